From an optimization exercise on the open Yosys and OpenROAD flow, aimed at small area; shortcuts taken in it are not production practice.
Where RTL was checked, it was by simulation tests only, not by an equivalence proof against the original.
The runs stand in the order in which they began. Some may have run side by side, so a run need not build on the results above it, and the first need not be the original design.
Not every run is shown, and edits may drop behaviour that the tests do not exercise.
For runs 1 and 6 to 8, only the layout was checked, not whether the RTL still works.
In runs 16 to 19 the design's own scripts or RTL, not TritonCTS, make the clock network.
No driver is modelled on the clock port, so clock power and skew are understated where the tree is cut down; a real chip needs a root buffer or a tree.
No activity file was given, so power comes from the tool's default toggle rates.

===== flow/design.v =====
`timescale 1ns / 1ps
module oneshot_universal(clk, rst, btn, btn_trig);
parameter WIDTH = 1;
input clk, rst;
input [WIDTH-1:0] btn;
reg [WIDTH-1:0] btn_reg;
output reg [WIDTH-1:0] btn_trig;
always @(negedge rst or posedge clk) begin
    if(!rst) begin
        btn_reg <= {WIDTH{1'b0}};
        btn_trig <= {WIDTH{1'b0}};
    end
    else begin
        btn_reg <= btn;
        btn_trig <= btn & ~btn_reg;
    end
end
endmodule
`timescale 1ns / 1ps
module clock(rst, clk, time_spd, add_hour_t, hour, min, sec, d_or_n);
input rst, clk;
input add_hour_t;
input [1:0] time_spd;
output reg [7:0] hour, min, sec;
output reg d_or_n;
reg i2so, so2st, st2mo, mo2mt, mt2ho, ho2ht, ht2d;
wire i2so_t, so2st_t, st2mo_t, mo2mt_t, mt2ho_t, ho2ht_t, ht2d_t;
reg [12:0] i;
oneshot_universal #(.WIDTH(7)) u2(clk, rst, {i2so, so2st, st2mo, mo2mt, mt2ho, ho2ht, ht2d}, {i2so_t, so2st_t, st2mo_t, mo2mt_t, mt2ho_t, ho2ht_t, ht2d_t});
always @(negedge rst or posedge clk) begin  
    if(~rst) begin;
        i <= 0;
        i2so<=0;
    end
    else begin
        case(time_spd) 
            2'b00 : 
                if(i>=1000) begin
                    i2so <= 1;
                    i<=0;
                end
                else begin
                    i<=i+1;
                    i2so<=0;
                end
            2'b01 : if(i>=100) begin
                    i2so <= 1;
                    i<=0;
                end
                else begin
                    i<=i+1;
                    i2so<=0;
                end
            2'b10 : if(i>=10) begin
                    i2so <= 1;
                    i<=0;
                end
                else begin
                    i<=i+1;
                    i2so<=0;
                end
            2'b11 : if(i>=5) begin
                    i2so <= 1;
                    i<=0;
                end
                else begin
                    i<=i+1;
                    i2so<=0;
                end
        endcase
    end
end
always @(negedge rst or posedge clk) begin  
    if(~rst) begin
        sec[3:0] <= 0;
        so2st<=0;
    end
    else begin
        if(i2so_t) begin
            if(sec[3:0]==9) begin
                sec[3:0]<=0;
                so2st<=1;
            end
            else begin
                sec[3:0] <= sec[3:0] + 1;
                so2st<=0;
            end
        end
    end
end
always @(negedge rst or posedge clk) begin  
    if(~rst) begin
        sec[7:4] <= 0;
        st2mo<=0;
    end
    else begin
        if(so2st_t) begin
            if(sec[7:4]==5) begin
                sec[7:4]<=0;
                st2mo<=1;
            end
            else begin
                sec[7:4] <= sec[7:4] + 1;
                st2mo<=0;
            end
        end
    end
end
always @(negedge rst or posedge clk) begin  
    if(~rst) begin
        min[3:0] <= 0;
        mo2mt<=0;
    end
    else begin
        if(st2mo_t) begin
            if(min[3:0]==9) begin
                min[3:0]<=0;
                mo2mt<=1;
            end
            else begin
                min[3:0] <= min[3:0] + 1;
                mo2mt<=0;
            end
        end
    end
end
always @(negedge rst or posedge clk) begin  
    if(~rst) begin
        min[7:4] <= 0;
        mt2ho<=0;
    end
    else begin
        if(mo2mt_t) begin
            if(min[7:4]==5) begin
                min[7:4]<=0;
                mt2ho<=1;
            end
            else begin
                min[7:4] <= min[7:4] + 1;
                mt2ho<=0;
            end
        end
    end
end
always @(negedge rst or posedge clk) begin  
    if(~rst) begin
        hour[3:0] <= 0;
        ho2ht<=0;
        ht2d<=0;
    end
    else begin
        if(mt2ho_t | add_hour_t) begin
            if(hour[3:0]==9) begin
                hour[3:0]<=0;
                ho2ht <= 1;
            end
            else begin
                if(hour[3:0]==3 & hour[7:4]==2) begin
                    hour[3:0]<=0;
                    ht2d <= 1;
                end
                else begin
                    hour[3:0] <= hour[3:0] + 1;
                    ht2d <= 0;
                    ho2ht <= 0;
                end
            end
        end
    end
end
always @(negedge rst or posedge clk) begin
    if(~rst) begin
        hour[7:4] <= 0;
    end
    else begin
        if(ht2d_t) hour[7:4]<=0;
        else begin
            if(ho2ht_t) hour[7:4] <= hour[7:4] + 1;
        end
    end
end
always @(negedge rst or posedge clk) begin
    if(~rst) begin
        d_or_n <= 1;  
    end
    else begin
        if(hour[7:4]*10 + hour[3:0] >= 8 & hour[7:4]*10 + hour[3:0] < 23) begin
            d_or_n <= 0;
        end
        else d_or_n <= 1;
    end
end
endmodule
`timescale 1ns / 1ps
`timescale 1ns / 1ps
module LCD(rst, clk, hour, min, sec, d_or_n, t_state, LCD_RS, LCD_RW, LCD_DATA);
input rst, clk, d_or_n;
input [2:0] t_state;
input [7:0] hour, min, sec; 
output LCD_RS, LCD_RW;
output reg [7:0] LCD_DATA;
reg LCD_text;
reg LCD_RS, LCD_RW;
reg [2:0] state; 
parameter DELAY = 3'b000,
          FUNCTION_SET = 3'b001,
          ENTRY_MODE = 3'b010,
          DISP_ONOFF = 3'b011,
          LINE1 = 3'b100,
          LINE2 = 3'b101,
          DELAY_T = 3'b110,
          CLEAR_DISP = 3'b111;
integer cnt;
always @(posedge clk or negedge rst)
begin
    if(!rst) begin
        state <= DELAY;
        cnt <= 0;
    end
    else
    begin
        case(state)
            DELAY : begin
                if(cnt >= 70) begin
                    state <= FUNCTION_SET;
                    cnt <= 0;
                end
                else cnt <= cnt + 1;
            end
            FUNCTION_SET : begin
                if(cnt >= 30) begin
                    state <= DISP_ONOFF;
                    cnt <= 0;
                end
                else cnt <= cnt + 1;
            end
            DISP_ONOFF : begin
                if(cnt >= 30) begin
                    state <= ENTRY_MODE;
                    cnt <= 0;
                end
                else cnt <= cnt + 1;
            end
            ENTRY_MODE : begin
                if(cnt >= 30) begin
                    state <= LINE1;
                    cnt <= 0;
                end
                else cnt <= cnt + 1;
            end
            LINE1 : begin
                if(cnt >= 20) begin
                    state <= LINE2;
                    cnt <= 0;
                end
                else cnt <= cnt + 1;
            end
            LINE2 : begin
                if(cnt >= 20) begin
                    state <= DELAY_T;
                    cnt <= 0;
                end
                else cnt <= cnt + 1;
            end
            DELAY_T : begin
                if(cnt >= 200) begin
                    state <= CLEAR_DISP;
                    cnt <= 0;
                end
                else cnt <= cnt + 1;
            end
            CLEAR_DISP : begin
                if(cnt >= 5) begin
                    state <= LINE1;
                    cnt <= 0;
                end
                else cnt <= cnt + 1;
            end
            default : state <= DELAY;
        endcase
    end
end
always @(posedge clk or negedge rst)
begin
    if(!rst) 
        {LCD_RS, LCD_RW, LCD_DATA} <= 10'b1_1_00000000;
    else begin
        case(state)
            FUNCTION_SET :
                {LCD_RS, LCD_RW, LCD_DATA} <= 10'b0_0_0011_1000;
            DISP_ONOFF :
                {LCD_RS, LCD_RW, LCD_DATA} <= 10'b0_0_0000_1100;
            ENTRY_MODE :
                {LCD_RS, LCD_RW, LCD_DATA} <= 10'b0_0_0000_0110;
            LINE1 :
                begin
                    case(cnt)
                    00 : {LCD_RS, LCD_RW, LCD_DATA} <= 10'b0_0_1000_0000;  
                    01 : {LCD_RS, LCD_RW, LCD_DATA} <= 10'b1_0_0101_0100;  
                    02 : {LCD_RS, LCD_RW, LCD_DATA} <= 10'b1_0_0110_1001;  
                    03 : {LCD_RS, LCD_RW, LCD_DATA} <= 10'b1_0_0110_1101;  
                    04 : {LCD_RS, LCD_RW, LCD_DATA} <= 10'b1_0_0110_0101;  
                    05 : {LCD_RS, LCD_RW, LCD_DATA} <= 10'b1_0_0010_0000; 
                    06 : {LCD_RS, LCD_RW, LCD_DATA} <= 10'b1_0_0011_1010;  
                    07 : {LCD_RS, LCD_RW, LCD_DATA} <= 10'b1_0_0010_0000;
                    08 : case(hour[7:4])  
                            0 : {LCD_RS, LCD_RW, LCD_DATA} <= 10'b1_0_0011_0000; 
                            1 : {LCD_RS, LCD_RW, LCD_DATA} <= 10'b1_0_0011_0001; 
                            2 : {LCD_RS, LCD_RW, LCD_DATA} <= 10'b1_0_0011_0010;
                            3 : {LCD_RS, LCD_RW, LCD_DATA} <= 10'b1_0_0011_0011;
                            4 : {LCD_RS, LCD_RW, LCD_DATA} <= 10'b1_0_0011_0100;
                            5 : {LCD_RS, LCD_RW, LCD_DATA} <= 10'b1_0_0011_0101;
                            6 : {LCD_RS, LCD_RW, LCD_DATA} <= 10'b1_0_0011_0110;
                            7 : {LCD_RS, LCD_RW, LCD_DATA} <= 10'b1_0_0011_0111;
                            8 : {LCD_RS, LCD_RW, LCD_DATA} <= 10'b1_0_0011_1000;
                            9 : {LCD_RS, LCD_RW, LCD_DATA} <= 10'b1_0_0011_1001;
                        endcase
                    09 : case(hour[3:0])  
                            0 : {LCD_RS, LCD_RW, LCD_DATA} <= 10'b1_0_0011_0000;
                            1 : {LCD_RS, LCD_RW, LCD_DATA} <= 10'b1_0_0011_0001;
                            2 : {LCD_RS, LCD_RW, LCD_DATA} <= 10'b1_0_0011_0010;
                            3 : {LCD_RS, LCD_RW, LCD_DATA} <= 10'b1_0_0011_0011;
                            4 : {LCD_RS, LCD_RW, LCD_DATA} <= 10'b1_0_0011_0100;
                            5 : {LCD_RS, LCD_RW, LCD_DATA} <= 10'b1_0_0011_0101;
                            6 : {LCD_RS, LCD_RW, LCD_DATA} <= 10'b1_0_0011_0110;
                            7 : {LCD_RS, LCD_RW, LCD_DATA} <= 10'b1_0_0011_0111;
                            8 : {LCD_RS, LCD_RW, LCD_DATA} <= 10'b1_0_0011_1000;
                            9 : {LCD_RS, LCD_RW, LCD_DATA} <= 10'b1_0_0011_1001;
                        endcase
                    10 : {LCD_RS, LCD_RW, LCD_DATA} <= 10'b1_0_0011_1010;  
                    11 : case(min[7:4])  
                            0 : {LCD_RS, LCD_RW, LCD_DATA} <= 10'b1_0_0011_0000;
                            1 : {LCD_RS, LCD_RW, LCD_DATA} <= 10'b1_0_0011_0001;
                            2 : {LCD_RS, LCD_RW, LCD_DATA} <= 10'b1_0_0011_0010;
                            3 : {LCD_RS, LCD_RW, LCD_DATA} <= 10'b1_0_0011_0011;
                            4 : {LCD_RS, LCD_RW, LCD_DATA} <= 10'b1_0_0011_0100;
                            5 : {LCD_RS, LCD_RW, LCD_DATA} <= 10'b1_0_0011_0101;
                            6 : {LCD_RS, LCD_RW, LCD_DATA} <= 10'b1_0_0011_0110;
                            7 : {LCD_RS, LCD_RW, LCD_DATA} <= 10'b1_0_0011_0111;
                            8 : {LCD_RS, LCD_RW, LCD_DATA} <= 10'b1_0_0011_1000;
                            9 : {LCD_RS, LCD_RW, LCD_DATA} <= 10'b1_0_0011_1001;
                        endcase
                    12 : case(min[3:0])  
                            0 : {LCD_RS, LCD_RW, LCD_DATA} <= 10'b1_0_0011_0000;
                            1 : {LCD_RS, LCD_RW, LCD_DATA} <= 10'b1_0_0011_0001;
                            2 : {LCD_RS, LCD_RW, LCD_DATA} <= 10'b1_0_0011_0010;
                            3 : {LCD_RS, LCD_RW, LCD_DATA} <= 10'b1_0_0011_0011;
                            4 : {LCD_RS, LCD_RW, LCD_DATA} <= 10'b1_0_0011_0100;
                            5 : {LCD_RS, LCD_RW, LCD_DATA} <= 10'b1_0_0011_0101;
                            6 : {LCD_RS, LCD_RW, LCD_DATA} <= 10'b1_0_0011_0110;
                            7 : {LCD_RS, LCD_RW, LCD_DATA} <= 10'b1_0_0011_0111;
                            8 : {LCD_RS, LCD_RW, LCD_DATA} <= 10'b1_0_0011_1000;
                            9 : {LCD_RS, LCD_RW, LCD_DATA} <= 10'b1_0_0011_1001;
                         endcase
                     13 : {LCD_RS, LCD_RW, LCD_DATA} <= 10'b1_0_0011_1010;  
                     14 : case(sec[7:4])  
                            0 : {LCD_RS, LCD_RW, LCD_DATA} <= 10'b1_0_0011_0000;
                            1 : {LCD_RS, LCD_RW, LCD_DATA} <= 10'b1_0_0011_0001;
                            2 : {LCD_RS, LCD_RW, LCD_DATA} <= 10'b1_0_0011_0010;
                            3 : {LCD_RS, LCD_RW, LCD_DATA} <= 10'b1_0_0011_0011;
                            4 : {LCD_RS, LCD_RW, LCD_DATA} <= 10'b1_0_0011_0100;
                            5 : {LCD_RS, LCD_RW, LCD_DATA} <= 10'b1_0_0011_0101;
                            6 : {LCD_RS, LCD_RW, LCD_DATA} <= 10'b1_0_0011_0110;
                            7 : {LCD_RS, LCD_RW, LCD_DATA} <= 10'b1_0_0011_0111;
                            8 : {LCD_RS, LCD_RW, LCD_DATA} <= 10'b1_0_0011_1000;
                            9 : {LCD_RS, LCD_RW, LCD_DATA} <= 10'b1_0_0011_1001;
                            10 : {LCD_RS, LCD_RW, LCD_DATA} <= 10'b1_0_0001_0110;
                        endcase
                    15 : case(sec[3:0])  
                            0 : {LCD_RS, LCD_RW, LCD_DATA} <= 10'b1_0_0011_0000;
                            1 : {LCD_RS, LCD_RW, LCD_DATA} <= 10'b1_0_0011_0001;
                            2 : {LCD_RS, LCD_RW, LCD_DATA} <= 10'b1_0_0011_0010;
                            3 : {LCD_RS, LCD_RW, LCD_DATA} <= 10'b1_0_0011_0011;
                            4 : {LCD_RS, LCD_RW, LCD_DATA} <= 10'b1_0_0011_0100;
                            5 : {LCD_RS, LCD_RW, LCD_DATA} <= 10'b1_0_0011_0101;
                            6 : {LCD_RS, LCD_RW, LCD_DATA} <= 10'b1_0_0011_0110;
                            7 : {LCD_RS, LCD_RW, LCD_DATA} <= 10'b1_0_0011_0111;
                            8 : {LCD_RS, LCD_RW, LCD_DATA} <= 10'b1_0_0011_1000;
                            9 : {LCD_RS, LCD_RW, LCD_DATA} <= 10'b1_0_0011_1001;
                        endcase
                    default : {LCD_RS, LCD_RW, LCD_DATA} <= 10'b1_0_0010_0000; 
                endcase
           end
           LINE2 :
                begin
                    case(cnt)
                    00 : {LCD_RS, LCD_RW, LCD_DATA} <= 10'b0_0_1100_0000;  
                    01 : {LCD_RS, LCD_RW, LCD_DATA} <= 10'b1_0_0101_0011;  
                    02 : {LCD_RS, LCD_RW, LCD_DATA} <= 10'b1_0_0111_0100;  
                    03 : {LCD_RS, LCD_RW, LCD_DATA} <= 10'b1_0_0110_0001;  
                    04 : {LCD_RS, LCD_RW, LCD_DATA} <= 10'b1_0_0111_0100;  
                    05 : {LCD_RS, LCD_RW, LCD_DATA} <= 10'b1_0_0110_0101;  
                    06 : {LCD_RS, LCD_RW, LCD_DATA} <= 10'b1_0_0010_0000; 
                    07 : {LCD_RS, LCD_RW, LCD_DATA} <= 10'b1_0_0011_1010;  
                    08 : {LCD_RS, LCD_RW, LCD_DATA} <= 10'b1_0_0010_0000; 
                    09 : case(t_state)
                            0 : {LCD_RS, LCD_RW, LCD_DATA} <= 10'b1_0_0100_0001;  
                            1 : {LCD_RS, LCD_RW, LCD_DATA} <= 10'b1_0_0100_0010;  
                            2 : {LCD_RS, LCD_RW, LCD_DATA} <= 10'b1_0_0100_0011;  
                            3 : {LCD_RS, LCD_RW, LCD_DATA} <= 10'b1_0_0100_0100;  
                            4 : {LCD_RS, LCD_RW, LCD_DATA} <= 10'b1_0_0100_0101;  
                            5 : {LCD_RS, LCD_RW, LCD_DATA} <= 10'b1_0_0100_0110;  
                            6 : {LCD_RS, LCD_RW, LCD_DATA} <= 10'b1_0_0100_0111;  
                            7 : {LCD_RS, LCD_RW, LCD_DATA} <= 10'b1_0_0100_1000;  
                            8 : {LCD_RS, LCD_RW, LCD_DATA} <= 10'b1_0_0100_0001;  
                        endcase
                    10 : {LCD_RS, LCD_RW, LCD_DATA} <= 10'b1_0_0010_1000;  
                    11 : {LCD_RS, LCD_RW, LCD_DATA} <= d_or_n? 10'b1_0_0100_1110 : 10'b1_0_0100_0100; 
                    12 : {LCD_RS, LCD_RW, LCD_DATA} <= d_or_n? 10'b1_0_0110_1001 : 10'b1_0_0110_0001; 
                    13 : {LCD_RS, LCD_RW, LCD_DATA} <= d_or_n? 10'b1_0_0110_0111 : 10'b1_0_0111_1001; 
                    14 : {LCD_RS, LCD_RW, LCD_DATA} <= d_or_n? 10'b1_0_0110_1000 : 10'b1_0_0010_1001; 
                    15 : {LCD_RS, LCD_RW, LCD_DATA} <= d_or_n? 10'b1_0_0111_0100 : 10'b1_0_0010_0000; 
                    16 : {LCD_RS, LCD_RW, LCD_DATA} <= d_or_n? 10'b1_0_0010_1001 : 10'b1_0_0010_0000; 
                    default : {LCD_RS, LCD_RW, LCD_DATA} <= 10'b1_0_0010_0000; 
                endcase
           end
            DELAY_T : 
                {LCD_RS, LCD_RW, LCD_DATA} <= 10'b0_0_0000_0010;
            CLEAR_DISP :
                {LCD_RS, LCD_RW, LCD_DATA} <= 10'b0_0_0000_0001;
            default :
                {LCD_RS, LCD_RW, LCD_DATA} <= 10'b1_1_0010_0000;
         endcase
     end
end
endmodule
`timescale 1ns / 1ps
module trafic_light(rst, clk, time_spd, add_hour, emgc_btn, LCD_RS, LCD_RW, LCD_DATA, N_C, W_C, S_C, E_C, Walk);
input rst, clk;
input add_hour, emgc_btn;
input [1:0] time_spd;
output LCD_RS, LCD_RW;
output wire [7:0] LCD_DATA;
output reg [3:0] N_C, W_C, S_C, E_C;  
output reg [7:0] Walk;  
wire d_or_n;
wire add_hour_t, emgc_btn_t; 
wire [7:0] hour, min, sec;
reg [3:0] t_state; 
reg [2:0] prev_t_state;
reg emgc;
reg d_or_n_stay;
integer emgc_cnt;
parameter A = 4'b0000,
          B = 4'b0001,
          C = 4'b0010,
          D = 4'b0011,
          E = 4'b0100,
          F = 4'b0101,
          G = 4'b0110,
          H = 4'b0111,
          E_A = 4'b1000,
          L_A = 24'b0100_0001_0100_0001_10_01_10_01,
          L_A_F = 24'b0100_0001_0100_0001_10_00_10_00,
          L_A_Y = 24'b0010_0010_0010_0010_10_01_10_01,
          L_A_Y_F = 24'b0010_0010_0010_0010_10_00_10_00,
          L_B = 24'b1100_0001_0001_0001_10_10_10_01,
          L_B_F = 24'b1100_0001_0001_0001_10_10_10_00,
          L_B_Y = 24'b0010_0010_0010_0010_10_10_10_01,
          L_B_Y_F = 24'b0010_0010_0010_0010_10_10_10_00,
          L_C = 24'b0001_0001_1100_0001_10_01_10_10,
          L_C_F = 24'b0001_0001_1100_0001_10_00_10_10,
          L_C_Y = 24'b0010_0010_0010_0010_10_01_10_10,
          L_C_Y_F = 24'b0010_0010_0010_0010_10_00_10_10,
          L_D = 24'b1000_0001_1000_0001_10_10_10_10,
          L_D_Y = 24'b0010_0010_0010_0010_10_10_10_10,
          L_E = 24'b0001_0100_0001_0100_01_10_01_10,
          L_E_F = 24'b0001_0100_0001_0100_00_10_00_10,
          L_E_Y = 24'b0010_0010_0010_0010_01_10_01_10,
          L_E_Y_F = 24'b0010_0010_0010_0010_00_10_00_10,
          L_F = 24'b0001_1100_0001_0001_01_10_10_10,
          L_F_F = 24'b0001_1100_0001_0001_00_10_10_10,
          L_F_Y = 24'b0010_0010_0010_0010_01_10_10_10,
          L_F_Y_F = 24'b0010_0010_0010_0010_00_10_10_10,
          L_G = 24'b0001_0001_0001_1100_10_10_01_10,
          L_G_F = 24'b0001_0001_0001_1100_10_10_00_10,
          L_G_Y = 24'b0010_0010_0010_0010_10_10_01_10,
          L_G_Y_F = 24'b0010_0010_0010_0010_10_10_00_10,
          L_H = 24'b0001_1000_0001_1000_10_10_10_10,
          L_H_Y = 24'b0010_0010_0010_0010_10_10_10_10,
          north = 2'b00,
          west = 2'b01,
          south = 2'b10,
          east = 2'b11;
integer t_cnt;
oneshot_universal #(.WIDTH(2)) u1(clk, rst, {add_hour, emgc_btn}, {add_hour_t, emgc_btn_t});
clock c1(rst, clk, time_spd, add_hour_t, hour, min, sec, d_or_n);
LCD l1(rst, clk, hour, min, sec, d_or_n, t_state, LCD_RS, LCD_RW, LCD_DATA);
always @(posedge clk or negedge rst)
begin
    if(!rst) begin
        t_state <= B;
        t_cnt <= 0;
        prev_t_state <= H;
        d_or_n_stay <= 1;
        emgc <= 0;
        emgc_cnt <= 0;
    end
    else begin
        if(emgc_btn_t) emgc <= !emgc;
        else begin
        if(d_or_n_stay) begin  
            case(t_state)
                B : begin
                    if(t_cnt >= 10000) begin
                        if(emgc) begin
                            t_state <= E_A;
                            t_cnt <= 0;
                            prev_t_state <= B;
                            d_or_n_stay <= d_or_n;
                            emgc_cnt <= 0;
                        end
                        else begin
                            if(!d_or_n) begin
                                t_state <= A;
                                t_cnt <= 0;
                                prev_t_state <= B;
                                d_or_n_stay <= d_or_n;
                            end
                            else begin
                                t_state <= A;
                                t_cnt <= 0;
                                prev_t_state <= B;
                                d_or_n_stay <= d_or_n;
                            end
                        end 
                    end   
                    else begin 
                        if(emgc) begin
                            if(emgc_cnt >= 1000) begin
                                t_state <= E_A;
                                t_cnt <= 0;
                                emgc_cnt <= 0;
                                d_or_n_stay <= d_or_n;
                                prev_t_state <= B;
                            end
                            else begin
                                t_cnt <= t_cnt + 1;
                                emgc_cnt <= emgc_cnt + 1;
                            end
                        end
                        else begin
                            t_cnt <= t_cnt + 1;
                        end
                    end
                end
                A : begin
                    if(t_cnt >= 10000) begin
                        if(emgc) begin
                            t_state <= E_A;
                            t_cnt <= 0;
                            prev_t_state <= A;
                            d_or_n_stay <= d_or_n;
                            emgc_cnt <= 0;
                        end
                        else begin
                            if(!d_or_n) begin
                                t_state <= A;
                                t_cnt <= 0;
                                prev_t_state <= A;
                                d_or_n_stay <= d_or_n;
                            end
                            else begin
                                if(prev_t_state == B) begin
                                    t_state <= C;
                                    t_cnt <= 0;
                                    prev_t_state <= A;
                                    d_or_n_stay <= d_or_n;
                                end
                                else begin
                                    t_state <= E;
                                    t_cnt <= 0;
                                    prev_t_state <= A;
                                    d_or_n_stay <= d_or_n;
                                end
                            end
                        end 
                    end   
                    else begin 
                        if(emgc) begin
                            if(emgc_cnt >= 1000) begin
                                t_state <= E_A;
                                t_cnt <= 0;
                                emgc_cnt <= 0;
                                d_or_n_stay <= d_or_n;
                                prev_t_state <= A;
                            end
                            else begin
                                t_cnt <= t_cnt + 1;
                                emgc_cnt <= emgc_cnt + 1;
                            end
                        end
                        else begin
                            t_cnt <= t_cnt + 1;
                        end
                    end
                end
                C : begin
                    if(t_cnt >= 10000) begin
                        if(emgc) begin
                            t_state <= E_A;
                            t_cnt <= 0;
                            prev_t_state <= C;
                            d_or_n_stay <= d_or_n;
                            emgc_cnt <= 0;
                        end
                        else begin
                            if(!d_or_n) begin
                                t_state <= A;
                                t_cnt <= 0;
                                prev_t_state <= C;
                                d_or_n_stay <= d_or_n;
                            end
                            else begin
                                t_state <= A;
                                t_cnt <= 0;
                                prev_t_state <= C;
                                d_or_n_stay <= d_or_n;
                            end
                        end 
                    end   
                    else begin 
                        if(emgc) begin
                            if(emgc_cnt >= 1000) begin
                                t_state <= E_A;
                                t_cnt <= 0;
                                emgc_cnt <= 0;
                                d_or_n_stay <= d_or_n;
                                prev_t_state <= C;
                            end
                            else begin
                                t_cnt <= t_cnt + 1;
                                emgc_cnt <= emgc_cnt + 1;
                            end
                        end
                        else begin
                            t_cnt <= t_cnt + 1;
                        end
                    end
                end
                E : begin
                    if(t_cnt >= 10000) begin
                        if(emgc) begin
                            t_state <= E_A;
                            t_cnt <= 0;
                            prev_t_state <= E;
                            d_or_n_stay <= d_or_n;
                            emgc_cnt <= 0;
                        end
                        else begin
                            if(!d_or_n) begin
                                t_state <= A;
                                t_cnt <= 0;
                                prev_t_state <= E;
                                d_or_n_stay <= d_or_n;
                            end
                            else begin
                                t_state <= H;
                                t_cnt <= 0;
                                prev_t_state <= E;
                                d_or_n_stay <= d_or_n;
                            end
                        end 
                    end   
                    else begin 
                        if(emgc) begin
                            if(emgc_cnt >= 1000) begin
                                t_state <= E_A;
                                t_cnt <= 0;
                                emgc_cnt <= 0;
                                d_or_n_stay <= d_or_n;
                                prev_t_state <= E;
                            end
                            else begin
                                t_cnt <= t_cnt + 1;
                                emgc_cnt <= emgc_cnt + 1;
                            end
                        end
                        else begin
                            t_cnt <= t_cnt + 1;
                        end
                    end
                end
                H : begin
                    if(t_cnt >= 10000) begin
                        if(emgc) begin
                            t_state <= E_A;
                            t_cnt <= 0;
                            prev_t_state <= H;
                            d_or_n_stay <= d_or_n;
                            emgc_cnt <= 0;
                        end
                        else begin
                            if(!d_or_n) begin
                                t_state <= A;
                                t_cnt <= 0;
                                prev_t_state <= H;
                                d_or_n_stay <= d_or_n;
                            end
                            else begin
                                t_state <= B;
                                t_cnt <= 0;
                                prev_t_state <= H;
                                d_or_n_stay <= d_or_n;
                            end
                        end 
                    end   
                    else begin 
                        if(emgc) begin
                            if(emgc_cnt >= 1000) begin
                                t_state <= E_A;
                                t_cnt <= 0;
                                emgc_cnt <= 0;
                                d_or_n_stay <= d_or_n;
                                prev_t_state <= H;
                            end
                            else begin
                                t_cnt <= t_cnt + 1;
                                emgc_cnt <= emgc_cnt + 1;
                            end
                        end
                        else begin
                            t_cnt <= t_cnt + 1;
                        end
                    end
                end
                E_A : begin
                    if(t_cnt >= 15000) begin
                        if(!d_or_n) begin
                            t_state <= A;
                            t_cnt <= 0;
                            emgc <= 0;
                            d_or_n_stay <= d_or_n;
                        end
                        else begin
                            t_state <= prev_t_state;
                            d_or_n_stay <= d_or_n;
                            t_cnt <= 0;
                            emgc <= 0;
                        end 
                    end   
                    else t_cnt <= t_cnt + 1;
                end
            endcase
        end
        else begin
            case(t_state)
                A : begin
                    if(t_cnt >= 5000) begin
                        if(emgc) begin
                            t_state <= E_A;
                            t_cnt <= 0;
                            prev_t_state <= A;
                            d_or_n_stay <= d_or_n;
                            emgc_cnt <= 0;
                        end
                        else begin
                            if(d_or_n) begin
                                t_state <= B;
                                t_cnt <= 0;
                                prev_t_state <= A;
                                d_or_n_stay <= d_or_n;
                            end
                            else begin
                                t_state <= D;
                                t_cnt <= 0;
                                prev_t_state <= A;
                                d_or_n_stay <= d_or_n;
                            end
                        end 
                    end   
                    else begin 
                        if(emgc) begin
                            if(emgc_cnt >= 1000) begin
                                t_state <= E_A;
                                t_cnt <= 0;
                                emgc_cnt <= 0;
                                d_or_n_stay <= d_or_n;
                                prev_t_state <= A;
                            end
                            else begin
                                t_cnt <= t_cnt + 1;
                                emgc_cnt <= emgc_cnt + 1;
                            end
                        end
                        else begin
                            t_cnt <= t_cnt + 1;
                        end
                    end
                end
                D : begin
                    if(t_cnt >= 5000) begin
                        if(emgc) begin
                            t_state <= E_A;
                            t_cnt <= 0;
                            prev_t_state <= D;
                            d_or_n_stay <= d_or_n;
                            emgc_cnt <= 0;
                        end
                        else begin
                            if(d_or_n) begin
                                t_state <= B;
                                t_cnt <= 0;
                                prev_t_state <= D;
                                d_or_n_stay <= d_or_n;
                            end
                            else begin
                                t_state <= F;
                                t_cnt <= 0;
                                prev_t_state <= D;
                                d_or_n_stay <= d_or_n;
                            end
                        end 
                    end   
                    else begin 
                        if(emgc) begin
                            if(emgc_cnt >= 1000) begin
                                t_state <= E_A;
                                t_cnt <= 0;
                                emgc_cnt <= 0;
                                d_or_n_stay <= d_or_n;
                                prev_t_state <= D;
                            end
                            else begin
                                t_cnt <= t_cnt + 1;
                                emgc_cnt <= emgc_cnt + 1;
                            end
                        end
                        else begin
                            t_cnt <= t_cnt + 1;
                        end
                    end
                end
                F : begin
                    if(t_cnt >= 5000) begin
                        if(emgc) begin
                            t_state <= E_A;
                            t_cnt <= 0;
                            prev_t_state <= F;
                            d_or_n_stay <= d_or_n;
                            emgc_cnt <= 0;
                        end
                        else begin
                            if(d_or_n) begin
                                t_state <= B;
                                t_cnt <= 0;
                                prev_t_state <= F;
                                d_or_n_stay <= d_or_n;
                            end
                            else begin
                                t_state <= E;
                                t_cnt <= 0;
                                prev_t_state <= F;
                                d_or_n_stay <= d_or_n;
                            end
                        end 
                    end   
                    else begin 
                        if(emgc) begin
                            if(emgc_cnt >= 1000) begin
                                t_state <= E_A;
                                t_cnt <= 0;
                                emgc_cnt <= 0;
                                d_or_n_stay <= d_or_n;
                                prev_t_state <= F;
                            end
                            else begin
                                t_cnt <= t_cnt + 1;
                                emgc_cnt <= emgc_cnt + 1;
                            end
                        end
                        else begin
                            t_cnt <= t_cnt + 1;
                        end
                    end
                end
                E : begin
                    if(t_cnt >= 5000) begin
                        if(emgc) begin
                            t_state <= E_A;
                            t_cnt <= 0;
                            prev_t_state <= E;
                            d_or_n_stay <= d_or_n;
                            emgc_cnt <= 0;
                        end
                        else begin
                            if(d_or_n) begin
                                t_state <= B;
                                t_cnt <= 0;
                                prev_t_state <= E;
                                d_or_n_stay <= d_or_n;
                            end
                            else begin
                                if(prev_t_state == F) begin
                                    t_state <= G;
                                    t_cnt <= 0;
                                    prev_t_state <= E;
                                    d_or_n_stay <= d_or_n;
                                end
                                else begin
                                    t_state <= A;
                                    t_cnt <= 0;
                                    prev_t_state <= E;
                                    d_or_n_stay <= d_or_n;
                                end
                            end
                        end 
                    end   
                    else begin 
                        if(emgc) begin
                            if(emgc_cnt >= 1000) begin
                                t_state <= E_A;
                                t_cnt <= 0;
                                emgc_cnt <= 0;
                                d_or_n_stay <= d_or_n;
                                prev_t_state <= E;
                            end
                            else begin
                                t_cnt <= t_cnt + 1;
                                emgc_cnt <= emgc_cnt + 1;
                            end
                        end
                        else begin
                            t_cnt <= t_cnt + 1;
                        end
                    end
                end
                G : begin
                    if(t_cnt >= 5000) begin
                        if(emgc) begin
                            t_state <= E_A;
                            t_cnt <= 0;
                            prev_t_state <= G;
                            d_or_n_stay <= d_or_n;
                            emgc_cnt <= 0;
                        end
                        else begin
                            if(d_or_n) begin
                                t_state <= B;
                                t_cnt <= 0;
                                prev_t_state <= G;
                                d_or_n_stay <= d_or_n;
                            end
                            else begin
                                t_state <= E;
                                t_cnt <= 0;
                                prev_t_state <= G;
                                d_or_n_stay <= d_or_n;
                            end
                        end 
                    end   
                    else begin 
                        if(emgc) begin
                            if(emgc_cnt >= 1000) begin
                                t_state <= E_A;
                                t_cnt <= 0;
                                emgc_cnt <= 0;
                                d_or_n_stay <= d_or_n;
                                prev_t_state <= G;
                            end
                            else begin
                                t_cnt <= t_cnt + 1;
                                emgc_cnt <= emgc_cnt + 1;
                            end
                        end
                        else begin
                            t_cnt <= t_cnt + 1;
                        end
                    end
                end
                E_A : begin
                    if(t_cnt >= 15000) begin
                        if(!d_or_n) begin
                            t_state <= A;
                            t_cnt <= 0;
                            emgc <= 0;
                            d_or_n_stay <= d_or_n;
                        end
                        else begin
                            t_state <= prev_t_state;
                            d_or_n_stay <= d_or_n;
                            t_cnt <= 0;
                            emgc <= 0;
                        end 
                    end   
                    else t_cnt <= t_cnt + 1;
                end
            endcase
        end
        end
    end
end
always @(posedge clk or negedge rst)
begin
    if(!rst) {N_C,W_C,S_C,E_C,Walk} <= 24'b1111_1111_1111_1111_11_11_11_11;
    else begin
        if(d_or_n_stay) begin  
            case(t_state)
                B : begin
                    if(emgc) {N_C,W_C,S_C,E_C,Walk} <= L_B_Y;
                    else begin
                        if(t_cnt < 5000) {N_C,W_C,S_C,E_C,Walk} <= L_B;
                        else if(t_cnt >= 5000 & t_cnt < 5500) {N_C,W_C,S_C,E_C,Walk} <= L_B_F;
                        else if(t_cnt >= 5500 & t_cnt < 6000) {N_C,W_C,S_C,E_C,Walk} <= L_B;
                        else if(t_cnt >= 6000 & t_cnt < 6500) {N_C,W_C,S_C,E_C,Walk} <= L_B_F;
                        else if(t_cnt >= 6500 & t_cnt < 7000) {N_C,W_C,S_C,E_C,Walk} <= L_B;
                        else if(t_cnt >= 7000 & t_cnt < 7500) {N_C,W_C,S_C,E_C,Walk} <= L_B_F;
                        else if(t_cnt >= 7500 & t_cnt < 8000) {N_C,W_C,S_C,E_C,Walk} <= L_B;
                        else if(t_cnt >= 8000 & t_cnt < 8500) {N_C,W_C,S_C,E_C,Walk} <= L_B_F;
                        else if(t_cnt >= 8500 & t_cnt < 9000) {N_C,W_C,S_C,E_C,Walk} <= L_B;
                        else if(t_cnt >= 9000 & t_cnt < 9500) {N_C,W_C,S_C,E_C,Walk} <= L_B_Y_F;
                        else {N_C,W_C,S_C,E_C,Walk} <= L_B_Y;
                    end
                end
                A : begin
                    if(emgc) {N_C,W_C,S_C,E_C,Walk} <= L_A_Y;
                    else begin
                        if(t_cnt < 5000) {N_C,W_C,S_C,E_C,Walk} <= L_A;
                        else if(t_cnt >= 5000 & t_cnt < 5500) {N_C,W_C,S_C,E_C,Walk} <= L_A_F;
                        else if(t_cnt >= 5500 & t_cnt < 6000) {N_C,W_C,S_C,E_C,Walk} <= L_A;
                        else if(t_cnt >= 6000 & t_cnt < 6500) {N_C,W_C,S_C,E_C,Walk} <= L_A_F;
                        else if(t_cnt >= 6500 & t_cnt < 7000) {N_C,W_C,S_C,E_C,Walk} <= L_A;
                        else if(t_cnt >= 7000 & t_cnt < 7500) {N_C,W_C,S_C,E_C,Walk} <= L_A_F;
                        else if(t_cnt >= 7500 & t_cnt < 8000) {N_C,W_C,S_C,E_C,Walk} <= L_A;
                        else if(t_cnt >= 8000 & t_cnt < 8500) {N_C,W_C,S_C,E_C,Walk} <= L_A_F;
                        else if(t_cnt >= 8500 & t_cnt < 9000) {N_C,W_C,S_C,E_C,Walk} <= L_A;
                        else if(t_cnt >= 9000 & t_cnt < 9500) {N_C,W_C,S_C,E_C,Walk} <= L_A_Y_F;
                        else {N_C,W_C,S_C,E_C,Walk} <= L_A_Y;
                    end
                end
                C : begin
                    if(emgc) {N_C,W_C,S_C,E_C,Walk} <= L_C_Y;
                    else begin
                        if(t_cnt < 5000) {N_C,W_C,S_C,E_C,Walk} <= L_C;
                        else if(t_cnt >= 5000 & t_cnt < 5500) {N_C,W_C,S_C,E_C,Walk} <= L_C_F;
                        else if(t_cnt >= 5500 & t_cnt < 6000) {N_C,W_C,S_C,E_C,Walk} <= L_C;
                        else if(t_cnt >= 6000 & t_cnt < 6500) {N_C,W_C,S_C,E_C,Walk} <= L_C_F;
                        else if(t_cnt >= 6500 & t_cnt < 7000) {N_C,W_C,S_C,E_C,Walk} <= L_C;
                        else if(t_cnt >= 7000 & t_cnt < 7500) {N_C,W_C,S_C,E_C,Walk} <= L_C_F;
                        else if(t_cnt >= 7500 & t_cnt < 8000) {N_C,W_C,S_C,E_C,Walk} <= L_C;
                        else if(t_cnt >= 8000 & t_cnt < 8500) {N_C,W_C,S_C,E_C,Walk} <= L_C_F;
                        else if(t_cnt >= 8500 & t_cnt < 9000) {N_C,W_C,S_C,E_C,Walk} <= L_C;
                        else if(t_cnt >= 9000 & t_cnt < 9500) {N_C,W_C,S_C,E_C,Walk} <= L_C_Y_F;
                        else {N_C,W_C,S_C,E_C,Walk} <= L_C_Y;
                    end
                end
                E : begin
                if(emgc) {N_C,W_C,S_C,E_C,Walk} <= L_E_Y;
                    else begin
                        if(t_cnt < 5000) {N_C,W_C,S_C,E_C,Walk} <= L_E;
                        else if(t_cnt >= 5000 & t_cnt < 5500) {N_C,W_C,S_C,E_C,Walk} <= L_E_F;
                        else if(t_cnt >= 5500 & t_cnt < 6000) {N_C,W_C,S_C,E_C,Walk} <= L_E;
                        else if(t_cnt >= 6000 & t_cnt < 6500) {N_C,W_C,S_C,E_C,Walk} <= L_E_F;
                        else if(t_cnt >= 6500 & t_cnt < 7000) {N_C,W_C,S_C,E_C,Walk} <= L_E;
                        else if(t_cnt >= 7000 & t_cnt < 7500) {N_C,W_C,S_C,E_C,Walk} <= L_E_F;
                        else if(t_cnt >= 7500 & t_cnt < 8000) {N_C,W_C,S_C,E_C,Walk} <= L_E;
                        else if(t_cnt >= 8000 & t_cnt < 8500) {N_C,W_C,S_C,E_C,Walk} <= L_E_F;
                        else if(t_cnt >= 8500 & t_cnt < 9000) {N_C,W_C,S_C,E_C,Walk} <= L_E;
                        else if(t_cnt >= 9000 & t_cnt < 9500) {N_C,W_C,S_C,E_C,Walk} <= L_E_Y_F;
                        else {N_C,W_C,S_C,E_C,Walk} <= L_E_Y;
                    end
                end
                H : begin
                    if(emgc) {N_C,W_C,S_C,E_C,Walk} <= L_H_Y;
                    else begin
                        if(t_cnt < 8500) {N_C,W_C,S_C,E_C,Walk} <= L_H;
                        else {N_C,W_C,S_C,E_C,Walk} <= L_H_Y;
                        end
                    end
                E_A : begin
                    if(t_cnt < 7500) {N_C,W_C,S_C,E_C,Walk} <= L_A;
                    else if(t_cnt >= 7500 & t_cnt < 8000) {N_C,W_C,S_C,E_C,Walk} <= L_A_F;
                    else if(t_cnt >= 8000 & t_cnt < 8500) {N_C,W_C,S_C,E_C,Walk} <= L_A;
                    else if(t_cnt >= 8500 & t_cnt < 9000) {N_C,W_C,S_C,E_C,Walk} <= L_A_F;
                    else if(t_cnt >= 9000 & t_cnt < 9500) {N_C,W_C,S_C,E_C,Walk} <= L_A;
                    else if(t_cnt >= 9500 & t_cnt < 10000) {N_C,W_C,S_C,E_C,Walk} <= L_A_F;
                    else if(t_cnt >= 10000 & t_cnt < 10500) {N_C,W_C,S_C,E_C,Walk} <= L_A;
                    else if(t_cnt >= 10500 & t_cnt < 11000) {N_C,W_C,S_C,E_C,Walk} <= L_A_F;                
                    else if(t_cnt >= 11000 & t_cnt < 11500) {N_C,W_C,S_C,E_C,Walk} <= L_A;
                    else if(t_cnt >= 11500 & t_cnt < 12000) {N_C,W_C,S_C,E_C,Walk} <= L_A_F;
                    else if(t_cnt >= 12000 & t_cnt < 12500) {N_C,W_C,S_C,E_C,Walk} <= L_A;
                    else if(t_cnt >= 12500 & t_cnt < 13000) {N_C,W_C,S_C,E_C,Walk} <= L_A_F;
                    else if(t_cnt >= 13000 & t_cnt < 13500) {N_C,W_C,S_C,E_C,Walk} <= L_A;                    
                    else if(t_cnt >= 13500 & t_cnt < 14000) {N_C,W_C,S_C,E_C,Walk} <= L_A_F;
                    else if(t_cnt >= 14000 & t_cnt < 14500) {N_C,W_C,S_C,E_C,Walk} <= L_A_Y;
                    else {N_C,W_C,S_C,E_C,Walk} <= L_A_Y_F;
                end
            endcase
        end
        else begin
            case(t_state)
                A : begin
                    if(emgc) {N_C,W_C,S_C,E_C,Walk} <= L_A_Y;
                    else begin
                        if(t_cnt < 2500) {N_C,W_C,S_C,E_C,Walk} <= L_A;
                        else if(t_cnt >= 2500 & t_cnt < 3000) {N_C,W_C,S_C,E_C,Walk} <= L_A_F;
                        else if(t_cnt >= 3000 & t_cnt < 3500) {N_C,W_C,S_C,E_C,Walk} <= L_A;
                        else if(t_cnt >= 3500 & t_cnt < 4000) {N_C,W_C,S_C,E_C,Walk} <= L_A_F;
                        else if(t_cnt >= 4000 & t_cnt < 4500) {N_C,W_C,S_C,E_C,Walk} <= L_A_Y;
                        else {N_C,W_C,S_C,E_C,Walk} <= L_A_Y_F;
                    end
                end
                D : begin
                    if(emgc) {N_C,W_C,S_C,E_C,Walk} <= L_D_Y;
                    else begin
                        if(t_cnt < 3500) {N_C,W_C,S_C,E_C,Walk} <= L_D;
                        else {N_C,W_C,S_C,E_C,Walk} <= L_D_Y;
                    end
                end
                F : begin
                    if(emgc) {N_C,W_C,S_C,E_C,Walk} <= L_F_Y;
                    else begin
                        if(t_cnt < 2500) {N_C,W_C,S_C,E_C,Walk} <= L_F;
                        else if(t_cnt >= 2500 & t_cnt < 3000) {N_C,W_C,S_C,E_C,Walk} <= L_F_F;
                        else if(t_cnt >= 3000 & t_cnt < 3500) {N_C,W_C,S_C,E_C,Walk} <= L_F;
                        else if(t_cnt >= 3500 & t_cnt < 4000) {N_C,W_C,S_C,E_C,Walk} <= L_F_F;
                        else if(t_cnt >= 4000 & t_cnt < 4500) {N_C,W_C,S_C,E_C,Walk} <= L_F_Y;
                        else {N_C,W_C,S_C,E_C,Walk} <= L_F_Y_F;
                    end
                end
                E : begin
                    if(emgc) {N_C,W_C,S_C,E_C,Walk} <= L_E_Y;
                    else begin
                        if(t_cnt < 2500) {N_C,W_C,S_C,E_C,Walk} <= L_E;
                        else if(t_cnt >= 2500 & t_cnt < 3000) {N_C,W_C,S_C,E_C,Walk} <= L_E_F;
                        else if(t_cnt >= 3000 & t_cnt < 3500) {N_C,W_C,S_C,E_C,Walk} <= L_E;
                        else if(t_cnt >= 3500 & t_cnt < 4000) {N_C,W_C,S_C,E_C,Walk} <= L_E_F;
                        else if(t_cnt >= 4000 & t_cnt < 4500) {N_C,W_C,S_C,E_C,Walk} <= L_E_Y;
                        else {N_C,W_C,S_C,E_C,Walk} <= L_E_Y_F;
                    end
                end
                G : begin
                    if(emgc) {N_C,W_C,S_C,E_C,Walk} <= L_G_Y;
                    else begin
                        if(t_cnt < 2500) {N_C,W_C,S_C,E_C,Walk} <= L_G;
                        else if(t_cnt >= 2500 & t_cnt < 3000) {N_C,W_C,S_C,E_C,Walk} <= L_G_F;
                        else if(t_cnt >= 3000 & t_cnt < 3500) {N_C,W_C,S_C,E_C,Walk} <= L_G;
                        else if(t_cnt >= 3500 & t_cnt < 4000) {N_C,W_C,S_C,E_C,Walk} <= L_G_F;
                        else if(t_cnt >= 4000 & t_cnt < 4500) {N_C,W_C,S_C,E_C,Walk} <= L_G_Y;
                        else {N_C,W_C,S_C,E_C,Walk} <= L_G_Y_F;
                    end
                end
                E_A : begin
                    if(t_cnt < 7500) {N_C,W_C,S_C,E_C,Walk} <= L_A;
                    else if(t_cnt >= 7500 & t_cnt < 8000) {N_C,W_C,S_C,E_C,Walk} <= L_A_F;
                    else if(t_cnt >= 8000 & t_cnt < 8500) {N_C,W_C,S_C,E_C,Walk} <= L_A;
                    else if(t_cnt >= 8500 & t_cnt < 9000) {N_C,W_C,S_C,E_C,Walk} <= L_A_F;
                    else if(t_cnt >= 9000 & t_cnt < 9500) {N_C,W_C,S_C,E_C,Walk} <= L_A;
                    else if(t_cnt >= 9500 & t_cnt < 10000) {N_C,W_C,S_C,E_C,Walk} <= L_A_F;
                    else if(t_cnt >= 10000 & t_cnt < 10500) {N_C,W_C,S_C,E_C,Walk} <= L_A;
                    else if(t_cnt >= 10500 & t_cnt < 11000) {N_C,W_C,S_C,E_C,Walk} <= L_A_F;                
                    else if(t_cnt >= 11000 & t_cnt < 11500) {N_C,W_C,S_C,E_C,Walk} <= L_A;
                    else if(t_cnt >= 11500 & t_cnt < 12000) {N_C,W_C,S_C,E_C,Walk} <= L_A_F;
                    else if(t_cnt >= 12000 & t_cnt < 12500) {N_C,W_C,S_C,E_C,Walk} <= L_A;
                    else if(t_cnt >= 12500 & t_cnt < 13000) {N_C,W_C,S_C,E_C,Walk} <= L_A_F;
                    else if(t_cnt >= 13000 & t_cnt < 13500) {N_C,W_C,S_C,E_C,Walk} <= L_A;                    
                    else if(t_cnt >= 13500 & t_cnt < 14000) {N_C,W_C,S_C,E_C,Walk} <= L_A_F;
                    else if(t_cnt >= 14000 & t_cnt < 14500) {N_C,W_C,S_C,E_C,Walk} <= L_A_Y;
                    else {N_C,W_C,S_C,E_C,Walk} <= L_A_Y_F;
                end
            endcase
        end
    end
end
endmodule

===== flow/run.sh =====
#!/bin/bash
# synth_recipe.tcl (not shown) runs the flow's synth.tcl, then flattens the netlist and writes it again
# the make line also repeats each setting of config.mk as NAME=value (left out here)
make -C /OpenROAD-flow-scripts/flow DESIGN_CONFIG=/design/flow/config.mk WORK_HOME=/design/flow/orfs CLKGATE_MAP_FILE= SYNTH_SCRIPT=/design/flow/synth_recipe.tcl finish

===== flow/config.mk =====
export PLATFORM = sky130hd
export DESIGN_NAME = trafic_light
export DESIGN_NICKNAME = trafic_light
export VERILOG_FILES = /design/flow/design.v
export SDC_FILE = /design/flow/constraint.sdc
export NUM_CORES = 4
export LEC_CHECK = 0
export CAP_MARGIN = 20
export CORE_MARGIN = 2
export CORE_UTILIZATION = 40
export SLEW_MARGIN = 20

===== flow/constraint.sdc =====
create_clock -name core_clock -period 10.0 [get_ports {clk}]
set_input_delay 2.0000 -clock core_clock [delete_from_list [all_inputs] [get_ports {clk}]]
set_output_delay 2.0000 -clock core_clock [all_outputs]
set_load 0.01 [all_outputs]

==> results.toml, run 1 <==
[run_status]
outcome = "complete, no violations"

[sta]
report.final.slew_viol_count = 0
rsz0062_at_grt = "no"
setup-tns-final_ps = 0
clock.fmax_mhz = 264.0
fin_crit_sh_pct = 37.88
relSlewSlack_pct = 23.10
skew_ps = 17.41
setup_viol = 0
post-route-min-period_ps = 3788
tightest_slew_ps = 1149
setup_slack_ps = 6212
hold_viol = 0

[routing]
top_layer = "met4"
dr_wl_met3_um = 1713
first_iter_violations = 1185
met2WireLength_um = 15400
drc = 0
m1WireLength_um = 17420
wl_um = 35330
postRouteAntennaNets = 0
via_count = 11839
firstDrtPassIters = 5
viasPerCell = 5.846
drt-wirelength-per-cell_um = 17.45

[synthesis]
syn_avg_cell_area_sq_um = 8.486
yosys_warnings = 6
synth_seq_area_share_pct = 38.61
synthesis.area_sq_mm = 0.01339
synth_seq_cells = 205
async_flop_share_pct = 100.0
yosys.cell_types.count = 91
synth_edf_count = 0
synthFlopType = "dfrtp_1"
netlist_instances = 1578

[final_layout]
area_growth_pct = 11.01
top_regs = "emgc_cnt: 32 flops, l1.cnt: 32 flops, t_cnt: 32 flops"
layout.nets = 1600
multi_input_area_sq_mm = 0.007595
antenna_cells = 0
final-seq-area_sq_mm = 0.005170
nFillCells = 3296
drive_gt1_share_pct = 7.926
post-route-util_pct = 44.67
final_cells = 2025

[min_path]
min_from = "c1.i2so$_DFF_PN0_"
min_path_type = "reg -> reg"

[grt]
grt_pass1_vias = 11287
grt_usage_pct = 20.03
overflow = 0
antenna_found_initial = 0
grt_pass1_wl_um = 59370
grt_max_degree = 74

[floorplan]
initial_utilization_pct = 40.24
rows = 67
fp.coreArea_sq_mm = 0.03328
die_x_um = 187.0
dieArea_sq_mm = 0.03496
die_h_um = 187.0
io_pins = 40

[critical_path]
reg2reg_from = "d_or_n_stay$_DFFE_PN1N_"
end_kind = "flop"
slowest_stage = "nor2_1"
crit_chain = "xor2_1 > mux2_2 > a21o_1 > nand2_1 > nor2_1 > o21ai_0 > a22o_1"
cp_max_fo = 34
startpoint_type = "flop"
max_stage_delay_ps = 1010
critPathTopFamily = "simple AND/OR/NAND/NOR gates"
worstSetupPathType = "reg -> reg"
cp.arrival_ps = 4220
crit_start = "d_or_n_stay$_DFFE_PN1N_"
cp.buffers_inverters = 0
worstPathRequired_ps = 10430

[clock_tree]
holdBufCountCts = 0
cts.sinks = 205
ctsHtreeMaxLevel = 1
cts_setup_buffers = 0
cts-root-buf = "clkbuf_16"
cts-resized-gates = 0
ctsLongestPathBuffers = 3
insertion_delay_ps = 550
cts_tree = "yes"
cts.clk_slew.worst_paths_ps = 60
cts_buffers = 25

[power]
peakVddDrop_mv = 0.1203
powerDensity_mw_per_mm2 = 165.4
power_leakage_nw = 6.131

[placement]
dpl.cell_count = 1981
place.port_buffers = 39
detailedPlacementHpwl_um = 24070
gp_congestion = 0.9421
pre_cts_ws_ps = 5732

[run]
cap_violations = 0
-- final timing paths --
kind,end,slack [ps],depth (start not counted)
worst max-delay path,t_cnt[5]$_DFFE_PN0P_,6210,7
worst max register to register,t_cnt[5]$_DFFE_PN0P_,6210,7
worst min-delay path,c1.u2.btn_reg[6]$_DFF_PN0_,370,0
min in group asynchronous,t_cnt[20]$_DFFE_PN0P_,1410,1
worst min register to register,c1.u2.btn_reg[6]$_DFF_PN0_,370,0
max in group asynchronous,c1.sec[2]$_DFFE_PN0P_,6460,3
-- power breakdown --
part,internal (mW),total [mW],switching (mW)
clock,0.542,0.911,0.369
combinational,0.204,0.484,0.280
sequential,0.929,1.06,0.135
total,1.67,2.46,0.783
-- per-stage QoR --
stage | power [mW] | hold slack, ps | instance area [sq um]
floorplan | 1.377 | 346.5 | 13400
global placement | 1.544 | 355.8 | 14040
detailed placement | 1.552 | 368.4 | 14050
CTS | 2.477 | 376.7 | 14870
global route | 2.589 | 397.3 | 14870
finish | 2.458 | 370.6 | 14870
-- kinds of logic after synthesis --
family                   Yosys count  synth area share (%)
AND/OR/NAND/NOR                  668                 25.02
AO/OA/AOI/OAI                    421                 22.15
flip-flops                       205                 38.61
buffers and inverters            160                 4.802
XOR/XNOR                          68                 4.447
adder cells (fa/ha/maj)           34                 3.289
multiplexers                      21                 1.654
other                              1               0.02800
-- cells in the mapped netlist (23+ instances only) --
cell type / n / area [sq um]
clkbuf_1: 72 / 270.3
nor2b_1: 34 / 212.7
nor3_1: 60 / 300.3
nand3_1: 78 / 390.4
a31oi_1: 23 / 143.9
nor4_1: 27 / 168.9
inv_1: 60 / 225.2
a21o_1: 24 / 180.2
nor2_1: 189 / 709.4
xor2_1: 29 / 254.0
ha_1: 32 / 400.4
xnor2_1: 39 / 341.6
and3_1: 41 / 256.5
nand2_1: 116 / 435.4
a21oi_1: 73 / 365.4
dfrtp_1: 173 / 4329
o21ai_0: 94 / 470.5
dfstp_2: 32 / 840.8
nand4_1: 28 / 175.2
-- layout make-up --
| class | instances | area share (%) |
|---|---|---|
| clock inverter | 9 | 0.7743 |
| inverter | 61 | 1.540 |
| timing repair buffer | 52 | 3.316 |
| multi-input combinational | 1215 | 51.09 |
| clock buffer | 35 | 4.730 |
| tap | 448 | 3.771 |
| sequential | 205 | 34.78 |
-- per-layer routing --
metal  vias to the layer above  global-route usage (%)
met5                         -                       0
met4                         0                   5.220
met3                        60                   2.289
met2                       347                   30.74
met1                      5704                   29.93
li1                       5728                       -
-- cells in the final DEF (no fill, tap or decap), types with 12 or more instances in the layout --
cell             instances
dfstp_2                 32
nor4_1                  27
dfrtp_1                173
and2_1                  15
xor2_1                  29
clkdlybuf4s50_1         38
nand2_1                116
clkbuf_16               25
nor3_1                  60
o211ai_1                12
a22o_1                  13
nor2_1                 188
xnor2_1                 39
or3_1                   14
o21ai_0                 94
mux2i_1                 12
and3_1                  41
inv_1                   60
buf_4                   13
nand3_1                 78
nand2b_1                17
a211oi_1                16
ha_1                    32
a31oi_1                 22
nor2b_1                 34
a21o_1                  24
a21oi_1                 73
nand4_1                 28
-- worst reg2reg max path, delay by kind of cell, from the launching register on --
kind             cells  cell delay, ps
AND/OR/NAND/NOR      2            1410
flip-flops           1             980
AO/OA/AOI/OAI        3             730
XOR/XNOR             1             310
multiplexers         1             250
==> run 2: changes to the inputs <==
==> flow/design.v (replaced) <==
module oneshot_universal(clk, rst, btn, btn_trig);
parameter WIDTH = 1;
input clk, rst;
input [WIDTH-1:0] btn;
reg [WIDTH-1:0] btn_reg;
output reg [WIDTH-1:0] btn_trig;
always @(negedge rst or posedge clk) begin
    if(!rst) begin
        btn_reg <= {WIDTH{1'b0}};
        btn_trig <= {WIDTH{1'b0}};
    end
    else begin
        btn_reg <= btn;
        btn_trig <= btn & ~btn_reg;
    end
end
endmodule
module clock(rst, clk, time_spd, add_hour_t, hour1, hour0, min1, min0, sec1, sec0, d_or_n);
input rst, clk;
input add_hour_t;
input [1:0] time_spd;
output reg [1:0] hour1;
output reg [3:0] hour0, min0, sec0;
output reg [2:0] min1, sec1;
output reg d_or_n;
reg [9:0] i;         
reg started;         
reg c_m0, mo2mt_t;   
reg c_m1, mt2ho_t;   
reg c_h9, ho2ht_t;   
reg c_h23, ht2d_t;   
reg wrap;
always @(*) begin
    case(time_spd)
        2'b00: wrap = (i >= 1000);
        2'b01: wrap = (i >= 100);
        2'b10: wrap = (i >= 10);
        default: wrap = (i >= 5);
    endcase
end
wire lowz = (i[9:3] == 0) & started;
wire k1 = lowz & (i[2:0] == 3'd1);
wire k3 = lowz & (i[2:0] == 3'd3);
wire k5 = lowz & (i[2:0] == 3'd5);
wire s0z = (sec0 == 0);
wire s1z = (sec1 == 0);
wire sec0_t = k1;                
wire sec1_t = k3 & s0z;          
wire min0_t = k5 & s0z & s1z;    
wire hour_t = mt2ho_t | add_hour_t;
wire sec0_9 = sec0[3] & sec0[0];
wire sec1_5 = sec1[2] & sec1[0];
wire min0_9 = min0[3] & min0[0];
wire min1_5 = min1[2] & min1[0];
wire hour0_9 = hour0[3] & hour0[0];
wire hour_23 = hour1[1] & (hour0 == 4'd3);
always @(negedge rst or posedge clk) begin
    if(!rst) begin
        i <= 0;
        started <= 0;
        c_m0 <= 0; mo2mt_t <= 0;
        c_m1 <= 0; mt2ho_t <= 0;
        c_h9 <= 0; ho2ht_t <= 0;
        c_h23 <= 0; ht2d_t <= 0;
        sec0 <= 0; sec1 <= 0; min0 <= 0; min1 <= 0; hour0 <= 0; hour1 <= 0;
        d_or_n <= 1;
    end
    else begin
        if(wrap) begin
            i <= 0;
            started <= 1;
        end
        else i <= i + 1'b1;
        if(sec0_t) sec0 <= sec0_9 ? 4'd0 : sec0 + 1'b1;
        if(sec1_t) sec1 <= sec1_5 ? 3'd0 : sec1 + 1'b1;
        if(min0_t) min0 <= min0_9 ? 4'd0 : min0 + 1'b1;
        c_m0 <= min0_t & min0_9;
        mo2mt_t <= c_m0;
        if(mo2mt_t) min1 <= min1_5 ? 3'd0 : min1 + 1'b1;
        c_m1 <= mo2mt_t & min1_5;
        mt2ho_t <= c_m1;
        if(hour_t) hour0 <= (hour0_9 | hour_23) ? 4'd0 : hour0 + 1'b1;
        c_h9 <= hour_t & hour0_9;
        c_h23 <= hour_t & hour_23;
        ho2ht_t <= c_h9;
        ht2d_t <= c_h23;
        if(ht2d_t) hour1 <= 0;
        else if(ho2ht_t) hour1 <= hour1 + 1'b1;
        d_or_n <= ~(hour1[0] | hour0[3] | (hour1[1] & ~(hour0[1] & hour0[0])));
    end
end
endmodule
module LCD(rst, clk, hour1, hour0, min1, min0, sec1, sec0, d_or_n, t_state, LCD_RS, LCD_RW, LCD_DATA);
input rst, clk, d_or_n;
input [2:0] t_state;
input [1:0] hour1;
input [3:0] hour0, min0, sec0;
input [2:0] min1, sec1;
output reg LCD_RS, LCD_RW;
output reg [7:0] LCD_DATA;
parameter DELAY = 3'b000,
          FUNCTION_SET = 3'b001,
          ENTRY_MODE = 3'b010,
          DISP_ONOFF = 3'b011,
          LINE1 = 3'b100,
          LINE2 = 3'b101,
          DELAY_T = 3'b110,
          CLEAR_DISP = 3'b111;
reg [2:0] state;
reg [7:0] cnt;
reg [3:0] snap;      
reg snap_d;          
reg [2:0] n_state;
reg [7:0] n_cnt;
always @(*) begin
    n_state = state;
    n_cnt = cnt + 1'b1;
    case(state)
        DELAY:        if(cnt >= 71)  begin n_state = FUNCTION_SET; n_cnt = 0; end
        FUNCTION_SET: if(cnt >= 30)  begin n_state = DISP_ONOFF;   n_cnt = 0; end
        DISP_ONOFF:   if(cnt >= 30)  begin n_state = ENTRY_MODE;   n_cnt = 0; end
        ENTRY_MODE:   if(cnt >= 30)  begin n_state = LINE1;        n_cnt = 0; end
        LINE1:        if(cnt >= 20)  begin n_state = LINE2;        n_cnt = 0; end
        LINE2:        if(cnt >= 20)  begin n_state = DELAY_T;      n_cnt = 0; end
        DELAY_T:      if(cnt >= 200) begin n_state = CLEAR_DISP;   n_cnt = 0; end
        default:      if(cnt >= 5)   begin n_state = LINE1;        n_cnt = 0; end
    endcase
end
reg [3:0] n_snap;
always @(*) begin
    case(cnt[3:0])
        4'd7:  n_snap = {2'b00, hour1};
        4'd8:  n_snap = state[0] ? {t_state == 3'd7, t_state + 3'd1} : hour0;
        4'd10: n_snap = {1'b0, min1};
        4'd11: n_snap = min0;
        4'd13: n_snap = {1'b0, sec1};
        default: n_snap = sec0;
    endcase
end
always @(posedge clk or negedge rst) begin
    if(!rst) begin
        state <= DELAY;
        cnt <= 0;
    end
    else begin
        state <= n_state;
        cnt <= n_cnt;
    end
end
always @(posedge clk) begin
    snap <= n_snap;
    snap_d <= d_or_n;
end
wire [7:0] digit = {4'b0011, snap};
always @(*) begin
    {LCD_RS, LCD_RW, LCD_DATA} = 10'b1_1_0010_0000;
    case(state)
        DELAY: if(cnt == 0) {LCD_RS, LCD_RW, LCD_DATA} = 10'b1_1_0000_0000;
        FUNCTION_SET: {LCD_RS, LCD_RW, LCD_DATA} = 10'b0_0_0011_1000;
        DISP_ONOFF:   {LCD_RS, LCD_RW, LCD_DATA} = 10'b0_0_0000_1100;
        ENTRY_MODE:   {LCD_RS, LCD_RW, LCD_DATA} = 10'b0_0_0000_0110;
        LINE1: begin
            {LCD_RS, LCD_RW} = 2'b10;
            case(cnt)
                0:  {LCD_RS, LCD_RW, LCD_DATA} = 10'b0_0_1000_0000;
                1:  LCD_DATA = 8'b0101_0100;  
                2:  LCD_DATA = 8'b0110_1001;  
                3:  LCD_DATA = 8'b0110_1101;  
                4:  LCD_DATA = 8'b0110_0101;  
                6:  LCD_DATA = 8'b0011_1010;  
                8, 9, 11, 12, 14, 15: LCD_DATA = digit;
                10, 13: LCD_DATA = 8'b0011_1010;  
                default: LCD_DATA = 8'b0010_0000;
            endcase
        end
        LINE2: begin
            {LCD_RS, LCD_RW} = 2'b10;
            case(cnt)
                0:  {LCD_RS, LCD_RW, LCD_DATA} = 10'b0_0_1100_0000;
                1:  LCD_DATA = 8'b0101_0011;  
                2:  LCD_DATA = 8'b0111_0100;  
                3:  LCD_DATA = 8'b0110_0001;  
                4:  LCD_DATA = 8'b0111_0100;  
                5:  LCD_DATA = 8'b0110_0101;  
                7:  LCD_DATA = 8'b0011_1010;  
                9:  LCD_DATA = {4'b0100, snap};
                10: LCD_DATA = 8'b0010_1000;  
                11: LCD_DATA = snap_d ? 8'b0100_1110 : 8'b0100_0100;  
                12: LCD_DATA = snap_d ? 8'b0110_1001 : 8'b0110_0001;  
                13: LCD_DATA = snap_d ? 8'b0110_0111 : 8'b0111_1001;  
                14: LCD_DATA = snap_d ? 8'b0110_1000 : 8'b0010_1001;  
                15: LCD_DATA = snap_d ? 8'b0111_0100 : 8'b0010_0000;  
                16: LCD_DATA = snap_d ? 8'b0010_1001 : 8'b0010_0000;  
                default: LCD_DATA = 8'b0010_0000;
            endcase
        end
        DELAY_T:    {LCD_RS, LCD_RW, LCD_DATA} = 10'b0_0_0000_0010;
        CLEAR_DISP: {LCD_RS, LCD_RW, LCD_DATA} = 10'b0_0_0000_0001;
    endcase
end
endmodule
module trafic_light(rst, clk, time_spd, add_hour, emgc_btn, LCD_RS, LCD_RW, LCD_DATA, N_C, W_C, S_C, E_C, Walk);
input rst, clk;
input add_hour, emgc_btn;
input [1:0] time_spd;
output LCD_RS, LCD_RW;
output wire [7:0] LCD_DATA;
output reg [3:0] N_C, W_C, S_C, E_C;  
output reg [7:0] Walk;  
parameter A = 3'd0, B = 3'd1, C = 3'd2, D = 3'd3,
          E = 3'd4, F = 3'd5, G = 3'd6, H = 3'd7;
wire d_or_n;
wire add_hour_t, emgc_btn_t;
wire [1:0] hour1;
wire [3:0] hour0, min0, sec0;
wire [2:0] min1, sec1;
reg ea;
reg [2:0] st;
reg pflag;           
reg night;           
reg emgc;
reg [4:0] hi;        
reg [8:0] lo;
reg [9:0] emgc_cnt;
reg lr;
reg [2:0] lp;
reg ly, lf;
oneshot_universal #(.WIDTH(2)) u1(clk, rst, {add_hour, emgc_btn}, {add_hour_t, emgc_btn_t});
clock c1(rst, clk, time_spd, add_hour_t, hour1, hour0, min1, min0, sec1, sec0, d_or_n);
LCD l1(rst, clk, hour1, hour0, min1, min0, sec1, sec0, d_or_n, ea ? A : st, LCD_RS, LCD_RW, LCD_DATA);
wire frozen = ~ea & (night ? (st == D || st == F || st == G) : (st == B || st == C || st == H));
wire lo_end = (lo == 9'd499);
wire ec_end = (emgc_cnt == 10'd1000);
wire t_end = ea ? (hi >= 30) : night ? (hi >= 20) : (hi >= 10);
reg [2:0] nxt;
always @(*) begin
    if(night) begin
        case(st)
            A: nxt = ~d_or_n ? A : pflag ? C : E;
            E: nxt = ~d_or_n ? A : H;
            H: nxt = ~d_or_n ? A : B;
            default: nxt = A;        
        endcase
    end
    else begin
        if(d_or_n) nxt = B;
        else case(st)
            A: nxt = D;
            D: nxt = F;
            E: nxt = pflag ? G : A;
            default: nxt = E;        
        endcase
    end
end
always @(posedge clk or negedge rst) begin
    if(!rst) begin
        ea <= 0;
        st <= B;
        pflag <= 0;
        night <= 1;
        emgc <= 0;
        hi <= 0;
        lo <= 0;
        emgc_cnt <= 0;
    end
    else if(emgc_btn_t) emgc <= ~emgc;
    else if(ea) begin
        if(t_end) begin
            ea <= 0;
            if(~d_or_n) st <= A;
            pflag <= (st == B || st == F);
            night <= d_or_n;
            emgc <= 0;
            hi <= 0; lo <= 0;
        end
        else begin
            lo <= lo_end ? 9'd0 : lo + 1'b1;
            hi <= hi + lo_end;
        end
    end
    else if(~frozen) begin
        if(t_end | (emgc & ec_end)) begin
            if(emgc) begin
                ea <= 1;
                emgc_cnt <= 0;
            end
            else st <= nxt;
            pflag <= (st == B || st == F);
            night <= d_or_n;
            hi <= 0; lo <= 0;
        end
        else begin
            lo <= lo_end ? 9'd0 : lo + 1'b1;
            hi <= hi + lo_end;
            if(emgc) emgc_cnt <= emgc_cnt + 1'b1;
        end
    end
end
reg n_y, n_f;
always @(*) begin
    n_y = 0; n_f = 0;
    if(ea) begin
        if(hi >= 29) begin n_y = 1; n_f = 1; end
        else if(hi == 28) n_y = 1;
        else if(hi >= 15) n_f = hi[0];
    end
    else if(emgc) n_y = 1;
    else if(night) begin
        if(st == H) n_y = (hi >= 17);
        else if(hi >= 19) n_y = 1;
        else if(hi == 18) begin n_y = 1; n_f = 1; end
        else if(hi >= 10) n_f = ~hi[0];
    end
    else begin
        if(st == D) n_y = (hi >= 7);
        else if(hi >= 9) begin n_y = 1; n_f = 1; end
        else if(hi == 8) n_y = 1;
        else if(hi >= 5) n_f = hi[0];
    end
end
always @(posedge clk or negedge rst) begin
    if(!rst) begin
        lr <= 1;
        lp <= A;
        ly <= 0;
        lf <= 0;
    end
    else if(~frozen) begin
        lr <= 0;
        lp <= ea ? A : st;
        ly <= n_y;
        lf <= n_f;
    end
end
reg [15:0] veh;
reg [7:0] walk;
always @(*) begin
    case(lp)
        A: begin veh = 16'b0100_0001_0100_0001; walk = 8'b10_01_10_01; end
        B: begin veh = 16'b1100_0001_0001_0001; walk = 8'b10_10_10_01; end
        C: begin veh = 16'b0001_0001_1100_0001; walk = 8'b10_01_10_10; end
        D: begin veh = 16'b1000_0001_1000_0001; walk = 8'b10_10_10_10; end
        E: begin veh = 16'b0001_0100_0001_0100; walk = 8'b01_10_01_10; end
        F: begin veh = 16'b0001_1100_0001_0001; walk = 8'b01_10_10_10; end
        G: begin veh = 16'b0001_0001_0001_1100; walk = 8'b10_10_01_10; end
        default: begin veh = 16'b0001_1000_0001_1000; walk = 8'b10_10_10_10; end
    endcase
    if(lr) {N_C, W_C, S_C, E_C, Walk} = 24'hffffff;
    else begin
        {N_C, W_C, S_C, E_C} = ly ? 16'b0010_0010_0010_0010 : veh;
        Walk = lf ? (walk & 8'b10_10_10_10) : walk;
    end
end
endmodule
==> run 2 against run 1 <==
  * Utilization rose by 0.98 points
  * Global-route usage fell by 1.9 points
  * Clock power fell by 61%
  * Non-clock buffer count fell by 11
  * Largest power group unchanged
==> results.toml, run 2 <==
[run_status]
outcome = "complete, no violations"

[power]
power_leakage_nw = 2.990
powerDensity_mw_per_mm2 = 170.3
peakVddDrop_mv = 0.1224
power_mw = 1.177

[sta]
setup_slack_ps = 4632
skew_ps = 7.468
hold_viol = 0
setup-tns-final_ps = 0
clock.fmax_mhz = 186.3
relSlewSlack_pct = 34.60
setup_viol = 0
tightest_slew_ps = 980.9
post-route-min-period_ps = 5368
fin_crit_sh_pct = 53.68
report.final.slew_viol_count = 0
rsz0062_at_grt = "no"

[critical_path]
cp.arrival_ps = 3370
crit_start = "l1.cnt[2]$_DFF_PN0_"
cp_max_fo = 32
worstSetupPathType = "reg -> out"
worstSetupEndpoint = "LCD_DATA[4]"
startpoint_type = "flop"
r2r_cells = 5
reg2reg_to = "l1.state[2]$_DFFE_PN0P_"
worstPathRequired_ps = 8000
reg2reg_from = "l1.cnt[3]$_DFF_PN0_"
reg2reg_setup_slack_ps = 7530
end_kind = "output port"

[synthesis]
yosys.area_share.adder_pct = 4.675
synth_area_leader_cell = "dfrtp_1"
synth.area.top_cells = "dfrtp_1, ha_1, nor2_1, nand2_1, o21ai_0"
netlist_instances = 699
synth_common_cells = "dfrtp_1, nor2_1, nand2_1, o21ai_0, inv_1"
yosys.area_share.simple_pct = 23.92
synthMuxAreaShare_pct = 2.967
synth_seq_cells = 97
synth-compound-area-share_pct = 19.67
synthFlopType = "dfrtp_1"
yosys.cell_types.count = 75
synth_edf_count = 0
synth_seq_area_share_pct = 39.11
yosys_warnings = 4
synthXorXnorAreaFrac_pct = 4.675
synth_top_family_by_area = "simple AND/OR/NAND/NOR gates"
syn_avg_cell_area_sq_um = 8.807
synth_top_area_share_pct = 35.77
synthesis.area_sq_mm = 0.006156
async_flop_share_pct = 94.85
yosysMostFrequentCell = "dfrtp_1"

[grt]
grt_max_degree = 49
overflow = 0
antenna_found_initial = 0
grt_pass1_wl_um = 24400
grt_pass1_vias = 4869
grt_usage_pct = 18.11

[floorplan]
die_x_um = 128.1
dieArea_sq_mm = 0.01640
rows = 45
fp.coreArea_sq_mm = 0.01515
die_h_um = 128.1
initial_utilization_pct = 40.64
io_pins = 40

[final_layout]
top_regs = "c1.i: 10 flops, emgc_cnt: 10 flops, lo: 9 flops"
final_cell_mix = "dfrtp_1, nor2_1, nand2_1"
nFillCells = 1430
antenna_cells = 0
final-seq-area_sq_mm = 0.002407
final_cells = 901
final_common_cell = "dfrtp_1"
multi_input_area_sq_mm = 0.003442
layout.nets = 737
post-route-util_pct = 45.64
area_growth_pct = 12.30
drive_gt1_share_pct = 8.275

[routing]
dr_wl_met3_um = 729
drc = 0
m1WireLength_um = 7201
via_count = 5150
top_layer = "met4"
met2WireLength_um = 6163
postRouteAntennaNets = 0
wl_um = 14330
firstDrtPassIters = 5
first_iter_violations = 435
drt-wirelength-per-cell_um = 15.91
viasPerCell = 5.716

[min_path]
min_path_type = "reg -> reg"

[clock_tree]
ctsLongestPathBuffers = 2
cts_buffers = 9
cts.sinks = 97
cts-resized-gates = 0
cts_tree = "yes"
cts_setup_buffers = 0
cts.clk_slew.worst_paths_ps = 70
insertion_delay_ps = 350
cts-root-buf = "clkbuf_16"
holdBufCountCts = 0
ctsHtreeMaxLevel = 3

[placement]
dpl.cell_count = 885
pre_cts_ws_ps = 5110
place.port_buffers = 39
detailedPlacementHpwl_um = 9957
gp_congestion = 0.8727

[run]
cap_violations = 0
==> run 2: cell types whose count changed after synthesis, sizes merged, moves of 35 or more <==
cell,before,now
dfrtp,173,88
nand2,116,58
nand3,78,30
a21oi,74,30
nor2,190,74
nor3,60,25
clkbuf,72,29
o21ai,108,42
==> run 2: layer usage <==
metal / global-route usage (%) / vias to the layer above
met4: 6.464 / 0
met2: 26.55 / 148
met3: 3.214 / 22
met1: 26.78 / 2463
met5: 0 / -
li1: - / 2517
==> run 2: logic make-up after synthesis <==
logic type | Yosys count
simple gates | 283
fa+ha+maj | 23
buf+inv | 76
compound gates | 172
xor+xnor | 31
mux | 17
flops | 97
==> run 2: worst min-delay path by stage <==
stage,slack (ps),to,startpoint,cells past startpoint
2_1_floorplan,330,c1.ho2ht_t$_DFF_PN0_,c1.c_h9$_DFF_PN0_,0
3_3_place_gp,330,c1.mo2mt_t$_DFF_PN0_,c1.c_m0$_DFF_PN0_,0
3_5_place_dp,330,c1.ht2d_t$_DFF_PN0_,c1.c_h23$_DFF_PN0_,0
4_1_cts,350,c1.mt2ho_t$_DFF_PN0_,c1.c_m1$_DFF_PN0_,0
5_1_grt,360,c1.ht2d_t$_DFF_PN0_,c1.c_h23$_DFF_PN0_,0
6_report,350,c1.mt2ho_t$_DFF_PN0_,c1.c_m1$_DFF_PN0_,0
==> run 2: worst max-delay path, cell delays in order (launching register included) <==
cell	delay [ps]
dfrtp_1	750
inv_2	310
nand2_1	120
a2111oi_1	740
a211oi_1	110
a221oi_1	380
clkdlybuf4s50_1	600
==> run 2: cell type report <==
type	count	share of cell area, %
Timing Repair Buffer	41	5.828
Inverter	33	1.792
Tap cell	188	3.403
Clock inverter	4	0.7964
Multi-Input combinational cell	526	49.79
Clock buffer	12	3.566
Sequential cell	97	34.82
==> run 2: through the flow <==
stage / hold slack, ps / instance area, sq um
floorplan: 331.2 / 6156
global placement: 333.4 / 6611
detailed placement: 334.7 / 6611
CTS: 348.1 / 6913
global route: 363.2 / 6913
finish: 345.4 / 6913
==> run 2: report_power, final <==
group          internal, mW  switching (mW)
Combinational         0.124           0.130
Clock                 0.202           0.156
Sequential            0.465          0.0999
Total                 0.791           0.386
==> run 3: changes to the inputs <==
--- a/flow/config.mk
+++ b/flow/config.mk
@@ -8,4 +8,5 @@
 export CAP_MARGIN = 20
 export CORE_MARGIN = 2
 export CORE_UTILIZATION = 40
+export CTS_BUF_LIST = sky130_fd_sc_hd__clkbuf_8
 export SLEW_MARGIN = 20
==> run 3 against run 2 <==
  * Still clean
  * Synthesized cell count stayed put
  * First-iteration DRC count decreased by 8.0%
  * Die area unchanged
  * Routed wire length is 0.14% lower
  * Via count hardly changed
  * Sequential share of layout area grew 0.52 points
  * Worst hold slack gained 7.7 ps
  * Critical path type unchanged
  * Largest cell class unchanged
  * Highest routed layer unchanged
==> results.toml, run 3 <==
[run]
cap_violations = 0

[floorplan]
initial_utilization_pct = 40.64
io_pins = 40
die_x_um = 128.1
rows = 45
die_h_um = 128.1
fp.coreArea_sq_mm = 0.01515
dieArea_sq_mm = 0.01640

[grt]
grt_max_degree = 49
antenna_found_initial = 0
grt_pass1_wl_um = 24430
grt_pass1_vias = 4875
grt_usage_pct = 18.13
overflow = 0

[power]
intPower_uw = 710.5
power_mw = 1.086
powerDensity_mw_per_mm2 = 159.4
clockPowerShare_pct = 24.6
seqPwrFrac_pct = 52.0
power_leakage_nw = 2.952
power_frac_comb_pct = 23.4
peakVddDrop_mv = 0.09688
p_sw_share_pct = 34.55
switchingPower_uw = 375.1

[sta]
skew_ps = 10.75
setup_viol = 0
post-route-min-period_ps = 5380
fin_crit_sh_pct = 53.80
clock.fmax_mhz = 185.9
hold_viol = 0
tightest_slew_ps = 956.3
relSlewSlack_pct = 36.25
rsz0062_at_grt = "no"
setup-tns-final_ps = 0
report.final.slew_viol_count = 0

[synthesis]
synthesis.area_sq_mm = 0.006156
synth_area_leader_cell = "dfrtp_1"
netlist_instances = 699
synth_top_area_share_pct = 35.77
yosysMostFrequentCell = "dfrtp_1"
async_flop_share_pct = 94.85
synth_seq_cells = 97
synth_common_cells = "dfrtp_1, nor2_1, nand2_1, o21ai_0, inv_1"
synth_edf_count = 0
syn_avg_cell_area_sq_um = 8.807
synth.area.top_cells = "dfrtp_1, ha_1, nor2_1, nand2_1, o21ai_0"
yosys_warnings = 4
synthFlopType = "dfrtp_1"
synth_seq_area_share_pct = 39.11
yosys.cell_types.count = 75

[critical_path]
reg2reg_setup_slack_ps = 7540
reg2reg_from = "l1.cnt[3]$_DFF_PN0_"
cp_max_fo = 15
end_kind = "output port"
critPathTopFamily = "compound AO/OA/AOI/OAI gates"
cp.arrival_ps = 3380
r2r_cells = 5
cp.buffers_inverters = 2
crit_chain = "inv_1 > ha_1 > nand2_1 > a2111oi_1 > a211oi_1 > a221oi_1 > clkdlybuf4s50_1"
reg2reg_to = "l1.state[2]$_DFFE_PN0P_"
worstSetupPathType = "reg -> out"
startpoint_type = "flop"
max_stage_delay_ps = 680
worstPathRequired_ps = 8000
slowest_stage = "a2111oi_1"

[clock_tree]
cts_setup_buffers = 0
holdBufCountCts = 0
cts_tree = "yes"
ctsHtreeMaxLevel = 3
ctsLongestPathBuffers = 2
cts-root-buf = "clkbuf_8"
cts.sinks = 97
cts_buffers = 9
cts-resized-gates = 0
cts.clk_slew.worst_paths_ps = 100
insertion_delay_ps = 370

[final_layout]
post-route-util_pct = 44.97
final_cell_mix = "dfrtp_1, nor2_1, nand2_1"
final_cells = 901
antenna_cells = 0
nFillCells = 1442
layout.nets = 737
area_growth_pct = 10.65
top_regs = "c1.i: 10 flops, emgc_cnt: 10 flops, lo: 9 flops"
drive_gt1_share_pct = 8.275
final_common_cell = "dfrtp_1"

[routing]
viasPerCell = 5.713
drc = 0
wl_um = 14310
via_count = 5147
firstDrtPassIters = 6
postRouteAntennaNets = 0
drt-wirelength-per-cell_um = 15.89
first_iter_violations = 400

[min_path]
min_to = "c1.mt2ho_t$_DFF_PN0_"
min_from = "c1.c_m1$_DFF_PN0_"
min_path_cells = 0
min_path_type = "reg -> reg"

[placement]
gp_congestion = 0.8727
place.port_buffers = 39
detailedPlacementHpwl_um = 9957
dpl.cell_count = 885

[run_status]
outcome = "complete, no violations"
-- run 3: worst max-delay path by stage --
stage	from	slack, ps	end	cells after the start
floorplan	l1.cnt[3]$_DFF_PN0_	6080	LCD_DATA[6]	6
finish	l1.cnt[1]$_DFF_PN0_	4620	LCD_DATA[4]	7
detailed placement	l1.cnt[2]$_DFF_PN0_	5110	LCD_DATA[4]	6
global route	l1.cnt[3]$_DFF_PN0_	4400	LCD_DATA[1]	6
global placement	l1.cnt[3]$_DFF_PN0_	5180	LCD_DATA[1]	6
CTS	l1.cnt[0]$_DFF_PN0_	4680	LCD_DATA[4]	7
-- run 3: final cells by class --
cell class,instances,area [sq um],area share [%]
clock inverters,6,62.56,0.9184
repair buffers,41,402.9,5.915
inverters,33,123.9,1.819
clock buffers,10,137.6,2.021
well taps,188,235.2,3.453
multi-input cells,526,3442,50.53
flip-flops and latches,97,2407,35.34
-- run 3: worst reg2reg max path, delay by kind of cell (launching register included) --
family | cells | cell delay (ps)
AOI/OAI and AO/OA | 1 | 240
DFF | 1 | 700
and+or+nand+nor | 4 | 1430
-- run 3: power groups by stage --
stage,logic (mW),clock network (mW),registers [mW]
final,0.254,0.267,0.565
after global routing,0.292,0.293,0.578
after CTS,0.257,0.278,0.562
after detailed placement,0.256,0,0.569
after global placement,0.248,0,0.567
after floorplan,0.205,0,0.531
-- run 3: logic make-up (layout without fill, tap and decap cells) --
| logic type | after synthesis | in the layout | share of synthesized area, % |
|---|---|---|---|
| AOI/OAI and AO/OA | 172 | 172 | 19.68 |
| xor gates and xnor gates | 31 | 31 | 4.675 |
| adders and majority gates | 23 | 23 | 4.675 |
| buffers and inverters | 76 | 90 | 4.980 |
| DFF | 97 | 97 | 39.11 |
| muxes | 17 | 17 | 2.968 |
| and+or+nand+nor | 283 | 283 | 23.92 |
-- run 3: stage by stage --
stage               hold slack [ps]  instance area, sq um  setup WS [ps]
floorplan                     331.2                  6156           6076
finish                        353.1                  6812           4620
detailed placement            334.7                  6611           5110
global route                  372.3                  6812           4399
CTS                           352.0                  6812           4682
global placement              333.4                  6611           5185
-- run 3: per-layer routing --
metal	part of all wire, %	wire length (um)	GRT usage (%)
met1	50	7201	26.84
met5	0	0	0
met4	1.4	199	5.624
met2	43	6115	26.64
met3	5.6	797	3.631
==> run 4: changes to the inputs <==
--- a/flow/config.mk
+++ b/flow/config.mk
@@ -9,4 +9,6 @@
 export CORE_MARGIN = 2
 export CORE_UTILIZATION = 40
 export CTS_BUF_LIST = sky130_fd_sc_hd__clkbuf_8
+export CTS_CLUSTER_DIAMETER = 200
+export CTS_CLUSTER_SIZE = 40
 export SLEW_MARGIN = 20
==> run 4 against run 3 <==
  * Utilization stayed put
  * Clock skew did not move
  * Highest routed layer unchanged
  * Total power unchanged
  * Routed wire length did not move
  * Global-route usage is the same
  * Area after synthesis stayed put
  * Clock power barely moved
  * Count of clock-buffer cells in the layout stayed put
  * First-iteration DRC count is the same
  * Non-clock buffer count did not move
  * Critical endpoint unchanged
==> results.toml, run 4 <==
[run_status]
outcome = "complete, no violations"

[power]
peakVddDrop_mv = 0.09688
p_sw_share_pct = 34.55
switchingPower_uw = 375.1
clockPowerShare_pct = 24.6
seqPwrFrac_pct = 52.0
power_frac_comb_pct = 23.4
powerDensity_mw_per_mm2 = 159.4
power_leakage_nw = 2.952
intPower_uw = 710.5

[placement]
detailedPlacementHpwl_um = 9957
gp_congestion = 0.8727
place.port_buffers = 39
placed_area_sq_mm = 0.006611

[clock_tree]
ctsHtreeMaxLevel = 3
cts.clk_slew.worst_paths_ps = 100
insertion_delay_ps = 370
cts_tree = "yes"
holdBufCountCts = 0
ctsLongestPathBuffers = 2
cts_setup_buffers = 0
cts.sinks = 97
cts-root-buf = "clkbuf_8"
cts-resized-gates = 0
cts_buffers = 9

[critical_path]
startpoint_type = "flop"
worstPathRequired_ps = 8000
cp.arrival_ps = 3380
cp_max_fo = 15
end_kind = "output port"
worstSetupPathType = "reg -> out"

[final_layout]
final-seq-area_sq_mm = 0.002407
final_common_cell = "dfrtp_1"
top_regs = "c1.i: 10 flops, emgc_cnt: 10 flops, lo: 9 flops"
drive_gt1_share_pct = 8.275
nFillCells = 1442
antenna_cells = 0
layout.nets = 737
final_cell_mix = "dfrtp_1, nor2_1, nand2_1"
multi_input_area_sq_mm = 0.003442
area_growth_pct = 10.65
fin_area_sq_mm = 0.006812

[grt]
grt_usage_pct = 18.13
antenna_found_initial = 0
grt_max_degree = 49
overflow = 0
grt_pass1_vias = 4875
grt_pass1_wl_um = 24430

[sta]
post-route-min-period_ps = 5380
clock.fmax_mhz = 185.9
report.final.slew_viol_count = 0
fin_crit_sh_pct = 53.80
tightest_slew_ps = 956.3
rsz0062_at_grt = "no"
setup_viol = 0
skew_ps = 10.75
setup-tns-final_ps = 0
relSlewSlack_pct = 36.25
hold_viol = 0

[routing]
first_iter_violations = 400
drc = 0
m1WireLength_um = 7201
wl_um = 14310
postRouteAntennaNets = 0
dr_wl_met3_um = 797
firstDrtPassIters = 6
drt-wirelength-per-cell_um = 15.89
met2WireLength_um = 6115
top_layer = "met4"
viasPerCell = 5.713
via_count = 5147

[synthesis]
async_flop_share_pct = 94.85
syn_avg_cell_area_sq_um = 8.807
yosys_warnings = 4
synthFlopType = "dfrtp_1"
synth_top_area_share_pct = 35.77
synth_common_cells = "dfrtp_1, nor2_1, nand2_1, o21ai_0, inv_1"
synth_area_leader_cell = "dfrtp_1"
yosys.cell_types.count = 75
synth_seq_cells = 97
synth_seq_area_share_pct = 39.11
synthesis.area_sq_mm = 0.006156
yosysMostFrequentCell = "dfrtp_1"
synth.area.top_cells = "dfrtp_1, ha_1, nor2_1, nand2_1, o21ai_0"
synth_edf_count = 0
netlist_instances = 699

[floorplan]
die_x_um = 128.1
initial_utilization_pct = 40.64
io_pins = 40
die_h_um = 128.1
fp.coreArea_sq_mm = 0.01515
dieArea_sq_mm = 0.01640
rows = 45

[run]
cap_violations = 0

[min_path]
min_path_type = "reg -> reg"
run 4: cell counts after synthesis:
No cell type changed its count.
run 4: worst paths after layout:
check	endpoint	cells after the start	slack, ps	start
setup / recovery	LCD_DATA[4]	7	4620	l1.cnt[1]$_DFF_PN0_
hold / removal	c1.mt2ho_t$_DFF_PN0_	0	350	c1.c_m1$_DFF_PN0_
setup reg to reg	l1.state[2]$_DFFE_PN0P_	5	7540	l1.cnt[3]$_DFF_PN0_
hold reg to reg	c1.mt2ho_t$_DFF_PN0_	0	350	c1.c_m1$_DFF_PN0_
max in group asynchronous	c1.started$_DFFE_PN0N_	2	7330	rst
min in group asynchronous	l1.state[1]$_DFFE_PN0P_	1	1630	rst
run 4: cell families (layout without fill, tap and decap cells):
logic type / Yosys count / count (layout) / share of synthesized area [%]
XOR/XNOR: 31 / 31 / 4.675
flip-flops: 97 / 97 / 39.11
buffers and inverters: 76 / 90 / 4.980
adder cells (fa/ha/maj): 23 / 23 / 4.675
multiplexers: 17 / 17 / 2.968
AO/OA/AOI/OAI: 172 / 172 / 19.68
AND/OR/NAND/NOR: 283 / 283 / 23.92
run 4: per-layer routing:
metal  vias to the layer above  track usage (%)
met3                        20            3.631
met4                         0            5.624
met5                         -                0
met2                       154            26.64
met1                      2458            26.84
li1                       2515                -
run 4: power groups by stage:
stage / Sequential, mW / Clock, mW / Combinational [mW]
6_report: 0.565 / 0.267 / 0.254
3_3_place_gp: 0.567 / 0 / 0.248
3_5_place_dp: 0.569 / 0 / 0.256
5_1_grt: 0.578 / 0.293 / 0.292
4_1_cts: 0.562 / 0.278 / 0.257
2_1_floorplan: 0.531 / 0 / 0.205
run 4: cell type report:
type / count / share of cell area [%]
clock inverters: 6 / 0.9184
multi-input cells: 526 / 50.53
clock buffers: 10 / 2.021
repair buffers: 41 / 5.915
well taps: 188 / 3.453
inverters: 33 / 1.819
flip-flops and latches: 97 / 35.34
run 4: worst max-delay path, cell delays in order (launching register included):
cell             delay [ps]
dfrtp_1                 440
inv_1                   100
ha_1                    550
nand2_1                 150
a2111oi_1               680
a211oi_1                110
a221oi_1                370
clkdlybuf4s50_1         600
run 4: per-stage QoR:
| stage | total power, mW | instances | util (%) | worst slack, ps | hold slack, ps |
|---|---|---|---|---|---|
| 2_1_floorplan | 0.7363 | 699 | - | 6076 | 331.2 |
| 3_3_place_gp | 0.8150 | 885 | 43.65 | 5185 | 333.4 |
| 3_5_place_dp | 0.8249 | 885 | 43.65 | 5110 | 334.7 |
| 4_1_cts | 1.097 | 901 | 44.97 | 4682 | 352.0 |
| 5_1_grt | 1.163 | 901 | 44.97 | 4399 | 372.3 |
| 6_report | 1.086 | 901 | 44.97 | 4620 | 353.1 |
==> run 5: changes to the inputs <==
==> flow/flow/run.sh (new file) <==
#!/bin/bash
# Layout flow: the standard synthesis, its combinational logic re-mapped for
# area by ABC (flip-flops untouched, result proven equal to the standard
# netlist, else the standard netlist is kept), then the standard layout with
# the smallest buffer on the ports.
set -uo pipefail
LIB=$FLOW_HOME/platforms/$FLOW_PLATFORM/lib/sky130_fd_sc_hd__tt_025C_1v80.lib
R=orfs/results/$FLOW_PLATFORM/trafic_light/base
bash standard.sh synth > 1_standard_synth.log 2>&1 || exit 1
cp $R/1_2_yosys.v std.v
sed "s#@LIB@#$LIB#g; s#@TOP@#$FLOW_TOP#g" flow/resynth.ys > resynth_run.ys
sed "s#@LIB@#$LIB#g; s#@TOP@#$FLOW_TOP#g" flow/equiv.ys > equiv_run.ys
if yosys -s resynth_run.ys > 2_resynth.log 2>&1 && yosys -s equiv_run.ys > 3_equiv.log 2>&1; then
  cp resynth.v $R/1_2_yosys.v
  touch $R/1_2_yosys.v
  echo "resynthesized netlist used" > resynth_status.log
else
  echo "standard netlist kept" > resynth_status.log
fi
bash standard.sh BUFFER_PORTS_ARGS="-buffer_cell sky130_fd_sc_hd__buf_1" finish > 4_standard_finish.log 2>&1
==> flow/flow/abc_area.script (new file) <==
strash
&get -n
&deepsyn -T 30
&put
dch -f
amap
==> flow/flow/equiv.ys (new file) <==
# Prove the re-mapped netlist equal to the standard one (same flip-flops).
read_liberty -ignore_miss_func @LIB@
read_verilog std.v
rename @TOP@ gold
read_verilog resynth.v
rename @TOP@ gate
flatten gold gate
hierarchy -check
async2sync
opt_clean
equiv_make gold gate equiv
hierarchy -top equiv
equiv_simple -seq 1
equiv_induct
equiv_status -assert
==> flow/flow/resynth.ys (new file) <==
# Re-map the combinational logic of the standard synthesis netlist for area.
# The flip-flops are kept as they are (same instances, names and cells).
read_liberty -ignore_miss_func @LIB@
blackbox sky130_fd_sc_hd__df*
read_verilog std.v
hierarchy -top @TOP@
flatten
opt_clean -purge
abc -script flow/abc_area.script -liberty @LIB@ -dont_use sky130_fd_sc_hd__lpflow_bleeder_1 -dont_use sky130_fd_sc_hd__lpflow_clkbufkapwr_1 -dont_use sky130_fd_sc_hd__lpflow_clkbufkapwr_16 -dont_use sky130_fd_sc_hd__lpflow_clkbufkapwr_2 -dont_use sky130_fd_sc_hd__lpflow_clkbufkapwr_4 -dont_use sky130_fd_sc_hd__lpflow_clkbufkapwr_8 -dont_use sky130_fd_sc_hd__lpflow_clkinvkapwr_1 -dont_use sky130_fd_sc_hd__lpflow_clkinvkapwr_16 -dont_use sky130_fd_sc_hd__lpflow_clkinvkapwr_2 -dont_use sky130_fd_sc_hd__lpflow_clkinvkapwr_4 -dont_use sky130_fd_sc_hd__lpflow_clkinvkapwr_8 -dont_use sky130_fd_sc_hd__lpflow_decapkapwr_12 -dont_use sky130_fd_sc_hd__lpflow_decapkapwr_3 -dont_use sky130_fd_sc_hd__lpflow_decapkapwr_4 -dont_use sky130_fd_sc_hd__lpflow_decapkapwr_6 -dont_use sky130_fd_sc_hd__lpflow_decapkapwr_8 -dont_use sky130_fd_sc_hd__lpflow_inputiso0n_1 -dont_use sky130_fd_sc_hd__lpflow_inputiso0p_1 -dont_use sky130_fd_sc_hd__lpflow_inputiso1n_1 -dont_use sky130_fd_sc_hd__lpflow_inputiso1p_1 -dont_use sky130_fd_sc_hd__lpflow_inputisolatch_1 -dont_use sky130_fd_sc_hd__lpflow_isobufsrc_1 -dont_use sky130_fd_sc_hd__lpflow_isobufsrc_16 -dont_use sky130_fd_sc_hd__lpflow_isobufsrc_2 -dont_use sky130_fd_sc_hd__lpflow_isobufsrc_4 -dont_use sky130_fd_sc_hd__lpflow_isobufsrc_8 -dont_use sky130_fd_sc_hd__lpflow_isobufsrckapwr_16 -dont_use sky130_fd_sc_hd__lpflow_lsbuf_lh_hl_isowell_tap_1 -dont_use sky130_fd_sc_hd__lpflow_lsbuf_lh_hl_isowell_tap_2 -dont_use sky130_fd_sc_hd__lpflow_lsbuf_lh_hl_isowell_tap_4 -dont_use sky130_fd_sc_hd__lpflow_lsbuf_lh_isowell_4 -dont_use sky130_fd_sc_hd__lpflow_lsbuf_lh_isowell_tap_1 -dont_use sky130_fd_sc_hd__lpflow_lsbuf_lh_isowell_tap_2 -dont_use sky130_fd_sc_hd__lpflow_lsbuf_lh_isowell_tap_4 -dont_use sky130_fd_sc_hd__probe -dont_use sky130_fd_sc_hd__probe_p_8 -dont_use sky130_fd_sc_hd__probec_p_8 
opt_clean -purge
insbuf -buf sky130_fd_sc_hd__buf_1 A X
hilomap -singleton -hicell sky130_fd_sc_hd__conb_1 HI -locell sky130_fd_sc_hd__conb_1 LO
splitnets
opt_clean -purge
hierarchy -top @TOP@
read_liberty -lib -ignore_redef @LIB@
check -assert
tee -o resynth_stat.log stat -liberty @LIB@
write_verilog -noattr -nohex -nodec resynth.v
==> flow/standard.sh (new file) <==
#!/bin/bash
# synth_recipe.tcl (not shown) runs the flow's synth.tcl, then flattens the netlist and writes it again
# the make line also repeats each setting of config.mk as NAME=value (left out here)
make -C /OpenROAD-flow-scripts/flow DESIGN_CONFIG=/design/flow/config.mk WORK_HOME=/design/flow/orfs CLKGATE_MAP_FILE= SYNTH_SCRIPT=/design/flow/synth_recipe.tcl "${@:-finish}"
--- a/flow/config.mk
+++ b/flow/config.mk
@@ -9,6 +9,4 @@
 export CORE_MARGIN = 2
 export CORE_UTILIZATION = 40
 export CTS_BUF_LIST = sky130_fd_sc_hd__clkbuf_8
-export CTS_CLUSTER_DIAMETER = 200
-export CTS_CLUSTER_SIZE = 40
 export SLEW_MARGIN = 20
removed: flow/run.sh
==> run 5 against run 4 <==
  * Total power decreased by 12%
  * Clock skew is 6.8 ps lower
  * Via count shrank 18%
  * Sequential power decreased by 4.1%
  * Non-clock buffer count is 1 lower
  * Still clean
  * Routed wire length shrank 20%
  * First-iteration DRC count shrank 14%
  * Global-route usage up 0.77 points
  * Critical path depth is 2 higher
  * Final area fell by 23%
==> results.toml, run 5 <==
[run_status]
outcome = "complete, no violations"

[clock_tree]
cts_buffers = 9
cts-resized-gates = 0
ctsHtreeMaxLevel = 3
holdBufCountCts = 0
cts.clk_slew.worst_paths_ps = 90
ctsLongestPathBuffers = 2
cts_tree = "yes"
insertion_delay_ps = 370
cts-root-buf = "clkbuf_8"
cts_setup_buffers = 0
cts.sinks = 97

[run]
cap_violations = 0

[floorplan]
rows = 39
io_pins = 40
fp.coreArea_sq_mm = 0.01152
die_x_um = 113.0
initial_utilization_pct = 41.24
die_h_um = 113.0
dieArea_sq_mm = 0.01276

[grt]
grt_usage_pct = 18.89
grt_pass1_vias = 3997
antenna_found_initial = 0
grt_max_degree = 56
overflow = 0
grt_pass1_wl_um = 19330

[min_path]
min_path_type = "reg -> reg"
min_path_cells = 0

[critical_path]
startpoint_type = "flop"
crit_start = "l1.cnt[3]$_DFF_PN0_"
r2r_cells = 13
cp.arrival_ps = 3570
worstSetupPathType = "reg -> out"
reg2reg_setup_slack_ps = 5720
reg2reg_from = "l1.cnt[3]$_DFF_PN0_"
cp_max_fo = 16
end_kind = "output port"
reg2reg_to = "l1.cnt[4]$_DFF_PN0_"
worstSetupEndpoint = "LCD_DATA[3]"
worstPathRequired_ps = 8000

[placement]
place.port_buffers = 39
dpl.cell_count = 757
gp_congestion = 0.9282
placed_area_sq_mm = 0.005075
detailedPlacementHpwl_um = 8470

[routing]
via_count = 4226
firstDrtPassIters = 16
viasPerCell = 5.467
postRouteAntennaNets = 0
wl_um = 11480
drc = 0
first_iter_violations = 343
drt-wirelength-per-cell_um = 14.85

[final_layout]
final_common_cell = "nor2_1"
antenna_cells = 0
area_growth_pct = 10.27
top_regs = "c1.i: 10 flops, emgc_cnt: 10 flops, lo: 9 flops"
final_cell_mix = "nor2_1, dfrtp_1, clkinv_1"
final_cells = 773
fin_area_sq_mm = 0.005238
drive_gt1_share_pct = 3.016
layout.nets = 631

[sta]
skew_ps = 3.989
setup-tns-final_ps = 0
report.final.slew_viol_count = 0
fin_crit_sh_pct = 55.71
hold_viol = 0
relSlewSlack_pct = 39.69
rsz0062_at_grt = "no"
clock.fmax_mhz = 179.5
setup_viol = 0
tightest_slew_ps = 895.2
post-route-min-period_ps = 5571

[power]
peakVddDrop_mv = 0.1199
power_leakage_nw = 2.121
power_uw = 954.3
powerDensity_mw_per_mm2 = 182.2

[synthesis]
netlist_instances = 577
syn_avg_cell_area_sq_um = 8.231
synthesis.area_sq_mm = 0.004750
yosys_warnings = 4
-- run 5: routing by layer --
| metal | up-vias | share of wire, % | track usage, % |
|---|---|---|---|
| met5 | - | 0 | 0 |
| met4 | 0 | 1.8 | 7.886 |
| met3 | 21 | 4.4 | 3.535 |
| met2 | 100 | 44 | 29.76 |
| met1 | 1991 | 49 | 25.81 |
| li1 | 2114 | - | - |
-- run 5: where the power goes --
part           total, mW  internal (mW)  switching [mW]  leakage, nW
combinational      0.191         0.0793           0.112        0.807
sequential         0.542          0.475          0.0662         1.22
clock              0.222         0.0867           0.135       0.0980
total              0.954          0.641           0.313         2.12
-- run 5: worst max-delay path, cell delays in order (launching register included) --
cell and delay, ps:
dfrtp_1 690, clkinv_1 470, nor2_1 390, o21ai_0 170, o21ai_0 310, clkinv_1 280
o21ai_0 260, nor2_1 90, o41ai_1 340, buf_1 190
-- run 5: cell type report --
type,count,area (sq um)
well taps,143,178.9
flip-flops and latches,97,2407
clock inverters,7,33.78
inverters,74,277.8
fillers,1161,6279
clock buffers,9,123.9
repair buffers,40,157.7
multi-input cells,403,2058
-- run 5: worst min-delay path by stage --
stage | start | end | slack [ps]
after floorplan | c1.c_h9$_DFF_PN0_ | c1.ho2ht_t$_DFF_PN0_ | 330
after CTS | c1.c_h23$_DFF_PN0_ | c1.ht2d_t$_DFF_PN0_ | 360
after global placement | c1.c_h9$_DFF_PN0_ | c1.ho2ht_t$_DFF_PN0_ | 330
final | c1.c_m0$_DFF_PN0_ | c1.mo2mt_t$_DFF_PN0_ | 360
after global routing | c1.c_m0$_DFF_PN0_ | c1.mo2mt_t$_DFF_PN0_ | 360
after detailed placement | c1.c_m0$_DFF_PN0_ | c1.mo2mt_t$_DFF_PN0_ | 340
-- run 5: metrics by stage --
stage	hold slack (ps)	setup WS, ps	utilization, %
final	355.3	4429	45.48
after global routing	360.9	4086	45.48
after CTS	358.1	4440	45.44
after detailed placement	337.2	4876	44.07
after global placement	333.4	4998	44.07
after floorplan	331.2	5619	-
==> run 6: changes to the inputs <==
==> flow/design.v (replaced) <==
module oneshot_universal(clk, rst, btn, btn_trig);
parameter WIDTH = 1;
input clk, rst;
input [WIDTH-1:0] btn;
reg [WIDTH-1:0] btn_reg, btn_reg2;
output reg [WIDTH-1:0] btn_trig;
always @(negedge rst or posedge clk) begin
    if(!rst) begin
        btn_reg <= {WIDTH{1'b0}};
        btn_reg2 <= {WIDTH{1'b0}};
        btn_trig <= {WIDTH{1'b0}};
    end
    else begin
        btn_reg <= btn;
        btn_reg2 <= btn_reg;
        btn_trig <= btn_reg & ~btn_reg2;
    end
end
endmodule
module clock(rst, clk, time_spd, add_hour_t, hour1, hour0, min1, min0, sec1, sec0, d_or_n, d_or_n_d);
input rst, clk;
input add_hour_t;        
input [1:0] time_spd;
output reg [1:0] hour1;
output reg [3:0] hour0, min0, sec0;
output reg [2:0] min1, sec1;
output d_or_n;           
output reg d_or_n_d;     
reg [9:0] i;         
reg started;         
reg st2mo_t;         
reg c_m0, mo2mt_t;   
reg c_m1, mt2ho_t;   
reg c_h9, ho2ht_t;   
reg c_h23, ht2d_t;   
reg wrap;
always @(*) begin
    case(time_spd)
        2'b00: wrap = (i >= 1000);
        2'b01: wrap = (i >= 100);
        2'b10: wrap = (i >= 10);
        default: wrap = (i >= 5);
    endcase
end
wire lowz = (i[9:3] == 0) & started;
wire k2 = lowz & (i[2:0] == 3'd2);
wire k4 = lowz & (i[2:0] == 3'd4);
wire k5 = lowz & (i[2:0] == 3'd5);
wire s0z = (sec0 == 0);
wire s1z = (sec1 == 0);
wire sec0_t = k2;                
wire sec1_t = k4 & s0z;          
wire hour_t = mt2ho_t | add_hour_t;
wire sec0_9 = sec0[3] & sec0[0];
wire sec1_5 = sec1[2] & sec1[0];
wire min0_9 = min0[3] & min0[0];
wire min1_5 = min1[2] & min1[0];
wire hour0_9 = hour0[3] & hour0[0];
wire hour_23 = hour1[1] & (hour0 == 4'd3);
assign d_or_n = ~(hour1[0] | hour0[3] | (hour1[1] & ~(hour0[1] & hour0[0])));
always @(negedge rst or posedge clk) begin
    if(!rst) begin
        i <= 0;
        started <= 0;
        st2mo_t <= 0;
        c_m0 <= 0; mo2mt_t <= 0;
        c_m1 <= 0; mt2ho_t <= 0;
        c_h9 <= 0; ho2ht_t <= 0;
        c_h23 <= 0; ht2d_t <= 0;
        sec0 <= 0; sec1 <= 0; min0 <= 0; min1 <= 0; hour0 <= 0; hour1 <= 0;
        d_or_n_d <= 1;
    end
    else begin
        if(wrap) begin
            i <= 0;
            started <= 1;
        end
        else i <= i + 1'b1;
        if(sec0_t) sec0 <= sec0_9 ? 4'd0 : sec0 + 1'b1;
        if(sec1_t) sec1 <= sec1_5 ? 3'd0 : sec1 + 1'b1;
        st2mo_t <= k5 & s0z & s1z;
        if(st2mo_t) min0 <= min0_9 ? 4'd0 : min0 + 1'b1;
        c_m0 <= st2mo_t & min0_9;
        mo2mt_t <= c_m0;
        if(mo2mt_t) min1 <= min1_5 ? 3'd0 : min1 + 1'b1;
        c_m1 <= mo2mt_t & min1_5;
        mt2ho_t <= c_m1;
        if(hour_t) hour0 <= (hour0_9 | hour_23) ? 4'd0 : hour0 + 1'b1;
        c_h9 <= hour_t & hour0_9;
        c_h23 <= hour_t & hour_23;
        ho2ht_t <= c_h9;
        ht2d_t <= c_h23;
        if(ht2d_t) hour1 <= 0;
        else if(ho2ht_t) hour1 <= hour1 + 1'b1;
        d_or_n_d <= d_or_n;
    end
end
endmodule
module LCD(rst, clk, hour1, hour0, min1, min0, sec1, sec0, d_or_n, t_state, LCD_RS, LCD_RW, LCD_DATA);
input rst, clk, d_or_n;
input [2:0] t_state;
input [1:0] hour1;
input [3:0] hour0, min0, sec0;
input [2:0] min1, sec1;
output reg LCD_RS, LCD_RW;
output reg [7:0] LCD_DATA;
parameter DELAY = 3'b000,
          FUNCTION_SET = 3'b001,
          ENTRY_MODE = 3'b010,
          DISP_ONOFF = 3'b011,
          LINE1 = 3'b100,
          LINE2 = 3'b101,
          DELAY_T = 3'b110,
          CLEAR_DISP = 3'b111;
reg [2:0] state;
reg [7:0] cnt;
reg [2:0] n_state;
reg [7:0] n_start;
always @(*) begin
    case(state)
        DELAY:        n_state = FUNCTION_SET;
        FUNCTION_SET: n_state = DISP_ONOFF;
        DISP_ONOFF:   n_state = ENTRY_MODE;
        ENTRY_MODE:   n_state = LINE1;
        LINE1:        n_state = LINE2;
        LINE2:        n_state = DELAY_T;
        DELAY_T:      n_state = CLEAR_DISP;
        default:      n_state = LINE1;
    endcase
    case(n_state)
        FUNCTION_SET, DISP_ONOFF, ENTRY_MODE: n_start = 8'd225;  
        LINE1, LINE2: n_start = 8'd235;                           
        DELAY_T:      n_start = 8'd55;                            
        default:      n_start = 8'd250;                           
    endcase
end
wire last = &cnt;
wire [4:0] k = cnt[4:0] - 5'd11;    
always @(posedge clk or negedge rst) begin
    if(!rst) begin
        state <= DELAY;
        cnt <= 8'd184;
    end
    else if(last) begin
        state <= n_state;
        cnt <= n_start;
    end
    else cnt <= cnt + 1'b1;
end
always @(*) begin
    {LCD_RS, LCD_RW, LCD_DATA} = 10'b1_1_0010_0000;
    case(state)
        DELAY: if(~cnt[6] && cnt[2:0] == 0) {LCD_RS, LCD_RW, LCD_DATA} = 10'b1_1_0000_0000;
        FUNCTION_SET: {LCD_RS, LCD_RW, LCD_DATA} = 10'b0_0_0011_1000;
        DISP_ONOFF:   {LCD_RS, LCD_RW, LCD_DATA} = 10'b0_0_0000_1100;
        ENTRY_MODE:   {LCD_RS, LCD_RW, LCD_DATA} = 10'b0_0_0000_0110;
        LINE1: begin
            {LCD_RS, LCD_RW} = 2'b10;
            case(k)
                0:  {LCD_RS, LCD_RW, LCD_DATA} = 10'b0_0_1000_0000;
                1:  LCD_DATA = 8'b0101_0100;  
                2:  LCD_DATA = 8'b0110_1001;  
                3:  LCD_DATA = 8'b0110_1101;  
                4:  LCD_DATA = 8'b0110_0101;  
                6:  LCD_DATA = 8'b0011_1010;  
                8:  LCD_DATA = {6'b0011_00, hour1};
                9:  LCD_DATA = {4'b0011, hour0};
                10: LCD_DATA = 8'b0011_1010;  
                11: LCD_DATA = {5'b0011_0, min1};
                12: LCD_DATA = {4'b0011, min0};
                13: LCD_DATA = 8'b0011_1010;  
                14: LCD_DATA = {5'b0011_0, sec1};
                15: LCD_DATA = {4'b0011, sec0};
                default: LCD_DATA = 8'b0010_0000;
            endcase
        end
        LINE2: begin
            {LCD_RS, LCD_RW} = 2'b10;
            case(k)
                0:  {LCD_RS, LCD_RW, LCD_DATA} = 10'b0_0_1100_0000;
                1:  LCD_DATA = 8'b0101_0011;  
                2:  LCD_DATA = 8'b0111_0100;  
                3:  LCD_DATA = 8'b0110_0001;  
                4:  LCD_DATA = 8'b0111_0100;  
                5:  LCD_DATA = 8'b0110_0101;  
                7:  LCD_DATA = 8'b0011_1010;  
                9:  LCD_DATA = {4'b0100, t_state == 3'd7, t_state + 3'd1};  
                10: LCD_DATA = 8'b0010_1000;  
                11: LCD_DATA = d_or_n ? 8'b0100_1110 : 8'b0100_0100;  
                12: LCD_DATA = d_or_n ? 8'b0110_1001 : 8'b0110_0001;  
                13: LCD_DATA = d_or_n ? 8'b0110_0111 : 8'b0111_1001;  
                14: LCD_DATA = d_or_n ? 8'b0110_1000 : 8'b0010_1001;  
                15: LCD_DATA = d_or_n ? 8'b0111_0100 : 8'b0010_0000;  
                16: LCD_DATA = d_or_n ? 8'b0010_1001 : 8'b0010_0000;  
                default: LCD_DATA = 8'b0010_0000;
            endcase
        end
        DELAY_T:    {LCD_RS, LCD_RW, LCD_DATA} = 10'b0_0_0000_0010;
        CLEAR_DISP: {LCD_RS, LCD_RW, LCD_DATA} = 10'b0_0_0000_0001;
    endcase
end
endmodule
module trafic_light(rst, clk, time_spd, add_hour, emgc_btn, LCD_RS, LCD_RW, LCD_DATA, N_C, W_C, S_C, E_C, Walk);
input rst, clk;
input add_hour, emgc_btn;
input [1:0] time_spd;
output LCD_RS, LCD_RW;
output wire [7:0] LCD_DATA;
output reg [3:0] N_C, W_C, S_C, E_C;  
output reg [7:0] Walk;  
parameter A = 3'd0, B = 3'd1, C = 3'd2, D = 3'd3,
          E = 3'd4, F = 3'd5, G = 3'd6, H = 3'd7;
wire d_or_n_now, d_or_n;
wire add_hour_t, emgc_btn_t;
wire [1:0] hour1;
wire [3:0] hour0, min0, sec0;
wire [2:0] min1, sec1;
reg ea;
reg [2:0] st;
reg pflag;           
reg night;           
reg emgc;
reg [4:0] hi;        
reg [8:0] lo;
reg [9:0] emgc_cnt;
oneshot_universal #(.WIDTH(2)) u1(clk, rst, {add_hour, emgc_btn}, {add_hour_t, emgc_btn_t});
clock c1(rst, clk, time_spd, add_hour_t, hour1, hour0, min1, min0, sec1, sec0, d_or_n_now, d_or_n);
LCD l1(rst, clk, hour1, hour0, min1, min0, sec1, sec0, d_or_n, ea ? A : st, LCD_RS, LCD_RW, LCD_DATA);
wire frozen = ~ea & (night ? (st == D || st == F || st == G) : (st == B || st == C || st == H));
wire lo_end = (lo == 9'd499);
wire ec_end = (emgc_cnt == 10'd1000);
wire t_end = ea ? (hi == 5'd30) : night ? (hi == 5'd20) : (hi == 5'd10);
reg [2:0] nxt;
always @(*) begin
    if(night) begin
        case(st)
            A: nxt = ~d_or_n ? A : pflag ? C : E;
            E: nxt = ~d_or_n ? A : H;
            H: nxt = ~d_or_n ? A : B;
            default: nxt = A;        
        endcase
    end
    else begin
        if(d_or_n) nxt = B;
        else case(st)
            A: nxt = D;
            D: nxt = F;
            E: nxt = pflag ? G : A;
            default: nxt = E;        
        endcase
    end
end
always @(posedge clk or negedge rst) begin
    if(!rst) begin
        ea <= 0;
        st <= B;
        pflag <= 0;
        night <= 1;
        emgc <= 0;
        hi <= 5'd31;
        lo <= 9'd499;
        emgc_cnt <= 0;
    end
    else if(emgc_btn_t) emgc <= ~emgc;
    else if(ea) begin
        if(t_end) begin
            ea <= 0;
            if(~d_or_n) st <= A;
            pflag <= (st == B || st == F);
            night <= d_or_n;
            emgc <= 0;
            hi <= 0; lo <= 0;
        end
        else begin
            lo <= lo_end ? 9'd0 : lo + 1'b1;
            hi <= hi + lo_end;
        end
    end
    else if(~frozen) begin
        if(t_end | (emgc & ec_end)) begin
            if(emgc) begin
                ea <= 1;
                emgc_cnt <= 0;
            end
            else st <= nxt;
            pflag <= (st == B || st == F);
            night <= d_or_n;
            hi <= 0; lo <= 0;
        end
        else begin
            lo <= lo_end ? 9'd0 : lo + 1'b1;
            hi <= hi + lo_end;
            if(emgc) emgc_cnt <= emgc_cnt + 1'b1;
        end
    end
end
reg ly, lf;
always @(*) begin
    ly = 0; lf = 0;
    if(ea | frozen) begin
        if(frozen | hi >= 29) begin ly = 1; lf = 1; end
        else if(hi == 28) ly = 1;
        else if(hi >= 15) lf = hi[0];
    end
    else if(emgc) ly = 1;
    else if(night) begin
        if(st == H) ly = (hi >= 17);
        else if(hi >= 19) ly = 1;
        else if(hi == 18) begin ly = 1; lf = 1; end
        else if(hi >= 10) lf = ~hi[0];
    end
    else begin
        if(st == D) ly = (hi >= 7);
        else if(hi >= 9) begin ly = 1; lf = 1; end
        else if(hi == 8) ly = 1;
        else if(hi >= 5) lf = hi[0];
    end
end
wire [2:0] lp = (ea | frozen) ? A : st;
reg [15:0] veh;
reg [7:0] walk;
always @(*) begin
    case(lp)
        A: begin veh = 16'b0100_0001_0100_0001; walk = 8'b10_01_10_01; end
        B: begin veh = 16'b1100_0001_0001_0001; walk = 8'b10_10_10_01; end
        C: begin veh = 16'b0001_0001_1100_0001; walk = 8'b10_01_10_10; end
        D: begin veh = 16'b1000_0001_1000_0001; walk = 8'b10_10_10_10; end
        E: begin veh = 16'b0001_0100_0001_0100; walk = 8'b01_10_01_10; end
        F: begin veh = 16'b0001_1100_0001_0001; walk = 8'b01_10_10_10; end
        G: begin veh = 16'b0001_0001_0001_1100; walk = 8'b10_10_01_10; end
        default: begin veh = 16'b0001_1000_0001_1000; walk = 8'b10_10_10_10; end
    endcase
    if(&hi) {N_C, W_C, S_C, E_C, Walk} = 24'hffffff;    
    else begin
        {N_C, W_C, S_C, E_C} = ly ? 16'b0010_0010_0010_0010 : veh;
        Walk = lf ? (walk & 8'b10_10_10_10) : walk;
    end
end
endmodule
==> run 6 against run 5 <==
  * Still clean on timing, DRC and antenna
  * Sequential share of layout area is 1.0 points lower
  * Synthesized cell count is 5.9% lower
  * Area after synthesis is 5.8% lower
  * Maximum frequency is 0.63% higher
  * Clock power is 16% higher
  * Clock skew is 1.1 ps higher
  * First-iteration DRC count is 9.3% higher
  * Flip-flop and latch count is 8 lower
  * Register-to-register slack worse by 20 ps
  * Sequential power is 8.7% lower
  * Largest cell class unchanged
  * Largest power group unchanged
==> results.toml, run 6 <==
[run_status]
outcome = "complete, no violations"

[sta]
report.final.slew_viol_count = 0
setup_viol = 0
relSlewSlack_pct = 52.61
rsz0062_at_grt = "no"
fin_crit_sh_pct = 55.36
tightest_slew_ps = 710.8
setup-tns-final_ps = 0
post-route-min-period_ps = 5536
clock.fmax_mhz = 180.6
hold_viol = 0
skew_ps = 5.129

[clock_tree]
cts.clk_slew.worst_paths_ps = 90
holdBufCountCts = 0
ctsHtreeMaxLevel = 3
ctsLongestPathBuffers = 2
cts-root-buf = "clkbuf_8"
cts.sinks = 89
cts-resized-gates = 0
cts_tree = "yes"
cts_buffers = 9
cts_setup_buffers = 0
insertion_delay_ps = 380

[grt]
grt_max_degree = 57
overflow = 0
grt_usage_pct = 19.81
grt_pass1_wl_um = 18280
antenna_found_initial = 0
grt_pass1_vias = 3753

[floorplan]
initial_utilization_pct = 41.08
die_h_um = 109.7
rows = 38
dieArea_sq_mm = 0.01204
io_pins = 40
die_x_um = 109.7
fp.coreArea_sq_mm = 0.01089

[routing]
firstDrtPassIters = 5
wl_um = 10830
via_count = 4049
viasPerCell = 5.494
first_iter_violations = 375
postRouteAntennaNets = 0
drt-wirelength-per-cell_um = 14.70
drc = 0

[power]
power_uw = 929.2
peakVddDrop_mv = 0.1207
power_leakage_nw = 1.990
powerDensity_mw_per_mm2 = 185.6

[placement]
place.port_buffers = 39
detailedPlacementHpwl_um = 8154
gp_congestion = 0.9551

[final_layout]
layout.nets = 598
antenna_cells = 0
final_cell_mix = "nor2_1, clkinv_1, dfrtp_1"
top_regs = "c1.i: 10 flops, emgc_cnt: 10 flops, lo: 9 flops"
area_growth_pct = 11.92
drive_gt1_share_pct = 6.198
post-route-util_pct = 45.98
final_common_cell = "nor2_1"

[critical_path]
end_kind = "output port"
worstSetupPathType = "reg -> out"
worstPathRequired_ps = 8000
cp_max_fo = 6
cp.arrival_ps = 3540
reg2reg_to = "emgc_cnt[9]$_DFFE_PN0P_"
r2r_cells = 18
startpoint_type = "flop"
reg2reg_setup_slack_ps = 5700
reg2reg_from = "st[0]$_DFFE_PN1P_"

[min_path]
min_to = "c1.ht2d_t$_DFF_PN0_"
min_path_cells = 0
min_path_type = "reg -> reg"
min_from = "c1.c_h23$_DFF_PN0_"

[synthesis]
syn_avg_cell_area_sq_um = 8.238
netlist_instances = 543
synthesis.area_sq_mm = 0.004473
yosys_warnings = 4

[run]
cap_violations = 0
[run 6: final cells by class]
type	count	area [sq um]
clock inverter	7	80.08
tap	140	175.2
sequential	89	2251
clock buffer	9	123.9
timing repair buffer	41	165.2
inverter	71	266.5
multi-input combinational	380	1944
fill	1078	5882
[run 6: worst max path at each step]
stage / startpoint / to / cells after the start
after CTS: st[0]$_DFFE_PN1P_ / E_C[0] / 12
final: st[0]$_DFFE_PN1P_ / E_C[0] / 12
after global routing: st[0]$_DFFE_PN1P_ / S_C[2] / 12
after detailed placement: st[0]$_DFFE_PN1P_ / E_C[0] / 12
after floorplan: st[0]$_DFFE_PN1P_ / E_C[0] / 11
after global placement: st[0]$_DFFE_PN1P_ / E_C[2] / 12
[run 6: power by group]
group	internal, mW	switching [mW]
clock network	0.118	0.140
registers	0.438	0.0566
logic	0.0733	0.103
total	0.630	0.300
[run 6: metrics by stage]
| step | setup slack, ps | hold slack (ps) | std cells | instance area (sq um) |
|---|---|---|---|---|
| 6_report | 4464 | 354.4 | 737 | 5006 |
| 5_1_grt | 3999 | 369.8 | 737 | 5006 |
| 2_1_floorplan | 5361 | 331.2 | 543 | 4473 |
| 3_5_place_dp | 4886 | 337.9 | 721 | 4802 |
| 3_3_place_gp | 5125 | 331.3 | 721 | 4802 |
| 4_1_cts | 4443 | 364.6 | 737 | 5006 |
[run 6: worst max-delay path: stages, from the launching register on]
cell	delay, ps
dfstp_2	580
clkinv_1	150
nor2_1	240
clkinv_1	120
o211ai_1	240
a21oi_1	100
o21ai_0	220
clkinv_1	180
nor3_1	470
a22oi_1	280
nor2b_1	260
nor2_1	150
buf_1	160
[run 6: layer usage]
layer	vias up	track usage (%)	part of all wire, %
li1	1987	-	-
met1	1937	28.06	47
met2	108	28.17	45
met3	17	5.453	5.5
met4	0	8.770	2.5
met5	-	0	0
==> run 7: changes to the inputs <==
--- a/flow/flow/run.sh
+++ b/flow/flow/run.sh
@@ -17,4 +17,4 @@
 else
   echo "standard netlist kept" > resynth_status.log
 fi
-bash standard.sh BUFFER_PORTS_ARGS="-buffer_cell sky130_fd_sc_hd__buf_1" finish > 4_standard_finish.log 2>&1
+bash standard.sh BUFFER_PORTS_ARGS="-buffer_cell sky130_fd_sc_hd__buf_1" CTS_ARGS="-sink_clustering_enable -repair_clock_nets -dont_use_dummy_load -buf_list sky130_fd_sc_hd__clkbuf_8" finish > 4_standard_finish.log 2>&1
==> run 7 against run 6 <==
  * Count of clock-buffer cells in the layout is the same
  * Non-clock buffer count is the same
  * Critical path type unchanged
  * Worst hold slack gained 5.5 ps
  * Setup slack gained 62 ps
  * Clock skew grew 18 ps
  * Synthesized cell count is the same
  * Combinational power is essentially flat
  * Clock power shrank 24%
  * Critical endpoint unchanged
==> results.toml, run 7 <==
[critical_path]
startpoint_type = "flop"
slowest_stage = "dfstp_2"
reg2reg_from = "st[0]$_DFFE_PN1P_"
cpMostUsedCell = "clkinv_1"
end_kind = "output port"
cp.arrival_ps = 3470
cp_max_fo = 6
max_stage_delay_ps = 570
r2r_cells = 18
worstPathRequired_ps = 8000
reg2reg_setup_slack_ps = 5770
worstSetupPathType = "reg -> out"
reg2reg_to = "emgc_cnt[9]$_DFFE_PN0P_"
crit_start = "st[0]$_DFFE_PN1P_"
crit_chain = "clkinv_1 > nor2_1 > clkinv_1 > o211ai_1 > a21oi_1 > o21ai_0 > clkinv_1 > nor3_1 > a22oi_1 > nor2b_1 > nor2_1 > buf_1"

[final_layout]
final_cell_mix = "nor2_1, clkinv_1, dfrtp_1"
final_common_cell = "nor2_1"
drive_gt1_share_pct = 5.254
area_growth_pct = 10.13
fin_area_sq_mm = 0.004926
top_regs = "c1.i: 10 flops, emgc_cnt: 10 flops, lo: 9 flops"
final-seq-area_sq_mm = 0.002251
antenna_cells = 0
layout.nets = 598
multi_input_area_sq_mm = 0.001944
nFillCells = 1087

[sta]
tightest_slew_ps = 713.0
skew_ps = 23.30
hold_viol = 0
clock.fmax_mhz = 182.7
setup-tns-final_ps = 0
report.final.slew_viol_count = 0
rsz0062_at_grt = "no"
setup_viol = 0
fin_crit_sh_pct = 54.74
post-route-min-period_ps = 5474
relSlewSlack_pct = 51.86

[routing]
postRouteAntennaNets = 0
viasPerCell = 5.540
firstDrtPassIters = 5
via_count = 4044
drt-wirelength-per-cell_um = 14.70
wl_um = 10730
drc = 0
first_iter_violations = 352

[clock_tree]
cts-root-buf = "clkbuf_8"
insertion_delay_ps = 370
ctsLongestPathBuffers = 2
cts_tree = "yes"
cts-resized-gates = 0
cts.clk_slew.worst_paths_ps = 90
cts.sinks = 89
cts_setup_buffers = 0
cts_buffers = 9
ctsHtreeMaxLevel = 3
holdBufCountCts = 0

[min_path]
min_path_cells = 0
min_path_type = "reg -> reg"
min_from = "c1.c_h23$_DFF_PN0_"
min_to = "c1.ht2d_t$_DFF_PN0_"

[floorplan]
die_h_um = 109.7
initial_utilization_pct = 41.08
die_x_um = 109.7
rows = 38
fp.coreArea_sq_mm = 0.01089
io_pins = 40
dieArea_sq_mm = 0.01204

[grt]
grt_pass1_wl_um = 18220
grt_max_degree = 57
overflow = 0
antenna_found_initial = 0
grt_pass1_vias = 3740
grt_usage_pct = 19.74

[synthesis]
syn_avg_cell_area_sq_um = 8.238
netlist_instances = 543
yosys_warnings = 4
synthesis.area_sq_mm = 0.004473

[placement]
placed_area_sq_mm = 0.004802
detailedPlacementHpwl_um = 8154
place.port_buffers = 39
gp_congestion = 0.9551

[power]
powerDensity_mw_per_mm2 = 175.7
power_leakage_nw = 1.954
peakVddDrop_mv = 0.1164

[run_status]
outcome = "complete, no violations"

[run]
cap_violations = 0
run 7: metal layers:
| layer | global-route usage, % | vias to the layer above | part of all wire (%) |
|---|---|---|---|
| met5 | 0 | - | 0 |
| met4 | 8.409 | 0 | 2.5 |
| met3 | 5.453 | 19 | 5.6 |
| met2 | 28.26 | 122 | 45 |
| met1 | 27.91 | 1917 | 47 |
| li1 | - | 1986 | - |
run 7: per-stage QoR:
stage	setup slack, ps	cells	total power [mW]	hold slack (ps)	utilization [%]
after floorplan	5361	543	0.6241	331.2	-
after global placement	5125	721	0.6712	331.3	44.10
after detailed placement	4886	721	0.6812	337.9	44.10
after CTS	4479	730	0.8787	365.9	45.24
after global routing	4036	730	0.9315	371.9	45.24
final	4526	730	0.8654	359.8	45.24
run 7: final cells by class:
cell class	instances	share of cell area, %
clock buffer	9	2.515
inverter	71	5.410
multi-input combinational	380	39.47
sequential	89	45.69
tap	140	3.556
timing repair buffer	41	3.353
run 7: worst max-delay path by stage:
| stage | end | slack (ps) |
|---|---|---|
| 3_5_place_dp | E_C[0] | 4890 |
| 5_1_grt | S_C[2] | 4040 |
| 4_1_cts | E_C[0] | 4480 |
| 6_report | E_C[0] | 4530 |
| 2_1_floorplan | E_C[0] | 5360 |
| 3_3_place_gp | E_C[2] | 5130 |
run 7: power breakdown:
| group | leakage [nW] | internal, mW | switching [mW] | total [mW] |
|---|---|---|---|---|
| sequential | 1.10 | 0.438 | 0.0564 | 0.495 |
| combinational | 0.789 | 0.0732 | 0.103 | 0.176 |
| clock | 0.0647 | 0.0806 | 0.114 | 0.195 |
| total | 1.95 | 0.592 | 0.273 | 0.865 |
run 7: critical path, delay by kind of cell (launching register included):
family,cells,cell delay [ps]
AO/OA/AOI/OAI,4,820
buffers and inverters,4,590
flip-flops,1,570
AND/OR/NAND/NOR,4,1120
==> run 8: changes to the inputs <==
--- a/flow/flow/run.sh
+++ b/flow/flow/run.sh
@@ -17,4 +17,4 @@
 else
   echo "standard netlist kept" > resynth_status.log
 fi
-bash standard.sh BUFFER_PORTS_ARGS="-buffer_cell sky130_fd_sc_hd__buf_1" CTS_ARGS="-sink_clustering_enable -repair_clock_nets -dont_use_dummy_load -buf_list sky130_fd_sc_hd__clkbuf_8" finish > 4_standard_finish.log 2>&1
+bash standard.sh BUFFER_PORTS_ARGS="-buffer_cell sky130_fd_sc_hd__buf_1" CTS_ARGS="-sink_clustering_enable -repair_clock_nets -dont_use_dummy_load -buf_list sky130_fd_sc_hd__clkbuf_8 -sink_clustering_size 30 -sink_clustering_max_diameter 150" finish > 4_standard_finish.log 2>&1
==> run 8 against run 7 <==
  * Non-clock buffer count is the same
  * Clock power is essentially flat
  * Worst hold slack is the same
  * Setup slack is the same
  * Largest power group unchanged
  * Critical path depth is the same
  * Still clean
  * Die area is the same
  * Total power is the same
  * Register-to-register slack is essentially flat
  * Sequential power is essentially flat
  * Synthesized cell count is the same
==> results.toml, run 8 <==
[final_layout]
final-seq-area_sq_mm = 0.002251
top_regs = "c1.i: 10 flops, emgc_cnt: 10 flops, lo: 9 flops"
final_common_cell = "nor2_1"
final_cell_mix = "nor2_1, clkinv_1, dfrtp_1"
layout.nets = 598
nFillCells = 1087
antenna_cells = 0
multi_input_area_sq_mm = 0.001944
area_growth_pct = 10.13
drive_gt1_share_pct = 5.254

[synthesis]
yosys_warnings = 4
syn_avg_cell_area_sq_um = 8.238
netlist_instances = 543
synthesis.area_sq_mm = 0.004473

[placement]
detailedPlacementHpwl_um = 8154
gp_congestion = 0.9551
place.port_buffers = 39

[power]
peakVddDrop_mv = 0.1164
power_leakage_nw = 1.954
powerDensity_mw_per_mm2 = 175.7

[sta]
holdWs_ps = 359.8
setup_viol = 0
tightest_slew_ps = 713.0
rsz0062_at_grt = "no"
setup-tns-final_ps = 0
relSlewSlack_pct = 51.86
report.final.slew_viol_count = 0
hold_viol = 0
post-route-min-period_ps = 5474
clock.fmax_mhz = 182.7
fin_crit_sh_pct = 54.74
skew_ps = 23.30

[floorplan]
rows = 38
die_x_um = 109.7
io_pins = 40
dieArea_sq_mm = 0.01204
fp.coreArea_sq_mm = 0.01089
die_h_um = 109.7
initial_utilization_pct = 41.08

[clock_tree]
cts.sinks = 89
cts_setup_buffers = 0
insertion_delay_ps = 370
cts_buffers = 9
cts_tree = "yes"
ctsLongestPathBuffers = 2
holdBufCountCts = 0
cts.clk_slew.worst_paths_ps = 90
cts-resized-gates = 0
ctsHtreeMaxLevel = 3
cts-root-buf = "clkbuf_8"

[routing]
via_count = 4044
drt-wirelength-per-cell_um = 14.70
viasPerCell = 5.540
wl_um = 10730
first_iter_violations = 352
postRouteAntennaNets = 0
firstDrtPassIters = 5
drc = 0

[grt]
antenna_found_initial = 0
grt_usage_pct = 19.74
grt_max_degree = 57
grt_pass1_vias = 3740
grt_pass1_wl_um = 18220
overflow = 0

[critical_path]
startpoint_type = "flop"
worstPathRequired_ps = 8000
cp_max_fo = 6
cp.arrival_ps = 3470
worstSetupPathType = "reg -> out"
end_kind = "output port"

[run_status]
outcome = "complete, no violations"

[run]
cap_violations = 0

[min_path]
min_path_type = "reg -> reg"
-- run 8: where the power goes --
| group | leakage, nW | switching [mW] | internal (mW) | total (mW) |
|---|---|---|---|---|
| Clock | 0.0647 | 0.114 | 0.0806 | 0.195 |
| Sequential | 1.10 | 0.0564 | 0.438 | 0.495 |
| Combinational | 0.789 | 0.103 | 0.0732 | 0.176 |
-- run 8: layout make-up --
cell class / instances / area share, %
Inverter: 71 / 5.410
Sequential cell: 89 / 45.69
Clock buffer: 9 / 2.515
Tap cell: 140 / 3.556
Timing Repair Buffer: 41 / 3.353
Multi-Input combinational cell: 380 / 39.47
-- run 8: stage by stage --
step	utilization, %	worst slack (ps)	cell area [sq um]	instances	total power [mW]
after floorplan	-	5361	4473	543	0.6241
after global placement	44.10	5125	4802	721	0.6712
after detailed placement	44.10	4886	4802	721	0.6812
after CTS	45.24	4479	4926	730	0.8787
after global routing	45.24	4036	4926	730	0.9315
final	45.24	4526	4926	730	0.8654
-- run 8: path summary, 6_finish.rpt --
check / from / end / slack [ps] / cells after the start
worst max-delay path: st[0]$_DFFE_PN1P_ / E_C[0] / 4530 / 12
worst min-delay path: c1.c_h23$_DFF_PN0_ / c1.ht2d_t$_DFF_PN0_ / 360 / 0
worst max register to register: st[0]$_DFFE_PN1P_ / emgc_cnt[9]$_DFFE_PN0P_ / 5770 / 18
worst min register to register: c1.c_h23$_DFF_PN0_ / c1.ht2d_t$_DFF_PN0_ / 360 / 0
max in group asynchronous: rst / st[1]$_DFFE_PN0P_ / 7320 / 2
min in group asynchronous: rst / lo[3]$_DFFE_PN0P_ / 1600 / 1
-- run 8: metal layers --
metal	global-route usage [%]	up-vias	routed length, um
met1	27.91	1917	5069
met4	8.409	0	263
met5	0	-	0
met3	5.453	19	602
met2	28.26	122	4798
li1	-	1986	-
-- run 8: worst max-delay path, cell delays in order, from the launching register on --
cell and delay [ps]:
dfstp_2 570, clkinv_1 140, nor2_1 240, clkinv_1 120, o211ai_1 240, a21oi_1 100, o21ai_0 210, clkinv_1 170
nor3_1 470, a22oi_1 270, nor2b_1 260, nor2_1 150, buf_1 160
==> run 9: changes to the inputs <==
--- a/flow/design.v
+++ b/flow/design.v
@@ -104,57 +104,44 @@
 input [2:0] min1, sec1;
 output reg LCD_RS, LCD_RW;
 output reg [7:0] LCD_DATA;
-parameter DELAY = 3'b000,
-          FUNCTION_SET = 3'b001,
-          ENTRY_MODE = 3'b010,
-          DISP_ONOFF = 3'b011,
-          LINE1 = 3'b100,
-          LINE2 = 3'b101,
-          DELAY_T = 3'b110,
-          CLEAR_DISP = 3'b111;
-reg [2:0] state;
-reg [7:0] cnt;
-reg [2:0] n_state;
-reg [7:0] n_start;
+parameter P_FS = 4'd3, P_DO = 4'd4, P_EM = 4'd5, P_L1 = 4'd6, P_L2 = 4'd7,
+          P_DT = 4'd14, P_CD = 4'd15;
+reg [3:0] ph;
+reg [4:0] c;
+wire last = &c;
+wire [3:0] n_ph = (ph == P_CD) ? P_L1 : ph + 1'b1;
+reg [4:0] n_start;
 always @(*) begin
-    case(state)
-        DELAY:        n_state = FUNCTION_SET;
-        FUNCTION_SET: n_state = DISP_ONOFF;
-        DISP_ONOFF:   n_state = ENTRY_MODE;
-        ENTRY_MODE:   n_state = LINE1;
-        LINE1:        n_state = LINE2;
-        LINE2:        n_state = DELAY_T;
-        DELAY_T:      n_state = CLEAR_DISP;
-        default:      n_state = LINE1;
-    endcase
-    case(n_state)
-        FUNCTION_SET, DISP_ONOFF, ENTRY_MODE: n_start = 8'd225;  
-        LINE1, LINE2: n_start = 8'd235;                           
-        DELAY_T:      n_start = 8'd55;                            
-        default:      n_start = 8'd250;                           
+    case(n_ph)
+        4'd1, 4'd8, 4'd9, 4'd10, 4'd11, 4'd12, 4'd13: n_start = 5'd0;
+        4'd2: n_start = 5'd16;
+        P_FS, P_DO, P_EM: n_start = 5'd1;
+        P_L1, P_L2: n_start = 5'd11;
+        P_DT: n_start = 5'd23;
+        default: n_start = 5'd26;   
     endcase
 end
-wire last = &cnt;
-wire [4:0] k = cnt[4:0] - 5'd11;    
 always @(posedge clk or negedge rst) begin
     if(!rst) begin
-        state <= DELAY;
-        cnt <= 8'd184;
+        ph <= 4'd0;
+        c <= 5'd8;
     end
     else if(last) begin
-        state <= n_state;
-        cnt <= n_start;
+        ph <= n_ph;
+        c <= n_start;
     end
-    else cnt <= cnt + 1'b1;
+    else c <= c + 1'b1;
 end
+wire [4:0] k = c - 5'd11;    
 always @(*) begin
     {LCD_RS, LCD_RW, LCD_DATA} = 10'b1_1_0010_0000;
-    case(state)
-        DELAY: if(~cnt[6] && cnt[2:0] == 0) {LCD_RS, LCD_RW, LCD_DATA} = 10'b1_1_0000_0000;
-        FUNCTION_SET: {LCD_RS, LCD_RW, LCD_DATA} = 10'b0_0_0011_1000;
-        DISP_ONOFF:   {LCD_RS, LCD_RW, LCD_DATA} = 10'b0_0_0000_1100;
-        ENTRY_MODE:   {LCD_RS, LCD_RW, LCD_DATA} = 10'b0_0_0000_0110;
-        LINE1: begin
+    case(ph)
+        4'd0: if(c == 5'd8) {LCD_RS, LCD_RW, LCD_DATA} = 10'b1_1_0000_0000;
+        4'd1, 4'd2: ;
+        P_FS: {LCD_RS, LCD_RW, LCD_DATA} = 10'b0_0_0011_1000;
+        P_DO: {LCD_RS, LCD_RW, LCD_DATA} = 10'b0_0_0000_1100;
+        P_EM: {LCD_RS, LCD_RW, LCD_DATA} = 10'b0_0_0000_0110;
+        P_L1: begin
             {LCD_RS, LCD_RW} = 2'b10;
             case(k)
                 0:  {LCD_RS, LCD_RW, LCD_DATA} = 10'b0_0_1000_0000;
@@ -174,7 +161,7 @@
                 default: LCD_DATA = 8'b0010_0000;
             endcase
         end
-        LINE2: begin
+        P_L2: begin
             {LCD_RS, LCD_RW} = 2'b10;
             case(k)
                 0:  {LCD_RS, LCD_RW, LCD_DATA} = 10'b0_0_1100_0000;
@@ -195,8 +182,8 @@
                 default: LCD_DATA = 8'b0010_0000;
             endcase
         end
-        DELAY_T:    {LCD_RS, LCD_RW, LCD_DATA} = 10'b0_0_0000_0010;
-        CLEAR_DISP: {LCD_RS, LCD_RW, LCD_DATA} = 10'b0_0_0000_0001;
+        P_CD:    {LCD_RS, LCD_RW, LCD_DATA} = 10'b0_0_0000_0001;
+        default: {LCD_RS, LCD_RW, LCD_DATA} = 10'b0_0_0000_0010;   
     endcase
 end
 endmodule
--- a/flow/flow/run.sh
+++ b/flow/flow/run.sh
@@ -17,4 +17,4 @@
 else
   echo "standard netlist kept" > resynth_status.log
 fi
-bash standard.sh BUFFER_PORTS_ARGS="-buffer_cell sky130_fd_sc_hd__buf_1" CTS_ARGS="-sink_clustering_enable -repair_clock_nets -dont_use_dummy_load -buf_list sky130_fd_sc_hd__clkbuf_8 -sink_clustering_size 30 -sink_clustering_max_diameter 150" finish > 4_standard_finish.log 2>&1
+bash standard.sh BUFFER_PORTS_ARGS="-buffer_cell sky130_fd_sc_hd__buf_1" CTS_ARGS="-sink_clustering_enable -repair_clock_nets -dont_use_dummy_load -buf_list sky130_fd_sc_hd__clkbuf_8" finish > 4_standard_finish.log 2>&1
==> run 9 against run 8 <==
  * Still clean
  * Synthesized cell count up 4.1%
  * Utilization about the same
  * Maximum frequency down 3.5%
  * Register-to-register slack better by 710 ps
  * Critical path type unchanged
  * Critical endpoint is now LCD_DATA[4]
==> results.toml, run 9 <==
[routing]
first_iter_violations = 337
viasPerCell = 5.477
wl_um = 10630
firstDrtPassIters = 5
drt-wirelength-per-cell_um = 14.14
drc = 0
postRouteAntennaNets = 0
via_count = 4119

[floorplan]
die_h_um = 109.7
rows = 38
die_x_um = 109.7
io_pins = 40
initial_utilization_pct = 41.04
fp.coreArea_sq_mm = 0.01089
dieArea_sq_mm = 0.01203

[sta]
report.final.slew_viol_count = 0
fin_crit_sh_pct = 56.74
relSlewSlack_pct = 38.83
rsz0062_at_grt = "no"
clock.fmax_mhz = 176.2
post-route-min-period_ps = 5674
setup_viol = 0
setup-tns-final_ps = 0
skew_ps = 21.28
tightest_slew_ps = 917.6
hold_viol = 0

[synthesis]
netlist_instances = 565
yosys_warnings = 4
synthesis.area_sq_mm = 0.004468
syn_avg_cell_area_sq_um = 7.908

[placement]
place.port_buffers = 39
detailedPlacementHpwl_um = 7918
placed_area_sq_mm = 0.004797
gp_congestion = 0.9526

[clock_tree]
cts-resized-gates = 0
cts.clk_slew.worst_paths_ps = 90
cts_buffers = 9
cts-root-buf = "clkbuf_8"
ctsHtreeMaxLevel = 3
insertion_delay_ps = 360
ctsLongestPathBuffers = 2
holdBufCountCts = 0
cts_tree = "yes"
cts_setup_buffers = 0
cts.sinks = 87

[final_layout]
antenna_cells = 0
drive_gt1_share_pct = 4.575
final_common_cell = "nor2_1"
top_regs = "c1.i: 10 flops, emgc_cnt: 10 flops, lo: 9 flops"
fin_area_sq_mm = 0.004921
final_cell_mix = "nor2_1, dfrtp_1, clkinv_1"
area_growth_pct = 10.14
layout.nets = 620

[grt]
grt_usage_pct = 19.45
overflow = 0
grt_max_degree = 75
grt_pass1_wl_um = 18300
grt_pass1_vias = 3868
antenna_found_initial = 0

[run_status]
outcome = "complete, no violations"

[power]
power_leakage_nw = 1.977
powerDensity_mw_per_mm2 = 175.8
peakVddDrop_mv = 0.1272

[critical_path]
end_kind = "output port"
worstPathRequired_ps = 8000
cp.arrival_ps = 3670
cp_max_fo = 10
worstSetupPathType = "reg -> out"
startpoint_type = "flop"

[run]
cap_violations = 0

[min_path]
min_path_type = "reg -> reg"
==> run 9: final cells by class <==
class,count,area [sq um]
flip-flops and latches,87,2197
well taps,140,175.2
repair buffers,41,165.2
inverters,66,247.7
fillers,1111,5967
clock buffers,9,123.9
multi-input cells,409,2012
==> run 9: critical path: stages (launching register included) <==
cell      delay, ps
dfrtp_1         520
clkinv_1        290
nor2_1          440
clkinv_1        220
o32ai_1         260
nor3_1          100
o311ai_0        470
clkinv_1        160
a21oi_1         150
o21ai_0         110
a211o_1         250
a31o_1          220
buf_1           120
==> run 9: path summary, 6_finish.rpt <==
kind	to	slack [ps]	depth (start not counted)	start
max	LCD_DATA[4]	4330	12	l1.c[0]$_DFF_PN0_
min	c1.mo2mt_t$_DFF_PN0_	330	0	c1.c_m0$_DFF_PN0_
max reg2reg	hi[4]$_DFFE_PN1P_	6480	15	night$_DFFE_PN1P_
min reg2reg	c1.mo2mt_t$_DFF_PN0_	330	0	c1.c_m0$_DFF_PN0_
max in group asynchronous	l1.ph[3]$_DFFE_PN0P_	7320	2	rst
min in group asynchronous	lo[2]$_DFFE_PN0P_	1500	1	rst
==> run 9: metrics by stage <==
step	instances	utilization, %	power, mW	worst slack (ps)	hold WS [ps]
floorplan	565	-	0.6210	5386	331.2
global placement	742	43.99	0.6702	4886	331.8
detailed placement	743	44.06	0.6812	4829	334.7
CTS	752	45.20	0.8791	4388	338.8
global route	752	45.20	0.9385	4027	339.7
finish	752	45.20	0.8651	4326	330.1
==> run 9: power by group <==
group	internal (mW)	total, mW	switching (mW)
clock network	0.0806	0.191	0.110
registers	0.430	0.491	0.0607
logic	0.0734	0.184	0.110
total	0.584	0.865	0.281
==> run 9: routing by layer <==
| metal | share of wire, % | vias up | GRT usage, % |
|---|---|---|---|
| li1 | - | 2039 | - |
| met1 | 46 | 1940 | 25.85 |
| met2 | 47 | 123 | 30.47 |
| met3 | 5.4 | 17 | 4.920 |
| met4 | 1.6 | 0 | 7.685 |
| met5 | 0 | - | 0 |
==> run 10: changes to the inputs <==
==> flow/flow/run.sh (replaced) <==
#!/bin/bash
# Layout flow: the standard synthesis, its combinational logic re-mapped for
# area by ABC (flip-flops untouched; a few ABC scripts are tried, each result
# is proven equal to the standard netlist, and the smallest proven one is
# used, else the standard netlist is kept), then the standard layout with the
# smallest buffer on the ports and a clock tree without dummy loads.
set -uo pipefail
LIB=$FLOW_HOME/platforms/$FLOW_PLATFORM/lib/sky130_fd_sc_hd__tt_025C_1v80.lib
R=orfs/results/$FLOW_PLATFORM/trafic_light/base
bash standard.sh synth > 1_standard_synth.log 2>&1 || exit 1
cp $R/1_2_yosys.v std.v
for n in 1 2 3; do
  (
    mkdir -p rs$n
    sed "s#@LIB@#$LIB#g; s#@TOP@#$FLOW_TOP#g; s#@SCRIPT@#flow/abc_$n.script#g; s#@DIR@#rs$n#g" flow/resynth.ys > rs$n/resynth.ys
    sed "s#@LIB@#$LIB#g; s#@TOP@#$FLOW_TOP#g; s#@DIR@#rs$n#g" flow/equiv.ys > rs$n/equiv.ys
    timeout 900 yosys -s rs$n/resynth.ys > 2_resynth_$n.log 2>&1 &&
      timeout 900 yosys -s rs$n/equiv.ys > 3_equiv_$n.log 2>&1 &&
      grep "Chip area" rs$n/resynth_stat.log | awk '{print $NF}' > rs$n/ok
  ) &
done
wait
best=""; bestarea=""
for n in 1 2 3; do
  if [[ -s rs$n/ok ]]; then
    a=$(cat rs$n/ok)
    if [[ -z "$best" ]] || awk "BEGIN{exit !($a < $bestarea)}"; then best=$n; bestarea=$a; fi
  fi
done
if [[ -n "$best" ]]; then
  cp rs$best/resynth.v $R/1_2_yosys.v
  touch $R/1_2_yosys.v
  echo "resynthesized netlist $best used, area $bestarea" > resynth_status.log
else
  echo "standard netlist kept" > resynth_status.log
fi
bash standard.sh BUFFER_PORTS_ARGS="-buffer_cell sky130_fd_sc_hd__buf_1" \
  CTS_ARGS="-sink_clustering_enable -repair_clock_nets -dont_use_dummy_load -buf_list sky130_fd_sc_hd__clkbuf_8" \
  finish > 4_standard_finish.log 2>&1
==> flow/flow/abc_1.script (new file) <==
strash
&get -n
&deepsyn -T 30
&put
dch -f
amap
==> flow/flow/abc_2.script (new file) <==
strash
&get -n
&deepsyn -T 30 -S 7
&put
strash
dch -f
map -a
strash
dch -f
amap
==> flow/flow/abc_3.script (new file) <==
strash
&get -n
&dc2
&dch -f
&if -a -K 6
&mfs
&put
strash
dch -f
amap
--- a/flow/flow/equiv.ys
+++ b/flow/flow/equiv.ys
@@ -2,7 +2,7 @@
 read_liberty -ignore_miss_func @LIB@
 read_verilog std.v
 rename @TOP@ gold
-read_verilog resynth.v
+read_verilog @DIR@/resynth.v
 rename @TOP@ gate
 flatten gold gate
 hierarchy -check
==> flow/flow/resynth.ys (replaced) <==
# Re-map the combinational logic of the standard synthesis netlist for area.
# The flip-flops are kept as they are (same instances, names and cells).
read_liberty -ignore_miss_func @LIB@
blackbox sky130_fd_sc_hd__df*
read_verilog std.v
hierarchy -top @TOP@
flatten
opt_clean -purge
abc -script @SCRIPT@ -liberty @LIB@ -dont_use sky130_fd_sc_hd__lpflow_bleeder_1 -dont_use sky130_fd_sc_hd__lpflow_clkbufkapwr_1 -dont_use sky130_fd_sc_hd__lpflow_clkbufkapwr_16 -dont_use sky130_fd_sc_hd__lpflow_clkbufkapwr_2 -dont_use sky130_fd_sc_hd__lpflow_clkbufkapwr_4 -dont_use sky130_fd_sc_hd__lpflow_clkbufkapwr_8 -dont_use sky130_fd_sc_hd__lpflow_clkinvkapwr_1 -dont_use sky130_fd_sc_hd__lpflow_clkinvkapwr_16 -dont_use sky130_fd_sc_hd__lpflow_clkinvkapwr_2 -dont_use sky130_fd_sc_hd__lpflow_clkinvkapwr_4 -dont_use sky130_fd_sc_hd__lpflow_clkinvkapwr_8 -dont_use sky130_fd_sc_hd__lpflow_decapkapwr_12 -dont_use sky130_fd_sc_hd__lpflow_decapkapwr_3 -dont_use sky130_fd_sc_hd__lpflow_decapkapwr_4 -dont_use sky130_fd_sc_hd__lpflow_decapkapwr_6 -dont_use sky130_fd_sc_hd__lpflow_decapkapwr_8 -dont_use sky130_fd_sc_hd__lpflow_inputiso0n_1 -dont_use sky130_fd_sc_hd__lpflow_inputiso0p_1 -dont_use sky130_fd_sc_hd__lpflow_inputiso1n_1 -dont_use sky130_fd_sc_hd__lpflow_inputiso1p_1 -dont_use sky130_fd_sc_hd__lpflow_inputisolatch_1 -dont_use sky130_fd_sc_hd__lpflow_isobufsrc_1 -dont_use sky130_fd_sc_hd__lpflow_isobufsrc_16 -dont_use sky130_fd_sc_hd__lpflow_isobufsrc_2 -dont_use sky130_fd_sc_hd__lpflow_isobufsrc_4 -dont_use sky130_fd_sc_hd__lpflow_isobufsrc_8 -dont_use sky130_fd_sc_hd__lpflow_isobufsrckapwr_16 -dont_use sky130_fd_sc_hd__lpflow_lsbuf_lh_hl_isowell_tap_1 -dont_use sky130_fd_sc_hd__lpflow_lsbuf_lh_hl_isowell_tap_2 -dont_use sky130_fd_sc_hd__lpflow_lsbuf_lh_hl_isowell_tap_4 -dont_use sky130_fd_sc_hd__lpflow_lsbuf_lh_isowell_4 -dont_use sky130_fd_sc_hd__lpflow_lsbuf_lh_isowell_tap_1 -dont_use sky130_fd_sc_hd__lpflow_lsbuf_lh_isowell_tap_2 -dont_use sky130_fd_sc_hd__lpflow_lsbuf_lh_isowell_tap_4 -dont_use sky130_fd_sc_hd__probe -dont_use sky130_fd_sc_hd__probe_p_8 -dont_use sky130_fd_sc_hd__probec_p_8 
opt_clean -purge
insbuf -buf sky130_fd_sc_hd__buf_1 A X
hilomap -singleton -hicell sky130_fd_sc_hd__conb_1 HI -locell sky130_fd_sc_hd__conb_1 LO
splitnets
opt_clean -purge
hierarchy -top @TOP@
read_liberty -lib -ignore_redef @LIB@
check -assert
tee -o @DIR@/resynth_stat.log stat -liberty @LIB@
write_verilog -noattr -nohex -nodec @DIR@/resynth.v
removed: flow/flow/abc_area.script
==> run 10 against run 9 <==
  * Final cell count is 1.6% lower
  * Clock power hardly changed
  * Critical endpoint is now S_C[2]
  * First-iteration DRC count is 25% lower
  * Final area is 0.38% lower
  * Critical path type unchanged
  * Sequential power is 0.8% lower
  * Still clean
==> results.toml, run 10 <==
[run_status]
outcome = "complete, no violations"

[routing]
first_iter_violations = 254
drt-wirelength-per-cell_um = 14.33
viasPerCell = 5.432
wl_um = 10610
postRouteAntennaNets = 0
via_count = 4020
drc = 0
firstDrtPassIters = 5

[min_path]
min_from = "c1.c_h23$_DFF_PN0_"
min_path_type = "reg -> reg"

[sta]
tightest_slew_ps = 891.0
hold_viol = 0
report.final.slew_viol_count = 0
post-route-min-period_ps = 5107
rsz0062_at_grt = "no"
setup_viol = 0
clock.fmax_mhz = 195.8
relSlewSlack_pct = 40.60
fin_crit_sh_pct = 51.07
setup-tns-final_ps = 0
holdWs_ps = 351.6
skew_ps = 22.68

[final_layout]
top_regs = "c1.i: 10 flops, emgc_cnt: 10 flops, lo: 9 flops"
final_cell_mix = "nor2_1, clkinv_1, dfrtp_1"
nFillCells = 1101
layout.nets = 608
fin_area_sq_mm = 0.004902
final_common_cell = "nor2_1"
area_growth_pct = 9.994
final-seq-area_sq_mm = 0.002197
drive_gt1_share_pct = 4.500
multi_input_area_sq_mm = 0.001959
antenna_cells = 0

[placement]
detailedPlacementHpwl_um = 7977
place.port_buffers = 39
gp_congestion = 0.9444
placed_area_sq_mm = 0.004778

[critical_path]
startpoint_type = "flop"
crit_start = "night$_DFFE_PN1P_"
end_kind = "output port"
reg2reg_from = "night$_DFFE_PN1P_"
worstSetupPathType = "reg -> out"
cp.arrival_ps = 3110
worstPathRequired_ps = 8000
cp_max_fo = 6

[synthesis]
yosys_warnings = 4
syn_avg_cell_area_sq_um = 8.045
netlist_instances = 554
synthesis.area_sq_mm = 0.004457

[grt]
grt_pass1_vias = 3712
grt_usage_pct = 18.55
grt_max_degree = 59
antenna_found_initial = 0
grt_pass1_wl_um = 17520
overflow = 0

[floorplan]
die_x_um = 109.6
dieArea_sq_mm = 0.01200
die_h_um = 109.6
fp.coreArea_sq_mm = 0.01084
initial_utilization_pct = 41.11
rows = 38
io_pins = 40

[run]
cap_violations = 0

[power]
powerDensity_mw_per_mm2 = 176.8
power_uw = 866.9
power_leakage_nw = 1.934
peakVddDrop_mv = 0.07822

[clock_tree]
cts-root-buf = "clkbuf_8"
cts_buffers = 9
cts-resized-gates = 0
holdBufCountCts = 0
insertion_delay_ps = 360
cts.clk_slew.worst_paths_ps = 90
cts_tree = "yes"
ctsHtreeMaxLevel = 3
cts.sinks = 87
cts_setup_buffers = 0
ctsLongestPathBuffers = 2
## run 10: area by class of cell
cell class                 count  area share (%)
inverter                      77           5.896
multi-input combinational    387           39.97
clock buffer                   9           2.527
tap                          140           3.573
timing repair buffer          40           3.216
sequential                    87           44.82
## run 10: power breakdown
| group | internal (mW) | total, mW | switching, mW |
|---|---|---|---|
| clock | 0.0808 | 0.192 | 0.111 |
| sequential | 0.433 | 0.487 | 0.0547 |
| combinational | 0.0735 | 0.188 | 0.114 |
| total | 0.587 | 0.867 | 0.280 |
## run 10: worst paths after layout
check	slack (ps)	endpoint	cells past startpoint
max	4890	S_C[2]	11
min	350	c1.ht2d_t$_DFF_PN0_	0
max reg2reg	6500	emgc_cnt[9]$_DFFE_PN0P_	15
min reg2reg	350	c1.ht2d_t$_DFF_PN0_	0
max in group asynchronous	7320	l1.c[2]$_DFF_PN0_	2
min in group asynchronous	1600	lo[2]$_DFFE_PN0P_	1
## run 10: per-stage QoR
stage                     utilization, %  setup WS (ps)  instances
after floorplan                        -           5765        554
after global placement             44.08           5469        731
after detailed placement           44.08           5326        731
after CTS                          45.22           4923        740
after global routing               45.22           4580        740
final                              45.22           4893        740
## run 10: routing by layer
metal | wire length (um) | GRT usage, %
met1 | 5281 | 26.42
met2 | 4619 | 28.57
met3 | 544 | 2.845
met4 | 161 | 6.962
met5 | 0 | 0
## run 10: worst max-delay path: stages (launching register included)
cell,delay [ps]
dfstp_2,580
clkinv_1,180
o22ai_1,260
o22ai_1,170
nor2_1,340
o211ai_1,210
a31oi_1,240
clkinv_1,160
o21ai_0,140
nor2_1,150
nor2_1,160
buf_1,160
==> run 11: changes to the inputs <==
--- a/flow/config.mk
+++ b/flow/config.mk
@@ -7,6 +7,7 @@
 export LEC_CHECK = 0
 export CAP_MARGIN = 20
 export CORE_MARGIN = 2
-export CORE_UTILIZATION = 40
+export CORE_UTILIZATION = 70
 export CTS_BUF_LIST = sky130_fd_sc_hd__clkbuf_8
+export PLACE_DENSITY = 0.8
 export SLEW_MARGIN = 20
==> run 11 against run 10 <==
  * Count of clock-buffer cells in the layout stayed put
  * Largest cell class unchanged
  * Clock skew down 4.2 ps
  * Critical endpoint is now E_C[0]
  * Synthesized cell count is the same
  * Die area fell by 42%
  * Setup slack lost 4.4 ps
==> results.toml, run 11 <==
[run_status]
outcome = "complete, no violations"

[clock_tree]
ctsHtreeMaxLevel = 3
cts-root-buf = "clkbuf_8"
cts_tree = "yes"
insertion_delay_ps = 350
cts_setup_buffers = 0
cts-resized-gates = 0
cts_buffers = 9
cts.sinks = 87
holdBufCountCts = 0
cts.clk_slew.worst_paths_ps = 70
ctsLongestPathBuffers = 2

[critical_path]
end_kind = "output port"
max_stage_delay_ps = 580
reg2reg_setup_slack_ps = 6330
crit_chain = "clkinv_1 > o22ai_1 > o22ai_1 > nor2_1 > o211ai_1 > a31oi_1 > clkinv_1 > o21ai_0 > nor2_1 > nor2_1 > buf_1"
reg2reg_to = "emgc_cnt[9]$_DFFE_PN0P_"
cp_max_fo = 6
cp.arrival_ps = 3110
crit_start = "night$_DFFE_PN1P_"
critPathTopFamily = "compound AO/OA/AOI/OAI gates"
cp.buffers_inverters = 3
worstSetupPathType = "reg -> out"
worstSetupEndpoint = "E_C[0]"
slowest_stage = "dfstp_2"
startpoint_type = "flop"
worstPathRequired_ps = 8000
reg2reg_from = "night$_DFFE_PN1P_"
r2r_cells = 15
cpMostUsedCell = "nor2_1"
path_depth = 11

[power]
clockPowerShare_pct = 21.6
power_frac_comb_pct = 22.1
seqPwrFrac_pct = 56.3
switchingPower_uw = 284.0
power_leakage_nw = 1.936
p_sw_share_pct = 32.60
powerDensity_mw_per_mm2 = 180.4
peakVddDrop_mv = 0.1691
intPower_uw = 587.1

[floorplan]
initial_utilization_pct = 71.41
fp.coreArea_sq_mm = 0.006241
dieArea_sq_mm = 0.007021
die_h_um = 83.79
io_pins = 40
die_x_um = 83.79
rows = 29

[final_layout]
final_cell_mix = "nor2_1, clkinv_1, dfrtp_1"
top_regs = "c1.i: 10 flops, emgc_cnt: 10 flops, lo: 9 flops"
final-seq-area_sq_mm = 0.002197
final_common_cell = "nor2_1"
drive_gt1_share_pct = 4.500
antenna_cells = 0
multi_input_area_sq_mm = 0.001959
nFillCells = 454
area_growth_pct = 8.310
layout.nets = 608

[routing]
via_count = 4222
drt-wirelength-per-cell_um = 15.98
firstDrtPassIters = 7
wl_um = 10820
viasPerCell = 6.236
postRouteAntennaNets = 0
first_iter_violations = 421
drc = 0

[synthesis]
syn_avg_cell_area_sq_um = 8.045
netlist_instances = 554
synthesis.area_sq_mm = 0.004457
yosys_warnings = 4

[sta]
relSlewSlack_pct = 42.29
skew_ps = 18.43
fin_crit_sh_pct = 51.12
rsz0062_at_grt = "no"
clock.fmax_mhz = 195.6
setup-tns-final_ps = 0
holdWs_ps = 349.4
hold_viol = 0
report.final.slew_viol_count = 0
post-route-min-period_ps = 5112
tightest_slew_ps = 865.6
setup_viol = 0

[grt]
grt_pass1_wl_um = 18750
overflow = 0
grt_pass1_vias = 4090
grt_max_degree = 84
antenna_found_initial = 0
grt_usage_pct = 33.04

[placement]
detailedPlacementHpwl_um = 7835
place.port_buffers = 39
gp_congestion = 1.011

[min_path]
min_path_type = "reg -> reg"

[run]
cap_violations = 0
==> run 11: cell count changes in the layout (fill, tap and decap cells not counted) <==
cell and change:
buf_6 +1, buf_4 -1
==> run 11: worst register-to-register path: stages, from the launching register on <==
cell and delay, ps:
dfstp_2 580, clkinv_1 180, o22ai_1 270, o22ai_1 170, nor2_1 320, clkinv_1 250
nor2_1 220, and3_1 240, nand2_1 100, nor2_1 180, nand2_1 120, nor2_1 180
clkinv_1 150, nor2_1 220, nand2_1 110, a221oi_1 280
==> run 11: power groups by stage <==
stage          Combinational [mW]  Clock (mW)  Sequential (mW)
3_5_place_dp                0.189           0            0.495
4_1_cts                     0.192       0.190            0.489
3_3_place_gp                0.179           0            0.489
6_report                    0.193       0.188            0.490
5_1_grt                     0.221       0.200            0.499
2_1_floorplan               0.147           0            0.479
==> run 11: worst min path at each step <==
stage | end | cells past startpoint | slack [ps] | from
6_report | c1.mo2mt_t$_DFF_PN0_ | 0 | 350 | c1.c_m0$_DFF_PN0_
5_1_grt | c1.mo2mt_t$_DFF_PN0_ | 0 | 360 | c1.c_m0$_DFF_PN0_
4_1_cts | c1.mo2mt_t$_DFF_PN0_ | 0 | 350 | c1.c_m0$_DFF_PN0_
3_5_place_dp | c1.mo2mt_t$_DFF_PN0_ | 0 | 340 | c1.c_m0$_DFF_PN0_
3_3_place_gp | c1.ht2d_t$_DFF_PN0_ | 0 | 330 | c1.c_h23$_DFF_PN0_
2_1_floorplan | c1.ho2ht_t$_DFF_PN0_ | 0 | 330 | c1.c_h9$_DFF_PN0_
==> run 11: metal layers <==
metal	up-vias	global-route usage, %	share of wire, %
li1	2003	-	-
met1	2002	46.60	44
met2	190	52.73	48
met3	27	5.440	6.4
met4	0	11.44	1.8
met5	-	0	0
==> run 11: area by class of cell <==
type                    count  share of cell area [%]
clock buffers               9                   2.566
inverters                  77                   5.988
multi-input cells         387                   40.59
flip-flops and latches     87                   45.52
well taps                  77                   1.996
repair buffers             40                   3.344
==> run 11: metrics by stage <==
step           setup slack [ps]  util [%]  total power, mW  cell area [sq um]  instances
6_report                   4888     77.35           0.8710               4827        677
3_3_place_gp               5530     75.30           0.6684               4700        668
5_1_grt                    4653     77.35           0.9200               4827        677
3_5_place_dp               5352     75.30           0.6839               4700        668
4_1_cts                    4990     77.29           0.8711               4823        677
2_1_floorplan              5765         -           0.6256               4457        554
==> run 12: changes to the inputs <==
--- a/flow/design.v
+++ b/flow/design.v
@@ -68,7 +68,6 @@
         c_h9 <= 0; ho2ht_t <= 0;
         c_h23 <= 0; ht2d_t <= 0;
         sec0 <= 0; sec1 <= 0; min0 <= 0; min1 <= 0; hour0 <= 0; hour1 <= 0;
-        d_or_n_d <= 1;
     end
     else begin
         if(wrap) begin
@@ -92,11 +91,11 @@
         ht2d_t <= c_h23;
         if(ht2d_t) hour1 <= 0;
         else if(ho2ht_t) hour1 <= hour1 + 1'b1;
-        d_or_n_d <= d_or_n;
     end
 end
+always @(posedge clk) d_or_n_d <= d_or_n;
 endmodule
-module LCD(rst, clk, hour1, hour0, min1, min0, sec1, sec0, d_or_n, t_state, LCD_RS, LCD_RW, LCD_DATA);
+module LCD(rst, clk, hour1, hour0, min1, min0, sec1, sec0, d_or_n, t_state, LCD_RS, LCD_RW, LCD_DATA, in_reset);
 input rst, clk, d_or_n;
 input [2:0] t_state;
 input [1:0] hour1;
@@ -104,6 +103,7 @@
 input [2:0] min1, sec1;
 output reg LCD_RS, LCD_RW;
 output reg [7:0] LCD_DATA;
+output in_reset;     
 parameter P_FS = 4'd3, P_DO = 4'd4, P_EM = 4'd5, P_L1 = 4'd6, P_L2 = 4'd7,
           P_DT = 4'd14, P_CD = 4'd15;
 reg [3:0] ph;
@@ -133,10 +133,11 @@
     else c <= c + 1'b1;
 end
 wire [4:0] k = c - 5'd11;    
+assign in_reset = (ph == 4'd0) && (c == 5'd8);
 always @(*) begin
     {LCD_RS, LCD_RW, LCD_DATA} = 10'b1_1_0010_0000;
     case(ph)
-        4'd0: if(c == 5'd8) {LCD_RS, LCD_RW, LCD_DATA} = 10'b1_1_0000_0000;
+        4'd0: if(in_reset) {LCD_RS, LCD_RW, LCD_DATA} = 10'b1_1_0000_0000;
         4'd1, 4'd2: ;
         P_FS: {LCD_RS, LCD_RW, LCD_DATA} = 10'b0_0_0011_1000;
         P_DO: {LCD_RS, LCD_RW, LCD_DATA} = 10'b0_0_0000_1100;
@@ -198,6 +199,7 @@
 parameter A = 3'd0, B = 3'd1, C = 3'd2, D = 3'd3,
           E = 3'd4, F = 3'd5, G = 3'd6, H = 3'd7;
 wire d_or_n_now, d_or_n;
+wire in_reset;
 wire add_hour_t, emgc_btn_t;
 wire [1:0] hour1;
 wire [3:0] hour0, min0, sec0;
@@ -208,14 +210,19 @@
 reg night;           
 reg emgc;
 reg [4:0] hi;        
-reg [8:0] lo;
+reg [8:0] lo;        
 reg [9:0] emgc_cnt;
+localparam [8:0] LO_499 = 9'b000100001;
+localparam [8:0] LO_M1 = 9'b100000000;
+localparam [9:0] EC_1000 = 10'b0101100100;
+wire [8:0] lo_inc = {lo[7:0], ~(lo[8] ^ lo[4])};
+wire [9:0] ec_inc = {emgc_cnt[8:0], ~(emgc_cnt[9] ^ emgc_cnt[6])};
 oneshot_universal #(.WIDTH(2)) u1(clk, rst, {add_hour, emgc_btn}, {add_hour_t, emgc_btn_t});
 clock c1(rst, clk, time_spd, add_hour_t, hour1, hour0, min1, min0, sec1, sec0, d_or_n_now, d_or_n);
-LCD l1(rst, clk, hour1, hour0, min1, min0, sec1, sec0, d_or_n, ea ? A : st, LCD_RS, LCD_RW, LCD_DATA);
+LCD l1(rst, clk, hour1, hour0, min1, min0, sec1, sec0, d_or_n, ea ? A : st, LCD_RS, LCD_RW, LCD_DATA, in_reset);
 wire frozen = ~ea & (night ? (st == D || st == F || st == G) : (st == B || st == C || st == H));
-wire lo_end = (lo == 9'd499);
-wire ec_end = (emgc_cnt == 10'd1000);
+wire lo_end = (lo == LO_499);
+wire ec_end = (emgc_cnt == EC_1000);
 wire t_end = ea ? (hi == 5'd30) : night ? (hi == 5'd20) : (hi == 5'd10);
 reg [2:0] nxt;
 always @(*) begin
@@ -244,8 +251,8 @@
         pflag <= 0;
         night <= 1;
         emgc <= 0;
-        hi <= 5'd31;
-        lo <= 9'd499;
+        hi <= 0;
+        lo <= LO_M1;
         emgc_cnt <= 0;
     end
     else if(emgc_btn_t) emgc <= ~emgc;
@@ -259,7 +266,7 @@
             hi <= 0; lo <= 0;
         end
         else begin
-            lo <= lo_end ? 9'd0 : lo + 1'b1;
+            lo <= lo_end ? 9'd0 : lo_inc;
             hi <= hi + lo_end;
         end
     end
@@ -275,9 +282,9 @@
             hi <= 0; lo <= 0;
         end
         else begin
-            lo <= lo_end ? 9'd0 : lo + 1'b1;
+            lo <= lo_end ? 9'd0 : lo_inc;
             hi <= hi + lo_end;
-            if(emgc) emgc_cnt <= emgc_cnt + 1'b1;
+            if(emgc) emgc_cnt <= ec_inc;
         end
     end
 end
@@ -317,7 +324,7 @@
         G: begin veh = 16'b0001_0001_0001_1100; walk = 8'b10_10_01_10; end
         default: begin veh = 16'b0001_1000_0001_1000; walk = 8'b10_10_10_10; end
     endcase
-    if(&hi) {N_C, W_C, S_C, E_C, Walk} = 24'hffffff;    
+    if(in_reset) {N_C, W_C, S_C, E_C, Walk} = 24'hffffff;
     else begin
         {N_C, W_C, S_C, E_C} = ly ? 16'b0010_0010_0010_0010 : veh;
         Walk = lf ? (walk & 8'b10_10_10_10) : walk;
--- a/flow/config.mk
+++ b/flow/config.mk
@@ -7,7 +7,6 @@
 export LEC_CHECK = 0
 export CAP_MARGIN = 20
 export CORE_MARGIN = 2
-export CORE_UTILIZATION = 70
+export CORE_UTILIZATION = 40
 export CTS_BUF_LIST = sky130_fd_sc_hd__clkbuf_8
-export PLACE_DENSITY = 0.8
 export SLEW_MARGIN = 20
==> run 12 against run 11 <==
  * Still clean
  * Die area increased by 66%
  * Maximum frequency shrank 5.5%
  * Utilization shrank 32 points
  * Worst hold slack lost 12 ps
  * Non-clock buffer count stayed put
  * Global-route usage fell by 13 points
  * Largest cell class unchanged
  * Highest routed layer unchanged
==> results.toml, run 12 <==
[run_status]
outcome = "complete, no violations"

[synthesis]
netlist_instances = 525
syn_avg_cell_area_sq_um = 8.239
yosys_warnings = 4
synthesis.area_sq_mm = 0.004325

[grt]
grt_usage_pct = 20.16
antenna_found_initial = 0
overflow = 0
grt_pass1_vias = 3653
grt_max_degree = 62
grt_pass1_wl_um = 18270

[sta]
setup_viol = 0
report.final.slew_viol_count = 0
hold_viol = 0
relSlewSlack_pct = 43.10
setup_slack_ps = 4589
holdWs_ps = 337.2
post-route-min-period_ps = 5411
rsz0062_at_grt = "no"
fin_crit_sh_pct = 54.11
tightest_slew_ps = 832.0
skew_ps = 21.54
clock.fmax_mhz = 184.8
setup-tns-final_ps = 0

[min_path]
min_from = "c1.c_m1$_DFF_PN0_"
min_path_type = "reg -> reg"
min_path_cells = 0
min_to = "c1.mt2ho_t$_DFF_PN0_"

[routing]
via_count = 3919
drt-wirelength-per-cell_um = 15.36
wl_um = 10860
postRouteAntennaNets = 0
first_iter_violations = 405
firstDrtPassIters = 6
drc = 0
viasPerCell = 5.543

[floorplan]
fp.coreArea_sq_mm = 0.01042
dieArea_sq_mm = 0.01166
die_x_um = 108.0
rows = 37
initial_utilization_pct = 41.53
io_pins = 40
die_h_um = 108.0

[critical_path]
reg2reg_to = "st[1]$_DFFE_PN0P_"
cp.arrival_ps = 3410
worstSetupPathType = "reg -> out"
worstPathRequired_ps = 8000
end_kind = "output port"
reg2reg_from = "hi[4]$_DFFE_PN0P_"
startpoint_type = "flop"
cp_max_fo = 10
r2r_cells = 14
reg2reg_setup_slack_ps = 6270

[clock_tree]
cts_tree = "yes"
insertion_delay_ps = 360
cts_setup_buffers = 0
cts.clk_slew.worst_paths_ps = 90
holdBufCountCts = 0
ctsLongestPathBuffers = 2
cts-root-buf = "clkbuf_8"
ctsHtreeMaxLevel = 3
cts_buffers = 9
cts.sinks = 87
cts-resized-gates = 0

[final_layout]
nFillCells = 1001
area_growth_pct = 10.33
final_cells = 707
drive_gt1_share_pct = 2.802
final_common_cell = "nor2_1"
antenna_cells = 0
post-route-util_pct = 45.81
layout.nets = 579
top_regs = "c1.i: 10 flops, emgc_cnt: 10 flops, lo: 9 flops"
fin_area_sq_mm = 0.004772
final_cell_mix = "nor2_1, dfrtp_1, clkinv_1"

[placement]
gp_congestion = 0.9157
place.port_buffers = 39
pre_cts_ws_ps = 5091
detailedPlacementHpwl_um = 8126
placed_area_sq_mm = 0.004647
dpl.cell_count = 698

[power]
powerDensity_mw_per_mm2 = 188.5
power_leakage_nw = 1.880
peakVddDrop_mv = 0.1522
power_uw = 899.7

[run]
cap_violations = 0
run 12: layout make-up:
cell class | count | area, sq um | area share (%)
clock buffer | 9 | 123.9 | 2.596
inverter | 76 | 285.3 | 5.978
multi-input combinational | 359 | 1858 | 38.94
sequential | 87 | 2177 | 45.62
tap | 136 | 170.2 | 3.566
timing repair buffer | 40 | 157.7 | 3.304
run 12: critical path, cell delays in order (launching register included):
cell and delay, ps:
dfrtp_1 550, clkinv_1 270, nor2_1 440, clkinv_1 170, nor2_1 220, nor2b_1 70, a2111oi_0 560, nor3_1 140
nor2_1 130, nor2_1 50, o41a_1 320, buf_1 130
run 12: how the worst max path moves through the flow:
stage                                  from          end  cells past startpoint  slack (ps)
after floorplan           l1.c[4]$_DFF_PN0_  LCD_DATA[0]                     11        5620
after global routing      l1.c[1]$_DFF_PN0_  LCD_DATA[0]                     11        4330
after detailed placement  l1.c[4]$_DFF_PN0_  LCD_DATA[0]                     12        5090
final                     l1.c[1]$_DFF_PN0_  LCD_DATA[0]                     11        4590
after CTS                 l1.c[4]$_DFF_PN0_  LCD_DATA[0]                     12        4680
after global placement    l1.c[4]$_DFF_PN0_  LCD_DATA[0]                     12        5170
run 12: where the power goes:
part           internal [mW]  leakage, nW  switching [mW]  total [mW]
clock network         0.0806       0.0647           0.110       0.190
logic                 0.0826        0.711           0.130       0.213
registers              0.429         1.10          0.0673       0.496
total                  0.592         1.88           0.307       0.900
run 12: routing by layer:
metal / up-vias / global-route usage, % / share of wire (%) / wire (um)
met4: 0 / 7.143 / 2.0 / 218
met2: 126 / 30.14 / 45 / 4900
met3: 20 / 5.304 / 5.6 / 610
li1: 1934 / - / - / -
met1: 1839 / 28.37 / 47 / 5133
met5: - / 0 / 0 / 0
==> run 13: changes to the inputs <==
--- a/flow/design.v
+++ b/flow/design.v
@@ -1,24 +1,23 @@
-module oneshot_universal(clk, rst, btn, btn_trig);
+module oneshot_universal(clk, clr, btn, btn_trig);
 parameter WIDTH = 1;
-input clk, rst;
+input clk, clr;
 input [WIDTH-1:0] btn;
 reg [WIDTH-1:0] btn_reg, btn_reg2;
 output reg [WIDTH-1:0] btn_trig;
-always @(negedge rst or posedge clk) begin
-    if(!rst) begin
-        btn_reg <= {WIDTH{1'b0}};
+always @(posedge clk) begin
+    btn_reg <= btn;
+    if(clr) begin
         btn_reg2 <= {WIDTH{1'b0}};
         btn_trig <= {WIDTH{1'b0}};
     end
     else begin
-        btn_reg <= btn;
         btn_reg2 <= btn_reg;
         btn_trig <= btn_reg & ~btn_reg2;
     end
 end
 endmodule
-module clock(rst, clk, time_spd, add_hour_t, hour1, hour0, min1, min0, sec1, sec0, d_or_n, d_or_n_d);
-input rst, clk;
+module clock(clr, clk, time_spd, add_hour_t, hour1, hour0, min1, min0, sec1, sec0, d_or_n, d_or_n_d);
+input clr, clk;      
 input add_hour_t;        
 input [1:0] time_spd;
 output reg [1:0] hour1;
@@ -58,9 +57,9 @@
 wire hour0_9 = hour0[3] & hour0[0];
 wire hour_23 = hour1[1] & (hour0 == 4'd3);
 assign d_or_n = ~(hour1[0] | hour0[3] | (hour1[1] & ~(hour0[1] & hour0[0])));
-always @(negedge rst or posedge clk) begin
-    if(!rst) begin
-        i <= 0;
+always @(posedge clk) begin
+    if(clr) begin
+        i <= 1;
         started <= 0;
         st2mo_t <= 0;
         c_m0 <= 0; mo2mt_t <= 0;
@@ -213,12 +212,11 @@
 reg [8:0] lo;        
 reg [9:0] emgc_cnt;
 localparam [8:0] LO_499 = 9'b000100001;
-localparam [8:0] LO_M1 = 9'b100000000;
 localparam [9:0] EC_1000 = 10'b0101100100;
 wire [8:0] lo_inc = {lo[7:0], ~(lo[8] ^ lo[4])};
 wire [9:0] ec_inc = {emgc_cnt[8:0], ~(emgc_cnt[9] ^ emgc_cnt[6])};
-oneshot_universal #(.WIDTH(2)) u1(clk, rst, {add_hour, emgc_btn}, {add_hour_t, emgc_btn_t});
-clock c1(rst, clk, time_spd, add_hour_t, hour1, hour0, min1, min0, sec1, sec0, d_or_n_now, d_or_n);
+oneshot_universal #(.WIDTH(2)) u1(clk, in_reset, {add_hour, emgc_btn}, {add_hour_t, emgc_btn_t});
+clock c1(in_reset, clk, time_spd, add_hour_t, hour1, hour0, min1, min0, sec1, sec0, d_or_n_now, d_or_n);
 LCD l1(rst, clk, hour1, hour0, min1, min0, sec1, sec0, d_or_n, ea ? A : st, LCD_RS, LCD_RW, LCD_DATA, in_reset);
 wire frozen = ~ea & (night ? (st == D || st == F || st == G) : (st == B || st == C || st == H));
 wire lo_end = (lo == LO_499);
@@ -244,15 +242,15 @@
         endcase
     end
 end
-always @(posedge clk or negedge rst) begin
-    if(!rst) begin
+always @(posedge clk) begin
+    if(in_reset) begin
         ea <= 0;
         st <= B;
         pflag <= 0;
         night <= 1;
         emgc <= 0;
         hi <= 0;
-        lo <= LO_M1;
+        lo <= 0;
         emgc_cnt <= 0;
     end
     else if(emgc_btn_t) emgc <= ~emgc;
==> flow/flow/abc_3.script (replaced) <==
strash
&get -n
&deepsyn -T 30 -S 3
&put
dch -f
amap
==> run 13 against run 12 <==
  * Final area down 5.2%
  * Synthesized cell count is 5.1% higher
  * Count of clock-buffer cells in the layout is the same
  * Clock skew down 0.59 ps
  * Flip-flop and latch count is the same
  * Critical path type unchanged
  * Largest power group unchanged
==> results.toml, run 13 <==
[floorplan]
rows = 36
die_x_um = 105.1
die_h_um = 105.1
io_pins = 40
dieArea_sq_mm = 0.01105
fp.coreArea_sq_mm = 0.009864
initial_utilization_pct = 41.46

[placement]
place.port_buffers = 39
gp_congestion = 0.9765
dpl.cell_count = 722
detailedPlacementHpwl_um = 7894
placed_area_sq_mm = 0.004399

[grt]
grt_usage_pct = 19.79
grt_pass1_wl_um = 17730
antenna_found_initial = 0
grt_max_degree = 32
overflow = 0
grt_pass1_vias = 3687

[clock_tree]
ctsHtreeMaxLevel = 3
ctsLongestPathBuffers = 2
cts-root-buf = "clkbuf_8"
insertion_delay_ps = 360
cts_buffers = 9
cts.clk_slew.worst_paths_ps = 80
cts-resized-gates = 0
cts_setup_buffers = 0
cts_tree = "yes"
holdBufCountCts = 0
cts.sinks = 87

[critical_path]
max_stage_delay_ps = 490
reg2reg_setup_slack_ps = 6590
worstSetupPathType = "reg -> out"
critPathTopFamily = "compound AO/OA/AOI/OAI gates"
cp.arrival_ps = 3490
cp_max_fo = 9
r2r_cells = 10
startpoint_type = "flop"
reg2reg_to = "st[2]$_SDFFE_PP0P_"
crit_chain = "clkinv_1 > nor2_1 > clkinv_1 > o21ai_0 > nor2_1 > a21oi_1 > nand2_1 > or3_1 > a31oi_1 > clkinv_1 > o21ai_0 > nor2_1 > a21oi_1 > nand2_1 > o21ai_0 > buf_1"
slowest_stage = "dfxtp_1"
worstPathRequired_ps = 8000
end_kind = "output port"
cp.buffers_inverters = 4
reg2reg_from = "l1.c[2]$_DFF_PN0_"

[power]
powerDensity_mw_per_mm2 = 251.8
power_mw = 1.139
power_leakage_nw = 1.629
peakVddDrop_mv = 0.1304

[run_status]
outcome = "complete, no violations"

[routing]
drt-wirelength-per-cell_um = 14.44
via_count = 4086
drc = 0
first_iter_violations = 257
firstDrtPassIters = 8
viasPerCell = 5.590
postRouteAntennaNets = 0
wl_um = 10560

[final_layout]
final_cell_mix = "nor2_1, clkinv_1, dfxtp_1"
drive_gt1_share_pct = 1.839
fin_area_sq_mm = 0.004523
antenna_cells = 0
final_common_cell = "nor2_1"
final_cells = 731
top_regs = "c1.i: 10 flops, emgc_cnt: 10 flops, lo: 9 flops"
area_growth_pct = 10.58
nFillCells = 1007
layout.nets = 606

[synthesis]
synthesis.area_sq_mm = 0.004090
yosys_warnings = 4
netlist_instances = 552
syn_avg_cell_area_sq_um = 7.410

[sta]
setup-tns-final_ps = 0
skew_ps = 20.95
holdWs_ps = 391.0
clock.fmax_mhz = 182.0
relSlewSlack_pct = 29.56
fin_crit_sh_pct = 54.94
hold_viol = 0
report.final.slew_viol_count = 0
tightest_slew_ps = 1046
rsz0062_at_grt = "no"
setup_viol = 0
post-route-min-period_ps = 5494

[min_path]
min_from = "u1.btn_reg2[0]$_SDFF_PP0_"
min_path_cells = 1
min_to = "u1.btn_trig[0]$_SDFF_PP0_"
min_path_type = "reg -> reg"

[run]
cap_violations = 0
==> run 13: changes by cell type in the layout (fill, tap and decap cells not counted), sizes merged, moves of 4 or more <==
cell    previous run  this run
dfxtp              1        78
dfrtp             82         8
clkinv            76        86
nor3              24        34
or3                2        12
nor2             112       104
o22ai             31        38
nand3             12         8
nand4              2         6
==> run 13: report_power, final <==
group	switching, mW	leakage, nW	total [mW]	internal [mW]
registers	0.0824	0.751	0.521	0.439
logic	0.273	0.814	0.427	0.154
clock network	0.110	0.0647	0.191	0.0807
==> run 13: area by class of cell <==
class	count	area [sq um]	area share [%]
multi-input cells	376	1968	43.51
flip-flops and latches	87	1788	39.53
inverters	86	322.8	7.137
well taps	133	166.4	3.679
repair buffers	40	153.9	3.402
clock buffers	9	123.9	2.739
==> run 13: worst max-delay path by stage <==
stage	depth (start not counted)	slack, ps	startpoint	endpoint
6_report	16	4510	st[0]$_SDFFE_PP1P_	S_C[0]
5_1_grt	16	4010	st[0]$_SDFFE_PP1P_	S_C[0]
4_1_cts	16	4540	st[0]$_SDFFE_PP1P_	S_C[0]
3_5_place_dp	16	4940	st[0]$_SDFFE_PP1P_	S_C[0]
3_3_place_gp	10	4980	l1.c[2]$_DFF_PN0_	W_C[0]
2_1_floorplan	15	5340	st[0]$_SDFFE_PP1P_	S_C[0]
==> run 13: metrics by stage <==
stage	worst slack (ps)	utilization, %
after global routing	4006	45.85
after CTS	4540	45.85
final	4506	45.85
after floorplan	5335	-
after global placement	4980	44.60
after detailed placement	4939	44.60
==> run 13: worst register-to-register path, stage by stage (launching register included) <==
cell,delay (ps)
dfrtp_1,470
clkinv_1,310
nand3_1,230
nor3_1,90
nand2_1,80
buf_4,240
clkinv_1,740
or2_0,550
or3_1,430
a21o_1,160
o21ai_0,60
==> run 13: per-layer routing <==
metal	up-vias	share of wire, %	GRT usage [%]
li1	2047	-	-
met1	1859	47	27.14
met2	147	44	29.41
met3	33	6.1	4.367
met4	0	2.9	9.429
met5	-	0	0
==> run 14: changes to the inputs <==
--- a/flow/flow/run.sh
+++ b/flow/flow/run.sh
@@ -9,7 +9,8 @@
 R=orfs/results/$FLOW_PLATFORM/trafic_light/base
 bash standard.sh synth > 1_standard_synth.log 2>&1 || exit 1
 cp $R/1_2_yosys.v std.v
-for n in 1 2 3; do
+cands="1 2 3 4 5 6"
+for n in $cands; do
   (
     mkdir -p rs$n
     sed "s#@LIB@#$LIB#g; s#@TOP@#$FLOW_TOP#g; s#@SCRIPT@#flow/abc_$n.script#g; s#@DIR@#rs$n#g" flow/resynth.ys > rs$n/resynth.ys
@@ -18,10 +19,11 @@
       timeout 900 yosys -s rs$n/equiv.ys > 3_equiv_$n.log 2>&1 &&
       grep "Chip area" rs$n/resynth_stat.log | awk '{print $NF}' > rs$n/ok
   ) &
+  if [[ $n == 3 ]]; then wait; fi
 done
 wait
 best=""; bestarea=""
-for n in 1 2 3; do
+for n in $cands; do
   if [[ -s rs$n/ok ]]; then
     a=$(cat rs$n/ok)
     if [[ -z "$best" ]] || awk "BEGIN{exit !($a < $bestarea)}"; then best=$n; bestarea=$a; fi
==> flow/flow/abc_4.script (new file) <==
strash
&get -n
&deepsyn -T 30 -S 11
&put
strash
dch -f
map -a
strash
dch -f
amap
==> flow/flow/abc_5.script (new file) <==
strash
&get -n
&deepsyn -T 30 -S 5
&put
dch -f
amap
==> flow/flow/abc_6.script (new file) <==
strash
&get -n
&deepsyn -T 30 -S 13
&put
strash
dch -f
map -a
strash
dch -f
amap
==> run 14 against run 13 <==
  * Critical path type unchanged
  * Total power did not move
  * First-iteration DRC count did not move
  * Utilization did not move
==> results.toml, run 14 <==
[final_layout]
fin_area_sq_mm = 0.004523
area_growth_pct = 10.58
antenna_cells = 0
final_common_cell = "nor2_1"
drive_gt1_share_pct = 1.839
post-route-util_pct = 45.85
final_cells = 731
layout.nets = 606
final_cell_mix = "nor2_1, clkinv_1, dfxtp_1"
top_regs = "c1.i: 10 flops, emgc_cnt: 10 flops, lo: 9 flops"

[floorplan]
initial_utilization_pct = 41.46
dieArea_sq_mm = 0.01105
rows = 36
io_pins = 40
die_h_um = 105.1
die_x_um = 105.1
fp.coreArea_sq_mm = 0.009864

[routing]
postRouteAntennaNets = 0
wl_um = 10560
drt-wirelength-per-cell_um = 14.44
first_iter_violations = 257
drc = 0
via_count = 4086
firstDrtPassIters = 8
viasPerCell = 5.590

[power]
powerDensity_mw_per_mm2 = 251.8
clockPowerShare_pct = 16.8
p_sw_share_pct = 40.87
switchingPower_uw = 465.6
power_leakage_nw = 1.629
power_mw = 1.139
seqPwrFrac_pct = 45.8
intPower_uw = 673.6
peakVddDrop_mv = 0.1304
power_frac_comb_pct = 37.4

[critical_path]
reg2reg_to = "st[2]$_SDFFE_PP0P_"
worstSetupEndpoint = "S_C[0]"
worstSetupPathType = "reg -> out"
max_stage_delay_ps = 490
cp.buffers_inverters = 4
worstPathRequired_ps = 8000
end_kind = "output port"
path_depth = 16
cp_max_fo = 9
crit_start = "st[0]$_SDFFE_PP1P_"
r2r_cells = 10
startpoint_type = "flop"
reg2reg_from = "l1.c[2]$_DFF_PN0_"
reg2reg_setup_slack_ps = 6590
critPathTopFamily = "compound AO/OA/AOI/OAI gates"
slowest_stage = "dfxtp_1"
crit_chain = "clkinv_1 > nor2_1 > clkinv_1 > o21ai_0 > nor2_1 > a21oi_1 > nand2_1 > or3_1 > a31oi_1 > clkinv_1 > o21ai_0 > nor2_1 > a21oi_1 > nand2_1 > o21ai_0 > buf_1"
cp.arrival_ps = 3490

[grt]
grt_pass1_vias = 3687
grt_pass1_wl_um = 17730
grt_usage_pct = 19.79
overflow = 0
grt_max_degree = 32
antenna_found_initial = 0

[sta]
clock.fmax_mhz = 182.0
relSlewSlack_pct = 29.56
setup_viol = 0
hold_viol = 0
report.final.slew_viol_count = 0
rsz0062_at_grt = "no"
setup_slack_ps = 4506
holdWs_ps = 391.0
fin_crit_sh_pct = 54.94
tightest_slew_ps = 1046
skew_ps = 20.95
post-route-min-period_ps = 5494
setup-tns-final_ps = 0

[synthesis]
yosys_warnings = 4
synthesis.area_sq_mm = 0.004090
netlist_instances = 552
syn_avg_cell_area_sq_um = 7.410

[clock_tree]
cts-resized-gates = 0
ctsLongestPathBuffers = 2
cts_buffers = 9
holdBufCountCts = 0
cts.sinks = 87
cts_setup_buffers = 0
insertion_delay_ps = 360
cts_tree = "yes"
cts-root-buf = "clkbuf_8"
cts.clk_slew.worst_paths_ps = 80
ctsHtreeMaxLevel = 3

[placement]
placed_area_sq_mm = 0.004399
dpl.cell_count = 722
pre_cts_ws_ps = 4939
detailedPlacementHpwl_um = 7894
gp_congestion = 0.9765
place.port_buffers = 39

[min_path]
min_path_type = "reg -> reg"

[run]
cap_violations = 0

[run_status]
outcome = "complete, no violations"
## run 14: cell type report
type,count,area (sq um)
Fill cell,1007,5341
Multi-Input combinational cell,376,1968
Sequential cell,87,1788
Inverter,86,322.8
Tap cell,133,166.4
Timing Repair Buffer,40,153.9
Clock buffer,9,123.9
## run 14: worst min path at each step
stage	start	endpoint	slack [ps]	depth (start not counted)
2_1_floorplan	u1.btn_reg2[0]$_SDFF_PP0_	u1.btn_trig[0]$_SDFF_PP0_	370	1
3_3_place_gp	u1.btn_reg2[1]$_SDFF_PP0_	u1.btn_trig[1]$_SDFF_PP0_	370	1
3_5_place_dp	u1.btn_reg2[1]$_SDFF_PP0_	u1.btn_trig[1]$_SDFF_PP0_	380	1
4_1_cts	u1.btn_reg2[0]$_SDFF_PP0_	u1.btn_trig[0]$_SDFF_PP0_	390	1
5_1_grt	u1.btn_reg2[0]$_SDFF_PP0_	u1.btn_trig[0]$_SDFF_PP0_	410	1
6_report	u1.btn_reg2[0]$_SDFF_PP0_	u1.btn_trig[0]$_SDFF_PP0_	390	1
## run 14: power by group through the flow
stage / Sequential, mW / Clock [mW] / Combinational [mW]
detailed placement: 0.528 / 0 / 0.424
finish: 0.521 / 0.191 / 0.427
global placement: 0.527 / 0 / 0.419
global route: 0.534 / 0.212 / 0.483
floorplan: 0.502 / 0 / 0.326
CTS: 0.520 / 0.200 / 0.425
## run 14: per-layer routing
layer  wire, um  part of all wire, %  global-route usage, %
met1       4962                   47                  27.14
met2       4640                   44                  29.41
met3        647                  6.1                  4.367
met4        305                  2.9                  9.429
met5          0                    0                      0
==> run 15: changes to the inputs <==
--- a/flow/design.v
+++ b/flow/design.v
@@ -2,18 +2,13 @@
 parameter WIDTH = 1;
 input clk, clr;
 input [WIDTH-1:0] btn;
-reg [WIDTH-1:0] btn_reg, btn_reg2;
-output reg [WIDTH-1:0] btn_trig;
+reg [WIDTH-1:0] btn_reg, btn_reg2, btn_reg3;
+output [WIDTH-1:0] btn_trig;
+assign btn_trig = btn_reg2 & ~btn_reg3;
 always @(posedge clk) begin
     btn_reg <= btn;
-    if(clr) begin
-        btn_reg2 <= {WIDTH{1'b0}};
-        btn_trig <= {WIDTH{1'b0}};
-    end
-    else begin
-        btn_reg2 <= btn_reg;
-        btn_trig <= btn_reg & ~btn_reg2;
-    end
+    btn_reg2 <= clr ? {WIDTH{1'b0}} : btn_reg;
+    btn_reg3 <= btn_reg2;
 end
 endmodule
 module clock(clr, clk, time_spd, add_hour_t, hour1, hour0, min1, min0, sec1, sec0, d_or_n, d_or_n_d);
--- a/flow/flow/run.sh
+++ b/flow/flow/run.sh
@@ -9,6 +9,9 @@
 R=orfs/results/$FLOW_PLATFORM/trafic_light/base
 bash standard.sh synth > 1_standard_synth.log 2>&1 || exit 1
 cp $R/1_2_yosys.v std.v
+# the flip-flops (instance and cell) of a netlist, to check they are kept
+seqcells() { grep -oE '^ *sky130_fd_sc_hd__(df|dl|edf|sdf|sdl|sedf)[a-z0-9_]* +[^ ]+' "$1" | sed -E 's/_[0-9]+ / /' | sort; }
+seqcells std.v > std_seq.log
 cands="1 2 3 4 5 6"
 for n in $cands; do
   (
@@ -17,6 +20,8 @@
     sed "s#@LIB@#$LIB#g; s#@TOP@#$FLOW_TOP#g; s#@DIR@#rs$n#g" flow/equiv.ys > rs$n/equiv.ys
     timeout 900 yosys -s rs$n/resynth.ys > 2_resynth_$n.log 2>&1 &&
       timeout 900 yosys -s rs$n/equiv.ys > 3_equiv_$n.log 2>&1 &&
+      ! grep -qE '^ *(always|reg) ' rs$n/resynth.v &&
+      seqcells rs$n/resynth.v | cmp -s - std_seq.log &&
       grep "Chip area" rs$n/resynth_stat.log | awk '{print $NF}' > rs$n/ok
   ) &
   if [[ $n == 3 ]]; then wait; fi
--- a/flow/flow/resynth.ys
+++ b/flow/flow/resynth.ys
@@ -1,7 +1,7 @@
 # Re-map the combinational logic of the standard synthesis netlist for area.
 # The flip-flops are kept as they are (same instances, names and cells).
 read_liberty -ignore_miss_func @LIB@
-blackbox sky130_fd_sc_hd__df*
+blackbox sky130_fd_sc_hd__df* sky130_fd_sc_hd__dl* sky130_fd_sc_hd__edf* sky130_fd_sc_hd__sdf* sky130_fd_sc_hd__sdl* sky130_fd_sc_hd__sedf* sky130_fd_sc_hd__lpflow_inputisolatch*
 read_verilog std.v
 hierarchy -top @TOP@
 flatten
==> run 15 against run 14 <==
  * Worst hold slack lost 38 ps
  * Flip-flop and latch count is the same
  * Global-route usage is essentially flat
  * Area after synthesis grew 0.12%
  * Via count down 1.3%
  * Count of clock-buffer cells in the layout did not move
  * Synthesized cell count stayed put
  * First-iteration DRC count fell by 23%
  * Routed wire length down 1.1%
  * Die area increased by 0.11%
  * Setup slack worse by 340 ps
==> results.toml, run 15 <==
[critical_path]
cp.arrival_ps = 3830
worstSetupPathType = "reg -> out"
worstPathRequired_ps = 8000
end_kind = "output port"
startpoint_type = "flop"
cp_max_fo = 31

[clock_tree]
insertion_delay_ps = 350
cts-resized-gates = 0
cts_tree = "yes"
cts.sinks = 87
cts_setup_buffers = 0
cts-root-buf = "clkbuf_8"
ctsHtreeMaxLevel = 3
holdBufCountCts = 0
cts.clk_slew.worst_paths_ps = 90
ctsLongestPathBuffers = 2
cts_buffers = 9

[grt]
antenna_found_initial = 0
grt_max_degree = 32
grt_pass1_vias = 3767
grt_usage_pct = 19.76
overflow = 0
grt_pass1_wl_um = 17900

[routing]
wl_um = 10440
via_count = 4032
drc = 0
drt-wirelength-per-cell_um = 14.28
postRouteAntennaNets = 0
firstDrtPassIters = 5
viasPerCell = 5.516
first_iter_violations = 197

[sta]
setup_viol = 0
hold_viol = 0
fin_crit_sh_pct = 58.32
rsz0062_at_grt = "no"
tightest_slew_ps = 1063
post-route-min-period_ps = 5832
report.final.slew_viol_count = 0
relSlewSlack_pct = 28.38
skew_ps = 31.38
setup-tns-final_ps = 0
holdWs_ps = 352.7
clock.fmax_mhz = 171.5

[floorplan]
io_pins = 40
rows = 36
fp.coreArea_sq_mm = 0.009864
dieArea_sq_mm = 0.01106
die_h_um = 105.2
initial_utilization_pct = 41.51
die_x_um = 105.2

[power]
power_uw = 882.1
power_leakage_nw = 1.634
powerDensity_mw_per_mm2 = 194.8
peakVddDrop_mv = 0.1114

[placement]
place.port_buffers = 39
gp_congestion = 0.9263
detailedPlacementHpwl_um = 7905

[final_layout]
layout.nets = 606
antenna_cells = 0
area_growth_pct = 10.57
final_cell_mix = "nor2_1, clkinv_1, dfxtp_1"
nFillCells = 969
top_regs = "c1.i: 10 flops, emgc_cnt: 10 flops, lo: 9 flops"
final_common_cell = "nor2_1"
drive_gt1_share_pct = 1.839

[synthesis]
yosys_warnings = 4
syn_avg_cell_area_sq_um = 7.419
netlist_instances = 552
synthesis.area_sq_mm = 0.004095

[min_path]
min_path_type = "reg -> reg"

[run]
cap_violations = 0

[run_status]
outcome = "complete, no violations"
[run 15: critical path, cell delays in order (launching register included)]
cell and delay, ps:
dfrtp_1 560, clkinv_1 410, nand3_1 260, nor3_1 90, nand2_1 70, buf_4 240, clkinv_1 710, nor2_1 440
clkinv_1 180, a21oi_1 230, or2_0 150, buf_1 150
[run 15: path summary, 6_finish.rpt]
kind | startpoint | endpoint | slack, ps | depth (start not counted)
max | l1.c[2]$_DFF_PN0_ | Walk[5] | 4170 | 11
max reg2reg | l1.c[2]$_DFF_PN0_ | emgc_cnt[9]$_SDFFE_PP0P_ | 5860 | 10
max in group asynchronous | rst | l1.c[3]$_DFF_PN1_ | 8060 | 1
min reg2reg | u1.btn_reg2[0]$_SDFF_PP0_ | u1.btn_reg3[0]$_DFF_P_ | 350 | 0
min in group asynchronous | rst | l1.ph[2]$_DFFE_PN0P_ | 1600 | 1
min | u1.btn_reg2[0]$_SDFF_PP0_ | u1.btn_reg3[0]$_DFF_P_ | 350 | 0
[run 15: power by group]
group	switching, mW	internal, mW
Sequential	0.0591	0.426
Combinational	0.126	0.0835
Clock	0.107	0.0807
[run 15: per-layer routing]
layer  track usage, %  share of wire (%)  vias to the layer above
met5                0                  0                        -
met4            7.524                2.6                        0
met3            3.993                5.7                       23
met2            30.69                 44                      134
met1            26.94                 48                     1845
li1                 -                  -                     2030
[run 15: final cells by class]
| cell class | count | area [sq um] | area share (%) |
|---|---|---|---|
| Multi-Input combinational cell | 380 | 1988 | 43.91 |
| Tap cell | 133 | 166.4 | 3.675 |
| Timing Repair Buffer | 40 | 153.9 | 3.399 |
| Inverter | 82 | 307.8 | 6.797 |
| Sequential cell | 87 | 1788 | 39.49 |
| Clock buffer | 9 | 123.9 | 2.736 |
[run 15: stage by stage]
step                std cells  util (%)  setup WS [ps]  instance area (sq um)
global route              731     45.90           3716                   4528
floorplan                 552         -           5268                   4095
CTS                       731     45.90           4189                   4528
detailed placement        722     44.65           4544                   4404
global placement          722     44.65           4669                   4404
finish                    731     45.90           4168                   4528
==> run 16: changes to the inputs <==
--- a/flow/flow/run.sh
+++ b/flow/flow/run.sh
@@ -41,6 +41,15 @@
 else
   echo "standard netlist kept" > resynth_status.log
 fi
-bash standard.sh BUFFER_PORTS_ARGS="-buffer_cell sky130_fd_sc_hd__buf_1" \
-  CTS_ARGS="-sink_clustering_enable -repair_clock_nets -dont_use_dummy_load -buf_list sky130_fd_sc_hd__clkbuf_8" \
-  finish > 4_standard_finish.log 2>&1
+ARGS=(BUFFER_PORTS_ARGS="-buffer_cell sky130_fd_sc_hd__buf_1"
+      CTS_ARGS="-sink_clustering_enable -repair_clock_nets -dont_use_dummy_load -buf_list sky130_fd_sc_hd__clkbuf_8")
+bash standard.sh "${ARGS[@]}" place > 4_standard_place.log 2>&1 || exit 1
+# own clock tree in place of ORFS's cts step; if it fails, ORFS's is used
+if PLATFORM_DIR=$FLOW_HOME/platforms/$FLOW_PLATFORM RESULTS=$R CLOCK_PORT=clk \
+    CTS_CELL=sky130_fd_sc_hd__clkbuf_16 timeout 600 openroad -no_init -exit flow/cts.tcl > 5_cts.log 2>&1; then
+  echo "own clock tree used" > cts_status.log
+else
+  rm -f $R/4_1_cts.odb $R/4_cts.sdc
+  echo "ORFS clock tree used" > cts_status.log
+fi
+bash standard.sh "${ARGS[@]}" finish > 6_standard_finish.log 2>&1
==> flow/flow/cts.tcl (new file) <==
# Clock tree: the clock port drives four buffers, each of which drives the
# flip-flops of one quarter of the placement (split at the median x, then at
# the median y of each half).  Replaces ORFS's cts step; writes its outputs.
set P $::env(PLATFORM_DIR)
set R $::env(RESULTS)
read_liberty $P/lib/sky130_fd_sc_hd__tt_025C_1v80.lib
read_db $R/3_place.odb
read_sdc $R/3_place.sdc
source $P/setRC.tcl
set db [ord::get_db]
set block [ord::get_db_block]
set clknet [$block findNet $::env(CLOCK_PORT)]
set sinks {}
foreach it [$clknet getITerms] {
  set inst [$it getInst]
  set bb [$inst getBBox]
  lappend sinks [list $it [expr {([$bb xMin]+[$bb xMax])/2}] [expr {([$bb yMin]+[$bb yMax])/2}]]
}
puts "clock sinks: [llength $sinks]"
set sx [lsort -integer -index 1 $sinks]
set n [llength $sx]
set groups {}
foreach half [list [lrange $sx 0 [expr {$n/2 - 1}]] [lrange $sx [expr {$n/2}] end]] {
  set sy [lsort -integer -index 2 $half]
  set m [llength $sy]
  lappend groups [lrange $sy 0 [expr {$m/2 - 1}]] [lrange $sy [expr {$m/2}] end]
}
set master [$db findMaster $::env(CTS_CELL)]
set k 0
foreach g $groups {
  set net [odb::dbNet_create $block "clknet_q$k"]
  $net setSigType CLOCK
  set buf [odb::dbInst_create $block $master "clkbuf_q$k"]
  [$buf findITerm A] connect $clknet
  [$buf findITerm X] connect $net
  set cx 0; set cy 0
  foreach s $g {
    set it [lindex $s 0]
    $it disconnect
    $it connect $net
    incr cx [lindex $s 1]; incr cy [lindex $s 2]
  }
  set cx [expr {$cx / [llength $g]}]; set cy [expr {$cy / [llength $g]}]
  $buf setLocation $cx $cy
  $buf setPlacementStatus PLACED
  puts "clock group $k: [llength $g] flip-flops, buffer at $cx $cy"
  incr k
}
$clknet setSigType CLOCK
set_propagated_clock [all_clocks]
detailed_placement
check_placement -verbose
estimate_parasitics -placement
report_clock_skew
report_worst_slack -min
report_worst_slack -max
set worst 0
foreach pin [get_pins -hierarchical */CLK] {
  set s [get_property $pin slew_max]
  if {$s > $worst} {set worst $s}
}
puts "worst flip-flop clock slew (placement estimate): $worst"
write_db $R/4_1_cts.odb
write_sdc $R/4_cts.sdc
==> run 16 against run 15 <==
  * Setup slack lost 57 ps
  * Combinational power decreased by 6%
  * Critical path depth grew 1
  * Flip-flop and latch count unchanged
  * Global-route usage down 1.2 points
  * First-iteration DRC count decreased by 21%
  * Clock skew decreased by 23 ps
  * Critical endpoint is now Walk[2]
  * Still clean on timing, DRC and antenna
  * Via count shrank 0.99%
  * Utilization decreased by 0.31 points
  * Maximum frequency down 0.97%
  * Area after synthesis fell by 0.49%
  * Critical path type unchanged
==> results.toml, run 16 <==
[floorplan]
die_h_um = 104.9
die_x_um = 104.9
dieArea_sq_mm = 0.01101
fp.coreArea_sq_mm = 0.009819
initial_utilization_pct = 41.50
io_pins = 40
rows = 36

[critical_path]
worstPathRequired_ps = 8000
critPathTopFamily = "simple AND/OR/NAND/NOR gates"
max_stage_delay_ps = 710
slowest_stage = "clkinv_1"
reg2reg_from = "l1.c[3]$_DFF_PN1_"
startpoint_type = "flop"
cp_max_fo = 25
cp.buffers_inverters = 3
cp.arrival_ps = 3890
crit_chain = "clkinv_1 > nor2_1 > nand2_1 > nor4_1 > nand3_1 > clkinv_1 > nor2_1 > nand3_1 > nor2_1 > nor2_1 > nor2_1 > buf_1"
worstSetupPathType = "reg -> out"
r2r_cells = 10
reg2reg_setup_slack_ps = 5990
reg2reg_to = "lo[0]$_SDFFE_PP0P_"
end_kind = "output port"
cpMostUsedCell = "nor2_1"

[final_layout]
final_cell_mix = "nor2_1, clkinv_1, dfxtp_1"
final_common_cell = "nor2_1"
antenna_cells = 0
area_growth_pct = 9.856
top_regs = "c1.i: 10 flops, emgc_cnt: 10 flops, lo: 9 flops"
drive_gt1_share_pct = 0.8418
layout.nets = 602

[grt]
overflow = 0
grt_pass1_wl_um = 17540
grt_pass1_vias = 3750
grt_usage_pct = 18.52
antenna_found_initial = 0
grt_max_degree = 26

[min_path]
min_path_cells = 0
min_from = "u1.btn_reg2[0]$_SDFF_PP0_"
min_to = "u1.btn_reg3[0]$_DFF_P_"
min_path_type = "reg -> reg"

[power]
powerDensity_mw_per_mm2 = 189.0
intPower_uw = 579.2
power_leakage_nw = 1.598
power_uw = 846.0
clockPowerShare_pct = 18.9
seqPwrFrac_pct = 57.6
peakVddDrop_mv = 0.09096
power_frac_comb_pct = 23.4
p_sw_share_pct = 31.54
switchingPower_uw = 266.8

[run_status]
outcome = "complete, no violations"

[sta]
setup_slack_ps = 4111
holdWs_ps = 352.1
setup_viol = 0
skew_ps = 8.631
report.final.slew_viol_count = 0
hold_viol = 0
post-route-min-period_ps = 5889
setup-tns-final_ps = 0
clock.fmax_mhz = 169.8
fin_crit_sh_pct = 58.89
relSlewSlack_pct = 38.83
rsz0062_at_grt = "no"
tightest_slew_ps = 908.0

[routing]
drc = 0
firstDrtPassIters = 5
viasPerCell = 5.491
via_count = 3992
drt-wirelength-per-cell_um = 14.12
postRouteAntennaNets = 0
first_iter_violations = 156
wl_um = 10270

[synthesis]
syn_avg_cell_area_sq_um = 7.356
synthesis.area_sq_mm = 0.004075
netlist_instances = 554
yosys_warnings = 4

[clock_tree]
cts.clk_slew.worst_paths_ps = 90
insertion_delay_ps = 150

[placement]
place.port_buffers = 39
gp_congestion = 0.9405
pre_cts_ws_ps = 4229
detailedPlacementHpwl_um = 7870

[run]
cap_violations = 0
-- run 16: final cells by class --
class,count,area (sq um)
timing repair buffer,39,146.4
multi-input combinational,381,1964
inverter,83,311.5
sequential,87,1788
buffer,4,100.1
tap,133,166.4
fill,1012,5343
-- run 16: power groups by stage --
stage	combinational (mW)	clock (mW)	sequential, mW
3_3_place_gp	0.195	0	0.495
3_5_place_dp	0.199	0	0.496
2_1_floorplan	0.159	0	0.478
6_report	0.198	0.160	0.488
5_1_grt	0.228	0.178	0.501
-- run 16: worst max-delay path by stage --
stage                 startpoint       to  slack [ps]  cells past startpoint
6_report       l1.c[3]$_DFF_PN1_  Walk[2]        4110                     12
5_1_grt        l1.c[3]$_DFF_PN1_  Walk[2]        3510                     12
3_5_place_dp   l1.c[3]$_DFF_PN1_  Walk[2]        4230                     12
3_3_place_gp   l1.c[3]$_DFF_PN1_  Walk[2]        4350                     12
2_1_floorplan  l1.c[3]$_DFF_PN1_  Walk[6]        5240                     11
-- run 16: worst register-to-register path, stage by stage, from the launching register on --
cell,delay (ps)
dfstp_2,570
clkinv_1,290
nor2_1,310
nand2_1,110
nor4_1,320
nand3_1,680
clkinv_1,710
nor2_1,270
nand2_1,250
or2_0,230
o22ai_1,110
-- run 16: per-stage QoR --
step | area (sq um) | util [%] | instances
5_1_grt | 4477 | 45.59 | 727
2_1_floorplan | 4075 | - | 554
3_5_place_dp | 4377 | 44.57 | 723
3_3_place_gp | 4377 | 44.57 | 723
6_report | 4477 | 45.59 | 727
-- run 16: metal layers --
| layer | global-route usage [%] | up-vias | part of all wire (%) |
|---|---|---|---|
| met4 | 2.857 | 0 | 1.7 |
| met2 | 32.37 | 90 | 47 |
| met5 | 0 | - | 0 |
| met1 | 25.58 | 1852 | 47 |
| li1 | - | 2036 | - |
| met3 | 1.248 | 14 | 3.9 |
==> run 17: changes to the inputs <==
--- a/flow/flow/run.sh
+++ b/flow/flow/run.sh
@@ -3,7 +3,8 @@
 # area by ABC (flip-flops untouched; a few ABC scripts are tried, each result
 # is proven equal to the standard netlist, and the smallest proven one is
 # used, else the standard netlist is kept), then the standard layout with the
-# smallest buffer on the ports and a clock tree without dummy loads.
+# smallest buffer on the ports, and a clock tree of four buffers driven by the
+# clock port (flow/cts.tcl) in place of ORFS's cts step.
 set -uo pipefail
 LIB=$FLOW_HOME/platforms/$FLOW_PLATFORM/lib/sky130_fd_sc_hd__tt_025C_1v80.lib
 R=orfs/results/$FLOW_PLATFORM/trafic_light/base
@@ -12,7 +13,7 @@
 # the flip-flops (instance and cell) of a netlist, to check they are kept
 seqcells() { grep -oE '^ *sky130_fd_sc_hd__(df|dl|edf|sdf|sdl|sedf)[a-z0-9_]* +[^ ]+' "$1" | sed -E 's/_[0-9]+ / /' | sort; }
 seqcells std.v > std_seq.log
-cands="1 2 3 4 5 6"
+cands="1 2 3 4 5 6 7 8"
 for n in $cands; do
   (
     mkdir -p rs$n
@@ -20,11 +21,11 @@
     sed "s#@LIB@#$LIB#g; s#@TOP@#$FLOW_TOP#g; s#@DIR@#rs$n#g" flow/equiv.ys > rs$n/equiv.ys
     timeout 900 yosys -s rs$n/resynth.ys > 2_resynth_$n.log 2>&1 &&
       timeout 900 yosys -s rs$n/equiv.ys > 3_equiv_$n.log 2>&1 &&
-      ! grep -qE '^ *(always|reg) ' rs$n/resynth.v &&
+      ! grep -qE '^ *(always|reg|assign) ' rs$n/resynth.v &&
       seqcells rs$n/resynth.v | cmp -s - std_seq.log &&
       grep "Chip area" rs$n/resynth_stat.log | awk '{print $NF}' > rs$n/ok
   ) &
-  if [[ $n == 3 ]]; then wait; fi
+  if [[ $n == 4 ]]; then wait; fi
 done
 wait
 best=""; bestarea=""
==> flow/flow/abc_7.script (new file) <==
strash
&get -n
&deepsyn -T 30 -S 17
&put
dch -f
amap
==> flow/flow/abc_8.script (new file) <==
strash
&get -n
&deepsyn -T 30 -S 19
&put
strash
dch -f
map -a
strash
dch -f
amap
--- a/flow/flow/resynth.ys
+++ b/flow/flow/resynth.ys
@@ -14,6 +14,6 @@
 opt_clean -purge
 hierarchy -top @TOP@
 read_liberty -lib -ignore_redef @LIB@
-check -assert
+check -assert -mapped
 tee -o @DIR@/resynth_stat.log stat -liberty @LIB@
 write_verilog -noattr -nohex -nodec @DIR@/resynth.v
==> run 17 against run 16 <==
  * Global-route usage stayed put
  * Clock skew unchanged
  * Utilization unchanged
  * Flip-flop and latch count unchanged
  * Largest power group unchanged
  * Sequential power about the same
  * Area after synthesis is the same
==> results.toml, run 17 <==
[critical_path]
startpoint_type = "flop"
end_kind = "output port"
worstPathRequired_ps = 8000
worstSetupPathType = "reg -> out"
cp_max_fo = 25
cp.arrival_ps = 3890

[power]
powerDensity_mw_per_mm2 = 189.0
seqPwrFrac_pct = 57.6
switchingPower_uw = 266.8
peakVddDrop_mv = 0.09096
p_sw_share_pct = 31.54
clockPowerShare_pct = 18.9
power_leakage_nw = 1.598
intPower_uw = 579.2
power_frac_comb_pct = 23.4

[routing]
viasPerCell = 5.491
drc = 0
via_count = 3992
first_iter_violations = 156
postRouteAntennaNets = 0
firstDrtPassIters = 5
drt-wirelength-per-cell_um = 14.12
wl_um = 10270

[sta]
post-route-min-period_ps = 5889
setup_slack_ps = 4111
relSlewSlack_pct = 38.83
hold_viol = 0
holdWs_ps = 352.1
setup-tns-final_ps = 0
fin_crit_sh_pct = 58.89
report.final.slew_viol_count = 0
clock.fmax_mhz = 169.8
skew_ps = 8.631
tightest_slew_ps = 908.0
setup_viol = 0
rsz0062_at_grt = "no"

[placement]
detailedPlacementHpwl_um = 7870
place.port_buffers = 39
pre_cts_ws_ps = 4229
dpl.cell_count = 723
gp_congestion = 0.9405

[run_status]
outcome = "complete, no violations"

[final_layout]
final_cells = 727
nFillCells = 1012
layout.nets = 602
final_cell_mix = "nor2_1, clkinv_1, dfxtp_1"
final_common_cell = "nor2_1"
area_growth_pct = 9.856
post-route-util_pct = 45.59
antenna_cells = 0
top_regs = "c1.i: 10 flops, emgc_cnt: 10 flops, lo: 9 flops"
drive_gt1_share_pct = 0.8418

[grt]
grt_pass1_wl_um = 17540
grt_usage_pct = 18.52
antenna_found_initial = 0
grt_max_degree = 26
use_met1_pct = 25.58
grt_pass1_vias = 3750
grtUsageMet3_pct = 1.248
overflow = 0
use_met2_pct = 32.37
grt-busiest-layer = "met2"

[floorplan]
io_pins = 40
die_x_um = 104.9
die_h_um = 104.9
initial_utilization_pct = 41.50
rows = 36
dieArea_sq_mm = 0.01101
fp.coreArea_sq_mm = 0.009819

[synthesis]
synthesis.area_sq_mm = 0.004075
syn_avg_cell_area_sq_um = 7.356
netlist_instances = 554
yosys_warnings = 4

[run]
cap_violations = 0

[clock_tree]
insertion_delay_ps = 150
cts.clk_slew.worst_paths_ps = 90

[min_path]
min_path_type = "reg -> reg"
run 17: final timing paths:
kind                                     endpoint  slack (ps)  cells after the start                      start
max                                       Walk[2]        4110                     12          l1.c[3]$_DFF_PN1_
min                        u1.btn_reg3[0]$_DFF_P_         350                      0  u1.btn_reg2[0]$_SDFF_PP0_
max reg2reg                    lo[0]$_SDFFE_PP0P_        5990                     10          l1.c[3]$_DFF_PN1_
min reg2reg                u1.btn_reg3[0]$_DFF_P_         350                      0  u1.btn_reg2[0]$_SDFF_PP0_
max in group asynchronous       l1.c[3]$_DFF_PN1_        7860                      1                        rst
min in group asynchronous    l1.ph[0]$_DFFE_PN0P_        1780                      1                        rst
run 17: per-layer routing:
metal | wire [um] | vias to the layer above
li1 | - | 2036
met1 | 4823 | 1852
met2 | 4866 | 90
met3 | 402 | 14
met4 | 176 | 0
met5 | 0 | -
run 17: power by group through the flow:
stage	registers (mW)	logic, mW	clock network, mW
final	0.488	0.198	0.160
after global routing	0.501	0.228	0.178
after detailed placement	0.496	0.199	0
after global placement	0.495	0.195	0
after floorplan	0.478	0.159	0
run 17: cell type report:
cell class                      instances  area, sq um  share of cell area [%]
Buffer                                  4        100.1                   2.236
Multi-Input combinational cell        381         1964                   43.88
Tap cell                              133        166.4                   3.717
Timing Repair Buffer                   39        146.4                   3.270
Inverter                               83        311.5                   6.959
Sequential cell                        87         1788                   39.94
run 17: critical path, cell delays in order (launching register included):
cell	delay (ps)
dfstp_2	570
clkinv_1	280
nor2_1	310
nand2_1	110
nor4_1	320
nand3_1	680
clkinv_1	710
nor2_1	130
nand3_1	170
nor2_1	100
nor2_1	140
nor2_1	70
buf_1	130
run 17: through the flow:
step | cell area, sq um | total power [mW]
global route | 4477 | 0.9069
floorplan | 4075 | 0.6367
detailed placement | 4377 | 0.6944
finish | 4477 | 0.8460
global placement | 4377 | 0.6903
==> run 18: changes to the inputs <==
--- a/flow/flow/run.sh
+++ b/flow/flow/run.sh
@@ -3,7 +3,7 @@
 # area by ABC (flip-flops untouched; a few ABC scripts are tried, each result
 # is proven equal to the standard netlist, and the smallest proven one is
 # used, else the standard netlist is kept), then the standard layout with the
-# smallest buffer on the ports, and a clock tree of four buffers driven by the
+# smallest buffer on the ports, and a clock tree of three buffers driven by the
 # clock port (flow/cts.tcl) in place of ORFS's cts step.
 set -uo pipefail
 LIB=$FLOW_HOME/platforms/$FLOW_PLATFORM/lib/sky130_fd_sc_hd__tt_025C_1v80.lib
@@ -47,7 +47,7 @@
 bash standard.sh "${ARGS[@]}" place > 4_standard_place.log 2>&1 || exit 1
 # own clock tree in place of ORFS's cts step; if it fails, ORFS's is used
 if PLATFORM_DIR=$FLOW_HOME/platforms/$FLOW_PLATFORM RESULTS=$R CLOCK_PORT=clk \
-    CTS_CELL=sky130_fd_sc_hd__clkbuf_16 timeout 600 openroad -no_init -exit flow/cts.tcl > 5_cts.log 2>&1; then
+    CTS_NX=3 CTS_NY=1 CTS_CELL=sky130_fd_sc_hd__clkbuf_16 timeout 600 openroad -no_init -exit flow/cts.tcl > 5_cts.log 2>&1; then
   echo "own clock tree used" > cts_status.log
 else
   rm -f $R/4_1_cts.odb $R/4_cts.sdc
--- a/flow/flow/cts.tcl
+++ b/flow/flow/cts.tcl
@@ -1,6 +1,3 @@
-# Clock tree: the clock port drives four buffers, each of which drives the
-# flip-flops of one quarter of the placement (split at the median x, then at
-# the median y of each half).  Replaces ORFS's cts step; writes its outputs.
 set P $::env(PLATFORM_DIR)
 set R $::env(RESULTS)
 read_liberty $P/lib/sky130_fd_sc_hd__tt_025C_1v80.lib
@@ -17,13 +14,18 @@
   lappend sinks [list $it [expr {([$bb xMin]+[$bb xMax])/2}] [expr {([$bb yMin]+[$bb yMax])/2}]]
 }
 puts "clock sinks: [llength $sinks]"
+# groups: NX columns by x, each split into NY rows by y
+set nx $::env(CTS_NX); set ny $::env(CTS_NY)
 set sx [lsort -integer -index 1 $sinks]
 set n [llength $sx]
 set groups {}
-foreach half [list [lrange $sx 0 [expr {$n/2 - 1}]] [lrange $sx [expr {$n/2}] end]] {
-  set sy [lsort -integer -index 2 $half]
+for {set i 0} {$i < $nx} {incr i} {
+  set col [lrange $sx [expr {$i*$n/$nx}] [expr {($i+1)*$n/$nx - 1}]]
+  set sy [lsort -integer -index 2 $col]
   set m [llength $sy]
-  lappend groups [lrange $sy 0 [expr {$m/2 - 1}]] [lrange $sy [expr {$m/2}] end]
+  for {set j 0} {$j < $ny} {incr j} {
+    lappend groups [lrange $sy [expr {$j*$m/$ny}] [expr {($j+1)*$m/$ny - 1}]]
+  }
 }
 set master [$db findMaster $::env(CTS_CELL)]
 set k 0
==> run 18 against run 17 <==
  * Still clean
  * Final cell count decreased by 0.14%
  * Synthesized cell count decreased by 0.36%
  * Flip-flop and latch count unchanged
  * Maximum frequency increased by 19%
  * Routed wire length increased by 2.2%
  * Utilization decreased by 0.051 points
  * Combinational power increased by 3%
  * Setup slack improved by 940 ps
  * Sequential share of layout area about the same
  * Register-to-register slack improved by 630 ps
  * Area after synthesis increased by 0.12%
  * Critical path type unchanged
  * Critical endpoint is now Walk[6]
  * Largest power group unchanged
==> results.toml, run 18 <==
[run_status]
outcome = "complete, no violations"

[placement]
placed_area_sq_mm = 0.004397
pre_cts_ws_ps = 5304
gp_congestion = 0.9761
detailedPlacementHpwl_um = 8116
dpl.cell_count = 723
place.port_buffers = 39

[power]
intPower_uw = 559.2
switchingPower_uw = 265.9
peakVddDrop_mv = 0.1087
clockPowerShare_pct = 17.4
powerDensity_mw_per_mm2 = 184.5
power_frac_comb_pct = 24.8
p_sw_share_pct = 32.22
power_leakage_nw = 1.595
seqPwrFrac_pct = 57.8
power_uw = 825.1

[sta]
tightest_slew_ps = 992.6
setup_viol = 0
hold_viol = 0
setup-tns-final_ps = 0
fin_crit_sh_pct = 49.53
skew_ps = 13.85
post-route-min-period_ps = 4953
holdWs_ps = 351.8
clock.fmax_mhz = 201.9
report.final.slew_viol_count = 0
relSlewSlack_pct = 32.12
setup_slack_ps = 5047
rsz0062_at_grt = "no"

[grt]
use_met1_pct = 27.03
use_met2_pct = 30.71
grt_usage_pct = 18.72
antenna_found_initial = 0
grt-busiest-layer = "met2"
grt_pass1_vias = 3680
overflow = 0
grt_pass1_wl_um = 17600
grt_max_degree = 32
grtUsageMet3_pct = 1.622

[floorplan]
die_x_um = 105.0
dieArea_sq_mm = 0.01102
fp.coreArea_sq_mm = 0.009819
die_h_um = 105.0
io_pins = 40
initial_utilization_pct = 41.55
rows = 36

[final_layout]
nFillCells = 1057
layout.nets = 601
fin_area_sq_mm = 0.004472
final_cell_mix = "nor2_1, clkinv_1, dfxtp_1"
final_cells = 726
top_regs = "c1.i: 10 flops, emgc_cnt: 10 flops, lo: 9 flops"
area_growth_pct = 9.598
antenna_cells = 0
post-route-util_pct = 45.54
final_common_cell = "nor2_1"
drive_gt1_share_pct = 1.012

[routing]
postRouteAntennaNets = 0
firstDrtPassIters = 5
viasPerCell = 5.530
via_count = 4015
wl_um = 10500
drc = 0
first_iter_violations = 222
drt-wirelength-per-cell_um = 14.46

[critical_path]
startpoint_type = "flop"
slowest_stage = "dfrtp_1"
reg2reg_from = "l1.c[0]$_DFF_PN0_"
critPathTopFamily = "simple AND/OR/NAND/NOR gates"
worstPathRequired_ps = 8000
reg2reg_to = "l1.c[3]$_DFF_PN1_"
cp.buffers_inverters = 4
worstSetupPathType = "reg -> out"
max_stage_delay_ps = 480
crit_chain = "clkinv_1 > nand3_1 > nor3_1 > nand2_1 > buf_4 > clkinv_1 > nor2_1 > nand2_1 > nor2_1 > nor2_1 > nor2_1 > buf_1"
end_kind = "output port"
cp_max_fo = 16
cpMostUsedCell = "nor2_1"
reg2reg_setup_slack_ps = 6620
cp.arrival_ps = 2950
r2r_cells = 13

[synthesis]
yosys_warnings = 4
synthesis.area_sq_mm = 0.004080
syn_avg_cell_area_sq_um = 7.392
netlist_instances = 552

[clock_tree]
insertion_delay_ps = 170
cts.clk_slew.worst_paths_ps = 100

[min_path]
min_to = "u1.btn_reg3[0]$_DFF_P_"
min_from = "u1.btn_reg2[0]$_SDFF_PP0_"
min_path_cells = 0
min_path_type = "reg -> reg"

[run]
cap_violations = 0
==> run 18: metal layers <==
layer / wire (um) / vias to the layer above
met2: 4720 / 156
met4: 231 / 0
met1: 4845 / 1812
met3: 698 / 23
met5: 0 / -
li1: - / 2024
==> run 18: area by class of cell <==
type                       count  area (sq um)  share of cell area, %
timing repair buffer          41         161.4                  3.609
tap                          133         166.4                  3.721
buffer                         3         75.07                  1.679
sequential                    87          1788                  39.98
multi-input combinational    377          1962                  43.87
inverter                      85         319.1                  7.135
==> run 18: how the worst max path moves through the flow <==
stage,from,to,slack [ps],cells after the start
after floorplan,l1.c[2]$_DFF_PN0_,Walk[2],5380,10
after global placement,l1.c[2]$_DFF_PN0_,Walk[6],5310,12
after detailed placement,l1.c[0]$_DFF_PN0_,S_C[3],5300,10
after global routing,l1.c[0]$_DFF_PN0_,N_C[3],4760,10
final,l1.c[2]$_DFF_PN0_,Walk[6],5050,12
==> run 18: power groups by stage <==
stage	registers [mW]	clock network [mW]	logic, mW
after floorplan	0.469	0	0.164
after global placement	0.485	0	0.200
after detailed placement	0.485	0	0.204
after global routing	0.488	0.162	0.235
final	0.477	0.143	0.204
==> run 18: worst register-to-register path: stages, from the launching register on <==
cell and delay (ps):
dfrtp_1 580, clkinv_1 230, nor2_1 360, clkinv_1 320
nor2_1 210, clkinv_1 130, nor2_1 150, clkinv_1 100
nor2_1 170, clkinv_1 220, nor2_1 180, o32a_1 180
nand3_1 140, a221oi_1 320
==> run 19: changes to the inputs <==
--- a/flow/flow/run.sh
+++ b/flow/flow/run.sh
@@ -13,7 +13,7 @@
 # the flip-flops (instance and cell) of a netlist, to check they are kept
 seqcells() { grep -oE '^ *sky130_fd_sc_hd__(df|dl|edf|sdf|sdl|sedf)[a-z0-9_]* +[^ ]+' "$1" | sed -E 's/_[0-9]+ / /' | sort; }
 seqcells std.v > std_seq.log
-cands="1 2 3 4 5 6 7 8"
+cands="1 2 3 4 5 6 7 8 9 10 11 12"
 for n in $cands; do
   (
     mkdir -p rs$n
@@ -25,7 +25,7 @@
       seqcells rs$n/resynth.v | cmp -s - std_seq.log &&
       grep "Chip area" rs$n/resynth_stat.log | awk '{print $NF}' > rs$n/ok
   ) &
-  if [[ $n == 4 ]]; then wait; fi
+  if [[ $n == 4 || $n == 8 ]]; then wait; fi
 done
 wait
 best=""; bestarea=""
==> flow/flow/abc_10.script (new file) <==
strash
&get -n
&deepsyn -T 60 -S 23
&put
dch -f
amap
==> flow/flow/abc_11.script (new file) <==
strash
&get -n
&deepsyn -T 60 -S 29
&put
strash
dch -f
map -a
strash
dch -f
amap
==> flow/flow/abc_12.script (new file) <==
strash
&get -n
&deepsyn -T 60 -S 31
&put
dch -f
amap
==> flow/flow/abc_9.script (new file) <==
strash
&get -n
&deepsyn -T 60 -S 3
&put
dch -f
amap
==> run 19 against run 18 <==
  * Utilization shrank 0.15 points
  * Largest power group unchanged
  * Die area stayed put
  * Clock skew grew 5.0 ps
  * Setup slack got worse by 640 ps
  * Routed wire length shrank 2.4%
  * Total power is 0.28% higher
  * Synthesized cell count fell by 0.54%
  * Worst hold slack gained 2.0 ps
  * Sequential power rose by 2%
  * Global-route usage shrank 0.23 points
  * Flip-flop and latch count is the same
  * Largest cell class unchanged
==> results.toml, run 19 <==
[sta]
fin_crit_sh_pct = 55.92
clock.fmax_mhz = 178.8
post-route-min-period_ps = 5592
relSlewSlack_pct = 35.15
tightest_slew_ps = 962.6
rsz0062_at_grt = "no"
setup_viol = 0
setup-tns-final_ps = 0
skew_ps = 18.82
holdWs_ps = 353.8
hold_viol = 0
report.final.slew_viol_count = 0

[routing]
via_count = 3899
wl_um = 10240
first_iter_violations = 203
postRouteAntennaNets = 0
firstDrtPassIters = 4
viasPerCell = 5.408
drt-wirelength-per-cell_um = 14.21
drc = 0

[final_layout]
antenna_cells = 0
layout.nets = 596
nFillCells = 1058
fin_area_sq_mm = 0.004457
top_regs = "c1.i: 10 flops, emgc_cnt: 10 flops, lo: 9 flops"
final_cell_mix = "nor2_1, clkinv_1, dfxtp_1"
drive_gt1_share_pct = 0.6803
final_common_cell = "nor2_1"
area_growth_pct = 9.230

[floorplan]
io_pins = 40
initial_utilization_pct = 41.55
die_h_um = 105.0
dieArea_sq_mm = 0.01102
die_x_um = 105.0
rows = 36
fp.coreArea_sq_mm = 0.009819

[power]
intPower_uw = 561.6
power_frac_comb_pct = 23.9
power_leakage_nw = 1.566
powerDensity_mw_per_mm2 = 185.6
seqPwrFrac_pct = 58.7
clockPowerShare_pct = 17.3
switchingPower_uw = 265.8
p_sw_share_pct = 32.12
power_uw = 827.4
peakVddDrop_mv = 0.09385

[grt]
grtUsageMet3_pct = 1.310
grt_pass1_wl_um = 17500
antenna_found_initial = 0
grt_usage_pct = 18.49
overflow = 0
use_met1_pct = 26.72
use_met2_pct = 30.47
grt_max_degree = 33
grt_pass1_vias = 3644
grt-busiest-layer = "met2"

[critical_path]
slowest_stage = "clkinv_1"
max_stage_delay_ps = 860
cp.buffers_inverters = 3
end_kind = "output port"
startpoint_type = "flop"
crit_chain = "nor2_1 > clkinv_1 > nor4_1 > nand2_1 > clkinv_1 > nor2_1 > nand3_1 > nor2_1 > nor2_1 > nor2_1 > buf_1"
cp.arrival_ps = 3590
reg2reg_to = "lo[1]$_SDFFE_PP0P_"
reg2reg_from = "l1.c[0]$_DFF_PN0_"
worstSetupPathType = "reg -> out"
cpMostUsedCell = "nor2_1"
cp_max_fo = 32
worstPathRequired_ps = 8000
critPathTopFamily = "simple AND/OR/NAND/NOR gates"
reg2reg_setup_slack_ps = 6350
crit_start = "l1.c[0]$_DFF_PN0_"
r2r_cells = 9

[clock_tree]
insertion_delay_ps = 180
cts.clk_slew.worst_paths_ps = 120

[placement]
gp_congestion = 0.9619
placed_area_sq_mm = 0.004382
place.port_buffers = 39
detailedPlacementHpwl_um = 7826

[min_path]
min_path_cells = 0
min_to = "u1.btn_reg3[0]$_DFF_P_"
min_path_type = "reg -> reg"
min_from = "u1.btn_reg2[0]$_SDFF_PP0_"

[synthesis]
yosys_warnings = 4
syn_avg_cell_area_sq_um = 7.432
synthesis.area_sq_mm = 0.004080
netlist_instances = 549

[run_status]
outcome = "complete, no violations"

[run]
cap_violations = 0
==> run 19: cell types whose count changed in the layout (fill, tap and decap cells not counted), sizes merged, moves of 4 or more <==
cell    before  now
nand2       47   39
a211oi      12    8
o21ai       32   26
a21oi       14   18
nor2       112  121
==> run 19: worst max path at each step <==
stage	end	slack, ps	cells after the start
after global placement	Walk[6]	4770	11
after detailed placement	Walk[2]	4590	12
final	Walk[6]	4410	11
after global routing	Walk[6]	3840	11
after floorplan	Walk[2]	5500	11
==> run 19: layout make-up <==
class                      count  area, sq um  share of cell area [%]
multi-input combinational    377         1973                   44.27
sequential                    87         1788                   40.12
tap                          133        166.4                   3.734
buffer                         3        75.07                   1.684
inverter                      82        307.8                   6.906
timing repair buffer          39        146.4                   3.285
==> run 19: power groups by stage <==
| stage | registers, mW | logic, mW | clock network [mW] |
|---|---|---|---|
| finish | 0.486 | 0.198 | 0.143 |
| global route | 0.498 | 0.230 | 0.161 |
| detailed placement | 0.495 | 0.198 | 0 |
| global placement | 0.493 | 0.194 | 0 |
| floorplan | 0.476 | 0.160 | 0 |
==> run 19: layer usage <==
metal  vias to the layer above  routed length [um]
met5                         -                   0
met4                         0                 110
li1                       2025                   -
met2                        76                4626
met3                         9                 399
met1                      1789                5108
==> run 19: metrics by stage <==
step / std cells / setup WS, ps / util, %
2_1_floorplan: 549 / 5501 / -
3_3_place_gp: 718 / 4767 / 44.62
3_5_place_dp: 718 / 4591 / 44.62
5_1_grt: 721 / 3837 / 45.39
6_report: 721 / 4408 / 45.39

afterwards: timing with drivers on the ports:
Ports are ideal in the flow. The routed layouts listed here were re-timed in OpenROAD.
Step 1 assumes that a clkbuf_16 drives the clock port and a buf_2 every other input.
Step 2, shift: input delay + t, output delay - t, t = (earliest + latest rising clock arrival at the registers) / 2. This alone moves slack from input paths to output paths.
Three values: no drivers, after step 1, after step 2; two values: the first two.
run	shift t [ns]	slack for setup (ns)	worst setup path at the end
run 1	0.599	6.212 / 6.212 / 5.864	input, reset recovery
run 2	0.382	4.632 / 4.593 / 4.975	register to output
run 3	0.402	4.620 / 4.586 / 4.988	register to output
run 4	0.402	4.620 / 4.586 / 4.988	register to output
run 5	0.401	4.429 / 4.395 / 4.796	register to output
run 6	0.416	4.464 / 4.427 / 4.844	register to output
run 7	0.398	4.526 / 4.492 / 4.890	register to output
run 8	0.398	4.526 / 4.492 / 4.890	register to output
run 9	0.389	4.326 / 4.291 / 4.679	register to output
run 10	0.377	4.893 / 4.861 / 5.237	register to output
run 11	0.373	4.888 / 4.856 / 5.229	register to output
run 12	0.386	4.589 / 4.556 / 4.942	register to output
run 13	0.382	4.506 / 4.474 / 4.855	register to output
run 14	0.382	4.506 / 4.474 / 4.855	register to output
run 15	0.366	4.168 / 4.136 / 4.502	register to output
run 16	0.232	4.111 / 4.028 / 4.261	register to output
run 17	0.232	4.111 / 4.028 / 4.261	register to output
run 18	0.228	5.047 / 4.985 / 5.213	register to output
run 19	0.233	4.408 / 4.342 / 4.576	register to output
After both steps setup and hold are still met in every run listed. For run 1, which loses most, drivers alone change the setup slack by 0.000 ns; drivers and shift together by -0.348 ns. Setup slack includes reset recovery checks.
